Source: an optimization exercise on an open RTL-to-GDS flow (aim: small area, a short achievable clock period and few clock cycles per item). Production flows keep margins and buffers that such runs may drop. RTL that was checked went through simulation tests only; none was proved equivalent to the original. Runs are listed by start time; runs that overlapped did not see each other's results, and the first one shown may already differ from the original design. Some runs may be left out. An edit can pass the tests and still lose a function that they never use. Only the layout flow was run in runs 2 to 5, 9, 12, 29 and 31 to 33; the RTL was not checked for function there. Power figures rest on the tool's default switching activity, not on a simulated workload.

===== config.mk =====
export PLATFORM = sky130hd
export DESIGN_NAME = multiplier
export DESIGN_NICKNAME = multiplier
export VERILOG_FILES = /design/flow/design.v
export SDC_FILE = /design/flow/constraint.sdc
export NUM_CORES = 4
export LEC_CHECK = 0
export CAP_MARGIN = 20
export CORE_MARGIN = 2
export CORE_UTILIZATION = 40
export SLEW_MARGIN = 20

===== constraint.sdc =====
create_clock -name core_clock -period 8.0 [get_ports {clk}]
set_input_delay 1.6000 -clock core_clock [delete_from_list [all_inputs] [get_ports {clk}]]
set_output_delay 1.6000 -clock core_clock [all_outputs]
set_load 0.01 [all_outputs]

===== design.v =====
module multiplier(
    input clk,
    input logic valid_in,
    input logic[31:0] a,
    input logic[31:0] b,
    output logic valid_out,
    output logic[63:0] r
);
    logic[31:0] mp, mp_next;
    logic[63:0] mc, mc_next;
    logic[63:0] acc, acc_next;
    logic[5:0] i, i_next;
    logic[3:0] mp_nibble;
    assign mp_nibble = mp[3:0];
    assign mp_next = ((valid_in ==1) ? a : ((i <= 7) ? mp>>4 : mp));
    assign mc_next = ((valid_in ==1) ? {32'b0, b} : ((i <= 7) ? mc<<4 : mc));
    assign acc_next = ((valid_in ==1) ? 0 : ((i <= 7) ? acc + mp_nibble * mc : acc));
    assign i_next = ((valid_in ==1) ? 0 : ((i <= 7) ? ((mp == 0) ? 8 : i + 1) : i));
    always_ff @(posedge clk) begin
        mp <= mp_next;
        mc <= mc_next;
        acc <= acc_next;
        i <= i_next;
        if (i_next==8) begin
            r <= acc_next;
            valid_out <= 1;
        end
        else begin
            r <= r;
            valid_out <= 0;
        end
    end
endmodule

===== run.sh =====
#!/bin/bash
# synth_recipe.tcl (not shown) runs the flow's synth.tcl, then flattens the netlist and writes it again
# the make line also repeats each setting of config.mk as NAME=value (left out here)
make -C /OpenROAD-flow-scripts/flow DESIGN_CONFIG=/design/flow/config.mk WORK_HOME=/design/flow/orfs CLKGATE_MAP_FILE= SYNTH_SCRIPT=/design/flow/synth_recipe.tcl finish

==> results.sh, run 1 <==
export IMPL_outcome="finished clean"
export IMPL_cts_sinks=231
export IMPL_dpl_cell_area_um2=20300
export IMPL_num_antenna_cells=0
export IMPL_syn_cell_area_um2=18500
export IMPL_critPathSlowestCell="edfxtp_1"
export IMPL_die_h_um=219
export IMPL_setup_viol=0
export IMPL_clockBufferDepth=3
export IMPL_final_common_cell="inv_1"
export IMPL_dp_hpwl_um=35100
export IMPL_cts_tree="yes"
export IMPL_initial_core_util=0.407
export IMPL_hold_viol=0
export IMPL_cts_hold_buf=0
export IMPL_p_per_area_nw_per_um2=296
export IMPL_synth_area_leaders="edfxtp_1 21%, fa_1 20%, dfxtp_1 11%, and2_1 8.2%, inv_1 6.3%"
export IMPL_yosys_area_top_type="edfxtp_1"
export IMPL_areaGrowthSynthToFinish_pct=14.7
export IMPL_synth_top_area_frac=0.208
export IMPL_cts_buffers=28
export IMPL_ys_ff_latch=231
export IMPL_first_pass_iters=5
export IMPL_final_max_slew_viol_count=0
export IMPL_clk_pin_slew_ns=0.06
export IMPL_timing_rr_end="r[63]"
export IMPL_dr_total_vias=13800
export IMPL_arrival_ns=6.49
export IMPL_grt_pass1_vias=14600
export IMPL_grt_met2_usage=0.351
export IMPL_layoutNonFillerInstCount=2664
export IMPL_grt_overflow=0
export IMPL_drt_initial_drc_count=785
export IMPL_min_path_cells=2
export IMPL_fillers=4399
export IMPL_drt_wl_total_um=46900
export IMPL_antenna_found_initial=0
export IMPL_synth_cell_types=74
export IMPL_swShare=0.439
export IMPL_synth_seq_area_share=0.319
export IMPL_finish_utilization=0.466
export IMPL_synth_edf_count=128
export IMPL_avgSynthCellArea_um2=9.38
export IMPL_syn_inst=1971
export IMPL_synth_ff_type="edfxtp_1"
export IMPL_use_met3=0.0291
export IMPL_power_mw=6.28
export IMPL_rows=78
export IMPL_r2r_cells=17
export IMPL_clock_power_share=0.204
export IMPL_fin_nets=2358
export IMPL_cp_num_buf_inv=3
export IMPL_routabilityCongestion=0.850
export IMPL_rsz0062_at_grt="false"
export IMPL_grt_max_degree=62
export IMPL_seq_power_share=0.251
export IMPL_final_cell_mix="307 x inv_1, 242 x and2_1, 209 x nand2_1"
export IMPL_worst_slack_ns=1.83
export IMPL_root_buffer="clkbuf_16"
export IMPL_synthArstFlopShare=0
export IMPL_crit_path_end_kind="register"
export IMPL_cp_top_family="adder cells"
export IMPL_fmax_mhz=162
export IMPL_max_stage_delay_ns=0.95
export IMPL_path_max_fanout=35
export IMPL_io_buffer_count=130
export IMPL_multi_input_area_um2=11100
export IMPL_leakage_nw=9.22
export IMPL_r2r_start="mp[1]"
export IMPL_cp_startpoint="mp[1]"
export IMPL_crit_cells=17
export IMPL_required_ns=8.32
export IMPL_die_w_um=219
export IMPL_crit_chain="buf_4 > and2_1 > fa_1 > fa_1 > inv_1 > fa_1 > inv_1 > ha_1 > a21oi_2 > o21ai_0 > a221oi_1 > nor2_1 > a211oi_1 > o21ai_1 > or2_1 > a211oi_2 > mux2_1"
export IMPL_dp_slack_ns=1.96
export IMPL_pwr_share_comb=0.544
export IMPL_avgRoutedWirePerCell_um=17.6
export IMPL_die_area_um2=48000
export IMPL_max_slew_margin=0.293
export IMPL_tightest_slew_ns=1.06
export IMPL_syn_nets=2287
export IMPL_p_sw_mw=2.76
export IMPL_yosysWarnings=1
export IMPL_r2r_setup_slack_ns=1.83
export IMPL_drcViolationCount=0
export IMPL_coreArea_um2=45500
export IMPL_viasPerCell=5.16
export IMPL_grt_total_usage=0.204
export IMPL_busiest_layer="met2"
export IMPL_max_cap_violations=0
export IMPL_startpoint_type="register"
export IMPL_dp_cells=2612
export IMPL_hp_class="register to register"
export IMPL_ant_nets=0
export IMPL_path_class="register to register"
export IMPL_htreeDepth=1
export IMPL_final_cell_area_um2=21200
export IMPL_met1_usage=0.265
export IMPL_post_cts_buffers=0
export IMPL_p_int_mw=3.52
export IMPL_drive_gt1_frac=0.0678
export IMPL_setup_tns_ns=0
export IMPL_crit_top_cell="fa_1"
export IMPL_worstSkewPairLatency_ns=0.58
export IMPL_cts_resized=0
export IMPL_hold_ws_ns=0.463
export IMPL_ir_drop_v=0.000205
export IMPL_pin_count=131
export IMPL_regArea_um2=5910
export IMPL_grt_pass1_wl_um=78000
export IMPL_fin_crit_ns=6.17
export IMPL_skew_ns=0.0147
export IMPL_endpoint="r[63]"
export IMPL_period_share=0.772
-- worst register-to-register path: cells and delay by family (launching register included) --
kind	cells	cell delay [ns]
AOI/OAI and AO/OA	6	1.63
adders and majority gates	4	1.76
buffers and inverters	3	0.58
DFF	1	0.95
muxes	1	0.36
and+or+nand+nor	3	0.63
-- routing by layer --
| layer | vias up | routed length, µm | share of wire |
|---|---|---|---|
| met4 | 0 | 1580 | 0.034 |
| met1 | 6745 | 20400 | 0.44 |
| li1 | 6585 | - | - |
| met2 | 341 | 22700 | 0.48 |
| met5 | - | 0 | 0 |
| met3 | 82 | 2220 | 0.047 |
-- power groups by stage --
stage               Combinational [mW]  Clock [mW]  Sequential, mW
global placement                  3.36           0            1.60
global route                      3.87        1.36            1.60
floorplan                         2.58           0            1.55
CTS                               3.43        1.32            1.58
finish                            3.42        1.28            1.58
detailed placement                3.40           0            1.60
-- logic make-up after synthesis --
kind of cell	Yosys count	synth area share
and+or+nand+nor	637	0.178
adders and majority gates	250	0.243
muxes	59	0.0358
DFF	231	0.319
buffers and inverters	411	0.0841
xor gates and xnor gates	45	0.0213
AOI/OAI and AO/OA	338	0.118
-- state kept, by name, summed over array words and instances, names as in the netlist --
register / flops
mp: 32
r: 64
acc: 64
mc: 64
valid_out: 1
i: 6
-- cell usage after synthesis, types with 5 or more instances --
cell / instances
ha_1: 68
nand3_1: 16
o21ai_0: 40
xor2_1: 20
nand3b_1: 5
buf_2: 9
dfxtp_1: 103
xnor2_1: 25
a21oi_1: 144
mux2_2: 56
o22ai_1: 16
o21ai_1: 9
and3_1: 5
a31oi_1: 7
nor2_1: 65
o21bai_1: 11
edfxtp_1: 128
inv_1: 308
nor3_1: 19
a21o_1: 34
and2_1: 242
a211oi_1: 8
nor4_1: 13
nor2b_1: 9
fa_1: 182
o21a_1: 11
or3_1: 5
nand4_1: 34
clkbuf_1: 90
o211ai_1: 7
nand2_1: 209
-- area by class of cell --
type | count | area share
well taps | 600 | 0.0354
repair buffers | 143 | 0.0662
clock buffers | 40 | 0.0385
inverters | 309 | 0.0547
clock inverters | 12 | 0.00531
multi-input cells | 1329 | 0.521
flip-flops and latches | 231 | 0.278
-- worst min-delay path by stage --
stage / from / endpoint / slack (ns)
2_1_floorplan: mc[63] / mc[63] / 0.44
3_3_place_gp: mc[63] / mc[63] / 0.45
3_5_place_dp: mc[63] / mc[63] / 0.46
4_1_cts: mc[63] / mc[63] / 0.47
5_1_grt: mc[63] / mc[63] / 0.48
6_report: mc[63] / mc[63] / 0.46
Testbench counts, summed over its fixed seeds: cycles 119,980, items 16,000.
==> run 2: changes to the inputs <==
==> design.v (replaced) <==
module multiplier(
    input clk,
    input logic valid_in,
    input logic[31:0] a,
    input logic[31:0] b,
    output logic valid_out,
    output logic[63:0] r
);
    localparam int K  = 4;
    localparam int NC = 32 / K;
    localparam int CW = $clog2(NC + 1);
    logic [31:0] A, B;
    logic [63:0] acc;
    logic [CW-1:0] cnt;
    logic [NC-1:0] za, zb, pa, pb;
    logic [CW-1:0] na, nb;
    logic swap;
    always_comb begin
        for (int i = 0; i < NC; i++) begin
            za[i] = |a[i*K +: K];
            zb[i] = |b[i*K +: K];
        end
        pa[NC-1] = za[NC-1];
        pb[NC-1] = zb[NC-1];
        for (int i = NC - 2; i >= 0; i--) begin
            pa[i] = pa[i+1] | za[i];
            pb[i] = pb[i+1] | zb[i];
        end
        na = '0;
        nb = '0;
        for (int i = 0; i < NC; i++) begin
            na = na + CW'(pa[i]);
            nb = nb + CW'(pb[i]);
        end
        swap = |(pa & ~pb);
    end
    logic [K-1:0] chunk;
    assign chunk = A[(cnt - 1'b1) * K +: K];
    always_ff @(posedge clk) begin
        if (valid_in) begin
            A   <= swap ? b : a;
            B   <= swap ? a : b;
            cnt <= swap ? nb : na;
            acc <= '0;
        end else if (cnt != 0) begin
            acc <= (acc << K) + chunk * B;
            cnt <= cnt - 1'b1;
        end
    end
    assign valid_out = (cnt == 0);
    assign r = acc;
endmodule
==> run 2 against run 1 <==
Still clean. Worst hold slack gained 0.012 ns. Global-route usage decreased by 1.0 points. Final cell count shrank 36%. Via count decreased by 36%. Fmax is 13% lower. Clock skew shrank 0.0011 ns. First-iteration DRC count is 37% lower. Non-clock buffer count decreased by 2. Count of clock-buffer cells in the layout decreased by 23. Cell area down 35%. Routed wire length decreased by 39%. Area after synthesis fell by 38%. Highest routed layer unchanged.
==> results.sh, run 2 <==
export IMPL_outcome="finished clean"
export IMPL_post_cts_buffers=0
export IMPL_worstSkewPairLatency_ns=0.43
export IMPL_cts_buffers=17
export IMPL_met1_usage=0.286
export IMPL_period_share=0.885
export IMPL_die_w_um=174
export IMPL_crit_chain="inv_1 > ha_1 > mux4_2 > a22oi_1 > nor2_1 > buf_4 > and2_1 > fa_1 > fa_1 > inv_1 > fa_1 > inv_1 > ha_1 > nand4_1 > nor2_1 > nand3_1 > a211oi_1 > o21ai_1 > a2111oi_1 > xnor2_1 > o21ai_0"
export IMPL_final_common_cell="inv_1"
export IMPL_drt_wl_total_um=28600
export IMPL_grt_max_degree=63
export IMPL_cts_hold_buf=0
export IMPL_syn_cell_area_um2=11500
export IMPL_htreeDepth=4
export IMPL_synth_area_leaders="edfxtp_1 18%, fa_1 17%, dfxtp_1 11%, and2_1 6.8%, ha_1 5.9%"
export IMPL_max_cap_violations=0
export IMPL_synthArstFlopShare=0
export IMPL_drive_gt1_frac=0.0933
export IMPL_clockBufferDepth=2
export IMPL_synth_edf_count=68
export IMPL_fin_crit_ns=7.08
export IMPL_rows=62
export IMPL_skew_ns=0.0136
export IMPL_arrival_ns=7.34
export IMPL_cts_tree="yes"
export IMPL_initial_core_util=0.404
export IMPL_first_pass_iters=5
export IMPL_top_register="acc"
export IMPL_finish_utilization=0.482
export IMPL_drt_initial_drc_count=498
export IMPL_use_met3=0.0241
export IMPL_avgRoutedWirePerCell_um=16.7
export IMPL_routabilityCongestion=0.859
export IMPL_grt_met2_usage=0.298
export IMPL_setup_tns_ns=0
export IMPL_syn_nets=1428
export IMPL_synth_ff_type="edfxtp_1"
export IMPL_dp_hpwl_um=22400
export IMPL_drcViolationCount=0
export IMPL_grt_overflow=0
export IMPL_grt_pass1_wl_um=46700
export IMPL_path_class="register to register"
export IMPL_io_buffer_count=130
export IMPL_dr_total_vias=8821
export IMPL_areaGrowthSynthToFinish_pct=19.3
export IMPL_grt_total_usage=0.194
export IMPL_fmax_mhz=141
export IMPL_final_cell_mix="138 x inv_1, 129 x clkdlybuf4s50_1, 125 x and2_1"
export IMPL_max_stage_delay_ns=0.60
export IMPL_ant_nets=0
export IMPL_cts_sinks=132
export IMPL_final_max_slew_viol_count=0
export IMPL_tightest_slew_ns=1.03
export IMPL_hold_viol=0
export IMPL_fillers=2756
export IMPL_fin_nets=1533
export IMPL_pin_count=131
export IMPL_synth_top_area_frac=0.177
export IMPL_yosysWarnings=1
export IMPL_busiest_layer="met2"
export IMPL_largest_reg_flops=64
export IMPL_required_ns=8.27
export IMPL_crit_path_end_kind="register"
export IMPL_largestRegisters="acc: 64 flops, A: 32 flops, B: 32 flops"
export IMPL_clk_pin_slew_ns=0.07
export IMPL_grt_pass1_vias=8693
export IMPL_avgSynthCellArea_um2=9.53
export IMPL_num_antenna_cells=0
export IMPL_hp_class="register to register"
export IMPL_viasPerCell=5.15
export IMPL_synth_seq_area_share=0.288
export IMPL_synth_most_common_cell="inv_1"
export IMPL_yosys_top_cells_count="138 x inv_1, 125 x and2_1, 97 x fa_1"
export IMPL_synth_cell_types=73
export IMPL_path_max_fanout=32
export IMPL_syn_inst=1211
export IMPL_die_h_um=174
export IMPL_coreArea_um2=28500
export IMPL_yosys_area_top_type="edfxtp_1"
export IMPL_die_area_um2=30200
export IMPL_ys_ff_latch=132
export IMPL_antenna_found_initial=0
export IMPL_rsz0062_at_grt="false"
export IMPL_max_slew_margin=0.313
export IMPL_critPathSlowestCell="ha_1"
export IMPL_setup_viol=0
export IMPL_root_buffer="clkbuf_16"
export IMPL_cts_resized=0
export IMPL_startpoint_type="register"
run 2: changes by cell type after synthesis, moves of 60 or more:
cell	delta
inv_1	-170
and2_1	-117
nand2_1	-114
fa_1	-85
a21oi_1	-84
edfxtp_1	-60
run 2: final cells by class:
type	instances	area [µm²]	area share
Clock buffer	17	425	0.0309
Clock inverter	15	179	0.0130
Multi-Input combinational cell	884	7450	0.541
Tap cell	384	480	0.0349
Inverter	140	526	0.0382
Sequential cell	132	3320	0.241
Timing Repair Buffer	141	1380	0.100
run 2: path summary, 6_finish.rpt:
| check | from | end | slack, ns | depth (start not counted) |
|---|---|---|---|---|
| worst min-delay path | acc[13] | acc[13] | 0.48 | 2 |
| worst min register to register | acc[13] | acc[13] | 0.48 | 2 |
| worst max-delay path | cnt[0] | acc[54] | 0.92 | 21 |
| worst max register to register | cnt[0] | acc[54] | 0.92 | 21 |
run 2: per-stage QoR:
step | hold WS, ns | instances | instance area [µm²] | setup slack [ns]
3_3_place_gp | 0.458 | 1681 | 13200 | 1.08
5_1_grt | 0.509 | 1713 | 13800 | 0.392
3_5_place_dp | 0.469 | 1681 | 13200 | 0.935
2_1_floorplan | 0.488 | 1211 | 11500 | 1.36
6_report | 0.476 | 1713 | 13800 | 0.923
4_1_cts | 0.478 | 1713 | 13800 | 0.912
run 2: worst max-delay path, delay by kind of cell, from the launching register on:
| kind | cells | cell delay [ns] |
|---|---|---|
| adder cells (fa/ha/maj) | 5 | 2.56 |
| AO/OA/AOI/OAI | 5 | 1.67 |
| AND/OR/NAND/NOR | 5 | 0.91 |
| flip-flops | 1 | 0.59 |
| multiplexers | 1 | 0.56 |
| buffers and inverters | 4 | 0.44 |
| XOR/XNOR | 1 | 0.17 |
run 2: layer usage:
metal  vias up  wire length (µm)
met3        33              1130
li1       4356                 -
met2       213             12700
met1      4219             14300
met5         -                 0
met4         0               587
run 2: cells by family after synthesis:
| kind of cell | count (synthesis) | synth area share |
|---|---|---|
| XOR/XNOR | 44 | 0.0334 |
| multiplexers | 72 | 0.0773 |
| buffers and inverters | 195 | 0.0674 |
| adder cells (fa/ha/maj) | 151 | 0.227 |
| flip-flops | 132 | 0.288 |
| AND/OR/NAND/NOR | 393 | 0.180 |
| AO/OA/AOI/OAI | 224 | 0.127 |
Power of run 2 is not shown: the default activity estimate is doubtful for this run.
==> run 3: changes to the inputs <==
==> design.v (replaced) <==
module multiplier(
    input clk,
    input logic valid_in,
    input logic[31:0] a,
    input logic[31:0] b,
    output logic valid_out,
    output logic[63:0] r
);
    logic [31:0] A, B;
    logic v;
    always_ff @(posedge clk) begin
        if (valid_in) begin
            A <= a;
            B <= b;
            v <= 1'b1;
        end
    end
    assign valid_out = v;
    assign r = {32'b0, A} * {32'b0, B};
endmodule
==> run 3 against run 2 <==
Worst setup slack got worse by 2.4 ns. Fmax decreased by 26%. Utilization increased by 2.4 points. Routed wire length increased to 3.6 times the previous value. Now fails the layout checks on setup timing. Die area increased to 3.0 times the previous value. Critical endpoint is now r[50]. Non-clock buffer count increased by 514. Global-route usage increased by 4.0 points.
==> results.sh, run 3 <==
export IMPL_synth_seq_area_share=0.0545
export IMPL_path_max_fanout=6
export IMPL_syn_inst=3760
export IMPL_fin_nets=5423
export IMPL_ys_ff_latch=64
export IMPL_grt_total_usage=0.234
export IMPL_num_antenna_cells=0
export IMPL_worst_slack_ns=-1.52
export IMPL_dp_slack_ns=-1.60
export IMPL_setup_viol=51
export IMPL_io_buffer_count=129
export IMPL_hp_class="input port to register"
export IMPL_route_met3_wl_um=3070
export IMPL_grt_pass1_wl_um=162000
export IMPL_avgRoutedWirePerCell_um=19.2
export IMPL_synth_ff_type="edfxtp_1"
export IMPL_drive_gt1_frac=0.219
export IMPL_startpoint_type="register"
export IMPL_drt_initial_drc_count=1322
export IMPL_tightest_slew_ns=1.04
export IMPL_first_pass_iters=5
export IMPL_outcome="finished with violations"
export IMPL_regArea_um2=1920
export IMPL_yosysWarnings=1
export IMPL_arrival_ns=7.92
export IMPL_ant_nets=0
export IMPL_cts_buffers=9
export IMPL_dr_total_vias=26500
export IMPL_hold_viol=0
export IMPL_synth_compound_gate_area_share=0.0384
export IMPL_syn_nets=4985
export IMPL_cts_hold_buf=0
export IMPL_wl_met1_um=38700
export IMPL_multi_input_area_um2=31000
export IMPL_viasPerCell=4.95
export IMPL_fmax_mhz=105
export IMPL_hold_start="valid_in"
export IMPL_coreArea_um2=87000
export IMPL_antenna_found_initial=1
export IMPL_final_cell_mix="834 x inv_1, 820 x fa_1, 571 x and2_1"
export IMPL_yosys_area_share_simple=0.174
export IMPL_max_cap_violations=0
export IMPL_pin_count=131
export IMPL_min_path_cells=1
export IMPL_root_buffer="clkbuf_16"
export IMPL_muxShareOfSynthArea=0.000284
export IMPL_initial_core_util=0.405
export IMPL_synth_edf_count=64
export IMPL_synth_cell_types=58
export IMPL_grt_overflow=0
export IMPL_largestRegisters="A: 32 flops, B: 32 flops"
export IMPL_final_common_cell="inv_1"
export IMPL_syn_cell_area_um2=35300
export IMPL_avgSynthCellArea_um2=9.38
export IMPL_rsz0062_at_grt="true"
export IMPL_synth_top_family_by_area="adder cells"
export IMPL_synth_most_common_cell="fa_1"
export IMPL_period_share=1.19
export IMPL_fillers=8023
export IMPL_yosys_area_top_type="fa_1"
export IMPL_hold_path_end="B[0]"
export IMPL_so_violations="setup timing"
export IMPL_clk_pin_slew_ns=0.09
export IMPL_hold_ws_ns=1.56
export IMPL_cts_tree="yes"
export IMPL_die_h_um=301
export IMPL_cts_sinks=64
export IMPL_synth_fa_ha_area_frac=0.602
export IMPL_drt_wl_total_um=103000
export IMPL_grt_pass1_vias=29300
export IMPL_wl_met2_um=56500
export IMPL_final_max_slew_viol_count=0
export IMPL_max_slew_margin=0.304
export IMPL_crit_path_end_kind="primary output"
export IMPL_required_ns=6.40
export IMPL_synthArstFlopShare=0
export IMPL_areaGrowthSynthToFinish_pct=24.8
export IMPL_path_class="register to primary output"
export IMPL_fin_crit_ns=9.52
export IMPL_synth_xor_area_frac=0.0146
export IMPL_finish_utilization=0.506
export IMPL_htreeDepth=3
export IMPL_synth_area_leaders="fa_1 51%, and2_1 11%, ha_1 9.3%, inv_1 9.2%, edfxtp_1 5.4%"
export IMPL_dp_hpwl_um=87000
export IMPL_grt_max_degree=57
export IMPL_drcViolationCount=0
export IMPL_top_layer="met4"
export IMPL_die_area_um2=90600
export IMPL_rows=108
export IMPL_die_w_um=301
export IMPL_synth_top_area_frac=0.508
export IMPL_routabilityCongestion=0.897
export IMPL_setup_tns_ns=-50.36
export IMPL_yosys_top_cells_count="896 x fa_1, 863 x inv_1, 603 x and2_1"
export IMPL_clockBufferDepth=2
run 3: how the worst max path moves through the flow:
stage	startpoint	endpoint	slack [ns]	cells after the start
floorplan	B[20]	r[62]	-0.58	24
finish	A[8]	r[50]	-1.52	24
global route	A[20]	r[50]	-1.74	25
CTS	B[22]	r[62]	-1.51	26
global placement	B[19]	r[54]	-1.51	25
detailed placement	B[21]	r[62]	-1.60	27
run 3: worst max-delay path, cell delays in order, from the launching register on:
cell and delay [ns]:
edfxtp_1 0.36, buf_6 0.15, buf_4 0.16, buf_4 0.15
nand2_1 0.08, fa_1 0.53, fa_1 0.51, fa_1 0.54
fa_2 0.48, fa_1 0.55, fa_2 0.64, fa_1 0.44
fa_1 0.51, inv_2 0.05, ha_4 0.26, nand4_1 0.21
or4_4 0.50, or3_4 0.38, a31oi_4 0.15, buf_6 0.14
a31o_4 0.18, buf_6 0.11, a21oi_2 0.05, xnor2_1 0.21
buf_2 0.17
run 3: kinds of logic (layout without fill, tap and decap cells):
family / count (synthesis) / after routing
compound gates: 205 / 205
xor+xnor: 59 / 59
fa+ha+maj: 1159 / 1159
buf+inv: 1091 / 1534
flops: 64 / 64
mux: 1 / 1
other cells: 1 / 1
simple gates: 1180 / 1180
run 3: through the flow:
step           instances  cell area (µm²)
2_1_floorplan       3760            35600
3_3_place_gp        5257            41200
3_5_place_dp        5257            41200
4_1_cts             5312            42900
5_1_grt             5358            44000
6_report            5358            44000
run 3: final cells by class:
class / instances / share of cell area
well taps: 1155 / 0.0328
inverters: 863 / 0.0736
repair buffers: 655 / 0.137
clock buffers: 9 / 0.00511
clock inverters: 7 / 0.00284
multi-input cells: 2605 / 0.705
flip-flops and latches: 64 / 0.0436
run 3: timing repair:
action | CTS | global route
buffers inserted | 40 | 51
pin swaps | 156 | 191
endpoints found under the setup margin | 55 | 55
gates resized for setup | 472 | 200
cloned | 1 | 4
run 3: metal layers:
layer	track usage	vias to the layer above
li1	-	11800
met1	0.277	14000
met2	0.440	567
met3	0.0177	193
met4	0.0924	0
met5	0	-
Power of run 3 is not shown: default switching activity piles up to over one toggle a cycle in this logic, so the estimate is an artifact.
==> run 4: changes to the inputs <==
==> design.v (replaced) <==
module multiplier(
    input clk,
    input logic valid_in,
    input logic[31:0] a,
    input logic[31:0] b,
    output logic valid_out,
    output logic[63:0] r
);
    localparam int K  = 4;
    localparam int NC = 32 / K;
    localparam int CW = $clog2(NC + 1);
    logic [31:0] A, B;
    logic [63:0] acc;
    logic [CW-1:0] cnt;
    logic [K-1:0] C;
    logic [NC-1:0] za, zb, pa, pb;
    logic [CW-1:0] na, nb;
    logic [K-1:0] ta, tb;
    logic swap;
    always_comb begin
        for (int i = 0; i < NC; i++) begin
            za[i] = |a[i*K +: K];
            zb[i] = |b[i*K +: K];
        end
        pa[NC-1] = za[NC-1];
        pb[NC-1] = zb[NC-1];
        for (int i = NC - 2; i >= 0; i--) begin
            pa[i] = pa[i+1] | za[i];
            pb[i] = pb[i+1] | zb[i];
        end
        na = '0;
        nb = '0;
        ta = '0;
        tb = '0;
        for (int i = 0; i < NC; i++) begin
            na = na + CW'(pa[i]);
            nb = nb + CW'(pb[i]);
            if (i == NC - 1) begin
                ta = ta | a[i*K +: K];
                tb = tb | b[i*K +: K];
            end else begin
                ta = ta | (a[i*K +: K] & {K{~pa[i+1]}});
                tb = tb | (b[i*K +: K] & {K{~pb[i+1]}});
            end
        end
        swap = |(pa & ~pb);
    end
    logic [K-1:0] nxt;
    always_comb begin
        nxt = '0;
        for (int i = 0; i < NC - 1; i++)
            if (cnt == CW'(i + 2)) nxt = A[i*K +: K];
    end
    always_ff @(posedge clk) begin
        if (valid_in) begin
            A   <= swap ? b : a;
            B   <= swap ? a : b;
            cnt <= swap ? nb : na;
            C   <= swap ? tb : ta;
            acc <= '0;
        end else if (cnt != 0) begin
            acc <= (acc << K) + C * B;
            cnt <= cnt - 1'b1;
            C   <= nxt;
        end
    end
    assign valid_out = (cnt == 0);
    assign r = acc;
endmodule
==> run 4 against run 3 <==
Sequential share of layout area is 19 points higher. Critical path type is now input port to register. Utilization decreased by 2.3 points. Flip-flop and latch count up 68. Critical endpoint is now cnt[1]. Now clean on timing, DRC and antenna.
==> results.sh, run 4 <==
export IMPL_outcome="finished clean"
export IMPL_yosys_top_cells_count="172 x inv_1, 129 x and2_1, 109 x nand2_1"
export IMPL_top_register="acc"
export IMPL_avgSynthCellArea_um2=8.96
export IMPL_synth_top_area_frac=0.170
export IMPL_final_cell_mix="172 x inv_1, 129 x and2_1, 129 x clkdlybuf4s50_1"
export IMPL_initial_core_util=0.406
export IMPL_cts_resized=0
export IMPL_clockBufferDepth=2
export IMPL_die_h_um=177
export IMPL_die_w_um=177
export IMPL_crit_path_end_kind="register"
export IMPL_tightest_slew_ns=1.04
export IMPL_rsz0062_at_grt="false"
export IMPL_grt_max_degree=82
export IMPL_yosysWarnings=1
export IMPL_avgRoutedWirePerCell_um=17.7
export IMPL_drt_wl_total_um=32500
export IMPL_fillers=2835
export IMPL_largestRegisters="acc: 64 flops, B: 32 flops, A: 28 flops"
export IMPL_clk_pin_slew_ns=0.06
export IMPL_grt_pass1_vias=9892
export IMPL_areaGrowthSynthToFinish_pct=19.0
export IMPL_die_area_um2=31400
export IMPL_fin_nets=1654
export IMPL_worstSkewPairLatency_ns=0.44
export IMPL_rows=63
export IMPL_grt_pass1_wl_um=53300
export IMPL_grt_overflow=0
export IMPL_syn_inst=1338
export IMPL_fin_crit_ns=6.38
export IMPL_syn_nets=1557
export IMPL_dp_hpwl_um=25000
export IMPL_startpoint_type="input port"
export IMPL_period_share=0.797
export IMPL_synth_ff_type="edfxtp_1"
export IMPL_routabilityCongestion=0.946
export IMPL_num_antenna_cells=0
export IMPL_htreeDepth=4
export IMPL_cts_buffers=17
export IMPL_ant_nets=0
export IMPL_setup_tns_ns=0
export IMPL_synth_cell_types=62
export IMPL_coreArea_um2=29600
export IMPL_synth_seq_area_share=0.277
export IMPL_final_max_slew_viol_count=0
export IMPL_cts_sinks=132
export IMPL_fmax_mhz=157
export IMPL_cts_hold_buf=0
export IMPL_drive_gt1_frac=0.0691
export IMPL_drt_initial_drc_count=695
export IMPL_final_common_cell="inv_1"
export IMPL_syn_cell_area_um2=12000
export IMPL_post_cts_buffers=0
export IMPL_grt_total_usage=0.216
export IMPL_largest_reg_flops=64
export IMPL_arrival_ns=6.66
export IMPL_critPathSlowestCell="or4_1"
export IMPL_path_class="input port to register"
export IMPL_path_max_fanout=9
export IMPL_root_buffer="clkbuf_16"
export IMPL_max_slew_margin=0.306
export IMPL_yosys_area_top_type="edfxtp_1"
export IMPL_hold_viol=0
export IMPL_ys_ff_latch=132
export IMPL_first_pass_iters=4
export IMPL_drcViolationCount=0
export IMPL_viasPerCell=5.38
export IMPL_synth_most_common_cell="inv_1"
export IMPL_max_cap_violations=0
export IMPL_synthArstFlopShare=0
export IMPL_synth_edf_count=68
export IMPL_antenna_found_initial=0
export IMPL_required_ns=8.28
export IMPL_pin_count=131
export IMPL_cts_tree="yes"
export IMPL_setup_viol=0
export IMPL_max_stage_delay_ns=0.70
export IMPL_io_buffer_count=130
export IMPL_skew_ns=0.00755
export IMPL_crit_chain="clkdlybuf4s50_1 > or4_1 > or4_4 > inv_2 > nand2_1 > or3_1 > nor3_1 > ha_1 > inv_1 > fa_1 > fa_1 > inv_1 > ha_1 > inv_1 > fa_1 > mux2_2 > mux2i_1"
export IMPL_synth_area_leaders="edfxtp_1 17%, fa_1 16%, dfxtp_1 11%, and2_1 6.7%, ha_1 5.8%"
export IMPL_dr_total_vias=9885
export IMPL_hp_class="register to register"
run 4: cell count changes in the layout (fill, tap and decap cells not counted), moves of 57 or more:
cell / delta
fa_1: -723
inv_1: -662
and2_1: -442
buf_4: -380
nand2_1: -356
ha_1: -167
buf_6: -86
fa_2: -76
a21oi_1: +64
dfxtp_1: +64
mux2_2: +57
run 4: area by class of cell:
| type | instances | area [µm²] | share of cell area |
|---|---|---|---|
| tap | 390 | 488 | 0.0342 |
| clock inverter | 13 | 229 | 0.0160 |
| inverter | 175 | 657 | 0.0460 |
| multi-input combinational | 972 | 7770 | 0.545 |
| sequential | 132 | 3320 | 0.233 |
| timing repair buffer | 137 | 1360 | 0.0956 |
| clock buffer | 19 | 433 | 0.0303 |
run 4: worst max-delay path, delay by kind of cell:
family	cells	cell delay (ns)
AND/OR/NAND/NOR	5	2.13
buffers and inverters	5	0.75
multiplexers	2	0.40
adder cells (fa/ha/maj)	5	1.79
run 4: path summary, 6_finish.rpt:
path              slack (ns)       to  startpoint  cells past startpoint
hold reg to reg         0.47   acc[8]      acc[8]                      2
hold / removal          0.47   acc[8]      acc[8]                      2
setup / recovery        1.62   cnt[1]       b[29]                     17
setup reg to reg        2.06  acc[40]        C[2]                     15
run 4: logic make-up after synthesis:
family | count (synthesis) | synth area share
flip-flops | 132 | 0.277
AND/OR/NAND/NOR | 415 | 0.185
adder cells (fa/ha/maj) | 153 | 0.220
XOR/XNOR | 37 | 0.0270
AO/OA/AOI/OAI | 301 | 0.155
buffers and inverters | 234 | 0.0745
multiplexers | 66 | 0.0611
run 4: per-stage QoR:
stage               hold WS [ns]  instances  utilization  worst slack (ns)  instance area [µm²]
finish                     0.468       1838        0.483              1.62                14300
global route               0.499       1838        0.483              1.37                14300
CTS                        0.472       1838        0.483              1.68                14300
detailed placement         0.463       1806        0.460              1.23                13600
global placement           0.458       1806        0.460              1.36                13600
floorplan                  0.488       1338            -              2.00                12000
run 4: routing by layer:
metal / up-vias / wire, µm / global-route usage
met2: 293 / 14400 / 0.334
met4: 0 / 687 / 0.0682
met1: 4724 / 15900 / 0.309
li1: 4819 / - / -
met5: - / 0 / 0
met3: 49 / 1530 / 0.0335
Power of run 4 is not shown: the default activity estimate is doubtful for this run.
==> run 5: changes to the inputs <==
--- a/config.mk
+++ b/config.mk
@@ -5,7 +5,9 @@
 export SDC_FILE = /design/flow/constraint.sdc
 export NUM_CORES = 4
 export LEC_CHECK = 0
+export ABC_CLOCK_PERIOD_IN_PS = 3500
 export CAP_MARGIN = 20
 export CORE_MARGIN = 2
-export CORE_UTILIZATION = 40
+export CORE_UTILIZATION = 60
+export SETUP_SLACK_MARGIN = 4.5
 export SLEW_MARGIN = 20
==> run 5 against run 4 <==
Register-to-register slack improved by 0.87 ns. Cell area is 19% higher. Fmax is 13% higher. Area after synthesis is the same. Routed wire length grew 40%. Critical path depth increased by 2. Count of clock-buffer cells in the layout shrank 2. Global-route usage increased by 16 points. Utilization is 39 points higher. Largest cell class unchanged. Highest routed layer unchanged.
==> results.sh, run 5 <==
export IMPL_crit_path_end_kind="register"
export IMPL_synth_area_leaders="edfxtp_1 17%, fa_1 16%, dfxtp_1 11%, and2_1 6.7%, ha_1 5.8%"
export IMPL_crit_top_cell="inv_1"
export IMPL_outcome="finished clean"
export IMPL_cp_num_buf_inv=6
export IMPL_grt_pass1_vias=11800
export IMPL_grt_pass1_wl_um=63300
export IMPL_grt_total_usage=0.377
export IMPL_dp_slack_ns=1.42
export IMPL_synthArstFlopShare=0
export IMPL_grt_max_degree=84
export IMPL_avgRoutedWirePerCell_um=24.4
export IMPL_arrival_ns=5.91
export IMPL_top_register="acc"
export IMPL_layoutNonFillerInstCount=1861
export IMPL_fin_nets=1802
export IMPL_num_antenna_cells=0
export IMPL_htreeDepth=4
export IMPL_tightest_slew_ns=1.20
export IMPL_dr_total_vias=12400
export IMPL_regArea_um2=3320
export IMPL_syn_cell_area_um2=12000
export IMPL_root_buffer="clkbuf_16"
export IMPL_die_area_um2=21100
export IMPL_max_cap_violations=0
export IMPL_drcViolationCount=0
export IMPL_synth_top_area_frac=0.170
export IMPL_fin_crit_ns=5.63
export IMPL_worst_slack_ns=2.37
export IMPL_startpoint_type="input port"
export IMPL_fillers=937
export IMPL_hold_viol=0
export IMPL_die_h_um=145
export IMPL_dpl_cell_area_um2=13900
export IMPL_dp_cells=1683
export IMPL_ys_ff_latch=132
export IMPL_skew_ns=0.0143
export IMPL_syn_inst=1338
export IMPL_cts_buffers=17
export IMPL_synth_edf_count=68
export IMPL_final_max_slew_viol_count=0
export IMPL_rsz0062_at_grt="true"
export IMPL_crit_chain="dlygate4sd2_1 > or4_4 > inv_4 > and4_4 > and2_4 > inv_1 > nor2_2 > nand2_2 > nor2_2 > ha_1 > inv_1 > fa_1 > fa_1 > inv_1 > ha_1 > inv_1 > fa_1 > mux2_4 > mux2i_1"
export IMPL_synth_seq_area_share=0.277
export IMPL_drive_gt1_frac=0.291
export IMPL_clk_pin_slew_ns=0.07
export IMPL_grt_overflow=0
export IMPL_io_buffer_count=130
export IMPL_drt_wl_total_um=45500
export IMPL_first_pass_iters=14
export IMPL_fmax_mhz=178
export IMPL_worstSkewPairLatency_ns=0.44
export IMPL_synth_most_common_cell="inv_1"
export IMPL_path_class="input port to register"
export IMPL_avgSynthCellArea_um2=8.96
export IMPL_yosys_top_cells_count="172 x inv_1, 129 x and2_1, 109 x nand2_1"
export IMPL_multi_input_area_um2=9190
export IMPL_max_stage_delay_ns=0.59
export IMPL_cp_top_family="adder cells"
export IMPL_cts_sinks=132
export IMPL_r2r_setup_slack_ns=2.93
export IMPL_coreArea_um2=19500
export IMPL_hp_class="register to register"
export IMPL_initial_core_util=0.614
export IMPL_final_common_cell="inv_1"
export IMPL_critPathSlowestCell="or4_4"
export IMPL_largestRegisters="acc: 64 flops, B: 32 flops, A: 28 flops"
export IMPL_routabilityCongestion=0.959
export IMPL_die_w_um=145
export IMPL_period_share=0.703
export IMPL_final_cell_area_um2=17000
export IMPL_clockBufferDepth=2
export IMPL_syn_nets=1557
export IMPL_areaGrowthSynthToFinish_pct=42.0
export IMPL_setup_tns_ns=0
export IMPL_required_ns=8.28
export IMPL_yosys_area_top_type="edfxtp_1"
export IMPL_ant_nets=0
export IMPL_final_cell_mix="157 x inv_1, 114 x and2_1, 103 x nand2_1"
export IMPL_antenna_found_initial=0
export IMPL_pin_count=131
export IMPL_drt_initial_drc_count=1360
export IMPL_max_slew_margin=0.198
export IMPL_synth_cell_types=62
export IMPL_rows=51
export IMPL_viasPerCell=6.69
export IMPL_setup_viol=0
export IMPL_yosysWarnings=1
export IMPL_dp_hpwl_um=25100
export IMPL_largest_reg_flops=64
export IMPL_path_max_fanout=3
export IMPL_cts_tree="yes"
export IMPL_synth_ff_type="edfxtp_1"
==> run 5: cell type report <==
cell class | instances | share of cell area
sequential | 132 | 0.195
tap | 265 | 0.0195
clock buffer | 17 | 0.0250
inverter | 175 | 0.0396
multi-input combinational | 974 | 0.540
timing repair buffer | 283 | 0.170
clock inverter | 15 | 0.0107
==> run 5: path summary, 6_finish.rpt <==
check          from      end  depth (start not counted)
min          acc[8]   acc[8]                          2
min reg2reg  acc[8]   acc[8]                          2
max           a[31]   cnt[1]                         19
max reg2reg    C[3]  acc[59]                         20
==> run 5: cell families (layout without fill, tap and decap cells) <==
kind of cell | after synthesis | after routing | synth area share
and+or+nand+nor | 415 | 416 | 0.185
AOI/OAI and AO/OA | 301 | 302 | 0.155
buffers and inverters | 234 | 490 | 0.0745
adders and majority gates | 153 | 153 | 0.220
DFF | 132 | 132 | 0.277
muxes | 66 | 66 | 0.0611
xor gates and xnor gates | 37 | 37 | 0.0270
==> run 5: layer usage <==
| metal | part of all wire | up-vias | track usage |
|---|---|---|---|
| met2 | 0.47 | 1065 | 0.611 |
| met1 | 0.36 | 5994 | 0.488 |
| met4 | 0.063 | 0 | 0.161 |
| met5 | 0 | - | 0 |
| li1 | - | 5126 | - |
| met3 | 0.11 | 258 | 0.0871 |
==> run 5: worst register-to-register path, cell delays in order, from the launching register on <==
cell	delay, ns
edfxtp_1	0.52
buf_6	0.19
buf_6	0.13
and2_4	0.13
fa_1	0.45
fa_1	0.50
inv_1	0.05
fa_1	0.53
inv_2	0.06
ha_4	0.23
a21o_1	0.16
a221o_1	0.36
buf_4	0.15
buf_6	0.11
a21oi_4	0.13
o31a_1	0.32
a21o_4	0.25
buf_6	0.15
nand3_4	0.17
a211oi_4	0.31
nor3_2	0.05
==> run 5: timing repair <==
item / 4_1_cts / 5_1_grt
setup endpoints to repair: 137 / 135
cloned: 9 / 6
hold buffers: 0 / 0
pin swaps: 106 / 71
buffers inserted: 96 / 35
resized for setup: 225 / 109
hold endpoints to repair: 0 / 0
==> run 5: metrics by stage <==
stage,util,hold WS (ns)
4_1_cts,0.829,0.476
6_report,0.872,0.472
5_1_grt,0.872,0.516
3_3_place_gp,0.712,0.456
3_5_place_dp,0.712,0.466
2_1_floorplan,-,0.488
Power of run 5 is not shown: the default activity estimate is doubtful for this run.
--- run 6: outline of the changes from run 5 ---
design.v: 69 -> 5791 lines; modules unchanged: 0
  multiplier: edited, 69 -> 5791 lines, shown in part
==> module multiplier, changes in run 6, first 75 of 5843 lines <==
@@ -6,64 +6,5786 @@
     output logic valid_out,
     output logic[63:0] r
 );
-    localparam int K  = 4;
-    localparam int NC = 32 / K;
-    localparam int CW = $clog2(NC + 1);
-    logic [31:0] A, B;
-    logic [63:0] acc;
-    logic [CW-1:0] cnt;
-    logic [K-1:0] C;
-    logic [NC-1:0] za, zb, pa, pb;
-    logic [CW-1:0] na, nb;
-    logic [K-1:0] ta, tb;
-    logic swap;
-    always_comb begin
-        for (int i = 0; i < NC; i++) begin
-            za[i] = |a[i*K +: K];
-            zb[i] = |b[i*K +: K];
-        end
-        pa[NC-1] = za[NC-1];
-        pb[NC-1] = zb[NC-1];
-        for (int i = NC - 2; i >= 0; i--) begin
-            pa[i] = pa[i+1] | za[i];
-            pb[i] = pb[i+1] | zb[i];
-        end
-        na = '0;
-        nb = '0;
-        ta = '0;
-        tb = '0;
-        for (int i = 0; i < NC; i++) begin
-            na = na + CW'(pa[i]);
-            nb = nb + CW'(pb[i]);
-            if (i == NC - 1) begin
-                ta = ta | a[i*K +: K];
-                tb = tb | b[i*K +: K];
-            end else begin
-                ta = ta | (a[i*K +: K] & {K{~pa[i+1]}});
-                tb = tb | (b[i*K +: K] & {K{~pb[i+1]}});
-            end
-        end
-        swap = |(pa & ~pb);
-    end
-    logic [K-1:0] nxt;
-    always_comb begin
-        nxt = '0;
-        for (int i = 0; i < NC - 1; i++)
-            if (cnt == CW'(i + 2)) nxt = A[i*K +: K];
-    end
+    wire p1;
+    wire p2;
+    wire p3;
+    wire p4;
+    wire p5;
+    wire p6;
+    wire p7;
+    wire p8;
+    wire p9;
+    wire p10;
+    wire p11;
+    wire p12;
+    wire p13;
+    wire p14;
+    wire p15;
+    wire p16;
+    wire p17;
+    wire p18;
+    wire p19;
+    wire p20;
+    wire p21;
+    wire p22;
+    wire p23;
+    wire p24;
+    wire p25;
+    wire p26;
==> config.mk (replaced) <==
export PLATFORM = sky130hd
export DESIGN_NAME = multiplier
export DESIGN_NICKNAME = multiplier
export VERILOG_FILES = /design/flow/design.v
export SDC_FILE = /design/flow/constraint.sdc
export NUM_CORES = 4
export LEC_CHECK = 0
export CAP_MARGIN = 20
export CORE_MARGIN = 2
export CORE_UTILIZATION = 40
export SLEW_MARGIN = 20
==> run 6 against run 5 <==
Worst hold slack improved by 1.2 ns. First-iteration DRC count rose by 60%. Flip-flop and latch count fell by 7.
==> results.sh, run 6 <==
export IMPL_grt_overflow=0
export IMPL_rows=109
export IMPL_pin_count=131
export IMPL_hold_path_end="xr[2]"
export IMPL_synth_area_leaders="fa_1 51%, edfxtp_1 11%, inv_1 10%, and2_1 10%, nand2_1 5.3%"
export IMPL_outcome="finished clean"
export IMPL_synth_edf_count=125
export IMPL_max_cap_violations=0
export IMPL_path_max_fanout=15
export IMPL_ys_ff_latch=125
export IMPL_path_class="input port to register"
export IMPL_viasPerCell=5.10
export IMPL_drcViolationCount=0
export IMPL_crit_chain="clkdlybuf4s50_1 > buf_4 > nand2_1 > fa_1 > fa_1 > fa_1 > fa_1 > inv_1 > fa_1 > inv_1 > fa_1 > inv_1 > fa_1"
export IMPL_htreeDepth=4
export IMPL_tightest_slew_ns=1.14
export IMPL_avgSynthCellArea_um2=9.35
export IMPL_yosysWarnings=1
export IMPL_grt_total_usage=0.266
export IMPL_period_share=0.841
export IMPL_cts_tree="yes"
export IMPL_hold_viol=0
export IMPL_areaGrowthSynthToFinish_pct=10.4
export IMPL_largest_reg_flops=63
export IMPL_hold_start="valid_in"
export IMPL_syn_cell_area_um2=35500
export IMPL_post_cts_buffers=0
export IMPL_final_cell_mix="994 x inv_1, 900 x fa_1, 594 x and2_1"
export IMPL_ant_nets=0
export IMPL_max_stage_delay_ns=1.07
export IMPL_crit_path_end_kind="register"
export IMPL_io_buffer_count=129
export IMPL_clk_pin_slew_ns=0.06
export IMPL_cts_hold_buf=0
export IMPL_max_slew_margin=0.238
export IMPL_hp_class="input port to register"
export IMPL_dpl_cell_area_um2=38600
export IMPL_drive_gt1_frac=0.0463
export IMPL_syn_nets=4858
export IMPL_regArea_um2=3750
export IMPL_final_common_cell="inv_1"
export IMPL_syn_inst=3799
export IMPL_dp_hpwl_um=91500
export IMPL_fin_crit_ns=6.73
export IMPL_yosys_top_cells_count="994 x inv_1, 900 x fa_1, 594 x and2_1"
export IMPL_die_w_um=302
export IMPL_synth_seq_area_share=0.106
export IMPL_cts_resized=0
export IMPL_clockBufferDepth=2
export IMPL_die_area_um2=91200
export IMPL_largestRegisters="xr: 63 flops, yr: 62 flops"
export IMPL_synth_top_area_frac=0.507
export IMPL_drt_initial_drc_count=2170
export IMPL_min_path_cells=1
export IMPL_fmax_mhz=149
export IMPL_fin_nets=4934
export IMPL_synthArstFlopShare=0
export IMPL_required_ns=8.18
export IMPL_startpoint_type="input port"
export IMPL_multi_input_area_um2=27300
export IMPL_arrival_ns=6.91
export IMPL_drt_wl_total_um=117000
export IMPL_grt_max_degree=73
export IMPL_critPathSlowestCell="clkdlybuf4s50_1"
export IMPL_crit_top_cell="fa_1"
export IMPL_cts_sinks=125
export IMPL_setup_tns_ns=0
export IMPL_cts_buffers=17
export IMPL_synth_cell_types=60
export IMPL_root_buffer="clkbuf_16"
export IMPL_antenna_found_initial=4
export IMPL_grt_pass1_wl_um=178000
export IMPL_synth_most_common_cell="inv_1"
export IMPL_fillers=8520
export IMPL_initial_core_util=0.403
export IMPL_final_cell_area_um2=39300
export IMPL_synth_ff_type="edfxtp_1"
export IMPL_die_h_um=302
export IMPL_routabilityCongestion=0.991
export IMPL_dr_total_vias=25800
export IMPL_first_pass_iters=5
export IMPL_yosys_area_top_type="fa_1"
export IMPL_top_register="xr"
export IMPL_grt_pass1_vias=28000
export IMPL_rsz0062_at_grt="false"
export IMPL_avgRoutedWirePerCell_um=23.1
export IMPL_final_max_slew_viol_count=0
export IMPL_coreArea_um2=88200
export IMPL_setup_viol=0
## run 6: cell count changes in the layout (fill, tap and decap cells not counted), moves of 50 or more
cell	change
and2_1	+480
dfxtp_1	-64
edfxtp_1	+57
fa_1	+812
ha_1	+67
inv_1	+837
mux2_2	-50
nand2_1	+397
## run 6: kinds of logic (layout without fill, tap and decap cells)
kind of cell,count (synthesis),after routing,share of synthesized area
AO/OA/AOI/OAI,224,224,0.0412
adder cells (fa/ha/maj),993,993,0.540
flip-flops,125,125,0.106
AND/OR/NAND/NOR,1200,1200,0.172
XOR/XNOR,55,55,0.0136
multiplexers,1,1,0.000282
buffers and inverters,1200,1289,0.127
other,1,5,0.000106
## run 6: routing by layer
layer	GRT usage	vias to the layer above	wire, µm
li1	-	11000	-
met1	0.383	13400	50400
met2	0.401	1250	50600
met3	0.0659	205	12200
met4	0.0724	0	3540
met5	0	-	0
## run 6: per-stage QoR
step / hold WS [ns] / worst slack [ns] / std cells / util
after floorplan: 1.71 / 1.87 / 3799 / -
after global placement: 2.18 / 0.932 / 5021 / 0.437
after detailed placement: 2.18 / 0.885 / 5021 / 0.437
after CTS: 1.71 / 1.36 / 5053 / 0.445
after global routing: 1.74 / 1.16 / 5054 / 0.445
final: 1.71 / 1.27 / 5057 / 0.445
## run 6: layout make-up
type,count,share of cell area
Sequential cell,125,0.0956
Multi-Input combinational cell,2474,0.695
Antenna cell,4,0.000255
Tap cell,1165,0.0371
Clock buffer,18,0.0109
Timing Repair Buffer,262,0.0599
Clock inverter,14,0.00644
Inverter,995,0.0952
## run 6: how the worst max path moves through the flow
stage | end | startpoint
floorplan | yr[33] | b[25]
global placement | yr[27] | a[10]
detailed placement | yr[29] | a[12]
CTS | yr[29] | a[12]
global route | yr[34] | a[7]
finish | yr[29] | a[12]
## run 6: critical path: cells and delay by family
kind                       cells  cell delay [ns]
buffers and inverters          5             1.63
and+or+nand+nor                1             0.11
adders and majority gates      7             3.54
Testbench counts for the RTL of run 6, summed over its fixed seeds: cycles 16,000, items 16,000.
Power of run 6 is not shown: the default activity estimate is doubtful for this run.
==> run 7: changes to the inputs <==
==> flow/run.sh (new file) <==
#!/bin/bash
# The standard layout, with Yosys's generic abc pass in synth's fine stage
# skipped (SYNTH_ARGS=-noabc) so that extract_fa maps the RTL's carry-save
# full adders to adder cells without inverters between them. Everything else,
# including the final abc mapping, is the standard flow.
set -euo pipefail
cd "$(dirname "$0")/.."
bash standard.sh SYNTH_ARGS=-noabc finish > standard_make.log 2>&1
==> standard.sh (new file) <==
#!/bin/bash
# synth_recipe.tcl (not shown) runs the flow's synth.tcl, then flattens the netlist and writes it again
# the make line also repeats each setting of config.mk as NAME=value (left out here)
make -C /OpenROAD-flow-scripts/flow DESIGN_CONFIG=/design/flow/config.mk WORK_HOME=/design/flow/orfs CLKGATE_MAP_FILE= SYNTH_SCRIPT=/design/flow/synth_recipe.tcl "${@:-finish}"
removed: run.sh
==> run 7 against run 6 <==
Global-route usage grew 1.7 points. Flip-flop and latch count is the same. Synthesized cell count shrank 26%. Critical path depth is the same. Utilization shrank 0.69 points. Via count shrank 11%. Critical endpoint is now r[61]. Highest routed layer is now met5.
==> results.sh, run 7 <==
export IMPL_yosys_area_top_type="fa_1"
export IMPL_hp_class="input port to register"
export IMPL_cts_hold_buf=0
export IMPL_rows=105
export IMPL_outcome="finished clean"
export IMPL_drt_wl_total_um=117000
export IMPL_grt_pass1_wl_um=175000
export IMPL_required_ns=6.40
export IMPL_synth_top_area_frac=0.545
export IMPL_top_register="xr"
export IMPL_dr_total_vias=23000
export IMPL_seq_power_share=0.132
export IMPL_die_w_um=292
export IMPL_period_share=0.857
export IMPL_startpoint_type="register"
export IMPL_antenna_found_initial=19
export IMPL_max_stage_delay_ns=0.95
export IMPL_crit_chain="ha_1 > fa_1 > a211oi_1 > o32ai_2 > a31o_2 > a31oi_2 > o21ai_1 > buf_4 > a311oi_1 > nor4bb_1 > a31oi_1 > xnor2_1 > clkdlybuf4s50_1"
export IMPL_cp_num_buf_inv=2
export IMPL_synth_most_common_cell="and2_1"
export IMPL_pin_count=131
export IMPL_drt_initial_drc_count=2421
export IMPL_critPathSlowestCell="a311oi_1"
export IMPL_synthArstFlopShare=0
export IMPL_synth_ff_type="edfxtp_1"
export IMPL_avgRoutedWirePerCell_um=30.0
export IMPL_ir_drop_v=0.000310
export IMPL_clk_pin_slew_ns=0.07
export IMPL_final_common_cell="and2_1"
export IMPL_die_h_um=292
export IMPL_max_cap_violations=0
export IMPL_hold_ws_ns=1.72
export IMPL_syn_inst=2816
export IMPL_rsz0062_at_grt="false"
export IMPL_areaGrowthSynthToFinish_pct=8.55
export IMPL_synth_edf_count=125
export IMPL_coreArea_um2=82000
export IMPL_synth_cell_types=63
export IMPL_path_max_fanout=4
export IMPL_hold_viol=0
export IMPL_drive_gt1_frac=0.0502
export IMPL_grt_overflow=0
export IMPL_crit_path_end_kind="primary output"
export IMPL_synth_seq_area_share=0.113
export IMPL_finish_utilization=0.438
export IMPL_grt_max_degree=70
export IMPL_pwr_share_comb=0.807
export IMPL_path_class="register to primary output"
export IMPL_avgSynthCellArea_um2=11.7
export IMPL_tightest_slew_ns=1.17
export IMPL_arrival_ns=5.26
export IMPL_leakage_nw=15.1
export IMPL_htreeDepth=4
export IMPL_swShare=0.475
export IMPL_grt_pass1_vias=26300
export IMPL_fin_crit_ns=6.86
export IMPL_die_area_um2=85000
export IMPL_initial_core_util=0.403
export IMPL_synth_area_leaders="fa_1 54%, and2_1 20%, edfxtp_1 11%, ha_1 3.5%, clkbuf_1 2.4%"
export IMPL_routabilityCongestion=0.960
export IMPL_fin_nets=3876
export IMPL_cts_resized=0
export IMPL_largestRegisters="xr: 63 flops, yr: 62 flops"
export IMPL_setup_tns_ns=0
export IMPL_cts_sinks=125
export IMPL_final_cell_mix="1034 x and2_1, 900 x fa_1, 125 x edfxtp_1"
export IMPL_cp_top_family="compound AO/OA/AOI/OAI gates"
export IMPL_drcViolationCount=0
export IMPL_yosysWarnings=1
export IMPL_ant_nets=0
export IMPL_max_slew_margin=0.216
export IMPL_root_buffer="clkbuf_16"
export IMPL_io_buffer_count=129
export IMPL_viasPerCell=5.89
export IMPL_p_sw_mw=6.93
export IMPL_cts_buffers=17
export IMPL_clockBufferDepth=2
export IMPL_fmax_mhz=146
export IMPL_largest_reg_flops=63
export IMPL_p_per_area_nw_per_um2=406
export IMPL_cts_tree="yes"
export IMPL_clock_power_share=0.061
export IMPL_grt_total_usage=0.283
export IMPL_ys_ff_latch=125
export IMPL_dp_hpwl_um=84600
export IMPL_syn_cell_area_um2=33100
export IMPL_post_cts_buffers=0
export IMPL_first_pass_iters=5
export IMPL_p_int_mw=7.66
export IMPL_setup_viol=0
export IMPL_yosys_top_cells_count="1034 x and2_1, 900 x fa_1, 213 x clkbuf_1"
export IMPL_final_max_slew_viol_count=0
export IMPL_syn_nets=3875
==> run 7: cell types whose count changed after synthesis, moves of 8 or more <==
cell / change
o21ai_0: +14
and3_1: +8
clkbuf_1: +17
nand2_1: -462
nor2_1: -13
o21ai_1: -12
nand3_1: +8
and2_1: +440
inv_1: -980
==> run 7: stage by stage <==
stage	total power, mW	area (µm²)	setup WS (ns)	instances
2_1_floorplan	9.03	33100	2.19	2816
3_3_place_gp	13.3	35300	1.01	3868
3_5_place_dp	13.6	35200	0.983	3868
4_1_cts	14.5	35900	1.11	3899
5_1_grt	15.8	35900	0.866	3902
6_report	14.6	35900	1.14	3908
==> run 7: per-layer routing <==
metal,GRT usage,vias to the layer above,wire length (µm)
met5,0,-,97
met3,0.0623,349,11100
li1,-,8900,-
met4,0.125,16,5410
met2,0.450,1453,54500
met1,0.373,12300,46200
==> run 7: final timing paths <==
path,startpoint,endpoint,cells after the start,slack (ns)
setup / recovery,xr[1],r[61],13,1.14
hold / removal,valid_in,xr[22],1,1.72
==> run 7: cell type report <==
| type | instances | area [µm²] |
|---|---|---|
| Sequential cell | 125 | 3750 |
| Inverter | 14 | 52.6 |
| Tap cell | 1070 | 1340 |
| Clock inverter | 9 | 191 |
| Antenna cell | 9 | 22.5 |
| Clock buffer | 22 | 444 |
| Fill cell | 7593 | 46100 |
| Timing Repair Buffer | 197 | 1640 |
| Multi-Input combinational cell | 2462 | 28500 |
==> run 7: power groups by stage <==
stage | Sequential (mW) | Clock [mW] | Combinational (mW)
final | 1.93 | 0.886 | 11.8
after global routing | 1.95 | 0.923 | 12.9
after CTS | 1.92 | 0.902 | 11.7
after global placement | 1.92 | 0 | 11.3
after floorplan | 1.81 | 0 | 7.23
after detailed placement | 1.93 | 0 | 11.7
==> run 7: cells by family (layout without fill, tap and decap cells) <==
| group | count (synthesis) | count (layout) | synth area share |
|---|---|---|---|
| mux | 1 | 1 | 0.000303 |
| simple gates | 1189 | 1189 | 0.220 |
| flops | 125 | 125 | 0.113 |
| other cells | 1 | 10 | 0.000113 |
| buf+inv | 229 | 242 | 0.0262 |
| fa+ha+maj | 993 | 993 | 0.580 |
| xor+xnor | 54 | 54 | 0.0143 |
| compound gates | 224 | 224 | 0.0460 |
==> run 8: changes to the inputs <==
--- a/config.mk
+++ b/config.mk
@@ -5,7 +5,8 @@
 export SDC_FILE = /design/flow/constraint.sdc
 export NUM_CORES = 4
 export LEC_CHECK = 0
+export ABC_CLOCK_PERIOD_IN_PS = 3000
 export CAP_MARGIN = 20
 export CORE_MARGIN = 2
-export CORE_UTILIZATION = 40
+export CORE_UTILIZATION = 60
 export SLEW_MARGIN = 20
==> run 8 against run 7 <==
Still clean on timing, DRC and antenna. Area after synthesis stayed put. Cell area is 1.6% lower. Synthesized cell count stayed put. Non-clock buffer count is 5 lower. Critical endpoint is now r[49].
==> results.sh, run 8 <==
export IMPL_path_max_fanout=4
export IMPL_max_stage_delay_ns=0.79
export IMPL_drive_gt1_frac=0.0521
export IMPL_dp_slack_ns=1.17
export IMPL_hold_ws_ns=1.78
export IMPL_die_h_um=239
export IMPL_avgSynthCellArea_um2=11.7
export IMPL_synth_ff_type="edfxtp_1"
export IMPL_outcome="finished clean"
export IMPL_worst_slack_ns=1.39
export IMPL_fmax_mhz=151
export IMPL_required_ns=6.40
export IMPL_cts_resized=0
export IMPL_grt_overflow=0
export IMPL_setup_tns_ns=0
export IMPL_period_share=0.826
export IMPL_first_pass_iters=6
export IMPL_synth_most_common_cell="and2_1"
export IMPL_cts_sinks=125
export IMPL_pin_count=131
export IMPL_final_cell_mix="1034 x and2_1, 900 x fa_1, 125 x edfxtp_1"
export IMPL_die_area_um2=57000
export IMPL_hold_viol=0
export IMPL_crit_chain="ha_1 > fa_1 > a211oi_1 > o32ai_2 > a31o_2 > a31oi_2 > o21ai_1 > a311oi_1 > nor2_1 > a31oi_1 > xnor2_1 > clkdlybuf4s50_1"
export IMPL_routabilityCongestion=0.977
export IMPL_htreeDepth=4
export IMPL_grt_pass1_wl_um=165000
export IMPL_rsz0062_at_grt="false"
export IMPL_cts_hold_buf=0
export IMPL_yosys_top_cells_count="1034 x and2_1, 900 x fa_1, 213 x clkbuf_1"
export IMPL_fin_crit_ns=6.61
export IMPL_ys_ff_latch=125
export IMPL_synth_edf_count=125
export IMPL_startpoint_type="register"
export IMPL_areaGrowthSynthToFinish_pct=6.85
export IMPL_antenna_found_initial=6
export IMPL_post_cts_buffers=0
export IMPL_max_cap_violations=0
export IMPL_cts_buffers=17
export IMPL_crit_path_end_kind="primary output"
export IMPL_tightest_slew_ns=1.15
export IMPL_ant_nets=0
export IMPL_arrival_ns=5.01
export IMPL_final_common_cell="and2_1"
export IMPL_cp_num_buf_inv=1
export IMPL_rows=86
export IMPL_root_buffer="clkbuf_16"
export IMPL_grt_max_degree=68
export IMPL_path_class="register to primary output"
export IMPL_synth_seq_area_share=0.113
export IMPL_max_slew_margin=0.234
export IMPL_initial_core_util=0.604
export IMPL_dp_hpwl_um=79400
export IMPL_synth_top_area_frac=0.545
export IMPL_coreArea_um2=54800
export IMPL_drt_initial_drc_count=2136
export IMPL_clk_pin_slew_ns=0.06
export IMPL_synth_area_leaders="fa_1 54%, and2_1 20%, edfxtp_1 11%, ha_1 3.5%, clkbuf_1 2.4%"
export IMPL_hp_class="input port to register"
export IMPL_fin_nets=3871
export IMPL_grt_total_usage=0.406
export IMPL_yosys_area_top_type="fa_1"
export IMPL_syn_nets=3875
export IMPL_top_register="xr"
export IMPL_cts_tree="yes"
export IMPL_fillers=4237
export IMPL_synth_cell_types=63
export IMPL_io_buffer_count=129
export IMPL_largestRegisters="xr: 63 flops, yr: 62 flops"
export IMPL_die_w_um=239
export IMPL_largest_reg_flops=63
export IMPL_cp_top_family="compound AO/OA/AOI/OAI gates"
export IMPL_drcViolationCount=0
export IMPL_dr_total_vias=22900
export IMPL_drt_wl_total_um=110000
export IMPL_finish_utilization=0.645
export IMPL_final_max_slew_viol_count=0
export IMPL_syn_inst=2816
export IMPL_critPathSlowestCell="a311oi_1"
export IMPL_yosysWarnings=1
export IMPL_grt_pass1_vias=25500
export IMPL_viasPerCell=6.50
export IMPL_avgRoutedWirePerCell_um=31.1
export IMPL_setup_viol=0
export IMPL_clockBufferDepth=2
export IMPL_synthArstFlopShare=0
export IMPL_syn_cell_area_um2=33100
run 8: cell count changes in the layout (fill, tap and decap cells not counted), sizes merged:
| cell | previous run | this run |
|---|---|---|
| clkdlybuf4s50 | 97 | 94 |
| clkbuf | 22 | 17 |
| bufinv | 6 | 3 |
| clkinvlp | 0 | 5 |
| buf | 100 | 98 |
| diode | 9 | 1 |
| inv | 14 | 16 |
run 8: area by class of cell:
cell class | count | area (µm²) | area share
tap | 704 | 881 | 0.0249
inverter | 14 | 52.6 | 0.00149
clock inverter | 13 | 168 | 0.00474
timing repair buffer | 192 | 1600 | 0.0454
antenna | 1 | 2.50 | 0.0000708
clock buffer | 17 | 425 | 0.0120
sequential | 125 | 3750 | 0.106
multi-input combinational | 2462 | 28500 | 0.805
run 8: metrics by stage:
step                instance area, µm²  std cells
CTS                              35300       3527
global route                     35300       3527
finish                           35300       3528
detailed placement               34700       3497
floorplan                        33100       2816
global placement                 34700       3497
run 8: worst paths after layout:
| path | from | end | slack, ns | cells after the start |
|---|---|---|---|---|
| max | xr[1] | r[49] | 1.39 | 12 |
| min | valid_in | yr[48] | 1.78 | 1 |
run 8: metal layers:
layer  global-route usage  routed length, µm  up-vias
li1                     -                  -     8878
met1                0.561              43000    12200
met2                0.612              49400     1542
met3                0.127              13600      267
met4                0.147               3880        6
met5                    0                 46        -
run 8: cells by family (layout without fill, tap and decap cells):
logic type | Yosys count | after routing | share of synthesized area
AOI/OAI and AO/OA | 224 | 224 | 0.0460
other | 1 | 2 | 0.000113
DFF | 125 | 125 | 0.113
adders and majority gates | 993 | 993 | 0.580
and+or+nand+nor | 1189 | 1189 | 0.220
muxes | 1 | 1 | 0.000303
xor gates and xnor gates | 54 | 54 | 0.0143
buffers and inverters | 229 | 236 | 0.0262
Power of run 8 is not shown: the default activity estimate is doubtful for this run.
--- run 9: outline of the changes from run 8 ---
design.v: 5791 -> 4275 lines; modules unchanged: 0
  multiplier: edited, 5791 -> 4275 lines, shown in part
==> module multiplier, changes in run 9, first 109 of 6834 lines <==
@@ -6,9 +6,9 @@
     output logic valid_out,
     output logic[63:0] r
 );
-    wire p1;
-    wire p2;
-    wire p3;
+    wire one1;
+    wire two2;
+    wire neg3;
     wire p4;
     wire p5;
     wire p6;
@@ -42,10 +42,10 @@
     wire p34;
     wire p35;
     wire p36;
-    wire p37;
-    wire p38;
-    wire p39;
-    wire p40;
+    wire ns37;
+    wire one38;
+    wire two39;
+    wire neg40;
     wire p41;
     wire p42;
     wire p43;
@@ -79,10 +79,10 @@
     wire p71;
     wire p72;
     wire p73;
-    wire p74;
-    wire p75;
-    wire p76;
-    wire p77;
+    wire ns74;
+    wire one75;
+    wire two76;
+    wire neg77;
     wire p78;
     wire p79;
     wire p80;
@@ -116,10 +116,10 @@
     wire p108;
     wire p109;
     wire p110;
-    wire p111;
-    wire p112;
-    wire p113;
-    wire p114;
+    wire ns111;
+    wire one112;
+    wire two113;
+    wire neg114;
     wire p115;
     wire p116;
     wire p117;
@@ -153,10 +153,10 @@
     wire p145;
     wire p146;
     wire p147;
-    wire p148;
-    wire p149;
-    wire p150;
-    wire p151;
+    wire ns148;
+    wire one149;
+    wire two150;
+    wire neg151;
     wire p152;
     wire p153;
     wire p154;
@@ -190,10 +190,10 @@
     wire p182;
     wire p183;
     wire p184;
-    wire p185;
-    wire p186;
-    wire p187;
-    wire p188;
+    wire ns185;
+    wire one186;
+    wire two187;
+    wire neg188;
     wire p189;
     wire p190;
     wire p191;
@@ -227,10 +227,10 @@
     wire p219;
     wire p220;
     wire p221;
-    wire p222;
-    wire p223;
-    wire p224;
-    wire p225;
+    wire ns222;
+    wire one223;
+    wire two224;
+    wire neg225;
     wire p226;
     wire p227;
     wire p228;
@@ -264,10 +264,10 @@
     wire p256;
     wire p257;
     wire p258;
-    wire p259;
-    wire p260;
--- a/config.mk
+++ b/config.mk
@@ -9,4 +9,5 @@
 export CAP_MARGIN = 20
 export CORE_MARGIN = 2
 export CORE_UTILIZATION = 60
+export SETUP_SLACK_MARGIN = 2.5
 export SLEW_MARGIN = 20
==> run 9 against run 8 <==
Highest routed layer unchanged. Critical endpoint is now yr[30]. Largest cell class unchanged. Via count rose by 62%. Still clean on timing, DRC and antenna. Die area grew 6.0%. Routed wire length up 40%. First-iteration DRC count grew to 2.9 times the previous value.
==> results.sh, run 9 <==
export IMPL_outcome="finished clean"
export IMPL_cts_sinks=127
export IMPL_avgRoutedWirePerCell_um=29.9
export IMPL_hold_path_end="xr[0]"
export IMPL_rsz0062_at_grt="true"
export IMPL_pin_count=131
export IMPL_ys_ff_latch=127
export IMPL_synth_edf_count=127
export IMPL_die_area_um2=60400
export IMPL_setup_tns_ns=0
export IMPL_hold_viol=0
export IMPL_die_h_um=246
export IMPL_final_max_slew_viol_count=0
export IMPL_io_buffer_count=129
export IMPL_rows=88
export IMPL_synth_seq_area_share=0.109
export IMPL_fin_nets=5071
export IMPL_die_w_um=246
export IMPL_regArea_um2=3810
export IMPL_final_common_cell="nor2_1"
export IMPL_synth_xor_area_frac=0.0312
export IMPL_first_pass_iters=10
export IMPL_largest_reg_flops=64
export IMPL_muxShareOfSynthArea=0.000285
export IMPL_yosys_area_top_type="fa_1"
export IMPL_synth_top_family_by_area="adder cells"
export IMPL_top_register="xr"
export IMPL_dr_total_vias=37100
export IMPL_dpl_cell_area_um2=36900
export IMPL_syn_cell_area_um2=35100
export IMPL_cts_buffers=17
export IMPL_path_max_fanout=25
export IMPL_multi_input_area_um2=30000
export IMPL_synth_fa_ha_area_frac=0.345
export IMPL_root_buffer="clkbuf_16"
export IMPL_leakage_nw=15.7
export IMPL_synth_top_area_frac=0.267
export IMPL_fin_crit_ns=5.58
export IMPL_yosysWarnings=1
export IMPL_drt_wl_total_um=154000
export IMPL_max_cap_violations=0
export IMPL_fmax_mhz=179
export IMPL_routabilityCongestion=1.04
export IMPL_antenna_found_initial=10
export IMPL_arrival_ns=5.78
export IMPL_htreeDepth=4
export IMPL_grt_max_degree=72
export IMPL_cts_tree="yes"
export IMPL_largestRegisters="xr: 64 flops, yr: 63 flops"
export IMPL_hold_start="a[1]"
export IMPL_crit_path_end_kind="register"
export IMPL_period_share=0.697
export IMPL_avgSynthCellArea_um2=7.80
export IMPL_path_class="input port to register"
export IMPL_grt_pass1_vias=33100
export IMPL_dp_hpwl_um=108000
export IMPL_max_slew_margin=0.329
export IMPL_synth_ff_type="edfxtp_1"
export IMPL_viasPerCell=7.22
export IMPL_synth_area_leaders="fa_1 27%, edfxtp_1 11%, a221oi_1 9.7%, nor2_1 7.3%, ha_1 6.5%"
export IMPL_required_ns=8.20
export IMPL_clk_pin_slew_ns=0.06
export IMPL_p_per_area_nw_per_um2=388
export IMPL_synthArstFlopShare=0
export IMPL_tightest_slew_ns=1.01
export IMPL_fillers=4800
export IMPL_final_cell_mix="669 x nor2_1, 576 x nand2_1, 435 x fa_1"
export IMPL_grt_total_usage=0.499
export IMPL_grt_pass1_wl_um=223000
export IMPL_clockBufferDepth=2
export IMPL_yosys_top_cells_count="686 x nor2_1, 590 x nand2_1, 482 x clkbuf_1"
export IMPL_final_cell_area_um2=40100
export IMPL_drcViolationCount=0
export IMPL_yosys_area_share_simple=0.158
export IMPL_syn_nets=5218
export IMPL_syn_inst=4501
export IMPL_grt_overflow=0
export IMPL_ir_drop_v=0.000551
export IMPL_startpoint_type="input port"
export IMPL_drt_initial_drc_count=6250
export IMPL_initial_core_util=0.607
export IMPL_synth_most_common_cell="nor2_1"
export IMPL_coreArea_um2=57800
export IMPL_setup_viol=0
export IMPL_ant_nets=0
export IMPL_areaGrowthSynthToFinish_pct=14.2
export IMPL_min_path_cells=1
export IMPL_synth_compound_gate_area_share=0.272
export IMPL_hp_class="input port to register"
export IMPL_synth_cell_types=73
export IMPL_drive_gt1_frac=0.150
## run 9: worst max-delay path, cell delays in order
cell and delay, ns:
buf_16 0.19, buf_6 0.18, inv_1 0.14, nand2_2 0.30
o21ai_0 0.15, a21oi_2 0.53, ha_1 0.36, fa_1 0.52
fa_2 0.46, fa_2 0.36, fa_2 0.54, fa_1 0.40
## run 9: where the power goes
| part | switching (mW) | internal, mW | total [mW] |
|---|---|---|---|
| registers | 0.260 | 1.72 | 1.98 |
| clock network | 0.344 | 0.435 | 0.779 |
| logic | 7.17 | 5.62 | 12.8 |
| total | 7.78 | 7.77 | 15.6 |
## run 9: kinds of logic after synthesis
group,after synthesis
mux,1
flops,127
simple gates,1401
other cells,1
buf+inv,794
xor+xnor,125
compound gates,1358
fa+ha+maj,694
## run 9: worst max path at each step
stage                from     end  slack [ns]  depth (start not counted)
detailed placement  a[12]  yr[34]        0.87                         12
global route        xr[3]   r[33]        2.37                         12
finish              a[17]  yr[30]        2.42                         12
global placement    a[20]  yr[32]        0.91                         12
floorplan           a[28]  yr[36]        2.40                         13
CTS                 a[21]  yr[31]        2.49                         12
## run 9: routing by layer
metal | share of wire | vias to the layer above | GRT usage
met1 | 0.36 | 17500 | 0.671
met4 | 0.059 | 10 | 0.206
li1 | - | 15500 | -
met2 | 0.39 | 3395 | 0.681
met5 | 0.00076 | - | 0.0155
met3 | 0.18 | 675 | 0.238
## run 9: layout make-up
type,count,share of cell area
Tap cell,765,0.0239
Multi-Input combinational cell,3593,0.748
Inverter,212,0.0205
Timing Repair Buffer,403,0.0975
Clock buffer,17,0.0106
Sequential cell,127,0.0952
Clock inverter,15,0.00375
Antenna cell,7,0.000437
## run 9: what timing repair did
| action | 4_1_cts | 5_1_grt |
|---|---|---|
| setup buffers | 36 | 35 |
| pin swaps | 38 | 40 |
| setup endpoints to repair | 110 | 94 |
| hold buffers | 0 | 0 |
| resized for setup | 358 | 184 |
| cloned | 16 | 4 |
## run 9: through the flow
stage | hold WS, ns | total power, mW | instances | worst slack (ns) | util
2_1_floorplan | 1.70 | 9.19 | 4501 | 2.40 | -
3_3_place_gp | 2.03 | 13.5 | 5009 | 0.906 | 0.638
3_5_place_dp | 2.03 | 13.8 | 5009 | 0.874 | 0.638
4_1_cts | 1.55 | 14.9 | 5093 | 2.49 | 0.674
5_1_grt | 1.55 | 16.6 | 5133 | 2.37 | 0.693
6_report | 1.57 | 15.6 | 5139 | 2.42 | 0.693
==> run 10: changes to the inputs <==
==> design.v: back to that of run 6 <==
--- a/config.mk
+++ b/config.mk
@@ -9,5 +9,5 @@
 export CAP_MARGIN = 20
 export CORE_MARGIN = 2
 export CORE_UTILIZATION = 60
-export SETUP_SLACK_MARGIN = 2.5
+export SETUP_SLACK_MARGIN = 3.5
 export SLEW_MARGIN = 20
==> run 10 against run 9 <==
Flip-flop and latch count decreased by 2. Highest routed layer unchanged. Critical path depth decreased by 1. Non-clock buffer count decreased by 20. Count of clock-buffer cells in the layout increased by 1. Cell area increased by 2.1%. Synthesized cell count decreased by 37%. Final cell count decreased by 27%. Die area decreased by 5.7%. Still clean. Worst setup slack improved by 0.13 ns. Sequential share of layout area decreased by 0.34 points.
==> results.sh, run 10 <==
export IMPL_fmax_mhz=184
export IMPL_fin_crit_ns=5.45
export IMPL_yosys_area_top_type="fa_1"
export IMPL_final_max_slew_viol_count=0
export IMPL_synth_ff_type="edfxtp_1"
export IMPL_syn_inst=2816
export IMPL_syn_nets=3875
export IMPL_synth_edf_count=125
export IMPL_avgSynthCellArea_um2=11.7
export IMPL_root_buffer="clkbuf_16"
export IMPL_synth_seq_area_share=0.113
export IMPL_fillers=3513
export IMPL_crit_path_end_kind="register"
export IMPL_largest_reg_flops=63
export IMPL_dp_slack_ns=1.04
export IMPL_coreArea_um2=54800
export IMPL_tightest_slew_ns=1.09
export IMPL_setup_tns_ns=0
export IMPL_viasPerCell=6.57
export IMPL_rsz0062_at_grt="true"
export IMPL_die_area_um2=57000
export IMPL_avgRoutedWirePerCell_um=33.0
export IMPL_startpoint_type="input port"
export IMPL_drt_initial_drc_count=2396
export IMPL_largestRegisters="xr: 63 flops, yr: 62 flops"
export IMPL_cts_buffers=17
export IMPL_synth_top_area_frac=0.545
export IMPL_period_share=0.681
export IMPL_worst_slack_ns=2.55
export IMPL_fin_nets=4062
export IMPL_top_register="xr"
export IMPL_crit_top_cell="fa_2"
export IMPL_required_ns=8.20
export IMPL_max_stage_delay_ns=0.58
export IMPL_crit_chain="buf_12 > buf_12 > buf_16 > and2_1 > fa_2 > fa_2 > fa_1 > fa_2 > fa_2 > fa_2 > fa_2"
export IMPL_hold_path_end="xr[0]"
export IMPL_drcViolationCount=0
export IMPL_synth_most_common_cell="and2_1"
export IMPL_final_common_cell="and2_1"
export IMPL_outcome="finished clean"
export IMPL_hold_ws_ns=1.60
export IMPL_yosysWarnings=1
export IMPL_final_cell_mix="881 x and2_1, 512 x fa_1, 388 x fa_2"
export IMPL_ant_nets=0
export IMPL_setup_viol=0
export IMPL_pin_count=131
export IMPL_synth_area_leaders="fa_1 54%, and2_1 20%, edfxtp_1 11%, ha_1 3.5%, clkbuf_1 2.4%"
export IMPL_path_class="input port to register"
export IMPL_synthArstFlopShare=0
export IMPL_max_slew_margin=0.270
export IMPL_htreeDepth=4
export IMPL_grt_pass1_vias=27300
export IMPL_path_max_fanout=6
export IMPL_dr_total_vias=24500
export IMPL_synth_cell_types=63
export IMPL_drive_gt1_frac=0.360
export IMPL_antenna_found_initial=23
export IMPL_yosys_top_cells_count="1034 x and2_1, 900 x fa_1, 213 x clkbuf_1"
export IMPL_die_w_um=239
export IMPL_cts_sinks=125
export IMPL_hp_class="input port to register"
export IMPL_syn_cell_area_um2=33100
export IMPL_initial_core_util=0.604
export IMPL_ys_ff_latch=125
export IMPL_rows=86
export IMPL_hold_start="b[0]"
export IMPL_max_cap_violations=0
export IMPL_io_buffer_count=129
export IMPL_clk_pin_slew_ns=0.08
export IMPL_first_pass_iters=7
export IMPL_drt_wl_total_um=123000
export IMPL_clockBufferDepth=2
export IMPL_areaGrowthSynthToFinish_pct=23.7
export IMPL_dp_hpwl_um=77100
export IMPL_cts_hold_buf=0
export IMPL_grt_total_usage=0.449
export IMPL_die_h_um=239
export IMPL_hold_viol=0
export IMPL_grt_overflow=0
export IMPL_min_path_cells=2
export IMPL_grt_pass1_wl_um=180000
export IMPL_grt_max_degree=79
export IMPL_finish_utilization=0.747
export IMPL_routabilityCongestion=0.944
export IMPL_arrival_ns=5.65
export IMPL_critPathSlowestCell="fa_2"
export IMPL_cts_tree="yes"
run 10: cell type report:
type / instances / area, µm² / area share
antenna: 13 / 32.5 / 0.000795
timing repair buffer: 383 / 4710 / 0.115
clock buffer: 18 / 429 / 0.0105
tap: 704 / 881 / 0.0215
multi-input combinational: 2462 / 30900 / 0.755
sequential: 125 / 3750 / 0.0917
inverter: 14 / 52.6 / 0.00128
clock inverter: 14 / 160 / 0.00391
run 10: cell families (layout without fill, tap and decap cells):
family,Yosys count,in the layout,share of synthesized area
adder cells (fa/ha/maj),993,993,0.580
buffers and inverters,229,429,0.0262
AO/OA/AOI/OAI,224,224,0.0460
other,1,14,0.000113
XOR/XNOR,54,54,0.0143
AND/OR/NAND/NOR,1189,1189,0.220
multiplexers,1,1,0.000303
flip-flops,125,125,0.113
run 10: how the worst max path moves through the flow:
stage,endpoint,depth (start not counted),slack (ns),start
after floorplan,yr[36],10,2.42,a[5]
after global placement,yr[37],10,1.03,b[29]
after detailed placement,yr[34],10,1.04,b[24]
after CTS,yr[35],11,2.60,b[25]
after global routing,yr[33],11,2.56,b[25]
final,yr[27],11,2.55,a[10]
run 10: repair_timing:
action | in CTS | in global routing
gates resized for setup | 1013 | 168
cloned | 30 | 0
endpoints found under the setup margin | 161 | 139
pin swaps | 339 | 189
endpoints found under the hold margin | 0 | 0
setup buffers | 107 | 43
run 10: routing by layer:
layer / global-route usage / part of all wire / vias up
met5: 0 / 0.00084 / -
met4: 0.240 / 0.061 / 16
met3: 0.179 / 0.14 / 477
met2: 0.661 / 0.44 / 1853
met1: 0.576 / 0.36 / 12900
li1: - / - / 9303
run 10: critical path: cells and delay by family:
family | cells | cell delay [ns]
buffers and inverters | 3 | 0.39
adders and majority gates | 7 | 3.47
and+or+nand+nor | 1 | 0.17
run 10: through the flow:
stage / instance area (µm²) / cells
2_1_floorplan: 34400 / 2816
3_3_place_gp: 35700 / 3508
3_5_place_dp: 35700 / 3508
4_1_cts: 39900 / 3677
5_1_grt: 40900 / 3723
6_report: 40900 / 3733
Testbench counts for the RTL of run 10, summed over its fixed seeds: cycles 16,000, items 16,000.
Power of run 10 is not shown: the default activity estimate is doubtful for this run.
==> run 11: changes to the inputs <==
--- a/config.mk
+++ b/config.mk
@@ -9,5 +9,5 @@
 export CAP_MARGIN = 20
 export CORE_MARGIN = 2
 export CORE_UTILIZATION = 60
-export SETUP_SLACK_MARGIN = 3.5
+export SETUP_SLACK_MARGIN = 2.5
 export SLEW_MARGIN = 20
==> run 11 against run 10 <==
Count of clock-buffer cells in the layout unchanged. Via count decreased by 5.3%. Non-clock buffer count shrank 154. Worst hold slack better by 0.10 ns. Synthesized cell count unchanged. Fmax is 2.6% lower. Final cell count fell by 4.3%. Die area unchanged.
==> results.sh, run 11 <==
export IMPL_outcome="finished clean"
export IMPL_routabilityCongestion=0.941
export IMPL_largestRegisters="xr: 63 flops, yr: 62 flops"
export IMPL_root_buffer="clkbuf_16"
export IMPL_pin_count=131
export IMPL_cts_sinks=125
export IMPL_hold_viol=0
export IMPL_synth_seq_area_share=0.113
export IMPL_coreArea_um2=54800
export IMPL_largest_reg_flops=63
export IMPL_syn_inst=2816
export IMPL_path_max_fanout=5
export IMPL_seq_power_share=0.128
export IMPL_rsz0062_at_grt="true"
export IMPL_regArea_um2=3750
export IMPL_min_path_cells=2
export IMPL_yosys_top_cells_count="1034 x and2_1, 900 x fa_1, 213 x clkbuf_1"
export IMPL_required_ns=8.23
export IMPL_syn_cell_area_um2=33100
export IMPL_grt_total_usage=0.418
export IMPL_setup_tns_ns=0
export IMPL_synth_xor_area_frac=0.0143
export IMPL_io_buffer_count=129
export IMPL_avgRoutedWirePerCell_um=31.8
export IMPL_synth_area_leaders="fa_1 54%, and2_1 20%, edfxtp_1 11%, ha_1 3.5%, clkbuf_1 2.4%"
export IMPL_die_h_um=239
export IMPL_grt_overflow=0
export IMPL_final_cell_mix="1020 x and2_1, 820 x fa_1, 125 x edfxtp_1"
export IMPL_cts_buffers=17
export IMPL_tightest_slew_ns=1.09
export IMPL_top_register="xr"
export IMPL_yosys_area_share_simple=0.220
export IMPL_swShare=0.479
export IMPL_areaGrowthSynthToFinish_pct=11.3
export IMPL_power_mw=15.7
export IMPL_final_max_slew_viol_count=0
export IMPL_pwr_share_comb=0.820
export IMPL_ant_nets=0
export IMPL_yosys_area_top_type="fa_1"
export IMPL_die_w_um=239
export IMPL_synth_edf_count=125
export IMPL_antenna_found_initial=9
export IMPL_clock_power_share=0.052
export IMPL_dp_slack_ns=0.955
export IMPL_max_slew_margin=0.275
export IMPL_first_pass_iters=5
export IMPL_leakage_nw=15.6
export IMPL_hp_class="input port to register"
export IMPL_avgSynthCellArea_um2=11.7
export IMPL_fillers=4076
export IMPL_synth_ff_type="edfxtp_1"
export IMPL_ys_ff_latch=125
export IMPL_die_area_um2=57000
export IMPL_fin_crit_ns=5.59
export IMPL_p_int_mw=8.20
export IMPL_synthArstFlopShare=0
export IMPL_startpoint_type="input port"
export IMPL_final_common_cell="and2_1"
export IMPL_synth_most_common_cell="and2_1"
export IMPL_grt_pass1_vias=26000
export IMPL_ir_drop_v=0.000331
export IMPL_dr_total_vias=23200
export IMPL_multi_input_area_um2=28900
export IMPL_grt_pass1_wl_um=168000
export IMPL_crit_path_end_kind="register"
export IMPL_clockBufferDepth=2
export IMPL_synth_fa_ha_area_frac=0.580
export IMPL_drive_gt1_frac=0.119
export IMPL_htreeDepth=4
export IMPL_initial_core_util=0.604
export IMPL_p_per_area_nw_per_um2=428
export IMPL_muxShareOfSynthArea=0.000303
export IMPL_period_share=0.699
export IMPL_synth_compound_gate_area_share=0.0460
export IMPL_synth_cell_types=63
export IMPL_fmax_mhz=179
export IMPL_synth_top_family_by_area="adder cells"
export IMPL_cts_tree="yes"
export IMPL_clk_pin_slew_ns=0.07
export IMPL_synth_top_area_frac=0.545
export IMPL_rows=86
export IMPL_grt_max_degree=75
export IMPL_arrival_ns=5.82
export IMPL_max_cap_violations=0
export IMPL_fin_nets=3908
export IMPL_dp_hpwl_um=75000
export IMPL_path_class="input port to register"
export IMPL_drcViolationCount=0
export IMPL_yosysWarnings=1
export IMPL_p_sw_mw=7.55
export IMPL_setup_viol=0
export IMPL_worst_slack_ns=2.41
export IMPL_syn_nets=3875
export IMPL_drt_initial_drc_count=2400
export IMPL_viasPerCell=6.50
export IMPL_drt_wl_total_um=114000
==> run 11: logic make-up after synthesis <==
family,after synthesis
buffers and inverters,229
muxes,1
AOI/OAI and AO/OA,224
DFF,125
other,1
adders and majority gates,993
and+or+nand+nor,1189
xor gates and xnor gates,54
==> run 11: worst paths after layout <==
check                 start  endpoint  slack, ns
worst max-delay path   a[7]    yr[36]       2.41
worst min-delay path   a[1]     yr[1]       1.70
==> run 11: timing repair <==
item,in CTS,in global routing
cloned,10,3
endpoints found under the setup margin,104,57
hold buffers,0,0
pin swaps,35,58
buffers inserted,29,21
gates resized for setup,213,120
==> run 11: stage by stage <==
stage | std cells | hold WS [ns] | cell area (µm²) | utilization
after floorplan | 2816 | 1.71 | 33300 | -
after global placement | 3471 | 2.19 | 34600 | 0.632
after detailed placement | 3471 | 2.20 | 34600 | 0.632
after CTS | 3542 | 1.66 | 36200 | 0.661
after global routing | 3567 | 1.68 | 36800 | 0.672
final | 3573 | 1.70 | 36800 | 0.672
==> run 11: final cells by class <==
type                    count  share of cell area
clock inverters            14             0.00435
diodes                      7            0.000476
flip-flops and latches    125               0.102
clock buffers              18              0.0117
repair buffers            229              0.0702
inverters                  14             0.00143
well taps                 704              0.0239
multi-input cells        2462               0.786
==> run 11: critical path, stage by stage <==
cell and delay, ns:
buf_6 0.11, buf_12 0.14, buf_12 0.12, and2_4 0.15, fa_1 0.51, fa_2 0.39
fa_2 0.41, fa_2 0.55, fa_2 0.46, fa_2 0.41, fa_2 0.55, fa_2 0.42
==> run 11: metal layers <==
layer	track usage	wire, µm
met1	0.569	43400
met2	0.624	51600
met3	0.134	14300
met4	0.178	4370
met5	0	24
==> run 11: power by group through the flow <==
stage / registers [mW] / clock network, mW / logic (mW)
after floorplan: 1.81 / 0 / 7.28
after global placement: 1.98 / 0 / 11.7
after detailed placement: 1.98 / 0 / 12.1
after CTS: 1.98 / 0.834 / 12.5
after global routing: 2.02 / 0.856 / 14.0
final: 2.01 / 0.819 / 12.9
--- run 12: outline of the changes from run 11 ---
design.v: 5791 -> 5331 lines; modules unchanged: 0
  multiplier: edited, 5791 -> 5331 lines, shown in part
==> module multiplier, changes in run 12, first 116 of 7256 lines <==
@@ -6,42 +6,42 @@
     output logic valid_out,
     output logic[63:0] r
 );
-    wire p1;
-    wire p2;
-    wire p3;
-    wire p4;
-    wire p5;
-    wire p6;
-    wire p7;
-    wire p8;
-    wire p9;
-    wire p10;
-    wire p11;
-    wire p12;
-    wire p13;
-    wire p14;
-    wire p15;
-    wire p16;
-    wire p17;
-    wire p18;
-    wire p19;
-    wire p20;
-    wire p21;
-    wire p22;
-    wire p23;
-    wire p24;
-    wire p25;
-    wire p26;
-    wire p27;
-    wire p28;
-    wire p29;
-    wire p30;
-    wire p31;
-    wire p32;
-    wire p33;
-    wire p34;
-    wire p35;
-    wire p36;
+    wire one1;
+    wire two2;
+    wire neg3;
+    wire bx4;
+    wire bx5;
+    wire bx6;
+    wire bx7;
+    wire bx8;
+    wire bx9;
+    wire bx10;
+    wire bx11;
+    wire bx12;
+    wire bx13;
+    wire bx14;
+    wire bx15;
+    wire bx16;
+    wire bx17;
+    wire bx18;
+    wire bx19;
+    wire bx20;
+    wire bx21;
+    wire bx22;
+    wire bx23;
+    wire bx24;
+    wire bx25;
+    wire bx26;
+    wire bx27;
+    wire bx28;
+    wire bx29;
+    wire bx30;
+    wire bx31;
+    wire bx32;
+    wire bx33;
+    wire bx34;
+    wire bx35;
+    wire bx36;
     wire p37;
     wire p38;
     wire p39;
@@ -75,43 +75,43 @@
     wire p67;
     wire p68;
     wire p69;
-    wire p70;
-    wire p71;
-    wire p72;
-    wire p73;
-    wire p74;
-    wire p75;
-    wire p76;
-    wire p77;
-    wire p78;
-    wire p79;
-    wire p80;
-    wire p81;
-    wire p82;
-    wire p83;
-    wire p84;
-    wire p85;
-    wire p86;
-    wire p87;
-    wire p88;
-    wire p89;
-    wire p90;
-    wire p91;
-    wire p92;
-    wire p93;
-    wire p94;
-    wire p95;
-    wire p96;
-    wire p97;
-    wire p98;
-    wire p99;
-    wire p100;
-    wire p101;
-    wire p102;
--- a/config.mk
+++ b/config.mk
@@ -8,6 +8,6 @@
 export ABC_CLOCK_PERIOD_IN_PS = 3000
 export CAP_MARGIN = 20
 export CORE_MARGIN = 2
-export CORE_UTILIZATION = 60
+export CORE_UTILIZATION = 50
 export SETUP_SLACK_MARGIN = 2.5
 export SLEW_MARGIN = 20
==> run 12 against run 11 <==
Sequential share of layout area increased by 0.63 points. Worst setup slack improved by 0.067 ns. Utilization decreased by 5.0 points. Largest power group unchanged. Critical path depth increased by 2. Synthesized cell count increased by 5.0%. Still clean.
==> results.sh, run 12 <==
export IMPL_arrival_ns=5.76
export IMPL_yosysWarnings=1
export IMPL_final_cell_mix="430 x xnor2_1, 403 x fa_1, 383 x o22ai_1"
export IMPL_final_max_slew_viol_count=0
export IMPL_die_w_um=244
export IMPL_root_buffer="clkbuf_16"
export IMPL_path_class="input port to register"
export IMPL_yosys_top_cells_count="522 x xnor2_1, 469 x fa_1, 436 x o22ai_1"
export IMPL_io_buffer_count=129
export IMPL_ys_ff_latch=127
export IMPL_grt_pass1_vias=25600
export IMPL_dr_total_vias=25400
export IMPL_hold_viol=0
export IMPL_dp_cells=3700
export IMPL_crit_chain="clkdlybuf4s15_1 > ha_1 > nand2b_4 > buf_4 > inv_6 > buf_4 > xnor2_2 > o22ai_1 > ha_1 > fa_1 > fa_1 > fa_1 > fa_1 > fa_1"
export IMPL_grt_pass1_wl_um=167000
export IMPL_max_stage_delay_ns=0.60
export IMPL_leakage_nw=13.8
export IMPL_fin_crit_ns=5.52
export IMPL_avgSynthCellArea_um2=9.72
export IMPL_clk_pin_slew_ns=0.07
export IMPL_max_slew_margin=0.301
export IMPL_fin_nets=3832
export IMPL_hp_class="input port to register"
export IMPL_initial_core_util=0.508
export IMPL_synth_most_common_cell="xnor2_1"
export IMPL_rsz0062_at_grt="true"
export IMPL_ant_nets=0
export IMPL_clockBufferDepth=2
export IMPL_synth_ff_type="edfxtp_1"
export IMPL_required_ns=8.24
export IMPL_synth_seq_area_share=0.133
export IMPL_largest_reg_flops=64
export IMPL_tightest_slew_ns=1.05
export IMPL_routabilityCongestion=1.01
export IMPL_htreeDepth=4
export IMPL_cts_buffers=17
export IMPL_dp_hpwl_um=84800
export IMPL_grt_max_degree=72
export IMPL_antenna_found_initial=5
export IMPL_coreArea_um2=56600
export IMPL_grt_total_usage=0.382
export IMPL_layoutNonFillerInstCount=3871
export IMPL_fmax_mhz=181
export IMPL_crit_path_end_kind="register"
export IMPL_synth_top_area_frac=0.327
export IMPL_synth_area_leaders="fa_1 33%, xnor2_1 16%, edfxtp_1 13%, o22ai_1 9.5%, ha_1 8.5%"
export IMPL_critPathSlowestCell="fa_1"
export IMPL_syn_inst=2958
export IMPL_final_common_cell="xnor2_1"
export IMPL_rows=87
export IMPL_drt_wl_total_um=115000
export IMPL_grt_overflow=0
export IMPL_syn_nets=3689
export IMPL_areaGrowthSynthToFinish_pct=22.5
export IMPL_cp_top_family="adder cells"
export IMPL_outcome="finished clean"
export IMPL_setup_tns_ns=0
export IMPL_path_max_fanout=4
export IMPL_drive_gt1_frac=0.212
export IMPL_largestRegisters="xr: 64 flops, yr: 63 flops"
export IMPL_die_h_um=244
export IMPL_pin_count=131
export IMPL_period_share=0.690
export IMPL_cts_sinks=127
export IMPL_synth_edf_count=127
export IMPL_startpoint_type="input port"
export IMPL_max_cap_violations=0
export IMPL_syn_cell_area_um2=28700
export IMPL_avgRoutedWirePerCell_um=29.6
export IMPL_ir_drop_v=0.000462
export IMPL_cts_tree="yes"
export IMPL_top_register="xr"
export IMPL_yosys_area_top_type="fa_1"
export IMPL_drcViolationCount=0
export IMPL_synth_cell_types=62
export IMPL_cp_num_buf_inv=4
export IMPL_synthArstFlopShare=0
export IMPL_p_per_area_nw_per_um2=465
export IMPL_drt_initial_drc_count=2983
export IMPL_die_area_um2=59400
export IMPL_first_pass_iters=8
export IMPL_crit_top_cell="fa_1"
export IMPL_viasPerCell=6.56
export IMPL_setup_viol=0
## run 12: through the flow
stage | area, µm² | hold WS [ns] | util | setup slack (ns) | power (mW)
final | 35200 | 1.47 | 0.622 | 2.48 | 16.4
after floorplan | 29100 | 1.70 | - | 2.43 | 9.85
after global placement | 30900 | 1.98 | 0.546 | 0.811 | 14.1
after CTS | 34000 | 1.46 | 0.601 | 2.36 | 15.9
after global routing | 35200 | 1.48 | 0.622 | 2.40 | 17.7
after detailed placement | 30900 | 1.99 | 0.546 | 0.756 | 14.5
## run 12: final cells by class
cell class                      count  area [µm²]
Timing Repair Buffer              351        3330
Inverter                          215        1030
Clock inverter                     14         155
Sequential cell                   127        3810
Clock buffer                       18         429
Antenna cell                        1        2.50
Tap cell                          756         946
Multi-Input combinational cell   2370       25300
Timing Repair inverter             19         185
Fill cell                        4721       21400
## run 12: final timing paths
kind,start,endpoint,slack (ns),cells after the start
setup / recovery,a[14],yr[45],2.48,14
hold / removal,a[1],xr[0],1.47,1
## run 12: timing repair
item / in CTS / in global routing
endpoints found under the hold margin: 0 / 0
pin swaps: 56 / 54
hold buffers: 0 / 0
buffers inserted: 89 / 26
setup endpoints to repair: 127 / 85
gates cloned: 20 / 3
resized for setup: 388 / 227
## run 12: kinds of logic (layout without fill, tap and decap cells)
logic type | after synthesis | count (layout) | share of synthesized area
XOR/XNOR | 548 | 548 | 0.167
other | 1 | 2 | 0.000130
AND/OR/NAND/NOR | 377 | 377 | 0.0584
adder cells (fa/ha/maj) | 665 | 665 | 0.412
buffers and inverters | 461 | 617 | 0.0606
flip-flops | 127 | 127 | 0.133
AO/OA/AOI/OAI | 779 | 779 | 0.169
## run 12: report_power, final
part | internal, mW | switching, mW | total (mW)
clock network | 0.461 | 0.355 | 0.816
registers | 1.85 | 0.280 | 2.13
logic | 6.21 | 7.20 | 13.4
total | 8.52 | 7.84 | 16.4
## run 12: per-layer routing
layer	routed length, µm	track usage	vias to the layer above	part of all wire
li1	-	-	10600	-
met1	44100	0.509	12600	0.38
met2	47900	0.543	1834	0.42
met3	15900	0.144	380	0.14
met4	6610	0.196	10	0.058
met5	133	0	-	0.0012
==> run 13: changes to the inputs <==
==> design.v: back to that of run 6 <==
--- a/config.mk
+++ b/config.mk
@@ -8,6 +8,6 @@
 export ABC_CLOCK_PERIOD_IN_PS = 3000
 export CAP_MARGIN = 20
 export CORE_MARGIN = 2
-export CORE_UTILIZATION = 50
+export CORE_UTILIZATION = 70
 export SETUP_SLACK_MARGIN = 2.5
 export SLEW_MARGIN = 20
==> run 13 against run 12 <==
Largest cell class unchanged. Via count fell by 5.0%. Die area fell by 18%. Final cell count fell by 10%.
==> results.sh, run 13 <==
export IMPL_max_stage_delay_ns=0.56
export IMPL_synth_top_area_frac=0.545
export IMPL_ys_ff_latch=125
export IMPL_cts_buffers=17
export IMPL_path_max_fanout=32
export IMPL_final_cell_area_um2=36500
export IMPL_fin_crit_ns=5.52
export IMPL_avgRoutedWirePerCell_um=31.9
export IMPL_areaGrowthSynthToFinish_pct=10.3
export IMPL_first_pass_iters=8
export IMPL_yosys_top_cells_count="1034 x and2_1, 900 x fa_1, 213 x clkbuf_1"
export IMPL_max_cap_violations=0
export IMPL_antenna_found_initial=10
export IMPL_grt_pass1_vias=26900
export IMPL_coreArea_um2=46600
export IMPL_yosys_area_top_type="fa_1"
export IMPL_syn_nets=3875
export IMPL_crit_path_end_kind="register"
export IMPL_route_met3_wl_um=17400
export IMPL_final_common_cell="and2_1"
export IMPL_hold_viol=0
export IMPL_pin_count=131
export IMPL_dp_hpwl_um=73100
export IMPL_drcViolationCount=0
export IMPL_largestRegisters="xr: 63 flops, yr: 62 flops"
export IMPL_cts_hold_buf=0
export IMPL_fin_nets=3888
export IMPL_final_cell_mix="1023 x and2_1, 804 x fa_1, 125 x edfxtp_1"
export IMPL_cts_tree="yes"
export IMPL_viasPerCell=6.96
export IMPL_ant_nets=0
export IMPL_clockBufferDepth=2
export IMPL_synth_ff_type="edfxtp_1"
export IMPL_top_layer="met5"
export IMPL_avgSynthCellArea_um2=11.7
export IMPL_startpoint_type="input port"
export IMPL_syn_cell_area_um2=33100
export IMPL_die_h_um=221
export IMPL_htreeDepth=4
export IMPL_hp_class="input port to register"
export IMPL_wl_met1_um=37800
export IMPL_outcome="finished clean"
export IMPL_dpl_cell_area_um2=34600
export IMPL_critPathSlowestCell="fa_1"
export IMPL_root_buffer="clkbuf_16"
export IMPL_drt_wl_total_um=111000
export IMPL_path_class="input port to register"
export IMPL_period_share=0.691
export IMPL_max_slew_margin=0.376
export IMPL_routabilityCongestion=1.00
export IMPL_setup_viol=0
export IMPL_rows=79
export IMPL_yosysWarnings=1
export IMPL_die_area_um2=49000
export IMPL_synth_cell_types=63
export IMPL_synthArstFlopShare=0
export IMPL_synth_area_leaders="fa_1 54%, and2_1 20%, edfxtp_1 11%, ha_1 3.5%, clkbuf_1 2.4%"
export IMPL_clk_pin_slew_ns=0.06
export IMPL_cts_sinks=125
export IMPL_fmax_mhz=181
export IMPL_top_register="xr"
export IMPL_grt_max_degree=72
export IMPL_tightest_slew_ns=0.936
export IMPL_wl_met2_um=48900
export IMPL_syn_inst=2816
export IMPL_grt_pass1_wl_um=165000
export IMPL_synth_edf_count=125
export IMPL_io_buffer_count=129
export IMPL_cp_num_buf_inv=1
export IMPL_initial_core_util=0.710
export IMPL_fillers=2864
export IMPL_drt_initial_drc_count=3078
export IMPL_largest_reg_flops=63
export IMPL_synth_most_common_cell="and2_1"
export IMPL_required_ns=8.18
export IMPL_drive_gt1_frac=0.115
export IMPL_crit_chain="buf_4 > and2_1 > fa_1 > fa_1 > fa_1 > fa_1 > fa_2 > fa_1 > fa_2"
export IMPL_rsz0062_at_grt="true"
export IMPL_synth_seq_area_share=0.113
export IMPL_crit_top_cell="fa_1"
export IMPL_die_w_um=221
export IMPL_final_max_slew_viol_count=0
export IMPL_arrival_ns=5.71
export IMPL_grt_total_usage=0.464
export IMPL_dr_total_vias=24100
export IMPL_setup_tns_ns=0
export IMPL_cp_top_family="adder cells"
export IMPL_grt_overflow=0
-- run 13: cell types whose count changed in the layout (fill, tap and decap cells not counted), sizes merged, moves of 19 or more --
cell,delta
a21oi,-27
and2,+1020
buf,-113
fa,+431
ha,-103
inv,-199
nand2,-141
nand3,-19
nor2,-45
o21ai,-70
o22ai,-436
xnor2,-490
-- run 13: cell type report --
| cell class | instances | area, µm² | area share |
|---|---|---|---|
| inverters | 14 | 52.6 | 0.00144 |
| multi-input cells | 2462 | 28900 | 0.793 |
| diodes | 18 | 45.0 | 0.00123 |
| flip-flops and latches | 125 | 3750 | 0.103 |
| clock buffers | 17 | 425 | 0.0117 |
| clock inverters | 15 | 161 | 0.00442 |
| well taps | 607 | 759 | 0.0208 |
| repair buffers | 209 | 2340 | 0.0642 |
-- run 13: kinds of logic after synthesis --
group | count (synthesis) | share of synthesized area
compound gates | 224 | 0.0460
xor+xnor | 54 | 0.0143
fa+ha+maj | 993 | 0.580
buf+inv | 229 | 0.0262
flops | 125 | 0.113
mux | 1 | 0.000303
other cells | 1 | 0.000113
simple gates | 1189 | 0.220
-- run 13: through the flow --
stage	hold slack [ns]	cells	utilization	worst slack, ns
after floorplan	1.71	2816	-	2.42
after global placement	2.10	3380	0.742	1.12
after detailed placement	2.11	3380	0.742	1.12
after CTS	1.63	3439	0.773	2.49
after global routing	1.65	3450	0.783	2.33
final	1.64	3467	0.784	2.48
-- run 13: path summary, 6_finish.rpt --
kind              start  slack, ns  depth (start not counted)      to
hold / removal     b[0]       1.64                          2   xr[0]
setup / recovery   b[7]       2.48                          9  yr[38]
-- run 13: per-layer routing --
metal  track usage  up-vias
met2         0.686     2271
met5      0.000978        -
met4         0.241        2
met1         0.585    12400
met3         0.205      524
li1              -     8946
-- run 13: repair_timing --
action / CTS / global route
pin swaps: 27 / 70
resized for setup: 233 / 126
cloned: 14 / 2
endpoints found under the setup margin: 113 / 61
buffers inserted: 13 / 8
Testbench counts for the RTL of run 13, summed over its fixed seeds: cycles 16,000, items 16,000.
Power of run 13 is not shown: the default activity estimate is doubtful for this run.
--- run 14: outline of the changes from run 13 ---
design.v: 5791 -> 4431 lines; modules unchanged: 0
  multiplier: edited, 5791 -> 4431 lines, shown in part
==> module multiplier, changes in run 14, first 116 of 7256 lines <==
@@ -6,42 +6,42 @@
     output logic valid_out,
     output logic[63:0] r
 );
-    wire p1;
-    wire p2;
-    wire p3;
-    wire p4;
-    wire p5;
-    wire p6;
-    wire p7;
-    wire p8;
-    wire p9;
-    wire p10;
-    wire p11;
-    wire p12;
-    wire p13;
-    wire p14;
-    wire p15;
-    wire p16;
-    wire p17;
-    wire p18;
-    wire p19;
-    wire p20;
-    wire p21;
-    wire p22;
-    wire p23;
-    wire p24;
-    wire p25;
-    wire p26;
-    wire p27;
-    wire p28;
-    wire p29;
-    wire p30;
-    wire p31;
-    wire p32;
-    wire p33;
-    wire p34;
-    wire p35;
-    wire p36;
+    wire one1;
+    wire two2;
+    wire neg3;
+    wire bx4;
+    wire bx5;
+    wire bx6;
+    wire bx7;
+    wire bx8;
+    wire bx9;
+    wire bx10;
+    wire bx11;
+    wire bx12;
+    wire bx13;
+    wire bx14;
+    wire bx15;
+    wire bx16;
+    wire bx17;
+    wire bx18;
+    wire bx19;
+    wire bx20;
+    wire bx21;
+    wire bx22;
+    wire bx23;
+    wire bx24;
+    wire bx25;
+    wire bx26;
+    wire bx27;
+    wire bx28;
+    wire bx29;
+    wire bx30;
+    wire bx31;
+    wire bx32;
+    wire bx33;
+    wire bx34;
+    wire bx35;
+    wire bx36;
     wire p37;
     wire p38;
     wire p39;
@@ -75,43 +75,43 @@
     wire p67;
     wire p68;
     wire p69;
-    wire p70;
-    wire p71;
-    wire p72;
-    wire p73;
-    wire p74;
-    wire p75;
-    wire p76;
-    wire p77;
-    wire p78;
-    wire p79;
-    wire p80;
-    wire p81;
-    wire p82;
-    wire p83;
-    wire p84;
-    wire p85;
-    wire p86;
-    wire p87;
-    wire p88;
-    wire p89;
-    wire p90;
-    wire p91;
-    wire p92;
-    wire p93;
-    wire p94;
-    wire p95;
-    wire p96;
-    wire p97;
-    wire p98;
-    wire p99;
-    wire p100;
-    wire p101;
-    wire p102;
--- a/config.mk
+++ b/config.mk
@@ -8,6 +8,6 @@
 export ABC_CLOCK_PERIOD_IN_PS = 3000
 export CAP_MARGIN = 20
 export CORE_MARGIN = 2
-export CORE_UTILIZATION = 70
-export SETUP_SLACK_MARGIN = 2.5
+export CORE_UTILIZATION = 55
+export SETUP_SLACK_MARGIN = 3.0
 export SLEW_MARGIN = 20
==> run 14 against run 13 <==
Still clean. Critical path depth increased by 6. First-iteration DRC count increased by 32%. Via count increased by 12%. Fmax increased by 1.2%. Non-clock buffer count increased by 314. Global-route usage decreased by 1.7 points. Highest routed layer unchanged.
==> results.sh, run 14 <==
export IMPL_dr_total_vias=26900
export IMPL_p_sw_mw=8.15
export IMPL_worst_slack_ns=2.54
export IMPL_drt_initial_drc_count=4053
export IMPL_critPathSlowestCell="fa_2"
export IMPL_ys_ff_latch=127
export IMPL_routabilityCongestion=1.04
export IMPL_avgRoutedWirePerCell_um=32.3
export IMPL_max_slew_margin=0.355
export IMPL_regArea_um2=3810
export IMPL_largest_reg_flops=64
export IMPL_startpoint_type="input port"
export IMPL_first_pass_iters=9
export IMPL_final_max_slew_viol_count=0
export IMPL_rsz0062_at_grt="true"
export IMPL_tightest_slew_ns=0.968
export IMPL_die_area_um2=51900
export IMPL_die_w_um=228
export IMPL_synthArstFlopShare=0
export IMPL_grt_total_usage=0.448
export IMPL_syn_nets=3472
export IMPL_final_cell_mix="350 x o22ai_1, 334 x xnor2_1, 291 x fa_1"
export IMPL_fin_crit_ns=5.46
export IMPL_rows=82
export IMPL_grt_pass1_vias=26400
export IMPL_leakage_nw=14.5
export IMPL_crit_top_cell="fa_2"
export IMPL_hold_viol=0
export IMPL_outcome="finished clean"
export IMPL_synth_seq_area_share=0.138
export IMPL_swShare=0.488
export IMPL_grt_max_degree=92
export IMPL_yosys_area_top_type="fa_1"
export IMPL_syn_cell_area_um2=27600
export IMPL_fin_nets=3790
export IMPL_cts_tree="yes"
export IMPL_final_cell_area_um2=38200
export IMPL_fillers=3123
export IMPL_finish_utilization=0.766
export IMPL_cts_buffers=17
export IMPL_path_class="input port to register"
export IMPL_ir_drop_v=0.000605
export IMPL_drcViolationCount=0
export IMPL_dp_hpwl_um=81900
export IMPL_ant_nets=0
export IMPL_io_buffer_count=129
export IMPL_avgSynthCellArea_um2=9.82
export IMPL_clock_power_share=0.047
export IMPL_p_per_area_nw_per_um2=438
export IMPL_yosysWarnings=1
export IMPL_path_max_fanout=7
export IMPL_crit_chain="buf_8 > ha_4 > nor2b_4 > buf_6 > buf_12 > buf_12 > xor2_4 > a22oi_2 > fa_1 > inv_2 > fa_1 > fa_2 > fa_2 > fa_2 > fa_2"
export IMPL_arrival_ns=5.69
export IMPL_antenna_found_initial=3
export IMPL_areaGrowthSynthToFinish_pct=38.4
export IMPL_dpl_cell_area_um2=30400
export IMPL_crit_path_end_kind="register"
export IMPL_clk_pin_slew_ns=0.07
export IMPL_root_buffer="clkbuf_16"
export IMPL_period_share=0.682
export IMPL_top_register="xr"
export IMPL_layoutNonFillerInstCount=3812
export IMPL_pin_count=131
export IMPL_clockBufferDepth=2
export IMPL_htreeDepth=4
export IMPL_synth_edf_count=127
export IMPL_hp_class="input port to register"
export IMPL_drt_wl_total_um=123000
export IMPL_synth_most_common_cell="xnor2_1"
export IMPL_max_stage_delay_ns=0.57
export IMPL_drive_gt1_frac=0.387
export IMPL_required_ns=8.23
export IMPL_setup_viol=0
export IMPL_viasPerCell=7.06
export IMPL_synth_ff_type="edfxtp_1"
export IMPL_synth_top_area_frac=0.340
export IMPL_cts_sinks=127
export IMPL_die_h_um=228
export IMPL_initial_core_util=0.553
export IMPL_p_int_mw=8.56
export IMPL_synth_cell_types=66
export IMPL_fmax_mhz=183
export IMPL_max_cap_violations=0
export IMPL_final_common_cell="o22ai_1"
export IMPL_multi_input_area_um2=26800
export IMPL_grt_pass1_wl_um=171000
export IMPL_setup_tns_ns=0
export IMPL_grt_overflow=0
export IMPL_yosys_top_cells_count="501 x xnor2_1, 468 x fa_1, 460 x o22ai_1"
export IMPL_dp_slack_ns=1.24
export IMPL_dp_cells=3442
export IMPL_syn_inst=2807
export IMPL_pwr_share_comb=0.830
export IMPL_largestRegisters="xr: 64 flops, yr: 63 flops"
export IMPL_synth_area_leaders="fa_1 34%, xnor2_1 16%, edfxtp_1 14%, o22ai_1 10%, ha_1 5.9%"
export IMPL_coreArea_um2=49900
export IMPL_seq_power_share=0.123
==> run 14: worst paths after layout <==
path	startpoint	end	slack [ns]	depth (start not counted)
worst max-delay path	a[28]	yr[38]	2.54	15
worst min-delay path	a[1]	xr[0]	1.44	1
==> run 14: metrics by stage <==
stage                     total power [mW]  hold slack [ns]
final                                 16.7             1.44
after global placement                13.7             2.09
after global routing                  17.8             1.43
after CTS                             15.6             1.42
after floorplan                       9.50             1.70
after detailed placement              14.0             2.09
==> run 14: what timing repair did <==
item,in CTS,in global routing
hold buffers,0,0
pin swaps,163,205
setup endpoints to repair,146,103
cloned,30,2
buffers inserted,212,92
gates resized for setup,814,407
==> run 14: logic make-up (layout without fill, tap and decap cells) <==
kind of cell    count (synthesis)  after routing  share of synthesized area
compound gates                782            783                      0.177
xor+xnor                      544            544                      0.173
fa+ha+maj                     599            599                      0.399
buf+inv                       355            685                     0.0490
flops                         127            127                      0.138
other cells                     1              3                   0.000136
simple gates                  399            399                     0.0638
==> run 14: power groups by stage <==
stage          logic (mW)  registers, mW  clock network [mW]
2_1_floorplan        7.68           1.83                   0
3_3_place_gp         11.7           1.99                   0
3_5_place_dp         12.0           1.99                   0
4_1_cts              12.8           1.99               0.790
5_1_grt              15.0           2.06               0.814
6_report             13.9           2.06               0.782
==> run 14: area by class of cell <==
class                   count  share of cell area
diodes                      2            0.000131
clock buffers              17              0.0111
clock inverters            15             0.00321
inverters                 105              0.0169
multi-input cells        2326               0.701
flip-flops and latches    127              0.0999
well taps                 672              0.0220
repair buffers            523               0.136
repair inverters           25             0.00901
==> run 14: critical path: cells and delay by family <==
family                     cells  cell delay (ns)
adders and majority gates      7             3.08
buffers and inverters          5             0.55
and+or+nand+nor                1             0.15
xor gates and xnor gates       1             0.16
AOI/OAI and AO/OA              1             0.11
==> run 14: metal layers <==
metal	up-vias	track usage	share of wire
li1	10600	-	-
met1	13200	0.567	0.35
met2	2464	0.641	0.42
met3	667	0.193	0.15
met4	4	0.255	0.074
met5	-	0.0129	0.0011
Testbench counts for the RTL of run 14, summed over its fixed seeds: cycles 16,000, items 16,000.
==> run 15: changes to the inputs <==
--- a/config.mk
+++ b/config.mk
@@ -8,6 +8,6 @@
 export ABC_CLOCK_PERIOD_IN_PS = 3000
 export CAP_MARGIN = 20
 export CORE_MARGIN = 2
-export CORE_UTILIZATION = 55
-export SETUP_SLACK_MARGIN = 3.0
+export CORE_UTILIZATION = 50
+export SETUP_SLACK_MARGIN = 2.5
 export SLEW_MARGIN = 20
==> run 15 against run 14 <==
Sequential share of layout area grew 1.5 points. Fmax shrank 2.9%. Via count shrank 8.8%. Global-route usage shrank 5.7 points. Worst hold slack lost 0.027 ns. Non-clock buffer count shrank 167. Final cell count shrank 3.8%. Worst setup slack lost 0.16 ns. Synthesized cell count is the same. Critical endpoint is now yr[32]. Highest routed layer unchanged.
==> results.sh, run 15 <==
export IMPL_outcome="finished clean"
export IMPL_regArea_um2=3810
export IMPL_largest_reg_flops=64
export IMPL_syn_cell_area_um2=27600
export IMPL_die_h_um=239
export IMPL_crit_path_end_kind="register"
export IMPL_grt_pass1_wl_um=161000
export IMPL_final_common_cell="xnor2_1"
export IMPL_path_class="input port to register"
export IMPL_finish_utilization=0.606
export IMPL_final_cell_area_um2=33200
export IMPL_io_buffer_count=129
export IMPL_power_mw=15.4
export IMPL_dpl_cell_area_um2=29800
export IMPL_syn_inst=2807
export IMPL_rows=86
export IMPL_first_pass_iters=7
export IMPL_routabilityCongestion=1.01
export IMPL_synthArstFlopShare=0
export IMPL_grt_max_degree=70
export IMPL_clk_pin_slew_ns=0.08
export IMPL_synth_most_common_cell="xnor2_1"
export IMPL_viasPerCell=6.70
export IMPL_final_max_slew_viol_count=0
export IMPL_seq_power_share=0.134
export IMPL_cp_top_family="adder cells"
export IMPL_p_per_area_nw_per_um2=464
export IMPL_fmax_mhz=178
export IMPL_synth_cell_types=66
export IMPL_drcViolationCount=0
export IMPL_max_slew_margin=0.343
export IMPL_crit_cells=12
export IMPL_leakage_nw=12.5
export IMPL_pwr_share_comb=0.816
export IMPL_final_cell_mix="449 x xnor2_1, 426 x o22ai_1, 422 x fa_1"
export IMPL_setup_tns_ns=0
export IMPL_antenna_found_initial=6
export IMPL_fin_crit_ns=5.62
export IMPL_yosysWarnings=1
export IMPL_endpoint="yr[32]"
export IMPL_crit_top_cell="fa_1"
export IMPL_max_cap_violations=0
export IMPL_pin_count=131
export IMPL_areaGrowthSynthToFinish_pct=20.3
export IMPL_hold_viol=0
export IMPL_dr_total_vias=24600
export IMPL_rsz0062_at_grt="true"
export IMPL_grt_pass1_vias=24600
export IMPL_dp_hpwl_um=83300
export IMPL_cts_sinks=127
export IMPL_synth_edf_count=127
export IMPL_critPathSlowestCell="fa_1"
export IMPL_crit_chain="clkbuf_4 > ha_4 > nor2b_4 > clkbuf_16 > xnor2_1 > o22ai_1 > fa_1 > fa_1 > fa_1 > fa_2 > fa_1 > fa_2"
export IMPL_p_sw_mw=7.49
export IMPL_htreeDepth=4
export IMPL_avgRoutedWirePerCell_um=30.4
export IMPL_hp_class="input port to register"
export IMPL_hold_ws_ns=1.41
export IMPL_setup_viol=0
export IMPL_top_register="xr"
export IMPL_fin_nets=3613
export IMPL_clock_power_share=0.050
export IMPL_path_max_fanout=7
export IMPL_cp_startpoint="a[29]"
export IMPL_worst_slack_ns=2.38
export IMPL_layoutNonFillerInstCount=3666
export IMPL_grt_total_usage=0.391
export IMPL_syn_nets=3472
export IMPL_arrival_ns=5.84
export IMPL_yosys_area_top_type="fa_1"
export IMPL_synth_top_area_frac=0.340
export IMPL_cp_num_buf_inv=2
export IMPL_ir_drop_v=0.000430
export IMPL_synth_seq_area_share=0.138
export IMPL_largestRegisters="xr: 64 flops, yr: 63 flops"
export IMPL_cts_hold_buf=0
export IMPL_synth_ff_type="edfxtp_1"
export IMPL_p_int_mw=7.91
export IMPL_drive_gt1_frac=0.200
export IMPL_dp_slack_ns=1.13
export IMPL_ys_ff_latch=127
export IMPL_tightest_slew_ns=0.986
export IMPL_yosys_top_cells_count="501 x xnor2_1, 468 x fa_1, 460 x o22ai_1"
export IMPL_drt_initial_drc_count=2931
export IMPL_initial_core_util=0.503
export IMPL_drt_wl_total_um=112000
export IMPL_max_stage_delay_ns=0.55
export IMPL_die_area_um2=57000
export IMPL_grt_overflow=0
export IMPL_root_buffer="clkbuf_16"
export IMPL_avgSynthCellArea_um2=9.82
export IMPL_fillers=4661
export IMPL_multi_input_area_um2=24000
export IMPL_ant_nets=0
export IMPL_required_ns=8.22
export IMPL_startpoint_type="input port"
export IMPL_swShare=0.486
export IMPL_period_share=0.702
export IMPL_coreArea_um2=54800
export IMPL_cts_tree="yes"
export IMPL_die_w_um=239
export IMPL_dp_cells=3499
export IMPL_synth_area_leaders="fa_1 34%, xnor2_1 16%, edfxtp_1 14%, o22ai_1 10%, ha_1 5.9%"
export IMPL_clockBufferDepth=2
export IMPL_cts_buffers=17
run 15: layout make-up:
class / instances / share of cell area
diodes: 1 / 0.0000754
repair buffers: 356 / 0.0966
well taps: 704 / 0.0265
repair inverters: 14 / 0.00434
clock buffers: 19 / 0.0130
inverters: 105 / 0.0195
multi-input cells: 2327 / 0.722
flip-flops and latches: 127 / 0.115
clock inverters: 13 / 0.00317
run 15: cells by family after synthesis:
group,after synthesis,synth area share
other cells,1,0.000136
simple gates,399,0.0638
flops,127,0.138
fa+ha+maj,599,0.399
compound gates,782,0.177
xor+xnor,544,0.173
buf+inv,355,0.0490
run 15: worst min-delay path by stage:
stage,endpoint,start,cells past startpoint
detailed placement,xr[40],valid_in,1
global route,xr[0],a[1],1
CTS,xr[0],a[1],1
global placement,xr[40],valid_in,1
floorplan,xr[0],a[1],0
finish,xr[0],a[1],1
run 15: power by group through the flow:
stage	clock, mW	sequential (mW)	combinational, mW
global route	0.803	2.07	13.7
CTS	0.781	2.03	12.1
floorplan	0	1.83	7.45
detailed placement	0	2.04	11.7
global placement	0	2.04	11.4
finish	0.770	2.07	12.6
run 15: routing by layer:
metal / global-route usage / routed length (µm) / vias up
li1: - / - / 10200
met1: 0.529 / 44000 / 12300
met2: 0.568 / 47600 / 1693
met3: 0.125 / 13900 / 372
met4: 0.187 / 5990 / 12
met5: 0 / 96 / -
run 15: repair_timing:
action                     in CTS  in global routing
hold endpoints to repair        0                  0
pin swaps                      31                 65
resized for setup             271                220
cloned                         13                  5
setup buffers                  80                 36
setup endpoints to repair     116                 77
==> run 16: changes to the inputs <==
--- a/config.mk
+++ b/config.mk
@@ -8,6 +8,6 @@
 export ABC_CLOCK_PERIOD_IN_PS = 3000
 export CAP_MARGIN = 20
 export CORE_MARGIN = 2
-export CORE_UTILIZATION = 50
-export SETUP_SLACK_MARGIN = 2.5
+export CORE_UTILIZATION = 60
+export SETUP_SLACK_MARGIN = 2.0
 export SLEW_MARGIN = 20
==> run 16 against run 15 <==
Utilization is 7.3 points higher. Via count down 2.3%. First-iteration DRC count increased by 27%. Fmax down 6.6%. Synthesized cell count unchanged. Worst hold slack improved by 0.16 ns. Sequential power about the same. Critical path depth is 3 lower. Combinational power decreased by 6%. Die area decreased by 16%. Total power down 5.3%. Flip-flop and latch count stayed put.
==> results.sh, run 16 <==
export IMPL_outcome="finished clean"
export IMPL_max_cap_violations=0
export IMPL_cts_sinks=127
export IMPL_antenna_found_initial=2
export IMPL_grt_overflow=0
export IMPL_largestRegisters="xr: 64 flops, yr: 63 flops"
export IMPL_cp_top_family="adder cells"
export IMPL_dr_total_vias=24000
export IMPL_final_cell_mix="495 x xnor2_1, 468 x fa_1, 459 x o22ai_1"
export IMPL_cts_tree="yes"
export IMPL_synth_edf_count=127
export IMPL_crit_chain="clkdlybuf4s50_1 > xnor2_1 > o22ai_1 > fa_1 > fa_1 > fa_1 > fa_1 > fa_1 > fa_1"
export IMPL_yosys_area_top_type="fa_1"
export IMPL_synth_seq_area_share=0.138
export IMPL_rows=78
export IMPL_drt_wl_total_um=102000
export IMPL_drive_gt1_frac=0.0903
export IMPL_hp_class="input port to register"
export IMPL_critPathSlowestCell="clkdlybuf4s50_1"
export IMPL_dp_hpwl_um=79200
export IMPL_arrival_ns=6.23
export IMPL_areaGrowthSynthToFinish_pct=11.7
export IMPL_top_register="xr"
export IMPL_pin_count=131
export IMPL_drcViolationCount=0
export IMPL_grt_pass1_wl_um=151000
export IMPL_dp_slack_ns=1.17
export IMPL_syn_inst=2807
export IMPL_fillers=3587
export IMPL_coreArea_um2=45400
export IMPL_max_slew_margin=0.176
export IMPL_cp_num_buf_inv=1
export IMPL_die_w_um=218
export IMPL_die_h_um=218
export IMPL_viasPerCell=6.94
export IMPL_drt_initial_drc_count=3719
export IMPL_routabilityCongestion=1.02
export IMPL_multi_input_area_um2=22700
export IMPL_avgRoutedWirePerCell_um=29.5
export IMPL_clk_pin_slew_ns=0.08
export IMPL_final_common_cell="xnor2_1"
export IMPL_setup_tns_ns=0
export IMPL_ant_nets=0
export IMPL_syn_nets=3472
export IMPL_crit_path_end_kind="register"
export IMPL_synth_most_common_cell="xnor2_1"
export IMPL_path_class="input port to register"
export IMPL_min_path_cells=1
export IMPL_root_buffer="clkbuf_16"
export IMPL_ys_ff_latch=127
export IMPL_regArea_um2=3810
export IMPL_largest_reg_flops=64
export IMPL_p_per_area_nw_per_um2=474
export IMPL_first_pass_iters=8
export IMPL_period_share=0.752
export IMPL_grt_total_usage=0.433
export IMPL_grt_max_degree=83
export IMPL_yosys_top_cells_count="501 x xnor2_1, 468 x fa_1, 460 x o22ai_1"
export IMPL_avgSynthCellArea_um2=9.82
export IMPL_grt_pass1_vias=24000
export IMPL_synth_cell_types=66
export IMPL_yosysWarnings=1
export IMPL_synth_area_leaders="fa_1 34%, xnor2_1 16%, edfxtp_1 14%, o22ai_1 10%, ha_1 5.9%"
export IMPL_startpoint_type="input port"
export IMPL_required_ns=8.21
export IMPL_htreeDepth=4
export IMPL_tightest_slew_ns=1.23
export IMPL_synth_top_area_frac=0.340
export IMPL_synth_ff_type="edfxtp_1"
export IMPL_hold_viol=0
export IMPL_synthArstFlopShare=0
export IMPL_clockBufferDepth=2
export IMPL_syn_cell_area_um2=27600
export IMPL_setup_viol=0
export IMPL_cts_hold_buf=0
export IMPL_worst_slack_ns=1.98
export IMPL_path_max_fanout=11
export IMPL_die_area_um2=47700
export IMPL_rsz0062_at_grt="true"
export IMPL_final_max_slew_viol_count=0
export IMPL_initial_core_util=0.608
export IMPL_hold_path_end="xr[0]"
export IMPL_crit_top_cell="fa_1"
export IMPL_leakage_nw=11.6
export IMPL_max_stage_delay_ns=1.05
export IMPL_fin_nets=3508
export IMPL_fin_crit_ns=6.02
export IMPL_hold_start="a[1]"
export IMPL_io_buffer_count=129
export IMPL_ir_drop_v=0.000595
export IMPL_cts_buffers=17
export IMPL_fmax_mhz=166
[run 16: cell counts after synthesis]
No cell type changed its count.
[run 16: worst max path at each step]
| stage | from | slack [ns] | cells past startpoint | endpoint |
|---|---|---|---|---|
| CTS | a[5] | 2.01 | 12 | yr[31] |
| floorplan | a[27] | 2.03 | 12 | yr[34] |
| finish | b[13] | 1.98 | 9 | yr[35] |
| detailed placement | a[19] | 1.17 | 12 | yr[29] |
| global route | xr[38] | 1.96 | 10 | r[49] |
| global placement | a[19] | 1.19 | 12 | yr[30] |
[run 16: layout make-up]
| cell class | count | area share |
|---|---|---|
| sequential | 127 | 0.124 |
| inverter | 105 | 0.0196 |
| timing repair inverter | 6 | 0.00146 |
| tap | 600 | 0.0244 |
| clock inverter | 15 | 0.00447 |
| timing repair buffer | 261 | 0.0763 |
| clock buffer | 17 | 0.0138 |
| multi-input combinational | 2325 | 0.736 |
| antenna | 2 | 0.000163 |
[run 16: repair_timing]
item	in CTS	in global routing
setup buffers	9	18
setup endpoints to repair	60	56
pin swaps	1	2
endpoints found under the hold margin	0	0
gates resized for setup	37	60
cloned	2	4
[run 16: power breakdown]
part	total (mW)	internal (mW)	switching (mW)
Clock	0.793	0.430	0.364
Sequential	2.04	1.76	0.278
Combinational	11.8	5.34	6.42
[run 16: cell families after synthesis]
logic type               share of synthesized area
AO/OA/AOI/OAI                                0.177
XOR/XNOR                                     0.173
adder cells (fa/ha/maj)                      0.399
buffers and inverters                       0.0490
flip-flops                                   0.138
other                                     0.000136
AND/OR/NAND/NOR                             0.0638
[run 16: stage by stage]
stage	util	hold slack, ns	cell area (µm²)	instances	power [mW]
floorplan	-	1.70	27600	2807	9.20
global placement	0.650	2.06	29500	3391	13.1
detailed placement	0.650	2.06	29500	3391	13.5
CTS	0.669	1.55	30300	3434	14.4
global route	0.678	1.59	30800	3456	15.9
finish	0.678	1.57	30800	3458	14.6
[run 16: layer usage]
layer  GRT usage  wire (µm)
met3       0.148      15100
met1       0.589      38400
met5           0        192
met2       0.622      42600
met4       0.205       5700
==> run 17: changes to the inputs <==
--- a/config.mk
+++ b/config.mk
@@ -5,7 +5,6 @@
 export SDC_FILE = /design/flow/constraint.sdc
 export NUM_CORES = 4
 export LEC_CHECK = 0
-export ABC_CLOCK_PERIOD_IN_PS = 3000
 export CAP_MARGIN = 20
 export CORE_MARGIN = 2
 export CORE_UTILIZATION = 60
==> run 17 against run 16 <==
First-iteration DRC count unchanged. Sequential share of layout area unchanged. Routed wire length unchanged. Worst hold slack unchanged.
==> results.sh, run 17 <==
export IMPL_fmax_mhz=166
export IMPL_drcViolationCount=0
export IMPL_swShare=0.484
export IMPL_crit_path_end_kind="register"
export IMPL_p_per_area_nw_per_um2=474
export IMPL_synthArstFlopShare=0
export IMPL_rsz0062_at_grt="true"
export IMPL_path_max_fanout=11
export IMPL_root_buffer="clkbuf_16"
export IMPL_first_pass_iters=8
export IMPL_dr_total_vias=24000
export IMPL_rows=78
export IMPL_hp_class="input port to register"
export IMPL_p_int_mw=7.53
export IMPL_syn_nets=3472
export IMPL_syn_cell_area_um2=27600
export IMPL_pin_count=131
export IMPL_regArea_um2=3810
export IMPL_clock_power_share=0.054
export IMPL_yosysWarnings=1
export IMPL_cts_sinks=127
export IMPL_setup_tns_ns=0
export IMPL_coreArea_um2=45400
export IMPL_htreeDepth=4
export IMPL_grt_pass1_wl_um=151000
export IMPL_ir_drop_v=0.000595
export IMPL_max_stage_delay_ns=1.05
export IMPL_max_slew_margin=0.176
export IMPL_die_area_um2=47700
export IMPL_final_cell_mix="495 x xnor2_1, 468 x fa_1, 459 x o22ai_1"
export IMPL_dp_cells=3391
export IMPL_cts_tree="yes"
export IMPL_critPathSlowestCell="clkdlybuf4s50_1"
export IMPL_leakage_nw=11.6
export IMPL_ant_nets=0
export IMPL_dp_hpwl_um=79200
export IMPL_hold_viol=0
export IMPL_syn_inst=2807
export IMPL_crit_top_cell="fa_1"
export IMPL_yosys_top_cells_count="501 x xnor2_1, 468 x fa_1, 460 x o22ai_1"
export IMPL_max_cap_violations=0
export IMPL_finish_utilization=0.678
export IMPL_cts_hold_buf=0
export IMPL_avgRoutedWirePerCell_um=29.5
export IMPL_required_ns=8.21
export IMPL_layoutNonFillerInstCount=3458
export IMPL_startpoint_type="input port"
export IMPL_hold_ws_ns=1.57
export IMPL_drt_wl_total_um=102000
export IMPL_tightest_slew_ns=1.23
export IMPL_synth_seq_area_share=0.138
export IMPL_outcome="finished clean"
export IMPL_synth_edf_count=127
export IMPL_final_common_cell="xnor2_1"
export IMPL_min_path_cells=1
export IMPL_io_buffer_count=129
export IMPL_die_w_um=218
export IMPL_clk_pin_slew_ns=0.08
export IMPL_drive_gt1_frac=0.0903
export IMPL_avgSynthCellArea_um2=9.82
export IMPL_synth_most_common_cell="xnor2_1"
export IMPL_fillers=3587
export IMPL_fin_nets=3508
export IMPL_final_cell_area_um2=30800
export IMPL_period_share=0.752
export IMPL_final_max_slew_viol_count=0
export IMPL_ys_ff_latch=127
export IMPL_seq_power_share=0.140
export IMPL_antenna_found_initial=2
export IMPL_synth_area_leaders="fa_1 34%, xnor2_1 16%, edfxtp_1 14%, o22ai_1 10%, ha_1 5.9%"
export IMPL_viasPerCell=6.94
export IMPL_synth_ff_type="edfxtp_1"
export IMPL_grt_pass1_vias=24000
export IMPL_grt_overflow=0
export IMPL_p_sw_mw=7.06
export IMPL_setup_viol=0
export IMPL_grt_total_usage=0.433
export IMPL_cts_buffers=17
export IMPL_yosys_area_top_type="fa_1"
export IMPL_multi_input_area_um2=22700
export IMPL_initial_core_util=0.608
export IMPL_routabilityCongestion=1.02
export IMPL_largestRegisters="xr: 64 flops, yr: 63 flops"
export IMPL_arrival_ns=6.23
export IMPL_synth_cell_types=66
export IMPL_fin_crit_ns=6.02
export IMPL_largest_reg_flops=64
export IMPL_areaGrowthSynthToFinish_pct=11.7
export IMPL_synth_top_area_frac=0.340
export IMPL_pwr_share_comb=0.806
export IMPL_grt_max_degree=83
export IMPL_drt_initial_drc_count=3719
export IMPL_clockBufferDepth=2
export IMPL_path_class="input port to register"
export IMPL_top_register="xr"
export IMPL_dpl_cell_area_um2=29500
export IMPL_crit_chain="clkdlybuf4s50_1 > xnor2_1 > o22ai_1 > fa_1 > fa_1 > fa_1 > fa_1 > fa_1 > fa_1"
export IMPL_die_h_um=218
-- run 17: cell counts in the layout (fill, tap and decap cells not counted) --
No cell type changed its count.
-- run 17: routing by layer --
metal / GRT usage / vias up / routed length, µm
met4: 0.205 / 4 / 5700
met1: 0.589 / 11700 / 38400
met5: 0 / - / 192
met3: 0.148 / 370 / 15100
li1: - / 9981 / -
met2: 0.622 / 1933 / 42600
-- run 17: cell type report --
cell class	count	share of cell area
multi-input combinational	2325	0.736
sequential	127	0.124
timing repair buffer	261	0.0763
tap	600	0.0244
inverter	105	0.0196
clock buffer	17	0.0138
clock inverter	15	0.00447
timing repair inverter	6	0.00146
antenna	2	0.000163
-- run 17: cells by family (layout without fill, tap and decap cells) --
| family | count (synthesis) | in the layout | share of synthesized area |
|---|---|---|---|
| compound gates | 782 | 782 | 0.177 |
| xor+xnor | 544 | 544 | 0.173 |
| fa+ha+maj | 599 | 599 | 0.399 |
| buf+inv | 355 | 404 | 0.0490 |
| flops | 127 | 127 | 0.138 |
| other cells | 1 | 3 | 0.000136 |
| simple gates | 399 | 399 | 0.0638 |
-- run 17: critical path: cells and delay by family --
kind | cells | cell delay (ns)
XOR/XNOR | 1 | 0.59
buffers and inverters | 1 | 1.05
adder cells (fa/ha/maj) | 6 | 2.82
AO/OA/AOI/OAI | 1 | 0.16
-- run 17: worst paths after layout --
check   from  endpoint  slack (ns)
max    b[13]    yr[35]        1.98
min     a[1]     xr[0]        1.57
-- run 17: power groups by stage --
stage | combinational, mW | sequential, mW | clock (mW)
after global routing | 13.0 | 2.05 | 0.824
after global placement | 11.0 | 2.02 | 0
final | 11.8 | 2.04 | 0.793
after CTS | 11.6 | 2.00 | 0.802
after floorplan | 7.37 | 1.83 | 0
after detailed placement | 11.4 | 2.01 | 0
-- run 17: what timing repair did --
item,4_1_cts,5_1_grt
pin swaps,1,2
cloned,2,4
setup endpoints to repair,60,56
buffers inserted,9,18
gates resized for setup,37,60
-- run 17: per-stage QoR --
| step | setup slack (ns) | power [mW] |
|---|---|---|
| final | 1.98 | 14.6 |
| after CTS | 2.01 | 14.4 |
| after global placement | 1.19 | 13.1 |
| after global routing | 1.96 | 15.9 |
| after detailed placement | 1.17 | 13.5 |
| after floorplan | 2.03 | 9.20 |
==> run 18: changes to the inputs <==
--- a/config.mk
+++ b/config.mk
@@ -5,8 +5,10 @@
 export SDC_FILE = /design/flow/constraint.sdc
 export NUM_CORES = 4
 export LEC_CHECK = 0
+export ABC_CLOCK_PERIOD_IN_PS = 3000
 export CAP_MARGIN = 20
 export CORE_MARGIN = 2
 export CORE_UTILIZATION = 60
-export SETUP_SLACK_MARGIN = 2.0
+export SETUP_SLACK_MARGIN = 2.5
 export SLEW_MARGIN = 20
+export TNS_END_PERCENT = 0
==> run 18 against run 17 <==
Still clean on timing, DRC and antenna. Clock power grew 8.8%. Fmax increased by 2.0%. Final cell count up 0.81%. Area after synthesis is the same. Flip-flop and latch count did not move. Total power increased by 3.2%. Non-clock buffer count rose by 22.
==> results.sh, run 18 <==
export IMPL_syn_nets=3472
export IMPL_fmax_mhz=169
export IMPL_root_buffer="clkbuf_16"
export IMPL_syn_cell_area_um2=27600
export IMPL_io_buffer_count=129
export IMPL_setup_viol=0
export IMPL_drt_initial_drc_count=3585
export IMPL_yosys_top_cells_count="501 x xnor2_1, 468 x fa_1, 460 x o22ai_1"
export IMPL_antenna_found_initial=4
export IMPL_die_h_um=218
export IMPL_viasPerCell=7.03
export IMPL_areaGrowthSynthToFinish_pct=16.3
export IMPL_pin_count=131
export IMPL_fin_crit_ns=5.90
export IMPL_final_cell_mix="456 x xnor2_1, 437 x o22ai_1, 433 x fa_1"
export IMPL_dr_total_vias=24500
export IMPL_die_area_um2=47700
export IMPL_synth_most_common_cell="xnor2_1"
export IMPL_avgSynthCellArea_um2=9.82
export IMPL_routabilityCongestion=1.02
export IMPL_grt_total_usage=0.437
export IMPL_avgRoutedWirePerCell_um=30.1
export IMPL_layoutNonFillerInstCount=3486
export IMPL_grt_overflow=0
export IMPL_final_max_slew_viol_count=0
export IMPL_setup_tns_ns=0
export IMPL_largestRegisters="xr: 64 flops, yr: 63 flops"
export IMPL_grt_pass1_wl_um=151000
export IMPL_synthArstFlopShare=0
export IMPL_cts_tree="yes"
export IMPL_path_max_fanout=11
export IMPL_p_sw_mw=7.27
export IMPL_final_common_cell="xnor2_1"
export IMPL_required_ns=8.21
export IMPL_leakage_nw=12.1
export IMPL_clockBufferDepth=2
export IMPL_drive_gt1_frac=0.150
export IMPL_dpl_cell_area_um2=29500
export IMPL_max_slew_margin=0.103
export IMPL_dp_hpwl_um=79100
export IMPL_dp_cells=3387
export IMPL_rows=78
export IMPL_fin_nets=3535
export IMPL_ir_drop_v=0.000581
export IMPL_hold_start="a[1]"
export IMPL_drt_wl_total_um=105000
export IMPL_first_pass_iters=7
export IMPL_tightest_slew_ns=1.34
export IMPL_initial_core_util=0.608
export IMPL_arrival_ns=6.11
export IMPL_outcome="finished clean"
export IMPL_syn_inst=2807
export IMPL_clk_pin_slew_ns=0.08
export IMPL_ys_ff_latch=127
export IMPL_cts_sinks=127
export IMPL_drcViolationCount=0
export IMPL_max_cap_violations=0
export IMPL_period_share=0.738
export IMPL_hold_ws_ns=1.59
export IMPL_startpoint_type="input port"
export IMPL_p_per_area_nw_per_um2=469
export IMPL_cts_buffers=17
export IMPL_synth_edf_count=127
export IMPL_seq_power_share=0.135
export IMPL_grt_max_degree=82
export IMPL_coreArea_um2=45400
export IMPL_p_int_mw=7.79
export IMPL_crit_path_end_kind="register"
export IMPL_yosys_area_top_type="fa_1"
export IMPL_cp_startpoint="b[26]"
export IMPL_synth_cell_types=66
export IMPL_top_register="xr"
export IMPL_hp_class="input port to register"
export IMPL_yosysWarnings=1
export IMPL_grt_pass1_vias=24200
export IMPL_synth_seq_area_share=0.138
export IMPL_clock_power_share=0.057
export IMPL_hold_viol=0
export IMPL_pwr_share_comb=0.808
export IMPL_rsz0062_at_grt="true"
export IMPL_synth_top_area_frac=0.340
export IMPL_synth_ff_type="edfxtp_1"
export IMPL_synth_area_leaders="fa_1 34%, xnor2_1 16%, edfxtp_1 14%, o22ai_1 10%, ha_1 5.9%"
export IMPL_largest_reg_flops=64
export IMPL_die_w_um=218
export IMPL_ant_nets=0
export IMPL_final_cell_area_um2=32100
export IMPL_path_class="input port to register"
export IMPL_cts_hold_buf=0
export IMPL_htreeDepth=4
export IMPL_swShare=0.483
[run 18: cell types whose count changed in the layout (fill, tap and decap cells not counted), sizes merged]
cell / change
inv: +8
clkbuf: +8
clkinv: -5
clkdlybuf4s15: +4
clkinvlp: -1
diode: +1
bufinv: +2
dlygate4sd2: +23
buf: +23
clkdlybuf4s50: -31
dlymetal6s2s: -4
[run 18: final timing paths]
kind,endpoint,slack (ns),depth (start not counted)
setup / recovery,yr[30],2.10,9
hold / removal,xr[0],1.59,1
[run 18: cell type report]
| class | count | area (µm²) |
|---|---|---|
| Inverter | 105 | 668 |
| Tap cell | 600 | 751 |
| Timing Repair inverter | 11 | 103 |
| Antenna cell | 3 | 7.51 |
| Fill cell | 3373 | 13300 |
| Sequential cell | 127 | 3810 |
| Timing Repair Buffer | 283 | 2620 |
| Clock inverter | 14 | 171 |
| Clock buffer | 18 | 429 |
| Multi-Input combinational cell | 2325 | 23500 |
[run 18: repair_timing]
action                                  CTS  global route
setup buffers                            34            17
endpoints found under the setup margin  117            93
endpoints found under the hold margin     0             0
gates cloned                              9             3
gates resized for setup                 194           124
pin swaps                                19            32
[run 18: power groups by stage]
stage / Combinational, mW / Clock [mW] / Sequential (mW)
3_5_place_dp: 11.5 / 0 / 2.01
2_1_floorplan: 7.42 / 0 / 1.83
3_3_place_gp: 11.1 / 0 / 2.01
6_report: 12.2 / 0.863 / 2.03
4_1_cts: 11.8 / 0.864 / 2.00
5_1_grt: 13.3 / 0.893 / 2.04
[run 18: through the flow]
| stage | setup WS (ns) | util | total power, mW |
|---|---|---|---|
| after CTS | 2.32 | 0.688 | 14.6 |
| after global routing | 2.17 | 0.707 | 16.2 |
| final | 2.10 | 0.707 | 15.1 |
| after floorplan | 2.46 | - | 9.25 |
| after global placement | 1.14 | 0.650 | 13.2 |
| after detailed placement | 1.03 | 0.650 | 13.5 |
[run 18: worst max-delay path, stage by stage]
cell,delay [ns]
dlygate4sd2_1,1.10
xnor2_1,0.24
o22ai_1,0.32
fa_2,0.50
fa_1,0.55
fa_2,0.49
fa_2,0.36
fa_1,0.54
fa_1,0.41
[run 18: cell families after synthesis]
| family | after synthesis | synth area share |
|---|---|---|
| flops | 127 | 0.138 |
| fa+ha+maj | 599 | 0.399 |
| simple gates | 399 | 0.0638 |
| xor+xnor | 544 | 0.173 |
| buf+inv | 355 | 0.0490 |
| other cells | 1 | 0.000136 |
| compound gates | 782 | 0.177 |
[run 18: per-layer routing]
metal / wire length (µm) / track usage
met5: 25 / 0
met4: 6860 / 0.236
met3: 15400 / 0.159
met2: 43300 / 0.620
met1: 39400 / 0.582
==> run 19: changes to the inputs <==
==> config.mk (replaced) <==
export PLATFORM = sky130hd
export DESIGN_NAME = multiplier
export DESIGN_NICKNAME = multiplier
export VERILOG_FILES = /design/flow/design.v
export SDC_FILE = /design/flow/constraint.sdc
export NUM_CORES = 4
export LEC_CHECK = 0
export ABC_AREA = 1
export CAP_MARGIN = 20
export CORE_MARGIN = 2
export CORE_UTILIZATION = 60
export SETUP_SLACK_MARGIN = 2.0
export SLEW_MARGIN = 20
==> run 19 against run 18 <==
First-iteration DRC count rose by 1.0%. Cell area rose by 3.1%. Synthesized cell count rose by 23%. Critical endpoint is now yr[33]. Final cell count rose by 22%. Worst setup slack got worse by 0.095 ns. Flip-flop and latch count did not move. Routed wire length rose by 8.5%. Non-clock buffer count rose by 8. Via count rose by 12%. Count of clock-buffer cells in the layout fell by 1. Die area rose by 7.5%. Fmax fell by 1.6%.
==> results.sh, run 19 <==
export IMPL_grt_pass1_wl_um=166000
export IMPL_yosysWarnings=1
export IMPL_finish_utilization=0.677
export IMPL_final_common_cell="nand2_1"
export IMPL_initial_core_util=0.608
export IMPL_hp_class="input port to register"
export IMPL_synth_most_common_cell="nand2_1"
export IMPL_grt_max_degree=67
export IMPL_top_register="xr"
export IMPL_syn_inst=3440
export IMPL_dpl_cell_area_um2=31600
export IMPL_avgRoutedWirePerCell_um=26.9
export IMPL_fin_nets=4227
export IMPL_synth_top_area_frac=0.316
export IMPL_rsz0062_at_grt="true"
export IMPL_fin_crit_ns=6.00
export IMPL_period_share=0.750
export IMPL_io_buffer_count=129
export IMPL_die_area_um2=51300
export IMPL_largestRegisters="xr: 64 flops, yr: 63 flops"
export IMPL_setup_viol=0
export IMPL_first_pass_iters=9
export IMPL_synth_area_leaders="fa_1 32%, edfxtp_1 13%, o22ai_1 11%, xor2_1 9.2%, nand2_1 8.5%"
export IMPL_final_cell_mix="664 x nand2_1, 521 x o22ai_1, 467 x fa_1"
export IMPL_crit_path_end_kind="register"
export IMPL_arrival_ns=6.19
export IMPL_syn_cell_area_um2=29700
export IMPL_tightest_slew_ns=0.997
export IMPL_cts_tree="yes"
export IMPL_viasPerCell=6.45
export IMPL_rows=81
export IMPL_synth_ff_type="edfxtp_1"
export IMPL_cts_sinks=127
export IMPL_cp_startpoint="b[16]"
export IMPL_dp_hpwl_um=90100
export IMPL_synthArstFlopShare=0
export IMPL_pin_count=131
export IMPL_synth_cell_types=31
export IMPL_cts_buffers=17
export IMPL_fmax_mhz=167
export IMPL_areaGrowthSynthToFinish_pct=11.4
export IMPL_routabilityCongestion=1.04
export IMPL_yosys_area_top_type="fa_1"
export IMPL_required_ns=8.20
export IMPL_yosys_top_cells_count="671 x nand2_1, 525 x o22ai_1, 468 x fa_1"
export IMPL_outcome="finished clean"
export IMPL_die_w_um=226
export IMPL_dr_total_vias=27400
export IMPL_setup_tns_ns=0
export IMPL_die_h_um=226
export IMPL_max_slew_margin=0.333
export IMPL_grt_overflow=0
export IMPL_largest_reg_flops=64
export IMPL_htreeDepth=4
export IMPL_ant_nets=0
export IMPL_startpoint_type="input port"
export IMPL_path_class="input port to register"
export IMPL_root_buffer="clkbuf_16"
export IMPL_grt_pass1_vias=26600
export IMPL_endpoint="yr[33]"
export IMPL_ys_ff_latch=127
export IMPL_drt_initial_drc_count=3622
export IMPL_syn_nets=4105
export IMPL_drive_gt1_frac=0.0887
export IMPL_antenna_found_initial=5
export IMPL_coreArea_um2=48800
export IMPL_synth_seq_area_share=0.128
export IMPL_final_cell_area_um2=33100
export IMPL_synth_edf_count=127
export IMPL_drcViolationCount=0
export IMPL_clk_pin_slew_ns=0.06
export IMPL_drt_wl_total_um=114000
export IMPL_path_max_fanout=15
export IMPL_clockBufferDepth=2
export IMPL_avgSynthCellArea_um2=8.63
export IMPL_hold_viol=0
export IMPL_final_max_slew_viol_count=0
export IMPL_grt_total_usage=0.448
export IMPL_cts_hold_buf=0
export IMPL_max_cap_violations=0
==> run 19: cell types whose count changed after synthesis, sizes merged, moves of 60 or more <==
cell and delta:
o21ai -60, xnor2 -289, xor2 +270, inv +356
nand2 +498, clkbuf -71, o22ai +65
==> run 19: routing by layer <==
layer,track usage,wire [µm],vias to the layer above
met2,0.668,48000,2203
met4,0.268,9070,2
li1,-,-,11600
met1,0.565,40300,13000
met5,0,13,-
met3,0.157,16500,559
==> run 19: worst max-delay path, stage by stage <==
cell             delay, ns
clkdlybuf4s50_1       0.67
inv_2                 0.56
xor2_1                0.30
o22ai_1               0.18
fa_1                  0.50
fa_1                  0.55
fa_1                  0.46
fa_1                  0.41
fa_1                  0.55
fa_1                  0.41
==> run 19: cells by family after synthesis <==
kind of cell,synth area share
xor gates and xnor gates,0.155
and+or+nand+nor,0.126
buffers and inverters,0.0930
other,0.000126
AOI/OAI and AO/OA,0.127
adders and majority gates,0.371
DFF,0.128
==> run 19: worst min-delay path by stage <==
stage	depth (start not counted)	from	to
after floorplan	0	a[1]	xr[0]
after global placement	1	a[1]	xr[0]
after detailed placement	1	a[1]	xr[0]
after CTS	1	a[1]	xr[0]
after global routing	1	a[1]	xr[0]
final	1	a[1]	xr[0]
==> run 19: timing repair <==
action / CTS / global route
gates resized for setup: 8 / 53
setup endpoints to repair: 38 / 47
pin swaps: 10 / 11
cloned: 5 / 2
setup buffers: 13 / 60
==> run 19: layout make-up <==
type | instances | area (µm²)
Timing Repair inverter | 1 | 7.51
Antenna cell | 2 | 5.00
Multi-Input combinational cell | 2658 | 23300
Timing Repair Buffer | 291 | 2660
Fill cell | 4054 | 15800
Clock buffer | 17 | 425
Inverter | 466 | 1810
Clock inverter | 14 | 179
Sequential cell | 127 | 3810
Tap cell | 664 | 831
==> run 19: per-stage QoR <==
stage          setup slack [ns]  hold slack, ns  instances
2_1_floorplan              2.30            1.70       3440
3_3_place_gp               1.31            2.07       4127
3_5_place_dp               1.21            2.08       4127
4_1_cts                    1.99            1.58       4176
5_1_grt                    1.96            1.58       4238
6_report                   2.00            1.59       4240
Power of run 19 is not shown: the default activity estimate is doubtful for this run.
==> run 20: changes to the inputs <==
==> flow/run.sh (replaced) <==
#!/bin/bash
# The standard layout, with two changes to how it is made:
# - Yosys's generic abc pass in synth's fine stage is skipped (SYNTH_ARGS=-noabc)
#   so that extract_fa maps the RTL's carry-save full adders to adder cells
#   without inverters between them; the final abc mapping is unchanged.
# - every input and output port is still buffered, but with sky130_fd_sc_hd__buf_2
#   instead of the slow delay buffer buffer_ports picks by default.
set -euo pipefail
cd "$(dirname "$0")/.."
bash standard.sh SYNTH_ARGS=-noabc "BUFFER_PORTS_ARGS=-buffer_cell sky130_fd_sc_hd__buf_2" finish > standard_make.log 2>&1
--- a/config.mk
+++ b/config.mk
@@ -5,7 +5,7 @@
 export SDC_FILE = /design/flow/constraint.sdc
 export NUM_CORES = 4
 export LEC_CHECK = 0
-export ABC_AREA = 1
+export ABC_CLOCK_PERIOD_IN_PS = 3000
 export CAP_MARGIN = 20
 export CORE_MARGIN = 2
 export CORE_UTILIZATION = 60
==> run 20 against run 19 <==
Still clean on timing, DRC and antenna. Routed wire length is 11% lower. First-iteration DRC count decreased by 4.4%. Critical path depth is 2 higher. Cell area decreased by 12%. Fmax barely moved. Utilization shrank 3.3 points. Worst hold slack lost 0.16 ns.
==> results.sh, run 20 <==
export IMPL_outcome="finished clean"
export IMPL_setup_viol=0
export IMPL_arrival_ns=6.20
export IMPL_setup_tns_ns=0
export IMPL_root_buffer="clkbuf_16"
export IMPL_crit_chain="buf_2 > ha_1 > nand2b_1 > inv_6 > xnor2_1 > o22ai_1 > fa_1 > fa_1 > fa_1 > fa_1 > fa_1 > fa_1"
export IMPL_first_pass_iters=6
export IMPL_power_mw=14.0
export IMPL_ant_nets=0
export IMPL_cts_tree="yes"
export IMPL_die_area_um2=47700
export IMPL_yosys_top_cells_count="501 x xnor2_1, 468 x fa_1, 460 x o22ai_1"
export IMPL_synthArstFlopShare=0
export IMPL_syn_inst=2807
export IMPL_tightest_slew_ns=1.21
export IMPL_ys_ff_latch=127
export IMPL_synth_ff_type="edfxtp_1"
export IMPL_met1_usage=0.584
export IMPL_die_h_um=218
export IMPL_busiest_layer="met2"
export IMPL_synth_edf_count=127
export IMPL_grt_pass1_vias=23700
export IMPL_p_per_area_nw_per_um2=477
export IMPL_leakage_nw=11.1
export IMPL_grt_max_degree=72
export IMPL_drive_gt1_frac=0.101
export IMPL_cts_hold_buf=0
export IMPL_grt_met2_usage=0.620
export IMPL_syn_cell_area_um2=27600
export IMPL_fmax_mhz=167
export IMPL_antenna_found_initial=5
export IMPL_crit_top_cell="fa_1"
export IMPL_die_w_um=218
export IMPL_synth_area_leaders="fa_1 34%, xnor2_1 16%, edfxtp_1 14%, o22ai_1 10%, ha_1 5.9%"
export IMPL_drt_initial_drc_count=3462
export IMPL_critPathSlowestCell="fa_1"
export IMPL_drt_wl_total_um=102000
export IMPL_largest_reg_flops=64
export IMPL_path_max_fanout=26
export IMPL_use_met3=0.161
export IMPL_final_common_cell="xnor2_1"
export IMPL_required_ns=8.20
export IMPL_max_stage_delay_ns=0.55
export IMPL_startpoint_type="input port"
export IMPL_cts_sinks=127
export IMPL_coreArea_um2=45400
export IMPL_cts_buffers=17
export IMPL_grt_total_usage=0.433
export IMPL_max_slew_margin=0.191
export IMPL_endpoint="yr[39]"
export IMPL_grt_pass1_wl_um=150000
export IMPL_ir_drop_v=0.000582
export IMPL_path_class="input port to register"
export IMPL_routabilityCongestion=1.04
export IMPL_htreeDepth=4
export IMPL_grt_overflow=0
export IMPL_rsz0062_at_grt="true"
export IMPL_rows=78
export IMPL_hold_viol=0
export IMPL_synth_most_common_cell="xnor2_1"
export IMPL_yosysWarnings=1
export IMPL_largestRegisters="xr: 64 flops, yr: 63 flops"
export IMPL_hp_class="input port to register"
export IMPL_initial_core_util=0.608
export IMPL_period_share=0.750
export IMPL_clockBufferDepth=2
export IMPL_pin_count=131
export IMPL_fin_nets=3442
export IMPL_top_register="xr"
export IMPL_cp_startpoint="a[15]"
export IMPL_avgSynthCellArea_um2=9.82
export IMPL_io_buffer_count=129
export IMPL_syn_nets=3472
export IMPL_max_cap_violations=0
export IMPL_drcViolationCount=0
export IMPL_dp_hpwl_um=78800
export IMPL_num_antenna_cells=0
export IMPL_synth_seq_area_share=0.138
export IMPL_avgRoutedWirePerCell_um=30.0
export IMPL_areaGrowthSynthToFinish_pct=6.05
export IMPL_synth_cell_types=66
export IMPL_synth_top_area_frac=0.340
export IMPL_dr_total_vias=23800
export IMPL_final_max_slew_viol_count=0
export IMPL_final_cell_mix="501 x xnor2_1, 468 x fa_1, 460 x o22ai_1"
export IMPL_yosys_area_top_type="fa_1"
export IMPL_fin_crit_ns=6.00
export IMPL_viasPerCell=7.02
export IMPL_crit_path_end_kind="register"
export IMPL_clk_pin_slew_ns=0.07
-- run 20: cell count changes in the layout (fill, tap and decap cells not counted), sizes merged, moves of 17 or more --
| cell | change |
|---|---|
| nand2 | -498 |
| inv | -351 |
| xnor2 | +289 |
| xor2 | -270 |
| clkdlybuf4s50 | -126 |
| o22ai | -65 |
| o21ai | +60 |
| a21oi | +59 |
| nor2 | -53 |
| buf | +38 |
| a21o | +27 |
| nand2b | +17 |
-- run 20: through the flow --
stage | cell area (µm²) | hold WS [ns] | std cells | util | setup slack, ns
finish | 29200 | 1.43 | 3389 | 0.644 | 2.00
global route | 29200 | 1.46 | 3389 | 0.644 | 1.99
CTS | 29200 | 1.42 | 3388 | 0.644 | 1.95
detailed placement | 28600 | 1.92 | 3357 | 0.631 | 1.39
global placement | 28600 | 1.92 | 3357 | 0.631 | 1.44
floorplan | 27600 | 1.70 | 2807 | - | 2.03
-- run 20: per-layer routing --
metal	wire length, µm	up-vias
li1	-	9835
met1	38700	11700
met2	42400	1876
met3	15000	353
met4	5340	10
met5	68	-
-- run 20: what timing repair did --
action | 4_1_cts | 5_1_grt
endpoints found under the setup margin | 14 | 31
setup buffers | 0 | 0
gates cloned | 0 | 0
resized for setup | 2 | 7
hold endpoints to repair | 0 | 0
-- run 20: final cells by class --
type | instances | area (µm²)
Multi-Input combinational cell | 2325 | 22500
Sequential cell | 127 | 3810
Timing Repair Buffer | 201 | 1200
Fill cell | 3787 | 16100
Clock inverter | 12 | 136
Clock buffer | 19 | 433
Tap cell | 600 | 751
Inverter | 105 | 404
-- run 20: critical path, delay by kind of cell --
family	cells	cell delay, ns
compound gates	1	0.14
buf+inv	2	0.52
xor+xnor	1	0.33
fa+ha+maj	7	3.10
simple gates	1	0.48
-- run 20: worst min-delay path by stage --
stage          cells after the start  start  slack, ns     to
6_report                           1   a[1]       1.43  xr[0]
5_1_grt                            1   a[1]       1.46  xr[0]
4_1_cts                            1   a[1]       1.42  xr[0]
3_5_place_dp                       1   a[1]       1.92  xr[0]
3_3_place_gp                       1   a[1]       1.92  xr[0]
2_1_floorplan                      0   a[1]       1.70  xr[0]
-- run 20: logic make-up (layout without fill, tap and decap cells) --
family / after synthesis / after routing / synth area share
AOI/OAI and AO/OA: 782 / 782 / 0.177
buffers and inverters: 355 / 337 / 0.0490
and+or+nand+nor: 399 / 399 / 0.0638
other: 1 / 1 / 0.000136
DFF: 127 / 127 / 0.138
adders and majority gates: 599 / 599 / 0.399
xor gates and xnor gates: 544 / 544 / 0.173
-- run 20: report_power, final --
part / switching [mW] / internal (mW) / leakage (nW)
logic: 6.45 / 4.69 / 9.57
clock network: 0.345 / 0.458 / 0.272
registers: 0.246 / 1.76 / 1.24
total: 7.05 / 6.91 / 11.1
==> run 21: changes to the inputs <==
==> flow/run.sh (replaced) <==
#!/bin/bash
# The standard layout, with two changes to how it is made:
# - Yosys's generic abc pass in synth's fine stage is skipped (SYNTH_ARGS=-noabc)
#   so that extract_fa maps the RTL's carry-save full adders to adder cells
#   without inverters between them; the final abc mapping is unchanged.
# - every input and output port is still buffered, but with sky130_fd_sc_hd__buf_4
#   instead of the slow delay buffer buffer_ports picks by default.
set -euo pipefail
cd "$(dirname "$0")/.."
bash standard.sh SYNTH_ARGS=-noabc "BUFFER_PORTS_ARGS=-buffer_cell sky130_fd_sc_hd__buf_4" finish > standard_make.log 2>&1
==> run 21 against run 20 <==
Utilization rose by 0.91 points. Sequential power barely moved. Combinational power rose by 4%. Non-clock buffer count rose by 1. Via count fell by 0.53%. Flip-flop and latch count did not move.
==> results.sh, run 21 <==
export IMPL_coreArea_um2=45400
export IMPL_drcViolationCount=0
export IMPL_critPathSlowestCell="fa_1"
export IMPL_dp_hpwl_um=76600
export IMPL_setup_tns_ns=0
export IMPL_max_cap_violations=0
export IMPL_synth_area_leaders="fa_1 34%, xnor2_1 16%, edfxtp_1 14%, o22ai_1 10%, ha_1 5.9%"
export IMPL_setup_viol=0
export IMPL_hold_viol=0
export IMPL_grt_pass1_vias=23600
export IMPL_rsz0062_at_grt="false"
export IMPL_routabilityCongestion=0.999
export IMPL_p_sw_mw=7.06
export IMPL_die_w_um=218
export IMPL_fmax_mhz=170
export IMPL_final_max_slew_viol_count=0
export IMPL_die_h_um=218
export IMPL_clock_power_share=0.061
export IMPL_synth_top_area_frac=0.340
export IMPL_clk_pin_slew_ns=0.06
export IMPL_synth_seq_area_share=0.138
export IMPL_pwr_share_comb=0.799
export IMPL_root_buffer="clkbuf_16"
export IMPL_max_slew_margin=0.184
export IMPL_syn_inst=2807
export IMPL_avgSynthCellArea_um2=9.82
export IMPL_hp_class="input port to register"
export IMPL_required_ns=8.20
export IMPL_p_per_area_nw_per_um2=485
export IMPL_grt_total_usage=0.426
export IMPL_tightest_slew_ns=1.22
export IMPL_rows=78
export IMPL_avgRoutedWirePerCell_um=29.4
export IMPL_wl_met1_um=38500
export IMPL_grt_overflow=0
export IMPL_path_max_fanout=18
export IMPL_outcome="finished clean"
export IMPL_max_stage_delay_ns=0.71
export IMPL_path_class="input port to register"
export IMPL_largest_reg_flops=64
export IMPL_dr_total_vias=23700
export IMPL_clockBufferDepth=2
export IMPL_leakage_nw=11.2
export IMPL_synthArstFlopShare=0
export IMPL_final_cell_mix="501 x xnor2_1, 468 x fa_1, 460 x o22ai_1"
export IMPL_cp_startpoint="a[21]"
export IMPL_swShare=0.491
export IMPL_arrival_ns=6.08
export IMPL_antenna_found_initial=2
export IMPL_largestRegisters="xr: 64 flops, yr: 63 flops"
export IMPL_drt_wl_total_um=99800
export IMPL_cp_num_buf_inv=3
export IMPL_cp_top_family="adder cells"
export IMPL_crit_top_cell="fa_1"
export IMPL_grt_pass1_wl_um=148000
export IMPL_route_met3_wl_um=14000
export IMPL_yosys_top_cells_count="501 x xnor2_1, 468 x fa_1, 460 x o22ai_1"
export IMPL_syn_nets=3472
export IMPL_period_share=0.735
export IMPL_endpoint="yr[40]"
export IMPL_crit_cells=12
export IMPL_power_mw=14.4
export IMPL_ir_drop_v=0.000486
export IMPL_ys_ff_latch=127
export IMPL_synth_edf_count=127
export IMPL_first_pass_iters=6
export IMPL_p_int_mw=7.33
export IMPL_die_area_um2=47700
export IMPL_ant_nets=0
export IMPL_synth_most_common_cell="xnor2_1"
export IMPL_dp_slack_ns=1.50
export IMPL_synth_ff_type="edfxtp_1"
export IMPL_startpoint_type="input port"
export IMPL_wl_met2_um=42300
export IMPL_syn_cell_area_um2=27600
export IMPL_synth_cell_types=66
export IMPL_fin_crit_ns=5.88
export IMPL_top_register="xr"
export IMPL_pin_count=131
export IMPL_yosysWarnings=1
export IMPL_cts_tree="yes"
export IMPL_crit_chain="buf_4 > ha_1 > nand2b_1 > inv_2 > buf_4 > xnor2_1 > o22ai_1 > fa_1 > fa_1 > fa_1 > fa_1 > fa_1"
export IMPL_worst_slack_ns=2.12
export IMPL_initial_core_util=0.608
export IMPL_seq_power_share=0.140
export IMPL_top_layer="met5"
export IMPL_fin_nets=3443
export IMPL_final_common_cell="xnor2_1"
export IMPL_areaGrowthSynthToFinish_pct=7.55
export IMPL_cts_sinks=127
export IMPL_cts_buffers=17
export IMPL_viasPerCell=6.98
export IMPL_htreeDepth=4
export IMPL_cts_hold_buf=0
export IMPL_grt_max_degree=88
export IMPL_crit_path_end_kind="register"
export IMPL_drive_gt1_frac=0.102
export IMPL_yosys_area_top_type="fa_1"
export IMPL_io_buffer_count=129
export IMPL_drt_initial_drc_count=3321
## run 21: cell types whose count changed in the layout (fill, tap and decap cells not counted), moves of 2 or more
cell	change
buf_4	+126
bufinv_16	+2
inv_4	+3
buf_12	+2
buf_2	-128
clkbuf_1	-2
inv_2	-2
## run 21: power by group through the flow
stage	Combinational (mW)	Sequential, mW	Clock [mW]
after floorplan	7.37	1.83	0
after global placement	10.9	1.99	0
after detailed placement	11.2	1.99	0
after CTS	11.3	1.98	0.886
after global routing	12.6	2.02	0.912
final	11.5	2.01	0.883
## run 21: cells by family (layout without fill, tap and decap cells)
group           Yosys count  in the layout  synth area share
other cells               1              2          0.000136
compound gates          782            782             0.177
fa+ha+maj               599            599             0.399
simple gates            399            399            0.0638
buf+inv                 355            339            0.0490
flops                   127            127             0.138
xor+xnor                544            544             0.173
## run 21: worst min path at each step
stage,start,end,slack (ns),depth (start not counted)
3_5_place_dp,a[31],xr[63],2.12,2
5_1_grt,a[1],xr[0],1.67,1
2_1_floorplan,a[1],xr[0],1.70,0
3_3_place_gp,a[31],xr[63],2.13,2
6_report,a[1],xr[0],1.64,1
4_1_cts,a[31],xr[63],1.63,2
## run 21: stage by stage
stage	area, µm²	hold slack [ns]	cells	utilization
after floorplan	27600	1.70	2807	-
after global placement	28900	2.13	3353	0.637
after global routing	29700	1.67	3391	0.653
final	29700	1.64	3392	0.654
after detailed placement	28900	2.12	3353	0.637
after CTS	29600	1.63	3385	0.651
## run 21: routing by layer
| layer | vias up | track usage |
|---|---|---|
| li1 | 9852 | - |
| met1 | 11700 | 0.578 |
| met2 | 1785 | 0.617 |
| met3 | 330 | 0.143 |
| met4 | 4 | 0.196 |
| met5 | - | 0 |
## run 21: final cells by class
class                      count  area, µm²
multi-input combinational   2325      22500
fill                        3726      15700
sequential                   127       3810
timing repair buffer         202       1560
tap                          600        751
clock buffer                  17        425
inverter                     105        407
clock inverter                15        208
antenna                        1       2.50
## run 21: what timing repair did
action	4_1_cts	5_1_grt
resized for setup	2	13
setup buffers	0	6
hold endpoints to repair	0	0
setup endpoints to repair	4	29
==> run 22: changes to the inputs <==
--- a/config.mk
+++ b/config.mk
@@ -9,5 +9,5 @@
 export CAP_MARGIN = 20
 export CORE_MARGIN = 2
 export CORE_UTILIZATION = 60
-export SETUP_SLACK_MARGIN = 2.0
+export SETUP_SLACK_MARGIN = 3.0
 export SLEW_MARGIN = 20
==> run 22 against run 21 <==
Non-clock buffer count is 194 higher. Via count is 12% higher. Flip-flop and latch count stayed put. Worst hold slack worse by 0.11 ns. First-iteration DRC count is 16% higher.
==> results.sh, run 22 <==
export IMPL_dr_total_vias=26400
export IMPL_grt_total_usage=0.465
export IMPL_grt_pass1_vias=25500
export IMPL_final_cell_mix="369 x o22ai_1, 347 x xnor2_1, 306 x fa_1"
export IMPL_root_buffer="clkbuf_16"
export IMPL_initial_core_util=0.608
export IMPL_arrival_ns=5.54
export IMPL_yosys_area_top_type="fa_1"
export IMPL_ant_nets=0
export IMPL_setup_viol=0
export IMPL_final_max_slew_viol_count=0
export IMPL_fmax_mhz=189
export IMPL_cts_buffers=17
export IMPL_fin_nets=3661
export IMPL_pwr_share_comb=0.819
export IMPL_avgSynthCellArea_um2=9.82
export IMPL_hold_start="a[1]"
export IMPL_die_area_um2=47700
export IMPL_synth_cell_types=66
export IMPL_rows=78
export IMPL_viasPerCell=7.31
export IMPL_drive_gt1_frac=0.351
export IMPL_syn_nets=3472
export IMPL_drcViolationCount=0
export IMPL_synth_top_area_frac=0.340
export IMPL_syn_inst=2807
export IMPL_p_int_mw=8.35
export IMPL_path_class="input port to register"
export IMPL_required_ns=8.25
export IMPL_tightest_slew_ns=1.16
export IMPL_ir_drop_v=0.000699
export IMPL_max_slew_margin=0.224
export IMPL_final_common_cell="o22ai_1"
export IMPL_crit_path_end_kind="register"
export IMPL_cts_tree="yes"
export IMPL_synth_most_common_cell="xnor2_1"
export IMPL_antenna_found_initial=4
export IMPL_top_register="xr"
export IMPL_dp_hpwl_um=75500
export IMPL_hp_class="input port to register"
export IMPL_outcome="finished clean"
export IMPL_fin_crit_ns=5.29
export IMPL_clk_pin_slew_ns=0.07
export IMPL_grt_pass1_wl_um=161000
export IMPL_hold_viol=0
export IMPL_power_mw=16.2
export IMPL_period_share=0.661
export IMPL_first_pass_iters=14
export IMPL_synth_seq_area_share=0.138
export IMPL_rsz0062_at_grt="true"
export IMPL_drt_wl_total_um=116000
export IMPL_leakage_nw=13.6
export IMPL_die_h_um=218
export IMPL_p_sw_mw=7.84
export IMPL_hold_ws_ns=1.53
export IMPL_synth_edf_count=127
export IMPL_largestRegisters="xr: 64 flops, yr: 63 flops"
export IMPL_synthArstFlopShare=0
export IMPL_yosysWarnings=1
export IMPL_synth_ff_type="edfxtp_1"
export IMPL_synth_area_leaders="fa_1 34%, xnor2_1 16%, edfxtp_1 14%, o22ai_1 10%, ha_1 5.9%"
export IMPL_syn_cell_area_um2=27600
export IMPL_coreArea_um2=45400
export IMPL_ys_ff_latch=127
export IMPL_routabilityCongestion=1.05
export IMPL_seq_power_share=0.128
export IMPL_die_w_um=218
export IMPL_p_per_area_nw_per_um2=448
export IMPL_yosys_top_cells_count="501 x xnor2_1, 468 x fa_1, 460 x o22ai_1"
export IMPL_swShare=0.484
export IMPL_startpoint_type="input port"
export IMPL_io_buffer_count=129
export IMPL_max_cap_violations=0
export IMPL_largest_reg_flops=64
export IMPL_areaGrowthSynthToFinish_pct=31.0
export IMPL_drt_initial_drc_count=3863
export IMPL_cp_startpoint="a[7]"
export IMPL_setup_tns_ns=0
export IMPL_grt_overflow=0
export IMPL_path_max_fanout=13
export IMPL_avgRoutedWirePerCell_um=32.2
export IMPL_htreeDepth=4
export IMPL_cts_sinks=127
export IMPL_clock_power_share=0.053
export IMPL_pin_count=131
export IMPL_clockBufferDepth=2
export IMPL_grt_max_degree=75
## run 22: cell counts after synthesis
Identical to the previous run, type by type.
## run 22: routing by layer
layer / track usage / up-vias / routed length [µm]
li1: - / 10300 / -
met1: 0.599 / 12900 / 40200
met2: 0.664 / 2462 / 48700
met3: 0.194 / 715 / 18400
met4: 0.256 / 12 / 8720
met5: 0.00729 / - / 299
## run 22: cell type report
| cell class | count | area (µm²) |
|---|---|---|
| Timing Repair Buffer | 396 | 3790 |
| Tap cell | 600 | 751 |
| Sequential cell | 127 | 3810 |
| Clock buffer | 17 | 425 |
| Multi-Input combinational cell | 2325 | 26200 |
| Inverter | 105 | 657 |
| Antenna cell | 1 | 2.50 |
| Fill cell | 2723 | 9260 |
| Timing Repair inverter | 24 | 323 |
| Clock inverter | 15 | 181 |
## run 22: repair_timing
item | CTS | global route
hold endpoints to repair | 0 | 0
pin swaps | 86 | 118
setup endpoints to repair | 127 | 94
cloned | 24 | 5
resized for setup | 317 | 380
hold buffers | 0 | 0
setup buffers | 137 | 84
## run 22: critical path, cell delays in order
cell and delay [ns]:
buf_4 0.14, ha_4 0.13, nand2b_4 0.18, inv_16 0.07, buf_4 0.16, xnor2_2 0.22, o22ai_1 0.22, fa_1 0.47
fa_2 0.57, fa_2 0.44, fa_2 0.36, fa_2 0.54, fa_2 0.42
## run 22: path summary, 6_finish.rpt
check     end  slack (ns)  depth (start not counted)
max    yr[40]        2.71                         13
min     xr[0]        1.53                          1
## run 22: cells by family after synthesis
| kind of cell | Yosys count | share of synthesized area |
|---|---|---|
| flops | 127 | 0.138 |
| simple gates | 399 | 0.0638 |
| compound gates | 782 | 0.177 |
| fa+ha+maj | 599 | 0.399 |
| buf+inv | 355 | 0.0490 |
| other cells | 1 | 0.000136 |
| xor+xnor | 544 | 0.173 |
## run 22: power groups by stage
stage                     registers, mW  logic (mW)  clock network (mW)
after floorplan                    1.83        7.68                   0
after global placement             1.99        11.0                   0
after detailed placement           2.00        11.5                   0
after CTS                          1.99        12.1               0.861
after global routing               2.06        14.3               0.887
final                              2.07        13.3               0.862
## run 22: stage by stage
step,std cells,util,setup slack (ns),area (µm²)
3_3_place_gp,3327,0.654,1.61,29700
5_1_grt,3609,0.796,2.67,36100
6_report,3610,0.796,2.71,36100
3_5_place_dp,3327,0.654,1.59,29700
2_1_floorplan,2807,-,2.50,29200
4_1_cts,3520,0.733,2.77,33300
==> run 23: changes to the inputs <==
--- a/config.mk
+++ b/config.mk
@@ -9,5 +9,5 @@
 export CAP_MARGIN = 20
 export CORE_MARGIN = 2
 export CORE_UTILIZATION = 60
-export SETUP_SLACK_MARGIN = 3.0
+export SETUP_SLACK_MARGIN = 2.75
 export SLEW_MARGIN = 20
==> run 23 against run 22 <==
Global-route usage fell by 2.0 points. Largest power group unchanged. First-iteration DRC count is 1.6% lower. Routed wire length is 7.5% lower. Synthesized cell count unchanged. Worst hold slack got worse by 0.013 ns. Largest cell class unchanged. Via count decreased by 5.5%. Count of clock-buffer cells in the layout is the same. Combinational power is 7% lower. Critical path type unchanged. Sequential power decreased by 3%. Critical path depth is 1 lower.
==> results.sh, run 23 <==
export IMPL_coreArea_um2=45400
export IMPL_dr_total_vias=25000
export IMPL_seq_power_share=0.131
export IMPL_leakage_nw=12.3
export IMPL_cts_hold_buf=0
export IMPL_max_slew_margin=0.313
export IMPL_hold_start="a[1]"
export IMPL_synth_seq_area_share=0.138
export IMPL_viasPerCell=7.14
export IMPL_max_cap_violations=0
export IMPL_areaGrowthSynthToFinish_pct=18.0
export IMPL_cts_tree="yes"
export IMPL_p_per_area_nw_per_um2=469
export IMPL_crit_top_cell="fa_2"
export IMPL_root_buffer="clkbuf_16"
export IMPL_fmax_mhz=187
export IMPL_p_int_mw=7.71
export IMPL_yosysWarnings=1
export IMPL_startpoint_type="input port"
export IMPL_clock_power_share=0.053
export IMPL_die_area_um2=47700
export IMPL_synth_most_common_cell="xnor2_1"
export IMPL_drive_gt1_frac=0.218
export IMPL_antenna_found_initial=1
export IMPL_largestRegisters="xr: 64 flops, yr: 63 flops"
export IMPL_regArea_um2=3810
export IMPL_pin_count=131
export IMPL_ant_nets=0
export IMPL_syn_cell_area_um2=27600
export IMPL_dp_hpwl_um=76800
export IMPL_routabilityCongestion=1.02
export IMPL_required_ns=8.22
export IMPL_cp_startpoint="a[7]"
export IMPL_drt_initial_drc_count=3803
export IMPL_grt_total_usage=0.445
export IMPL_ir_drop_v=0.000595
export IMPL_syn_nets=3472
export IMPL_top_register="xr"
export IMPL_grt_overflow=0
export IMPL_initial_core_util=0.608
export IMPL_hold_ws_ns=1.52
export IMPL_power_mw=15.2
export IMPL_crit_chain="buf_4 > ha_2 > clkinvlp_4 > o21ai_0 > nand2_1 > o21ai_0 > ha_1 > fa_2 > fa_2 > fa_2 > fa_2 > fa_1"
export IMPL_rsz0062_at_grt="true"
export IMPL_synth_ff_type="edfxtp_1"
export IMPL_hp_class="input port to register"
export IMPL_yosys_area_top_type="fa_1"
export IMPL_endpoint="yr[41]"
export IMPL_multi_input_area_um2=24000
export IMPL_clockBufferDepth=2
export IMPL_synth_top_area_frac=0.340
export IMPL_rows=78
export IMPL_dp_slack_ns=1.52
export IMPL_drcViolationCount=0
export IMPL_fin_nets=3546
export IMPL_setup_tns_ns=0
export IMPL_finish_utilization=0.717
export IMPL_period_share=0.668
export IMPL_synthArstFlopShare=0
export IMPL_crit_path_end_kind="register"
export IMPL_cp_top_family="adder cells"
export IMPL_clk_pin_slew_ns=0.08
export IMPL_crit_cells=12
export IMPL_synth_cell_types=66
export IMPL_synth_area_leaders="fa_1 34%, xnor2_1 16%, edfxtp_1 14%, o22ai_1 10%, ha_1 5.9%"
export IMPL_die_w_um=218
export IMPL_worst_slack_ns=2.66
export IMPL_path_class="input port to register"
export IMPL_final_cell_mix="435 x xnor2_1, 423 x o22ai_1, 402 x fa_1"
export IMPL_critPathSlowestCell="fa_2"
export IMPL_max_stage_delay_ns=0.55
export IMPL_swShare=0.494
export IMPL_cp_num_buf_inv=2
export IMPL_yosys_top_cells_count="501 x xnor2_1, 468 x fa_1, 460 x o22ai_1"
export IMPL_cts_buffers=17
export IMPL_p_sw_mw=7.53
export IMPL_io_buffer_count=129
export IMPL_final_common_cell="xnor2_1"
export IMPL_hold_viol=0
export IMPL_tightest_slew_ns=1.03
export IMPL_drt_wl_total_um=108000
export IMPL_fin_crit_ns=5.34
export IMPL_syn_inst=2807
export IMPL_avgRoutedWirePerCell_um=30.8
export IMPL_final_max_slew_viol_count=0
export IMPL_pwr_share_comb=0.816
export IMPL_arrival_ns=5.57
export IMPL_outcome="finished clean"
export IMPL_num_antenna_cells=0
export IMPL_synth_edf_count=127
export IMPL_first_pass_iters=7
export IMPL_htreeDepth=4
export IMPL_cts_sinks=127
export IMPL_path_max_fanout=12
export IMPL_fillers=3357
export IMPL_grt_pass1_wl_um=154000
export IMPL_grt_max_degree=74
export IMPL_largest_reg_flops=64
export IMPL_setup_viol=0
export IMPL_avgSynthCellArea_um2=9.82
export IMPL_grt_pass1_vias=24300
export IMPL_ys_ff_latch=127
export IMPL_die_h_um=218
run 23: cell type report:
type / count / area share
multi-input cells: 2326 / 0.738
well taps: 600 / 0.0231
repair inverters: 16 / 0.00431
flip-flops and latches: 127 / 0.117
repair buffers: 288 / 0.0796
inverters: 105 / 0.0196
clock buffers: 17 / 0.0131
clock inverters: 15 / 0.00481
run 23: layer usage:
layer / vias to the layer above / GRT usage / part of all wire
li1: 10100 / - / -
met1: 12000 / 0.605 / 0.37
met2: 2267 / 0.631 / 0.41
met3: 537 / 0.160 / 0.15
met4: 2 / 0.219 / 0.067
met5: - / 0 / 0.00012
run 23: timing repair:
action / 4_1_cts / 5_1_grt
endpoints found under the setup margin: 102 / 70
setup buffers: 57 / 46
pin swaps: 5 / 45
gates cloned: 14 / 7
resized for setup: 119 / 144
run 23: stage by stage:
| stage | area [µm²] | instances |
|---|---|---|
| 6_report | 32500 | 3494 |
| 5_1_grt | 32500 | 3494 |
| 4_1_cts | 31200 | 3441 |
| 3_5_place_dp | 29400 | 3338 |
| 3_3_place_gp | 29400 | 3338 |
| 2_1_floorplan | 28700 | 2807 |
run 23: logic make-up (layout without fill, tap and decap cells):
group                    Yosys count  count (layout)  share of synthesized area
AO/OA/AOI/OAI                    782             783                      0.177
XOR/XNOR                         544             544                      0.173
adder cells (fa/ha/maj)          599             599                      0.399
buffers and inverters            355             441                     0.0490
flip-flops                       127             127                      0.138
other                              1               1                   0.000136
AND/OR/NAND/NOR                  399             399                     0.0638
run 23: worst min-delay path by stage:
| stage | to | cells after the start |
|---|---|---|
| after floorplan | xr[0] | 0 |
| after global placement | r[0] | 2 |
| after detailed placement | r[0] | 2 |
| after CTS | xr[0] | 1 |
| after global routing | xr[63] | 2 |
| final | xr[0] | 1 |
run 23: power by group through the flow:
| stage | Sequential, mW | Combinational (mW) | Clock [mW] |
|---|---|---|---|
| 2_1_floorplan | 1.83 | 7.60 | 0 |
| 3_3_place_gp | 1.98 | 11.3 | 0 |
| 3_5_place_dp | 1.98 | 11.7 | 0 |
| 4_1_cts | 1.97 | 11.9 | 0.820 |
| 5_1_grt | 2.01 | 13.4 | 0.837 |
| 6_report | 2.00 | 12.4 | 0.804 |
==> run 24: changes to the inputs <==
--- a/config.mk
+++ b/config.mk
@@ -9,5 +9,5 @@
 export CAP_MARGIN = 20
 export CORE_MARGIN = 2
 export CORE_UTILIZATION = 60
-export SETUP_SLACK_MARGIN = 2.75
+export SETUP_SLACK_MARGIN = 2.25
 export SLEW_MARGIN = 20
==> run 24 against run 23 <==
Still clean. Critical path depth is 2 lower. Global-route usage is 1.6 points lower. Worst setup slack worse by 0.35 ns. Fmax is 6.2% lower. Via count is 5.0% lower. Final cell count is 3.2% lower. Critical endpoint is now yr[45].
==> results.sh, run 24 <==
export IMPL_largestRegisters="xr: 64 flops, yr: 63 flops"
export IMPL_drive_gt1_frac=0.102
export IMPL_synth_edf_count=127
export IMPL_grt_overflow=0
export IMPL_drcViolationCount=0
export IMPL_hold_viol=0
export IMPL_areaGrowthSynthToFinish_pct=7.95
export IMPL_ant_nets=0
export IMPL_dr_total_vias=23700
export IMPL_yosysWarnings=1
export IMPL_rsz0062_at_grt="false"
export IMPL_cts_hold_buf=0
export IMPL_crit_path_end_kind="register"
export IMPL_grt_met2_usage=0.618
export IMPL_cp_startpoint="a[19]"
export IMPL_cts_buffers=17
export IMPL_avgRoutedWirePerCell_um=29.8
export IMPL_setup_viol=0
export IMPL_syn_nets=3472
export IMPL_required_ns=8.17
export IMPL_clockBufferDepth=2
export IMPL_finish_utilization=0.656
export IMPL_largest_reg_flops=64
export IMPL_fin_nets=3434
export IMPL_initial_core_util=0.608
export IMPL_period_share=0.712
export IMPL_viasPerCell=7.01
export IMPL_max_cap_violations=0
export IMPL_pin_count=131
export IMPL_path_class="input port to register"
export IMPL_busiest_layer="met2"
export IMPL_arrival_ns=5.87
export IMPL_num_antenna_cells=0
export IMPL_yosys_area_top_type="fa_1"
export IMPL_synth_ff_type="edfxtp_1"
export IMPL_die_h_um=218
export IMPL_synthArstFlopShare=0
export IMPL_routabilityCongestion=0.978
export IMPL_avgSynthCellArea_um2=9.82
export IMPL_clk_pin_slew_ns=0.06
export IMPL_fin_crit_ns=5.70
export IMPL_cts_tree="yes"
export IMPL_first_pass_iters=6
export IMPL_synth_area_leaders="fa_1 34%, xnor2_1 16%, edfxtp_1 14%, o22ai_1 10%, ha_1 5.9%"
export IMPL_setup_tns_ns=0
export IMPL_outcome="finished clean"
export IMPL_synth_top_area_frac=0.340
export IMPL_drt_initial_drc_count=3141
export IMPL_path_max_fanout=20
export IMPL_die_area_um2=47700
export IMPL_rows=78
export IMPL_final_max_slew_viol_count=0
export IMPL_root_buffer="clkbuf_16"
export IMPL_die_w_um=218
export IMPL_syn_inst=2807
export IMPL_synth_seq_area_share=0.138
export IMPL_use_met3=0.161
export IMPL_final_cell_mix="501 x xnor2_1, 468 x fa_1, 459 x o22ai_1"
export IMPL_grt_pass1_wl_um=149000
export IMPL_yosys_top_cells_count="501 x xnor2_1, 468 x fa_1, 460 x o22ai_1"
export IMPL_antenna_found_initial=0
export IMPL_grt_max_degree=70
export IMPL_final_common_cell="xnor2_1"
export IMPL_met1_usage=0.574
export IMPL_hold_start="a[1]"
export IMPL_tightest_slew_ns=1.03
export IMPL_coreArea_um2=45400
export IMPL_grt_total_usage=0.429
export IMPL_synth_most_common_cell="xnor2_1"
export IMPL_htreeDepth=4
export IMPL_max_slew_margin=0.310
export IMPL_fmax_mhz=176
export IMPL_io_buffer_count=129
export IMPL_dp_hpwl_um=77500
export IMPL_syn_cell_area_um2=27600
export IMPL_cts_sinks=127
export IMPL_ys_ff_latch=127
export IMPL_synth_cell_types=66
export IMPL_top_register="xr"
export IMPL_drt_wl_total_um=101000
export IMPL_startpoint_type="input port"
export IMPL_hp_class="input port to register"
export IMPL_grt_pass1_vias=23400
run 24: cell families (layout without fill, tap and decap cells):
family | after synthesis | in the layout | synth area share
other | 1 | 1 | 0.000136
flip-flops | 127 | 127 | 0.138
AND/OR/NAND/NOR | 399 | 399 | 0.0638
XOR/XNOR | 544 | 544 | 0.173
adder cells (fa/ha/maj) | 599 | 599 | 0.399
AO/OA/AOI/OAI | 782 | 782 | 0.177
buffers and inverters | 355 | 330 | 0.0490
run 24: metrics by stage:
step                      cells  worst slack [ns]  area, µm²  hold WS (ns)
after floorplan            2807              2.26      27600          1.70
after global placement     3345              1.43      28900          2.12
after detailed placement   3345              1.36      28900          2.13
after CTS                  3380              2.26      29600          1.53
after global routing       3382              2.25      29800          1.49
final                      3382              2.30      29800          1.48
run 24: path summary, 6_finish.rpt:
kind                  to  slack [ns]  cells after the start
setup / recovery  yr[45]        2.30                     10
hold / removal     xr[0]        1.48                      1
run 24: worst max-delay path: stages:
cell     delay, ns
buf_4         0.15
ha_1          0.30
inv_1         0.70
buf_4         0.39
o22ai_1       0.14
fa_1          0.47
fa_1          0.50
fa_1          0.51
fa_1          0.55
fa_1          0.54
run 24: final cells by class:
class                           count  area [µm²]
Clock buffer                       18         429
Multi-Input combinational cell   2325       22600
Timing Repair inverter              1        8.76
Clock inverter                     14         204
Tap cell                          600         751
Sequential cell                   127        3810
Fill cell                        3740       15600
Timing Repair Buffer              192        1500
Inverter                          105         485
run 24: repair_timing:
action,in CTS,in global routing
gates cloned,0,1
buffers inserted,3,1
resized for setup,13,46
setup endpoints to repair,42,53
pin swaps,0,0
run 24: routing by layer:
metal | routed length, µm | vias up
met5 | 26 | -
met4 | 5100 | 2
met3 | 14700 | 319
met2 | 42900 | 1837
met1 | 38100 | 11700
li1 | - | 9844
Power of run 24 is not shown: the default activity estimate is doubtful for this run.
==> run 25: changes to the inputs <==
--- a/config.mk
+++ b/config.mk
@@ -8,6 +8,6 @@
 export ABC_CLOCK_PERIOD_IN_PS = 3000
 export CAP_MARGIN = 20
 export CORE_MARGIN = 2
-export CORE_UTILIZATION = 60
-export SETUP_SLACK_MARGIN = 2.25
+export CORE_UTILIZATION = 70
+export SETUP_SLACK_MARGIN = 2.5
 export SLEW_MARGIN = 20
==> run 25 against run 24 <==
Global-route usage up 7.9 points. Non-clock buffer count increased by 48. Worst hold slack got worse by 0.021 ns. Die area down 14%. First-iteration DRC count is 48% higher. Via count increased by 7.1%. Largest cell class unchanged. Highest routed layer unchanged.
==> results.sh, run 25 <==
export IMPL_outcome="finished clean"
export IMPL_largestRegisters="xr: 64 flops, yr: 63 flops"
export IMPL_crit_top_cell="fa_1"
export IMPL_areaGrowthSynthToFinish_pct=11.9
export IMPL_rows=72
export IMPL_leakage_nw=11.7
export IMPL_crit_chain="buf_4 > ha_1 > nand2b_4 > clkinv_8 > xnor2_1 > o22ai_1 > fa_1 > fa_1 > fa_2 > fa_1 > fa_1 > fa_1"
export IMPL_required_ns=8.23
export IMPL_routabilityCongestion=1.07
export IMPL_fin_crit_ns=5.59
export IMPL_largest_reg_flops=64
export IMPL_p_sw_mw=7.35
export IMPL_path_class="input port to register"
export IMPL_antenna_found_initial=4
export IMPL_synth_ff_type="edfxtp_1"
export IMPL_die_area_um2=41000
export IMPL_p_per_area_nw_per_um2=480
export IMPL_rsz0062_at_grt="true"
export IMPL_crit_path_end_kind="register"
export IMPL_coreArea_um2=38700
export IMPL_drive_gt1_frac=0.147
export IMPL_die_w_um=202
export IMPL_syn_inst=2807
export IMPL_cts_buffers=17
export IMPL_ys_ff_latch=127
export IMPL_first_pass_iters=10
export IMPL_yosys_area_top_type="fa_1"
export IMPL_htreeDepth=4
export IMPL_dp_hpwl_um=75800
export IMPL_drt_wl_total_um=106000
export IMPL_seq_power_share=0.138
export IMPL_avgRoutedWirePerCell_um=31.5
export IMPL_avgSynthCellArea_um2=9.82
export IMPL_cp_top_family="adder cells"
export IMPL_grt_pass1_wl_um=154000
export IMPL_die_h_um=202
export IMPL_clk_pin_slew_ns=0.07
export IMPL_synthArstFlopShare=0
export IMPL_ant_nets=0
export IMPL_grt_overflow=0
export IMPL_synth_cell_types=66
export IMPL_cts_tree="yes"
export IMPL_pin_count=131
export IMPL_startpoint_type="input port"
export IMPL_setup_viol=0
export IMPL_synth_edf_count=127
export IMPL_yosys_area_share_simple=0.0638
export IMPL_hp_class="input port to register"
export IMPL_grt_max_degree=76
export IMPL_root_buffer="clkbuf_16"
export IMPL_syn_nets=3472
export IMPL_synth_area_leaders="fa_1 34%, xnor2_1 16%, edfxtp_1 14%, o22ai_1 10%, ha_1 5.9%"
export IMPL_synth_xor_area_frac=0.173
export IMPL_synth_most_common_cell="xnor2_1"
export IMPL_clockBufferDepth=2
export IMPL_grt_total_usage=0.508
export IMPL_synth_top_area_frac=0.340
export IMPL_path_max_fanout=16
export IMPL_synth_seq_area_share=0.138
export IMPL_max_slew_margin=0.234
export IMPL_initial_core_util=0.712
export IMPL_finish_utilization=0.796
export IMPL_grt_pass1_vias=25400
export IMPL_max_cap_violations=0
export IMPL_viasPerCell=7.55
export IMPL_top_register="xr"
export IMPL_max_stage_delay_ns=0.54
export IMPL_muxShareOfSynthArea=0
export IMPL_final_max_slew_viol_count=0
export IMPL_fmax_mhz=179
export IMPL_synth_top_family_by_area="adder cells"
export IMPL_setup_tns_ns=0
export IMPL_final_cell_mix="487 x xnor2_1, 451 x o22ai_1, 445 x fa_1"
export IMPL_synth_fa_ha_area_frac=0.399
export IMPL_tightest_slew_ns=1.15
export IMPL_drcViolationCount=0
export IMPL_swShare=0.496
export IMPL_syn_cell_area_um2=27600
export IMPL_yosysWarnings=1
export IMPL_ir_drop_v=0.000477
export IMPL_p_int_mw=7.46
export IMPL_pwr_share_comb=0.805
export IMPL_final_common_cell="xnor2_1"
export IMPL_drt_initial_drc_count=4662
export IMPL_synth_compound_gate_area_share=0.177
export IMPL_yosys_top_cells_count="501 x xnor2_1, 468 x fa_1, 460 x o22ai_1"
export IMPL_critPathSlowestCell="fa_1"
export IMPL_hold_viol=0
export IMPL_fin_nets=3491
export IMPL_cp_num_buf_inv=2
export IMPL_cts_sinks=127
export IMPL_period_share=0.698
export IMPL_arrival_ns=5.81
export IMPL_io_buffer_count=129
export IMPL_clock_power_share=0.057
export IMPL_dr_total_vias=25400
run 25: cell counts after synthesis:
No cell type changed its count.
run 25: routing by layer:
layer,routed length (µm),track usage,vias to the layer above
met1,36000,0.639,12200
met4,8350,0.296,6
met5,80,0.00357,-
met3,17900,0.222,715
met2,43500,0.732,2565
li1,-,-,9934
run 25: path summary, 6_finish.rpt:
path              startpoint  endpoint  slack, ns  depth (start not counted)
setup / recovery        a[5]    yr[37]       2.41                         12
hold / removal          a[1]     xr[0]       1.46                          1
run 25: kinds of logic (layout without fill, tap and decap cells):
logic type      Yosys count  after routing
compound gates          782            782
fa+ha+maj               599            599
xor+xnor                544            544
simple gates            399            400
buf+inv                 355            386
flops                   127            127
other cells               1              5
run 25: metrics by stage:
stage	cell area, µm²	hold WS [ns]	power, mW	instances	setup slack (ns)
2_1_floorplan	28000	1.70	9.27	2807	2.46
3_3_place_gp	28900	2.13	12.7	3261	1.66
3_5_place_dp	28900	2.15	13.3	3261	1.55
4_1_cts	30000	1.49	14.3	3319	2.48
5_1_grt	30800	1.45	15.8	3357	2.36
6_report	30900	1.46	14.8	3361	2.41
run 25: timing repair:
| action | 4_1_cts | 5_1_grt |
|---|---|---|
| buffers inserted | 20 | 32 |
| endpoints found under the setup margin | 79 | 52 |
| resized for setup | 64 | 89 |
| cloned | 6 | 6 |
| hold buffers | 0 | 0 |
| pin swaps | 0 | 5 |
run 25: power groups by stage:
stage	combinational [mW]	clock, mW	sequential, mW
2_1_floorplan	7.45	0	1.83
3_3_place_gp	10.7	0	1.99
3_5_place_dp	11.3	0	2.01
4_1_cts	11.4	0.837	2.00
5_1_grt	12.9	0.863	2.04
6_report	11.9	0.842	2.04
run 25: final cells by class:
cell class | instances | area [µm²]
fillers | 2383 | 7880
inverters | 105 | 642
clock inverters | 15 | 173
flip-flops and latches | 127 | 3810
multi-input cells | 2326 | 23000
clock buffers | 17 | 425
repair inverters | 9 | 68.8
repair buffers | 240 | 2030
diodes | 4 | 10.0
well taps | 518 | 648
==> run 26: changes to the inputs <==
--- a/config.mk
+++ b/config.mk
@@ -8,6 +8,6 @@
 export ABC_CLOCK_PERIOD_IN_PS = 3000
 export CAP_MARGIN = 20
 export CORE_MARGIN = 2
-export CORE_UTILIZATION = 70
+export CORE_UTILIZATION = 60
 export SETUP_SLACK_MARGIN = 2.5
 export SLEW_MARGIN = 20
==> run 26 against run 25 <==
Still clean on timing, DRC and antenna. Sequential share of layout area up 0.11 points. Clock power shrank 3.6%. Via count down 6.0%. Final cell count is 1.8% higher. First-iteration DRC count shrank 27%. Total power shrank 0.89%. Routed wire length shrank 4.0%. Flip-flop and latch count unchanged. Die area increased by 16%. Synthesized cell count stayed put. Sequential power is essentially flat. Highest routed layer unchanged.
==> results.sh, run 26 <==
export IMPL_io_buffer_count=129
export IMPL_syn_cell_area_um2=27600
export IMPL_routabilityCongestion=1.03
export IMPL_max_cap_violations=0
export IMPL_arrival_ns=5.69
export IMPL_regArea_um2=3810
export IMPL_final_max_slew_viol_count=0
export IMPL_htreeDepth=4
export IMPL_synth_ff_type="edfxtp_1"
export IMPL_yosys_area_top_type="fa_1"
export IMPL_yosysWarnings=1
export IMPL_grt_pass1_wl_um=148000
export IMPL_viasPerCell=6.97
export IMPL_path_max_fanout=10
export IMPL_period_share=0.689
export IMPL_coreArea_um2=45400
export IMPL_hold_viol=0
export IMPL_die_area_um2=47700
export IMPL_avgSynthCellArea_um2=9.82
export IMPL_cts_tree="yes"
export IMPL_ir_drop_v=0.000580
export IMPL_largestRegisters="xr: 64 flops, yr: 63 flops"
export IMPL_pin_count=131
export IMPL_path_class="input port to register"
export IMPL_grt_max_degree=69
export IMPL_setup_viol=0
export IMPL_met1_usage=0.570
export IMPL_die_h_um=218
export IMPL_rsz0062_at_grt="true"
export IMPL_areaGrowthSynthToFinish_pct=10.9
export IMPL_synth_edf_count=127
export IMPL_drt_wl_total_um=102000
export IMPL_busiest_layer="met2"
export IMPL_outcome="finished clean"
export IMPL_startpoint_type="input port"
export IMPL_ys_ff_latch=127
export IMPL_hold_ws_ns=1.47
export IMPL_synth_cell_types=66
export IMPL_drive_gt1_frac=0.135
export IMPL_multi_input_area_um2=22900
export IMPL_largest_reg_flops=64
export IMPL_synth_area_leaders="fa_1 34%, xnor2_1 16%, edfxtp_1 14%, o22ai_1 10%, ha_1 5.9%"
export IMPL_crit_path_end_kind="register"
export IMPL_clockBufferDepth=2
export IMPL_syn_inst=2807
export IMPL_hp_class="input port to register"
export IMPL_max_slew_margin=0.349
export IMPL_dp_hpwl_um=76700
export IMPL_top_register="xr"
export IMPL_synth_most_common_cell="xnor2_1"
export IMPL_yosys_top_cells_count="501 x xnor2_1, 468 x fa_1, 460 x o22ai_1"
export IMPL_hold_path_end="xr[0]"
export IMPL_drcViolationCount=0
export IMPL_synth_top_area_frac=0.340
export IMPL_fin_crit_ns=5.51
export IMPL_synthArstFlopShare=0
export IMPL_cts_sinks=127
export IMPL_tightest_slew_ns=0.976
export IMPL_grt_overflow=0
export IMPL_final_cell_mix="488 x xnor2_1, 457 x o22ai_1, 451 x fa_1"
export IMPL_use_met3=0.163
export IMPL_cts_buffers=17
export IMPL_final_common_cell="xnor2_1"
export IMPL_first_pass_iters=8
export IMPL_fmax_mhz=181
export IMPL_dr_total_vias=23900
export IMPL_fin_nets=3473
export IMPL_power_mw=14.7
export IMPL_ant_nets=0
export IMPL_leakage_nw=11.5
export IMPL_rows=78
export IMPL_fillers=3618
export IMPL_grt_pass1_vias=23400
export IMPL_grt_met2_usage=0.619
export IMPL_required_ns=8.17
export IMPL_antenna_found_initial=2
export IMPL_setup_tns_ns=0
export IMPL_hold_start="a[1]"
export IMPL_root_buffer="clkbuf_16"
export IMPL_min_path_cells=1
export IMPL_synth_seq_area_share=0.138
export IMPL_syn_nets=3472
export IMPL_die_w_um=218
export IMPL_initial_core_util=0.608
export IMPL_avgRoutedWirePerCell_um=29.7
export IMPL_clk_pin_slew_ns=0.08
export IMPL_drt_initial_drc_count=3413
export IMPL_p_per_area_nw_per_um2=480
export IMPL_grt_total_usage=0.425
==> run 26: cell count changes in the layout (fill, tap and decap cells not counted), sizes merged <==
| cell | before | now |
|---|---|---|
| buf | 238 | 223 |
| inv | 96 | 90 |
| bufinv | 8 | 7 |
| clkinvlp | 17 | 19 |
| nor2b | 9 | 8 |
| clkinv | 8 | 10 |
| diode | 4 | 3 |
==> run 26: per-layer routing <==
layer / part of all wire / vias up / wire, µm
li1: - / 9928 / -
met1: 0.38 / 11700 / 38400
met2: 0.42 / 1894 / 43100
met3: 0.15 / 325 / 15300
met4: 0.047 / 4 / 4810
met5: 0.00028 / - / 28
==> run 26: cells by family after synthesis <==
group | after synthesis | synth area share
other | 1 | 0.000136
flip-flops | 127 | 0.138
buffers and inverters | 355 | 0.0490
AO/OA/AOI/OAI | 782 | 0.177
adder cells (fa/ha/maj) | 599 | 0.399
AND/OR/NAND/NOR | 399 | 0.0638
XOR/XNOR | 544 | 0.173
==> run 26: metrics by stage <==
stage | area, µm² | setup WS [ns] | instances | util
3_3_place_gp | 29000 | 1.68 | 3346 | 0.639
3_5_place_dp | 29000 | 1.66 | 3346 | 0.639
4_1_cts | 29900 | 2.46 | 3384 | 0.658
5_1_grt | 30600 | 2.46 | 3420 | 0.673
2_1_floorplan | 28000 | 2.46 | 2807 | -
6_report | 30600 | 2.49 | 3423 | 0.674
==> run 26: worst max-delay path by stage <==
stage,slack (ns),start,end
3_3_place_gp,1.68,a[13],yr[29]
5_1_grt,2.46,a[23],yr[29]
2_1_floorplan,2.46,a[1],yr[31]
3_5_place_dp,1.66,a[13],yr[29]
6_report,2.49,a[9],xr[41]
4_1_cts,2.46,xr[11],r[60]
==> run 26: area by class of cell <==
cell class | count | share of cell area
inverters | 105 | 0.0205
well taps | 600 | 0.0246
clock buffers | 18 | 0.0140
repair inverters | 8 | 0.00188
diodes | 3 | 0.000246
flip-flops and latches | 127 | 0.125
multi-input cells | 2325 | 0.749
clock inverters | 13 | 0.00454
repair buffers | 224 | 0.0607
==> run 26: what timing repair did <==
item | in CTS | in global routing
pin swaps | 0 | 3
gates cloned | 0 | 8
hold buffers | 0 | 0
gates resized for setup | 44 | 76
endpoints found under the setup margin | 79 | 71
buffers inserted | 7 | 28
==> run 26: power by group <==
part,internal (mW),switching [mW],total [mW]
sequential,1.76,0.251,2.01
clock,0.456,0.355,0.812
combinational,5.17,6.68,11.8
total,7.39,7.28,14.7
==> run 26: worst max-delay path, cell delays in order <==
cell	delay, ns
buf_4	0.16
ha_1	0.44
clkinvlp_2	0.54
o22ai_1	0.30
ha_1	0.29
fa_1	0.53
fa_1	0.45
fa_2	0.36
fa_1	0.43
fa_1	0.58
==> run 27: changes to the inputs <==
--- a/design.v
+++ b/design.v
@@ -4417,15 +4417,21 @@
     assign c2204 = (ns1120 & p1152) | (ns1120 & c2080) | (p1152 & c2080);
     assign x = {s2203, c2200, s2199, c2196, c2194, s2193, c2190, c2188, c2186, c2184, s2183, c2180, c2178, c2176, c2174, c2172, c2170, c2168, s2167, c2164, c2162, c2160, c2158, c2156, c2154, c2152, c2150, c2148, c2146, c2144, c2142, c2140, c2138, c2136, c2134, c2132, c2130, c2128, c2126, c2124, c2122, c2120, c2118, c2116, c2114, c2112, c2110, c2108, c2106, c2104, c2102, c2100, c2098, c2096, c2094, c2092, c2090, c2088, c2086, c2084, c2082, p39, p38, neg3};
     assign y = {c2202, s2201, c2198, s2197, s2195, c2192, s2191, s2189, s2187, s2185, c2182, s2181, s2179, s2177, s2175, s2173, s2171, s2169, c2166, s2165, s2163, s2161, s2159, s2157, s2155, s2153, s2151, s2149, s2147, s2145, s2143, s2141, s2139, s2137, s2135, s2133, s2131, s2129, s2127, s2125, s2123, s2121, s2119, s2117, s2115, s2113, s2111, s2109, s2107, s2105, s2103, s2101, s2099, s2097, s2095, s2093, s2091, s2089, s2087, s2085, s2083, s2081, 1'b0, p37};
-    logic [63:0] xr, yr;
+    wire [12:0] lo;
+    assign lo = {1'b0, x[11:0]} + {1'b0, y[11:0]};
+    logic [12:0] lr;
+    logic [63:12] xr, yr;
     logic v;
     always_ff @(posedge clk) begin
         if (valid_in) begin
-            xr <= x;
-            yr <= y;
+            lr <= lo;
+            xr <= x[63:12];
+            yr <= y[63:12];
             v <= 1'b1;
         end
     end
     assign valid_out = v;
-    assign r = xr + yr;
+    wire [52:0] hi;
+    assign hi = {xr, lr[12]} + {yr, lr[12]};
+    assign r = {hi[52:1], lr[11:0]};
 endmodule
==> flow/run.sh (replaced) <==
#!/bin/bash
# The standard layout, with two changes to how it is made:
# - Yosys's generic abc pass in synth's fine stage is skipped (SYNTH_ARGS=-noabc)
#   so that extract_fa maps the RTL's carry-save full adders to adder cells
#   without inverters between them; the final abc mapping is unchanged.
# - every input and output port is still buffered, but with sky130_fd_sc_hd__buf_1
#   instead of the slow delay buffer buffer_ports picks by default.
set -euo pipefail
cd "$(dirname "$0")/.."
bash standard.sh SYNTH_ARGS=-noabc "BUFFER_PORTS_ARGS=-buffer_cell sky130_fd_sc_hd__buf_1" finish > standard_make.log 2>&1
==> run 27 against run 26 <==
Clock power shrank 3.6%. Global-route usage grew 0.36 points. Largest cell class unchanged. Flip-flop and latch count shrank 10. Worst setup slack lost 0.051 ns. Routed wire length grew 2.5%. Sequential share of layout area shrank 1.2 points.
==> results.sh, run 27 <==
export IMPL_outcome="finished clean"
export IMPL_final_max_slew_viol_count=0
export IMPL_grt_max_degree=78
export IMPL_synth_ff_type="edfxtp_1"
export IMPL_drive_gt1_frac=0.164
export IMPL_yosys_area_top_type="fa_1"
export IMPL_hp_class="input port to register"
export IMPL_grt_overflow=0
export IMPL_max_slew_margin=0.315
export IMPL_final_cell_mix="465 x xnor2_1, 437 x o22ai_1, 429 x fa_1"
export IMPL_initial_core_util=0.610
export IMPL_synth_cell_types=66
export IMPL_fmax_mhz=180
export IMPL_ant_nets=0
export IMPL_dp_cells=3263
export IMPL_io_buffer_count=129
export IMPL_yosys_top_cells_count="505 x xnor2_1, 469 x fa_1, 459 x o22ai_1"
export IMPL_grt_pass1_wl_um=147000
export IMPL_die_w_um=216
export IMPL_syn_inst=2695
export IMPL_syn_nets=3361
export IMPL_avgSynthCellArea_um2=10.0
export IMPL_largestRegisters="xr: 52 flops, yr: 52 flops, lr: 13 flops"
export IMPL_cts_sinks=117
export IMPL_grt_total_usage=0.429
export IMPL_coreArea_um2=44300
export IMPL_setup_viol=0
export IMPL_ys_ff_latch=117
export IMPL_crit_top_cell="fa_1"
export IMPL_clockBufferDepth=2
export IMPL_regArea_um2=3510
export IMPL_cts_hold_buf=0
export IMPL_crit_chain="clkbuf_8 > ha_1 > nand2b_4 > inv_8 > xnor2_1 > o22ai_1 > fa_1 > fa_1 > fa_2 > fa_2 > fa_1 > fa_1"
export IMPL_drcViolationCount=0
export IMPL_drt_wl_total_um=104000
export IMPL_die_area_um2=46800
export IMPL_leakage_nw=11.8
export IMPL_synthArstFlopShare=0
export IMPL_final_cell_area_um2=31200
export IMPL_root_buffer="clkbuf_16"
export IMPL_fin_nets=3464
export IMPL_first_pass_iters=6
export IMPL_p_per_area_nw_per_um2=460
export IMPL_pin_count=131
export IMPL_clk_pin_slew_ns=0.06
export IMPL_htreeDepth=4
export IMPL_arrival_ns=5.74
export IMPL_hold_viol=0
export IMPL_dpl_cell_area_um2=28300
export IMPL_syn_cell_area_um2=27000
export IMPL_max_stage_delay_ns=0.60
export IMPL_cts_buffers=17
export IMPL_max_cap_violations=0
export IMPL_fillers=3384
export IMPL_multi_input_area_um2=23100
export IMPL_die_h_um=216
export IMPL_antenna_found_initial=6
export IMPL_final_common_cell="xnor2_1"
export IMPL_path_class="input port to register"
export IMPL_rows=77
export IMPL_grt_pass1_vias=23300
export IMPL_startpoint_type="input port"
export IMPL_layoutNonFillerInstCount=3403
export IMPL_dp_hpwl_um=76300
export IMPL_fin_crit_ns=5.56
export IMPL_synth_seq_area_share=0.130
export IMPL_period_share=0.695
export IMPL_path_max_fanout=16
export IMPL_dr_total_vias=23800
export IMPL_synth_top_area_frac=0.347
export IMPL_avgRoutedWirePerCell_um=30.6
export IMPL_areaGrowthSynthToFinish_pct=15.4
export IMPL_tightest_slew_ns=1.03
export IMPL_synth_most_common_cell="xnor2_1"
export IMPL_cts_tree="yes"
export IMPL_critPathSlowestCell="fa_1"
export IMPL_setup_tns_ns=0
export IMPL_synth_edf_count=117
export IMPL_drt_initial_drc_count=3200
export IMPL_routabilityCongestion=1.02
export IMPL_rsz0062_at_grt="true"
export IMPL_hold_ws_ns=1.71
export IMPL_cp_top_family="adder cells"
export IMPL_crit_path_end_kind="register"
export IMPL_finish_utilization=0.704
export IMPL_yosysWarnings=1
export IMPL_cp_num_buf_inv=2
export IMPL_required_ns=8.18
export IMPL_viasPerCell=7.01
export IMPL_synth_area_leaders="fa_1 35%, xnor2_1 16%, edfxtp_1 13%, o22ai_1 11%, ha_1 6.1%"
export IMPL_ir_drop_v=0.000565
[run 27: cell count changes in the layout (fill, tap and decap cells not counted), moves of 30 or more]
| cell | change |
|---|---|
| buf_4 | -44 |
| o31ai_1 | +30 |
| nand2_1 | -40 |
| nand3_1 | -34 |
| o21ai_0 | -47 |
| buf_1 | +94 |
[run 27: logic make-up after synthesis]
| group | count (synthesis) | synth area share |
|---|---|---|
| AOI/OAI and AO/OA | 737 | 0.172 |
| and+or+nand+nor | 305 | 0.0522 |
| buffers and inverters | 361 | 0.0521 |
| xor gates and xnor gates | 574 | 0.186 |
| adders and majority gates | 600 | 0.408 |
| other | 1 | 0.000139 |
| DFF | 117 | 0.130 |
[run 27: layout make-up]
class	instances	area share
clock inverter	14	0.00441
tap	592	0.0237
multi-input combinational	2218	0.740
timing repair buffer	328	0.0818
antenna	1	0.0000802
clock buffer	17	0.0136
timing repair inverter	13	0.00357
sequential	117	0.113
inverter	103	0.0206
[run 27: power by group]
group | internal (mW) | total [mW] | switching (mW)
Combinational | 4.92 | 11.7 | 6.75
Sequential | 1.71 | 1.92 | 0.207
Clock | 0.452 | 0.783 | 0.331
Total | 7.08 | 14.4 | 7.28
[run 27: layer usage]
metal | wire (µm) | GRT usage | vias up
li1 | - | - | 9702
met1 | 38600 | 0.574 | 11700
met2 | 43900 | 0.633 | 2027
met3 | 15600 | 0.148 | 392
met4 | 5890 | 0.189 | 12
met5 | 121 | 0 | -
[run 27: path summary, 6_finish.rpt]
| kind | start | endpoint | slack, ns | cells after the start |
|---|---|---|---|---|
| setup / recovery | a[1] | yr[33] | 2.44 | 12 |
| hold / removal | a[31] | xr[63] | 1.71 | 3 |
[run 27: what timing repair did]
item / CTS / global route
setup buffers: 22 / 66
setup endpoints to repair: 83 / 61
resized for setup: 125 / 175
gates cloned: 4 / 16
pin swaps: 10 / 43
[run 27: stage by stage]
step                power, mW  setup WS, ns
finish                   14.4          2.44
global route             15.5          2.38
CTS                      13.8          2.49
detailed placement       12.8          1.45
global placement         12.5          1.47
floorplan                9.12          2.49
Testbench counts for the RTL of run 27, summed over its fixed seeds: cycles 16,000, items 16,000.
==> run 28: changes to the inputs <==
==> flow/run.sh (replaced) <==
#!/bin/bash
# The standard layout, with two changes to how it is made:
# - Yosys's generic abc pass in synth's fine stage is skipped (SYNTH_ARGS=-noabc)
#   so that extract_fa maps the RTL's carry-save full adders to adder cells
#   without inverters between them; the final abc mapping is unchanged.
# - every input and output port is still buffered, but with sky130_fd_sc_hd__buf_4
#   instead of the slow delay buffer buffer_ports picks by default.
set -euo pipefail
cd "$(dirname "$0")/.."
bash standard.sh SYNTH_ARGS=-noabc "BUFFER_PORTS_ARGS=-buffer_cell sky130_fd_sc_hd__buf_4" finish > standard_make.log 2>&1
--- a/config.mk
+++ b/config.mk
@@ -8,6 +8,6 @@
 export ABC_CLOCK_PERIOD_IN_PS = 3000
 export CAP_MARGIN = 20
 export CORE_MARGIN = 2
-export CORE_UTILIZATION = 60
+export CORE_UTILIZATION = 65
 export SETUP_SLACK_MARGIN = 2.5
 export SLEW_MARGIN = 20
==> run 28 against run 27 <==
Critical endpoint is now yr[32]. Largest power group unchanged. Critical path depth unchanged. Non-clock buffer count fell by 100. Count of clock-buffer cells in the layout grew 2. Clock power rose by 0.9%. Via count decreased by 0.62%. First-iteration DRC count increased by 0.47%. Worst hold slack better by 0.0091 ns. Area after synthesis is the same. Global-route usage increased by 1.6 points.
==> results.sh, run 28 <==
export IMPL_outcome="finished clean"
export IMPL_routabilityCongestion=1.05
export IMPL_synth_most_common_cell="xnor2_1"
export IMPL_fin_nets=3363
export IMPL_period_share=0.685
export IMPL_rsz0062_at_grt="true"
export IMPL_grt_pass1_wl_um=143000
export IMPL_initial_core_util=0.661
export IMPL_yosys_area_top_type="fa_1"
export IMPL_ys_ff_latch=117
export IMPL_wl_met1_um=35400
export IMPL_cts_sinks=117
export IMPL_p_per_area_nw_per_um2=474
export IMPL_drt_initial_drc_count=3215
export IMPL_tightest_slew_ns=1.12
export IMPL_grt_overflow=0
export IMPL_die_w_um=208
export IMPL_route_met3_wl_um=15400
export IMPL_path_class="input port to register"
export IMPL_drt_wl_total_um=99200
export IMPL_synth_ff_type="edfxtp_1"
export IMPL_avgSynthCellArea_um2=10.0
export IMPL_fillers=2939
export IMPL_final_common_cell="xnor2_1"
export IMPL_areaGrowthSynthToFinish_pct=11.4
export IMPL_hp_class="input port to register"
export IMPL_arrival_ns=5.67
export IMPL_fmax_mhz=182
export IMPL_yosys_top_cells_count="505 x xnor2_1, 469 x fa_1, 459 x o22ai_1"
export IMPL_synth_cell_types=66
export IMPL_synth_seq_area_share=0.130
export IMPL_grt_total_usage=0.445
export IMPL_syn_nets=3361
export IMPL_hold_path_end="lr[0]"
export IMPL_dr_total_vias=23700
export IMPL_root_buffer="clkbuf_16"
export IMPL_final_cell_mix="485 x xnor2_1, 448 x o22ai_1, 440 x fa_1"
export IMPL_grt_max_degree=81
export IMPL_clk_pin_slew_ns=0.06
export IMPL_viasPerCell=7.30
export IMPL_drcViolationCount=0
export IMPL_hold_start="a[1]"
export IMPL_clockBufferDepth=2
export IMPL_min_path_cells=2
export IMPL_ant_nets=0
export IMPL_synth_area_leaders="fa_1 35%, xnor2_1 16%, edfxtp_1 13%, o22ai_1 11%, ha_1 6.1%"
export IMPL_setup_tns_ns=0
export IMPL_top_layer="met5"
export IMPL_max_slew_margin=0.253
export IMPL_ir_drop_v=0.000467
export IMPL_die_area_um2=43300
export IMPL_die_h_um=208
export IMPL_cts_tree="yes"
export IMPL_hold_ws_ns=1.72
export IMPL_max_cap_violations=0
export IMPL_crit_path_end_kind="register"
export IMPL_syn_cell_area_um2=27000
export IMPL_final_max_slew_viol_count=0
export IMPL_dp_hpwl_um=69900
export IMPL_first_pass_iters=6
export IMPL_synth_edf_count=117
export IMPL_yosysWarnings=1
export IMPL_largestRegisters="xr: 52 flops, yr: 52 flops, lr: 13 flops"
export IMPL_setup_viol=0
export IMPL_path_max_fanout=13
export IMPL_hold_viol=0
export IMPL_htreeDepth=4
export IMPL_cts_hold_buf=0
export IMPL_synth_top_area_frac=0.347
export IMPL_coreArea_um2=40900
export IMPL_io_buffer_count=129
export IMPL_antenna_found_initial=4
export IMPL_drive_gt1_frac=0.148
export IMPL_cts_buffers=17
export IMPL_syn_inst=2695
export IMPL_startpoint_type="input port"
export IMPL_grt_pass1_vias=23400
export IMPL_pin_count=131
export IMPL_leakage_nw=11.5
export IMPL_required_ns=8.19
export IMPL_wl_met2_um=41000
export IMPL_fin_crit_ns=5.48
export IMPL_synthArstFlopShare=0
export IMPL_avgRoutedWirePerCell_um=30.5
export IMPL_rows=74
run 28: cell counts after synthesis:
Identical to the previous run, type by type.
run 28: critical path, stage by stage:
cell and delay [ns]:
buf_4 0.15, ha_1 0.20, nand2b_4 0.21, bufinv_16 0.28, xnor2_1 0.12, o22ai_1 0.25, fa_1 0.50, fa_1 0.53
fa_1 0.45, fa_2 0.37, fa_1 0.56, fa_1 0.44
run 28: worst max-delay path by stage:
| stage | slack, ns | cells past startpoint | to | from |
|---|---|---|---|---|
| final | 2.52 | 12 | yr[32] | a[7] |
| after global routing | 2.48 | 12 | yr[35] | a[31] |
| after CTS | 2.48 | 12 | yr[28] | a[9] |
| after detailed placement | 1.57 | 12 | yr[31] | a[1] |
| after global placement | 1.64 | 13 | yr[27] | a[1] |
| after floorplan | 2.49 | 13 | yr[38] | a[27] |
run 28: where the power goes:
| group | internal, mW | switching, mW | total (mW) |
|---|---|---|---|
| clock | 0.456 | 0.335 | 0.790 |
| combinational | 5.18 | 6.35 | 11.5 |
| sequential | 1.71 | 0.239 | 1.95 |
run 28: cells by family after synthesis:
kind of cell	Yosys count	share of synthesized area
flops	117	0.130
simple gates	305	0.0522
xor+xnor	574	0.186
compound gates	737	0.172
fa+ha+maj	600	0.408
buf+inv	361	0.0521
other cells	1	0.000139
run 28: metrics by stage:
| stage | instance area, µm² | power [mW] | instances | setup slack [ns] | util |
|---|---|---|---|---|---|
| after floorplan | 27500 | 9.12 | 2695 | 2.49 | - |
| after global placement | 28200 | 12.5 | 3148 | 1.64 | 0.690 |
| after detailed placement | 28200 | 12.9 | 3148 | 1.57 | 0.690 |
| after CTS | 29200 | 13.8 | 3195 | 2.48 | 0.715 |
| after global routing | 30100 | 15.3 | 3242 | 2.48 | 0.736 |
| final | 30100 | 14.3 | 3248 | 2.52 | 0.736 |
run 28: area by class of cell:
class / instances / area [µm²] / share of cell area
clock buffers: 19 / 433 / 0.0144
diodes: 6 / 15.0 / 0.000498
well taps: 532 / 666 / 0.0221
repair inverters: 11 / 87.6 / 0.00291
flip-flops and latches: 117 / 3510 / 0.117
inverters: 103 / 652 / 0.0216
repair buffers: 228 / 1890 / 0.0629
multi-input cells: 2219 / 22700 / 0.754
clock inverters: 13 / 134 / 0.00444
run 28: what timing repair did:
item	in CTS	in global routing
endpoints found under the setup margin	83	63
pin swaps	1	11
buffers inserted	8	39
gates cloned	7	8
resized for setup	59	92
run 28: per-layer routing:
metal / global-route usage / vias up
li1: - / 9500
met1: 0.580 / 11600
met2: 0.638 / 2112
met3: 0.169 / 508
met4: 0.255 / 4
met5: 0.00445 / -
==> run 29: changes to the inputs <==
--- a/design.v
+++ b/design.v
@@ -4417,21 +4417,21 @@
     assign c2204 = (ns1120 & p1152) | (ns1120 & c2080) | (p1152 & c2080);
     assign x = {s2203, c2200, s2199, c2196, c2194, s2193, c2190, c2188, c2186, c2184, s2183, c2180, c2178, c2176, c2174, c2172, c2170, c2168, s2167, c2164, c2162, c2160, c2158, c2156, c2154, c2152, c2150, c2148, c2146, c2144, c2142, c2140, c2138, c2136, c2134, c2132, c2130, c2128, c2126, c2124, c2122, c2120, c2118, c2116, c2114, c2112, c2110, c2108, c2106, c2104, c2102, c2100, c2098, c2096, c2094, c2092, c2090, c2088, c2086, c2084, c2082, p39, p38, neg3};
     assign y = {c2202, s2201, c2198, s2197, s2195, c2192, s2191, s2189, s2187, s2185, c2182, s2181, s2179, s2177, s2175, s2173, s2171, s2169, c2166, s2165, s2163, s2161, s2159, s2157, s2155, s2153, s2151, s2149, s2147, s2145, s2143, s2141, s2139, s2137, s2135, s2133, s2131, s2129, s2127, s2125, s2123, s2121, s2119, s2117, s2115, s2113, s2111, s2109, s2107, s2105, s2103, s2101, s2099, s2097, s2095, s2093, s2091, s2089, s2087, s2085, s2083, s2081, 1'b0, p37};
-    wire [12:0] lo;
-    assign lo = {1'b0, x[11:0]} + {1'b0, y[11:0]};
-    logic [12:0] lr;
-    logic [63:12] xr, yr;
+    wire [16:0] lo;
+    assign lo = {1'b0, x[15:0]} + {1'b0, y[15:0]};
+    logic [16:0] lr;
+    logic [63:16] xr, yr;
     logic v;
     always_ff @(posedge clk) begin
         if (valid_in) begin
             lr <= lo;
-            xr <= x[63:12];
-            yr <= y[63:12];
+            xr <= x[63:16];
+            yr <= y[63:16];
             v <= 1'b1;
         end
     end
     assign valid_out = v;
-    wire [52:0] hi;
-    assign hi = {xr, lr[12]} + {yr, lr[12]};
-    assign r = {hi[52:1], lr[11:0]};
+    wire [48:0] hi;
+    assign hi = {xr, lr[16]} + {yr, lr[16]};
+    assign r = {hi[48:1], lr[15:0]};
 endmodule
--- a/config.mk
+++ b/config.mk
@@ -8,6 +8,6 @@
 export ABC_CLOCK_PERIOD_IN_PS = 3000
 export CAP_MARGIN = 20
 export CORE_MARGIN = 2
-export CORE_UTILIZATION = 65
+export CORE_UTILIZATION = 60
 export SETUP_SLACK_MARGIN = 2.5
 export SLEW_MARGIN = 20
==> run 29 against run 28 <==
First-iteration DRC count down 26%. Utilization shrank 5.8 points. Via count decreased by 5.6%. Critical path type unchanged. Critical endpoint is now yr[24]. Largest cell class unchanged. Largest power group unchanged.
==> results.sh, run 29 <==
export IMPL_outcome="finished clean"
export IMPL_coreArea_um2=44200
export IMPL_syn_nets=3337
export IMPL_routabilityCongestion=0.954
export IMPL_clockBufferDepth=2
export IMPL_setup_viol=0
export IMPL_dp_hpwl_um=71000
export IMPL_fmax_mhz=181
export IMPL_yosys_top_cells_count="505 x xnor2_1, 469 x fa_1, 455 x o22ai_1"
export IMPL_grt_max_degree=65
export IMPL_grt_pass1_wl_um=140000
export IMPL_root_buffer="clkbuf_16"
export IMPL_rows=77
export IMPL_final_cell_mix="493 x xnor2_1, 447 x fa_1, 442 x o22ai_1"
export IMPL_rsz0062_at_grt="true"
export IMPL_max_stage_delay_ns=0.65
export IMPL_crit_top_cell="fa_1"
export IMPL_drt_wl_total_um=94400
export IMPL_yosysWarnings=1
export IMPL_syn_cell_area_um2=26900
export IMPL_synth_edf_count=113
export IMPL_die_w_um=216
export IMPL_synth_most_common_cell="xnor2_1"
export IMPL_final_cell_area_um2=30000
export IMPL_hp_class="input port to register"
export IMPL_avgSynthCellArea_um2=10.1
export IMPL_viasPerCell=6.82
export IMPL_ir_drop_v=0.000614
export IMPL_cts_sinks=113
export IMPL_crit_path_end_kind="register"
export IMPL_antenna_found_initial=3
export IMPL_io_buffer_count=129
export IMPL_yosys_area_top_type="fa_1"
export IMPL_synth_seq_area_share=0.126
export IMPL_final_max_slew_viol_count=0
export IMPL_clk_pin_slew_ns=0.06
export IMPL_largestRegisters="xr: 48 flops, yr: 48 flops, lr: 17 flops"
export IMPL_layoutNonFillerInstCount=3281
export IMPL_grt_total_usage=0.406
export IMPL_htreeDepth=4
export IMPL_synth_top_area_frac=0.349
export IMPL_final_common_cell="xnor2_1"
export IMPL_avgRoutedWirePerCell_um=28.8
export IMPL_grt_pass1_vias=23100
export IMPL_die_h_um=216
export IMPL_path_max_fanout=12
export IMPL_initial_core_util=0.608
export IMPL_fin_nets=3341
export IMPL_met1_usage=0.521
export IMPL_worst_slack_ns=2.49
export IMPL_synth_ff_type="edfxtp_1"
export IMPL_setup_tns_ns=0
export IMPL_cts_tree="yes"
export IMPL_arrival_ns=5.74
export IMPL_required_ns=8.23
export IMPL_dr_total_vias=22400
export IMPL_max_slew_margin=0.329
export IMPL_fin_crit_ns=5.51
export IMPL_startpoint_type="input port"
export IMPL_critPathSlowestCell="xnor2_1"
export IMPL_dp_cells=3198
export IMPL_cp_top_family="adder cells"
export IMPL_ys_ff_latch=113
export IMPL_grt_overflow=0
export IMPL_pin_count=131
export IMPL_cts_buffers=17
export IMPL_tightest_slew_ns=0.999
export IMPL_cts_hold_buf=0
export IMPL_grt_met2_usage=0.627
export IMPL_cp_num_buf_inv=3
export IMPL_busiest_layer="met2"
export IMPL_fillers=3463
export IMPL_max_cap_violations=0
export IMPL_p_per_area_nw_per_um2=471
export IMPL_syn_inst=2671
export IMPL_synthArstFlopShare=0
export IMPL_drt_initial_drc_count=2391
export IMPL_synth_cell_types=62
export IMPL_drive_gt1_frac=0.154
export IMPL_dpl_cell_area_um2=28200
export IMPL_drcViolationCount=0
export IMPL_dp_slack_ns=1.35
export IMPL_first_pass_iters=5
export IMPL_synth_area_leaders="fa_1 35%, xnor2_1 16%, edfxtp_1 13%, o22ai_1 11%, ha_1 6.1%"
export IMPL_path_class="input port to register"
export IMPL_ant_nets=0
export IMPL_areaGrowthSynthToFinish_pct=11.5
export IMPL_use_met3=0.122
export IMPL_die_area_um2=46500
export IMPL_crit_chain="buf_4 > ha_1 > nand2b_1 > clkinv_4 > buf_4 > xnor2_1 > o22ai_1 > fa_1 > fa_1 > fa_1 > fa_1"
export IMPL_leakage_nw=11.4
export IMPL_period_share=0.689
export IMPL_hold_viol=0
==> run 29: cell count changes after synthesis, moves of 4 or more <==
| cell | change |
|---|---|
| nand3_1 | -6 |
| and2_1 | -4 |
| buf_2 | +6 |
| buf_1 | -7 |
| edfxtp_1 | -4 |
| nand2_1 | -9 |
| nor4_1 | -4 |
| o22ai_1 | -4 |
| buf_4 | +4 |
| nand4_1 | +4 |
==> run 29: path summary, 6_finish.rpt <==
check | from | endpoint | slack, ns | cells past startpoint
setup / recovery | a[21] | yr[24] | 2.49 | 11
hold / removal | a[31] | xr[63] | 1.60 | 2
==> run 29: layer usage <==
layer	wire length, µm	share of wire
met4	5310	0.056
met3	10900	0.12
met2	42200	0.45
met5	54	0.00057
met1	36000	0.38
==> run 29: where the power goes <==
| group | total, mW | switching (mW) | internal (mW) |
|---|---|---|---|
| Sequential | 1.80 | 0.110 | 1.69 |
| Clock | 0.785 | 0.327 | 0.458 |
| Combinational | 11.5 | 6.33 | 5.20 |
| Total | 14.1 | 6.77 | 7.35 |
==> run 29: what timing repair did <==
action / in CTS / in global routing
endpoints found under the setup margin: 81 / 47
pin swaps: 2 / 4
setup buffers: 8 / 30
gates cloned: 5 / 7
resized for setup: 78 / 84
==> run 29: per-stage QoR <==
stage                     hold slack (ns)   util  power [mW]
final                                1.60  0.678        14.1
after global routing                 1.58  0.678        15.3
after global placement               2.01  0.638        12.5
after CTS                            1.57  0.662        13.9
after floorplan                      1.71      -        9.31
after detailed placement             2.01  0.638        13.0
==> run 29: cell type report <==
type / instances / area, µm² / area share
clock buffers: 17 / 425 / 0.0142
multi-input cells: 2196 / 22600 / 0.754
repair inverters: 11 / 82.6 / 0.00276
diodes: 1 / 2.50 / 0.0000835
clock inverters: 15 / 156 / 0.00522
repair buffers: 231 / 1900 / 0.0635
flip-flops and latches: 113 / 3390 / 0.113
inverters: 105 / 658 / 0.0220
well taps: 592 / 741 / 0.0247
==> run 29: cells by family (layout without fill, tap and decap cells) <==
| logic type | count (synthesis) | in the layout | synth area share |
|---|---|---|---|
| compound gates | 741 | 741 | 0.176 |
| xor+xnor | 574 | 574 | 0.187 |
| fa+ha+maj | 600 | 600 | 0.410 |
| buf+inv | 363 | 379 | 0.0536 |
| flops | 113 | 113 | 0.126 |
| other cells | 1 | 2 | 0.000140 |
| simple gates | 279 | 280 | 0.0467 |
==> run 30: changes to the inputs <==
--- a/design.v
+++ b/design.v
@@ -4417,21 +4417,21 @@
     assign c2204 = (ns1120 & p1152) | (ns1120 & c2080) | (p1152 & c2080);
     assign x = {s2203, c2200, s2199, c2196, c2194, s2193, c2190, c2188, c2186, c2184, s2183, c2180, c2178, c2176, c2174, c2172, c2170, c2168, s2167, c2164, c2162, c2160, c2158, c2156, c2154, c2152, c2150, c2148, c2146, c2144, c2142, c2140, c2138, c2136, c2134, c2132, c2130, c2128, c2126, c2124, c2122, c2120, c2118, c2116, c2114, c2112, c2110, c2108, c2106, c2104, c2102, c2100, c2098, c2096, c2094, c2092, c2090, c2088, c2086, c2084, c2082, p39, p38, neg3};
     assign y = {c2202, s2201, c2198, s2197, s2195, c2192, s2191, s2189, s2187, s2185, c2182, s2181, s2179, s2177, s2175, s2173, s2171, s2169, c2166, s2165, s2163, s2161, s2159, s2157, s2155, s2153, s2151, s2149, s2147, s2145, s2143, s2141, s2139, s2137, s2135, s2133, s2131, s2129, s2127, s2125, s2123, s2121, s2119, s2117, s2115, s2113, s2111, s2109, s2107, s2105, s2103, s2101, s2099, s2097, s2095, s2093, s2091, s2089, s2087, s2085, s2083, s2081, 1'b0, p37};
-    wire [16:0] lo;
-    assign lo = {1'b0, x[15:0]} + {1'b0, y[15:0]};
-    logic [16:0] lr;
-    logic [63:16] xr, yr;
+    wire [12:0] lo;
+    assign lo = {1'b0, x[11:0]} + {1'b0, y[11:0]};
+    logic [12:0] lr;
+    logic [63:12] xr, yr;
     logic v;
     always_ff @(posedge clk) begin
         if (valid_in) begin
             lr <= lo;
-            xr <= x[63:16];
-            yr <= y[63:16];
+            xr <= x[63:12];
+            yr <= y[63:12];
             v <= 1'b1;
         end
     end
     assign valid_out = v;
-    wire [48:0] hi;
-    assign hi = {xr, lr[16]} + {yr, lr[16]};
-    assign r = {hi[48:1], lr[15:0]};
+    wire [52:0] hi;
+    assign hi = {xr, lr[12]} + {yr, lr[12]};
+    assign r = {hi[52:1], lr[11:0]};
 endmodule
==> run 30 against run 29 <==
Still clean. Utilization increased by 0.22 points. Synthesized cell count is 0.90% higher. Clock power grew 11%. Critical path type unchanged. Critical endpoint is now xr[45]. Largest cell class unchanged. Largest power group unchanged.
==> results.sh, run 30 <==
export IMPL_outcome="finished clean"
export IMPL_rows=77
export IMPL_grt_max_degree=77
export IMPL_areaGrowthSynthToFinish_pct=11.4
export IMPL_htreeDepth=4
export IMPL_cts_buffers=17
export IMPL_final_max_slew_viol_count=0
export IMPL_drt_initial_drc_count=2908
export IMPL_synth_most_common_cell="xnor2_1"
export IMPL_path_class="input port to register"
export IMPL_startpoint_type="input port"
export IMPL_period_share=0.687
export IMPL_p_per_area_nw_per_um2=477
export IMPL_rsz0062_at_grt="true"
export IMPL_final_cell_mix="490 x xnor2_1, 448 x o22ai_1, 448 x fa_1"
export IMPL_max_cap_violations=0
export IMPL_synth_area_leaders="fa_1 35%, xnor2_1 16%, edfxtp_1 13%, o22ai_1 11%, ha_1 6.1%"
export IMPL_dp_slack_ns=1.51
export IMPL_cts_sinks=117
export IMPL_layoutNonFillerInstCount=3296
export IMPL_crit_path_end_kind="register"
export IMPL_synth_top_area_frac=0.347
export IMPL_ant_nets=0
export IMPL_first_pass_iters=7
export IMPL_synth_seq_area_share=0.130
export IMPL_drcViolationCount=0
export IMPL_yosys_top_cells_count="505 x xnor2_1, 469 x fa_1, 459 x o22ai_1"
export IMPL_antenna_found_initial=0
export IMPL_grt_pass1_wl_um=144000
export IMPL_routabilityCongestion=1.01
export IMPL_tightest_slew_ns=1.03
export IMPL_hold_viol=0
export IMPL_avgRoutedWirePerCell_um=29.7
export IMPL_pin_count=131
export IMPL_io_buffer_count=129
export IMPL_synth_edf_count=117
export IMPL_fin_crit_ns=5.50
export IMPL_die_area_um2=46800
export IMPL_clockBufferDepth=2
export IMPL_ir_drop_v=0.000561
export IMPL_root_buffer="clkbuf_16"
export IMPL_max_slew_margin=0.314
export IMPL_syn_cell_area_um2=27000
export IMPL_syn_nets=3361
export IMPL_synthArstFlopShare=0
export IMPL_drt_wl_total_um=97700
export IMPL_synth_cell_types=66
export IMPL_viasPerCell=7.00
export IMPL_yosys_area_top_type="fa_1"
export IMPL_grt_total_usage=0.417
export IMPL_clk_pin_slew_ns=0.07
export IMPL_cts_tree="yes"
export IMPL_grt_overflow=0
export IMPL_ys_ff_latch=117
export IMPL_dr_total_vias=23100
export IMPL_required_ns=8.22
export IMPL_hp_class="input port to register"
export IMPL_yosysWarnings=1
export IMPL_leakage_nw=11.4
export IMPL_path_max_fanout=15
export IMPL_largestRegisters="xr: 52 flops, yr: 52 flops, lr: 13 flops"
export IMPL_setup_viol=0
export IMPL_initial_core_util=0.610
export IMPL_drive_gt1_frac=0.145
export IMPL_die_h_um=216
export IMPL_die_w_um=216
export IMPL_dp_cells=3212
export IMPL_coreArea_um2=44300
export IMPL_avgSynthCellArea_um2=10.0
export IMPL_arrival_ns=5.71
export IMPL_setup_tns_ns=0
export IMPL_dp_hpwl_um=73900
export IMPL_synth_ff_type="edfxtp_1"
export IMPL_cts_hold_buf=0
export IMPL_fmax_mhz=182
export IMPL_final_common_cell="xnor2_1"
export IMPL_syn_inst=2695
export IMPL_fin_nets=3356
export IMPL_grt_pass1_vias=22800
export IMPL_worst_slack_ns=2.50
run 30: stage by stage:
stage,total power [mW],util,hold WS [ns],cell area (µm²)
after floorplan,9.12,-,1.71,27500
after global placement,12.6,0.639,2.01,28300
after detailed placement,13.0,0.639,2.01,28300
after CTS,14.0,0.662,1.59,29400
after global routing,15.5,0.680,1.62,30100
final,14.4,0.680,1.60,30100
run 30: final cells by class:
cell class	count	area [µm²]
multi-input combinational	2217	22700
clock inverter	15	210
timing repair buffer	227	1830
clock buffer	17	425
tap	592	741
sequential	117	3510
inverter	103	656
timing repair inverter	7	61.3
antenna	1	2.50
fill	3483	14200
run 30: report_power, final:
part / total [mW] / switching, mW / internal [mW]
logic: 11.6 / 6.40 / 5.17
clock network: 0.871 / 0.324 / 0.547
registers: 1.92 / 0.211 / 1.71
run 30: timing repair:
action / CTS / global route
pin swaps: 2 / 8
cloned: 0 / 7
setup buffers: 12 / 32
setup endpoints to repair: 84 / 56
resized for setup: 54 / 87
run 30: final timing paths:
check	from	end	slack, ns	depth (start not counted)
worst min-delay path	a[1]	lr[0]	1.60	2
worst max-delay path	a[23]	xr[45]	2.50	12
run 30: logic make-up after synthesis:
kind of cell               after synthesis  synth area share
and+or+nand+nor                        305            0.0522
other                                    1          0.000139
xor gates and xnor gates               574             0.186
DFF                                    117             0.130
buffers and inverters                  361            0.0521
AOI/OAI and AO/OA                      737             0.172
adders and majority gates              600             0.408
run 30: routing by layer:
| layer | vias up | wire, µm | global-route usage |
|---|---|---|---|
| met4 | 0 | 5260 | 0.193 |
| met1 | 11400 | 37500 | 0.572 |
| met2 | 1798 | 40700 | 0.598 |
| met5 | - | 0 | 0 |
| li1 | 9502 | - | - |
| met3 | 338 | 14300 | 0.142 |
run 30: worst max-delay path: stages:
cell and delay [ns]:
buf_4 0.15, ha_1 0.20, nand2b_2 0.28, bufinv_16 0.29, buf_6 0.24, xnor2_1 0.16
o22ai_1 0.30, fa_1 0.49, fa_1 0.41, fa_1 0.57, fa_1 0.57, fa_1 0.44
Testbench counts for the RTL of run 30, summed over its fixed seeds: cycles 16,000, items 16,000.
==> run 31: changes to the inputs <==
--- a/design.v
+++ b/design.v
@@ -4417,21 +4417,21 @@
     assign c2204 = (ns1120 & p1152) | (ns1120 & c2080) | (p1152 & c2080);
     assign x = {s2203, c2200, s2199, c2196, c2194, s2193, c2190, c2188, c2186, c2184, s2183, c2180, c2178, c2176, c2174, c2172, c2170, c2168, s2167, c2164, c2162, c2160, c2158, c2156, c2154, c2152, c2150, c2148, c2146, c2144, c2142, c2140, c2138, c2136, c2134, c2132, c2130, c2128, c2126, c2124, c2122, c2120, c2118, c2116, c2114, c2112, c2110, c2108, c2106, c2104, c2102, c2100, c2098, c2096, c2094, c2092, c2090, c2088, c2086, c2084, c2082, p39, p38, neg3};
     assign y = {c2202, s2201, c2198, s2197, s2195, c2192, s2191, s2189, s2187, s2185, c2182, s2181, s2179, s2177, s2175, s2173, s2171, s2169, c2166, s2165, s2163, s2161, s2159, s2157, s2155, s2153, s2151, s2149, s2147, s2145, s2143, s2141, s2139, s2137, s2135, s2133, s2131, s2129, s2127, s2125, s2123, s2121, s2119, s2117, s2115, s2113, s2111, s2109, s2107, s2105, s2103, s2101, s2099, s2097, s2095, s2093, s2091, s2089, s2087, s2085, s2083, s2081, 1'b0, p37};
-    wire [12:0] lo;
-    assign lo = {1'b0, x[11:0]} + {1'b0, y[11:0]};
-    logic [12:0] lr;
-    logic [63:12] xr, yr;
+    wire [16:0] lo;
+    assign lo = {1'b0, x[15:0]} + {1'b0, y[15:0]};
+    logic [16:0] lr;
+    logic [63:16] xr, yr;
     logic v;
     always_ff @(posedge clk) begin
         if (valid_in) begin
             lr <= lo;
-            xr <= x[63:12];
-            yr <= y[63:12];
+            xr <= x[63:16];
+            yr <= y[63:16];
             v <= 1'b1;
         end
     end
     assign valid_out = v;
-    wire [52:0] hi;
-    assign hi = {xr, lr[12]} + {yr, lr[12]};
-    assign r = {hi[52:1], lr[11:0]};
+    wire [48:0] hi;
+    assign hi = {xr, lr[16]} + {yr, lr[16]};
+    assign r = {hi[48:1], lr[15:0]};
 endmodule
--- a/config.mk
+++ b/config.mk
@@ -9,5 +9,5 @@
 export CAP_MARGIN = 20
 export CORE_MARGIN = 2
 export CORE_UTILIZATION = 60
-export SETUP_SLACK_MARGIN = 2.5
+export SETUP_SLACK_MARGIN = 2.65
 export SLEW_MARGIN = 20
==> run 31 against run 30 <==
Utilization grew 3.3 points. Area after synthesis decreased by 0.64%. Count of clock-buffer cells in the layout grew 1. Routed wire length increased by 1.1%. Final cell count increased by 1.1%. Fmax grew 1.6%. Via count grew 1.3%. Sequential share of layout area is 0.90 points lower. Die area is 0.63% lower. Combinational power grew 4%. Critical path type unchanged. Largest power group unchanged.
==> results.sh, run 31 <==
export IMPL_initial_core_util=0.608
export IMPL_path_max_fanout=6
export IMPL_ant_nets=0
export IMPL_leakage_nw=12.0
export IMPL_synth_most_common_cell="xnor2_1"
export IMPL_synthArstFlopShare=0
export IMPL_hp_class="input port to register"
export IMPL_clk_pin_slew_ns=0.06
export IMPL_final_cell_mix="453 x xnor2_1, 419 x o22ai_1, 411 x fa_1"
export IMPL_max_slew_margin=0.331
export IMPL_grt_max_degree=64
export IMPL_hold_ws_ns=1.48
export IMPL_synth_area_leaders="fa_1 35%, xnor2_1 16%, edfxtp_1 13%, o22ai_1 11%, ha_1 6.1%"
export IMPL_p_per_area_nw_per_um2=467
export IMPL_synth_ff_type="edfxtp_1"
export IMPL_layoutNonFillerInstCount=3333
export IMPL_ys_ff_latch=113
export IMPL_fin_nets=3394
export IMPL_drcViolationCount=0
export IMPL_root_buffer="clkbuf_16"
export IMPL_fin_crit_ns=5.41
export IMPL_drt_initial_drc_count=2889
export IMPL_io_buffer_count=129
export IMPL_yosys_area_share_simple=0.0467
export IMPL_regArea_um2=3390
export IMPL_yosys_top_cells_count="505 x xnor2_1, 469 x fa_1, 455 x o22ai_1"
export IMPL_outcome="finished clean"
export IMPL_startpoint_type="input port"
export IMPL_cts_sinks=113
export IMPL_setup_viol=0
export IMPL_synth_fa_ha_area_frac=0.410
export IMPL_dpl_cell_area_um2=28400
export IMPL_htreeDepth=4
export IMPL_grt_pass1_vias=23600
export IMPL_dp_hpwl_um=70000
export IMPL_setup_tns_ns=0
export IMPL_clock_power_share=0.054
export IMPL_antenna_found_initial=4
export IMPL_clockBufferDepth=2
export IMPL_die_area_um2=46500
export IMPL_period_share=0.676
export IMPL_max_cap_violations=0
export IMPL_pin_count=131
export IMPL_final_max_slew_viol_count=0
export IMPL_rows=77
export IMPL_routabilityCongestion=0.979
export IMPL_tightest_slew_ns=0.996
export IMPL_cts_tree="yes"
export IMPL_grt_overflow=0
export IMPL_synth_compound_gate_area_share=0.176
export IMPL_ir_drop_v=0.000525
export IMPL_final_cell_area_um2=31500
export IMPL_num_antenna_cells=0
export IMPL_grt_pass1_wl_um=143000
export IMPL_swShare=0.476
export IMPL_areaGrowthSynthToFinish_pct=17.3
export IMPL_seq_power_share=0.124
export IMPL_dr_total_vias=23400
export IMPL_die_w_um=216
export IMPL_synth_xor_area_frac=0.187
export IMPL_synth_top_family_by_area="adder cells"
export IMPL_syn_inst=2671
export IMPL_hold_viol=0
export IMPL_final_common_cell="xnor2_1"
export IMPL_multi_input_area_um2=23500
export IMPL_synth_cell_types=62
export IMPL_dp_cells=3185
export IMPL_viasPerCell=7.01
export IMPL_synth_seq_area_share=0.126
export IMPL_synth_edf_count=113
export IMPL_required_ns=8.23
export IMPL_drive_gt1_frac=0.219
export IMPL_rsz0062_at_grt="true"
export IMPL_grt_total_usage=0.414
export IMPL_largestRegisters="xr: 48 flops, yr: 48 flops, lr: 17 flops"
export IMPL_p_sw_mw=7.00
export IMPL_yosysWarnings=1
export IMPL_pwr_share_comb=0.822
export IMPL_drt_wl_total_um=98900
export IMPL_path_class="input port to register"
export IMPL_syn_nets=3337
export IMPL_avgSynthCellArea_um2=10.1
export IMPL_die_h_um=216
export IMPL_fillers=3229
export IMPL_fmax_mhz=185
export IMPL_yosys_area_top_type="fa_1"
export IMPL_syn_cell_area_um2=26900
export IMPL_crit_path_end_kind="register"
export IMPL_coreArea_um2=44200
export IMPL_arrival_ns=5.63
export IMPL_synth_top_area_frac=0.349
export IMPL_p_int_mw=7.72
export IMPL_cts_buffers=17
export IMPL_muxShareOfSynthArea=0
export IMPL_first_pass_iters=8
export IMPL_avgRoutedWirePerCell_um=29.7
[run 31: power groups by stage]
| stage | registers [mW] | clock network [mW] | logic, mW |
|---|---|---|---|
| final | 1.83 | 0.796 | 12.1 |
| after global placement | 1.81 | 0 | 10.8 |
| after detailed placement | 1.82 | 0 | 11.2 |
| after CTS | 1.81 | 0.816 | 11.5 |
| after global routing | 1.85 | 0.833 | 13.3 |
| after floorplan | 1.76 | 0 | 7.64 |
[run 31: critical path, stage by stage]
cell	delay [ns]
buf_4	0.15
ha_1	0.16
nand2b_4	0.29
inv_6	0.11
xnor2_1	0.28
o22ai_1	0.18
fa_1	0.48
fa_1	0.56
fa_1	0.47
fa_2	0.40
fa_1	0.53
fa_1	0.42
[run 31: kinds of logic after synthesis]
group           Yosys count
compound gates          741
fa+ha+maj               600
xor+xnor                574
other cells               1
simple gates            279
flops                   113
buf+inv                 363
[run 31: per-stage QoR]
stage / util / total power [mW] / setup slack [ns]
floorplan: - / 9.40 / 2.49
global placement: 0.642 / 12.6 / 1.38
detailed placement: 0.642 / 13.0 / 1.30
CTS: 0.670 / 14.1 / 2.58
global route: 0.713 / 16.0 / 2.53
finish: 0.713 / 14.7 / 2.59
[run 31: what timing repair did]
item / in CTS / in global routing
gates resized for setup: 84 / 183
setup buffers: 22 / 72
hold buffers: 0 / 0
endpoints found under the setup margin: 80 / 51
pin swaps: 4 / 44
gates cloned: 8 / 14
[run 31: per-layer routing]
layer,GRT usage,part of all wire,up-vias,wire length (µm)
met5,0,0.00026,-,26
met4,0.203,0.063,4,6260
met3,0.132,0.13,455,13300
met2,0.629,0.44,1819,43000
met1,0.537,0.37,11600,36300
li1,-,-,9495,-
[run 31: layout make-up]
class | instances | share of cell area
sequential | 113 | 0.108
clock buffer | 18 | 0.0136
multi-input combinational | 2199 | 0.747
inverter | 105 | 0.0220
tap | 592 | 0.0235
timing repair buffer | 279 | 0.0776
timing repair inverter | 13 | 0.00401
clock inverter | 14 | 0.00500
[run 31: worst paths after layout]
check  startpoint      to  cells after the start
max          a[3]  yr[32]                     12
min         a[31]  xr[63]                      2
==> run 32: changes to the inputs <==
--- a/config.mk
+++ b/config.mk
@@ -9,5 +9,6 @@
 export CAP_MARGIN = 20
 export CORE_MARGIN = 2
 export CORE_UTILIZATION = 60
-export SETUP_SLACK_MARGIN = 2.65
+export GPL_ROUTABILITY_DRIVEN = 0
+export SETUP_SLACK_MARGIN = 2.5
 export SLEW_MARGIN = 20
==> run 32 against run 31 <==
Still clean. Critical path depth did not move. Flip-flop and latch count did not move. Total power fell by 4.0%. Sequential power barely moved. Global-route usage fell by 0.57 points. Combinational power fell by 5%. Critical endpoint is now yr[34]. Largest power group unchanged. Highest routed layer unchanged.
==> results.sh, run 32 <==
export IMPL_pin_count=131
export IMPL_final_cell_mix="496 x xnor2_1, 449 x fa_1, 444 x o22ai_1"
export IMPL_cts_sinks=113
export IMPL_cp_top_family="adder cells"
export IMPL_synth_top_family_by_area="adder cells"
export IMPL_ir_drop_v=0.000507
export IMPL_final_common_cell="xnor2_1"
export IMPL_crit_chain="buf_4 > ha_1 > nand2b_4 > bufinv_16 > xnor2_1 > o22ai_2 > fa_1 > fa_1 > fa_1 > fa_1 > fa_1 > fa_1"
export IMPL_avgRoutedWirePerCell_um=28.7
export IMPL_wl_met1_um=35300
export IMPL_swShare=0.474
export IMPL_leakage_nw=11.4
export IMPL_cp_startpoint="a[3]"
export IMPL_yosysWarnings=1
export IMPL_ant_nets=0
export IMPL_synth_fa_ha_area_frac=0.410
export IMPL_dp_slack_ns=1.40
export IMPL_cts_tree="yes"
export IMPL_tightest_slew_ns=0.825
export IMPL_critPathSlowestCell="fa_1"
export IMPL_dr_total_vias=22500
export IMPL_top_layer="met5"
export IMPL_largestRegisters="xr: 48 flops, yr: 48 flops, lr: 17 flops"
export IMPL_outcome="finished clean"
export IMPL_dp_hpwl_um=70400
export IMPL_avgSynthCellArea_um2=10.1
export IMPL_die_w_um=216
export IMPL_rsz0062_at_grt="true"
export IMPL_crit_path_end_kind="register"
export IMPL_final_max_slew_viol_count=0
export IMPL_pwr_share_comb=0.814
export IMPL_synth_ff_type="edfxtp_1"
export IMPL_num_antenna_cells=0
export IMPL_arrival_ns=5.75
export IMPL_grt_total_usage=0.408
export IMPL_setup_viol=0
export IMPL_antenna_found_initial=3
export IMPL_synth_seq_area_share=0.126
export IMPL_die_area_um2=46500
export IMPL_fmax_mhz=181
export IMPL_setup_tns_ns=0
export IMPL_ys_ff_latch=113
export IMPL_clk_pin_slew_ns=0.06
export IMPL_path_class="input port to register"
export IMPL_muxShareOfSynthArea=0
export IMPL_max_cap_violations=0
export IMPL_root_buffer="clkbuf_16"
export IMPL_syn_cell_area_um2=26900
export IMPL_p_sw_mw=6.69
export IMPL_drcViolationCount=0
export IMPL_seq_power_share=0.127
export IMPL_startpoint_type="input port"
export IMPL_worst_slack_ns=2.49
export IMPL_die_h_um=216
export IMPL_synth_area_leaders="fa_1 35%, xnor2_1 16%, edfxtp_1 13%, o22ai_1 11%, ha_1 6.1%"
export IMPL_syn_nets=3337
export IMPL_syn_inst=2671
export IMPL_rows=77
export IMPL_yosys_top_cells_count="505 x xnor2_1, 469 x fa_1, 455 x o22ai_1"
export IMPL_crit_top_cell="fa_1"
export IMPL_synth_top_area_frac=0.349
export IMPL_cts_buffers=17
export IMPL_path_max_fanout=15
export IMPL_yosys_area_top_type="fa_1"
export IMPL_areaGrowthSynthToFinish_pct=11.6
export IMPL_drt_wl_total_um=93900
export IMPL_min_path_cells=2
export IMPL_io_buffer_count=129
export IMPL_initial_core_util=0.608
export IMPL_fin_crit_ns=5.51
export IMPL_viasPerCell=6.86
export IMPL_wl_met2_um=41800
export IMPL_cp_num_buf_inv=2
export IMPL_clock_power_share=0.058
export IMPL_p_per_area_nw_per_um2=471
export IMPL_drive_gt1_frac=0.150
export IMPL_fin_nets=3335
export IMPL_period_share=0.689
export IMPL_max_stage_delay_ns=0.60
export IMPL_p_int_mw=7.44
export IMPL_grt_pass1_vias=23200
export IMPL_fillers=3488
export IMPL_hold_start="a[1]"
export IMPL_grt_overflow=0
export IMPL_coreArea_um2=44200
export IMPL_max_slew_margin=0.445
export IMPL_synth_xor_area_frac=0.187
export IMPL_power_mw=14.1
export IMPL_drt_initial_drc_count=2367
export IMPL_grt_max_degree=64
export IMPL_synth_most_common_cell="xnor2_1"
export IMPL_synth_edf_count=113
export IMPL_grt_pass1_wl_um=140000
export IMPL_clockBufferDepth=2
export IMPL_htreeDepth=4
export IMPL_required_ns=8.24
export IMPL_route_met3_wl_um=11300
export IMPL_first_pass_iters=6
export IMPL_synth_cell_types=62
export IMPL_synth_compound_gate_area_share=0.176
export IMPL_hold_viol=0
export IMPL_synthArstFlopShare=0
export IMPL_yosys_area_share_simple=0.0467
export IMPL_hp_class="input port to register"
export IMPL_hold_path_end="lr[0]"
==> run 32: cell counts after synthesis <==
No cell type changed its count.
==> run 32: layer usage <==
layer  track usage  vias up
met5             0        -
met4         0.216        4
met3         0.120      342
met2         0.625     1509
met1         0.526    11200
li1              -     9399
==> run 32: kinds of logic after synthesis <==
| family | after synthesis |
|---|---|
| AOI/OAI and AO/OA | 741 |
| xor gates and xnor gates | 574 |
| adders and majority gates | 600 |
| buffers and inverters | 363 |
| DFF | 113 |
| other | 1 |
| and+or+nand+nor | 279 |
==> run 32: metrics by stage <==
step           cells  hold WS, ns   util  area [µm²]
6_report        3273         1.56  0.678       30000
5_1_grt         3273         1.55  0.678       30000
4_1_cts         3242         1.59  0.664       29400
3_5_place_dp    3193         2.01  0.638       28200
3_3_place_gp    3193         2.01  0.638       28200
2_1_floorplan   2671         1.71      -       27400
==> run 32: how the worst max path moves through the flow <==
stage,end,cells after the start
6_report,yr[34],12
3_5_place_dp,lr[14],17
2_1_floorplan,yr[34],12
5_1_grt,lr[14],18
3_3_place_gp,lr[14],17
4_1_cts,r[60],12
==> run 32: final cells by class <==
type | count | area (µm²) | area share
Inverter | 105 | 629 | 0.0210
Multi-Input combinational cell | 2197 | 22600 | 0.755
Sequential cell | 113 | 3390 | 0.113
Tap cell | 592 | 741 | 0.0247
Timing Repair inverter | 9 | 76.3 | 0.00254
Clock inverter | 14 | 189 | 0.00630
Timing Repair Buffer | 226 | 1890 | 0.0631
Clock buffer | 17 | 425 | 0.0142
==> run 32: power by group through the flow <==
stage | logic [mW] | clock network, mW | registers [mW]
after global placement | 10.7 | 0 | 1.80
after CTS | 11.2 | 0.840 | 1.80
after floorplan | 7.54 | 0 | 1.76
after detailed placement | 11.0 | 0 | 1.81
final | 11.5 | 0.823 | 1.80
after global routing | 12.7 | 0.857 | 1.82
==> run 32: repair_timing <==
| item | in CTS | in global routing |
|---|---|---|
| resized for setup | 78 | 71 |
| hold buffers | 0 | 0 |
| cloned | 8 | 4 |
| pin swaps | 2 | 14 |
| setup buffers | 10 | 27 |
| endpoints found under the setup margin | 82 | 55 |
==> run 33: changes to the inputs <==
--- a/config.mk
+++ b/config.mk
@@ -6,9 +6,8 @@
 export NUM_CORES = 4
 export LEC_CHECK = 0
 export ABC_CLOCK_PERIOD_IN_PS = 3000
-export CAP_MARGIN = 20
+export CAP_MARGIN = 0
 export CORE_MARGIN = 2
 export CORE_UTILIZATION = 60
-export GPL_ROUTABILITY_DRIVEN = 0
 export SETUP_SLACK_MARGIN = 2.5
-export SLEW_MARGIN = 20
+export SLEW_MARGIN = 0
==> run 33 against run 32 <==
Still clean on timing, DRC and antenna. Flip-flop and latch count stayed put. Final cell count is 0.24% higher. Cell area is 0.10% lower. Sequential share of layout area hardly changed. Total power hardly changed. Area after synthesis stayed put. Routed wire length is 0.58% higher. Die area stayed put. Via count is 0.36% lower. Critical endpoint is now yr[24].
==> results.sh, run 33 <==
export IMPL_outcome="finished clean"
export IMPL_arrival_ns=5.74
export IMPL_drt_wl_total_um=94400
export IMPL_grt_max_degree=65
export IMPL_grt_overflow=0
export IMPL_rows=77
export IMPL_synth_edf_count=113
export IMPL_leakage_nw=11.4
export IMPL_die_w_um=216
export IMPL_yosys_area_top_type="fa_1"
export IMPL_ir_drop_v=0.000614
export IMPL_seq_power_share=0.128
export IMPL_final_common_cell="xnor2_1"
export IMPL_cts_sinks=113
export IMPL_path_max_fanout=12
export IMPL_p_sw_mw=6.77
export IMPL_avgRoutedWirePerCell_um=28.8
export IMPL_pin_count=131
export IMPL_routabilityCongestion=0.954
export IMPL_synthArstFlopShare=0
export IMPL_final_cell_mix="493 x xnor2_1, 447 x fa_1, 442 x o22ai_1"
export IMPL_synth_most_common_cell="xnor2_1"
export IMPL_max_cap_violations=0
export IMPL_avgSynthCellArea_um2=10.1
export IMPL_synth_cell_types=62
export IMPL_root_buffer="clkbuf_16"
export IMPL_setup_viol=0
export IMPL_startpoint_type="input port"
export IMPL_drt_initial_drc_count=2391
export IMPL_cp_num_buf_inv=3
export IMPL_swShare=0.480
export IMPL_yosysWarnings=1
export IMPL_cp_top_family="adder cells"
export IMPL_ys_ff_latch=113
export IMPL_hold_viol=0
export IMPL_crit_top_cell="fa_1"
export IMPL_power_mw=14.1
export IMPL_initial_core_util=0.608
export IMPL_synth_ff_type="edfxtp_1"
export IMPL_pwr_share_comb=0.817
export IMPL_crit_chain="buf_4 > ha_1 > nand2b_1 > clkinv_4 > buf_4 > xnor2_1 > o22ai_1 > fa_1 > fa_1 > fa_1 > fa_1"
export IMPL_fin_crit_ns=5.51
export IMPL_syn_nets=3337
export IMPL_grt_total_usage=0.406
export IMPL_viasPerCell=6.82
export IMPL_cts_hold_buf=0
export IMPL_tightest_slew_ns=0.999
export IMPL_fmax_mhz=181
export IMPL_critPathSlowestCell="xnor2_1"
export IMPL_path_class="input port to register"
export IMPL_p_per_area_nw_per_um2=471
export IMPL_syn_cell_area_um2=26900
export IMPL_grt_pass1_wl_um=140000
export IMPL_die_h_um=216
export IMPL_coreArea_um2=44200
export IMPL_dr_total_vias=22400
export IMPL_drive_gt1_frac=0.154
export IMPL_final_cell_area_um2=30000
export IMPL_io_buffer_count=129
export IMPL_clockBufferDepth=2
export IMPL_setup_tns_ns=0
export IMPL_rsz0062_at_grt="true"
export IMPL_syn_inst=2671
export IMPL_dp_cells=3198
export IMPL_cts_buffers=17
export IMPL_p_int_mw=7.35
export IMPL_synth_seq_area_share=0.126
export IMPL_required_ns=8.23
export IMPL_yosys_top_cells_count="505 x xnor2_1, 469 x fa_1, 455 x o22ai_1"
export IMPL_crit_path_end_kind="register"
export IMPL_antenna_found_initial=3
export IMPL_first_pass_iters=5
export IMPL_areaGrowthSynthToFinish_pct=11.5
export IMPL_period_share=0.689
export IMPL_dp_hpwl_um=71000
export IMPL_cts_tree="yes"
export IMPL_grt_pass1_vias=23100
export IMPL_fin_nets=3341
export IMPL_dpl_cell_area_um2=28200
export IMPL_synth_area_leaders="fa_1 35%, xnor2_1 16%, edfxtp_1 13%, o22ai_1 11%, ha_1 6.1%"
export IMPL_final_max_slew_viol_count=0
export IMPL_max_stage_delay_ns=0.65
export IMPL_max_slew_margin=0.329
export IMPL_die_area_um2=46500
export IMPL_largestRegisters="xr: 48 flops, yr: 48 flops, lr: 17 flops"
export IMPL_hp_class="input port to register"
export IMPL_ant_nets=0
export IMPL_clk_pin_slew_ns=0.06
export IMPL_htreeDepth=4
export IMPL_synth_top_area_frac=0.349
export IMPL_layoutNonFillerInstCount=3281
export IMPL_clock_power_share=0.056
export IMPL_drcViolationCount=0
## run 33: cells by family (layout without fill, tap and decap cells)
group                    count (synthesis)  after routing  synth area share
adder cells (fa/ha/maj)                600            600             0.410
AO/OA/AOI/OAI                          741            741             0.176
XOR/XNOR                               574            574             0.187
AND/OR/NAND/NOR                        279            280            0.0467
buffers and inverters                  363            379            0.0536
other                                    1              2          0.000140
flip-flops                             113            113             0.126
## run 33: path summary, 6_finish.rpt
path / to / from / cells after the start
setup / recovery: yr[24] / a[21] / 11
hold / removal: xr[63] / a[31] / 2
## run 33: routing by layer
layer | GRT usage | part of all wire | routed length (µm)
met5 | 0 | 0.00057 | 54
met4 | 0.205 | 0.056 | 5310
met3 | 0.122 | 0.12 | 10900
met2 | 0.627 | 0.45 | 42200
met1 | 0.521 | 0.38 | 36000
## run 33: repair_timing
| action | CTS | global route |
|---|---|---|
| pin swaps | 2 | 4 |
| endpoints found under the setup margin | 81 | 47 |
| gates resized for setup | 78 | 84 |
| gates cloned | 5 | 7 |
| setup buffers | 8 | 30 |
## run 33: cell type report
class	instances	area, µm²
sequential	113	3390
inverter	105	658
clock inverter	15	156
fill	3463	14300
antenna	1	2.50
tap	592	741
timing repair inverter	11	82.6
clock buffer	17	425
multi-input combinational	2196	22600
timing repair buffer	231	1900
## run 33: power groups by stage
stage / registers (mW) / logic (mW) / clock network, mW
finish: 1.80 / 11.5 / 0.785
global route: 1.83 / 12.7 / 0.817
CTS: 1.80 / 11.3 / 0.798
detailed placement: 1.81 / 11.2 / 0
global placement: 1.80 / 10.7 / 0
floorplan: 1.76 / 7.54 / 0
## run 33: stage by stage
step	hold slack [ns]	utilization	setup slack, ns
3_3_place_gp	2.01	0.638	1.47
6_report	1.60	0.678	2.49
4_1_cts	1.57	0.662	2.47
3_5_place_dp	2.01	0.638	1.35
2_1_floorplan	1.71	-	2.48
5_1_grt	1.58	0.678	2.41

static timing again, ports no longer ideal:
How much do the figures lean on ideal ports? The routed layouts below were timed once more, with nothing changed but the port constraints. Step 1 assumes that a clkbuf_16 drives the clock port and a buf_2 every other input. Step 2 moves the port delays by t, midway between the first and last clock arrival at a register: inputs arrive t later, outputs are due t later. That takes back most of the time a late clock gives input paths. a / b / c = no drivers / after step 1 / after step 2; a / b = the first two.
| run | shift t [ns] | setup slack, ns | worst setup path after step 2 | slew at the worst register clock pin (ns) | worst data-port slew with drivers (ns) |
|---|---|---|---|---|---|
| run 1 | 0.625 | 1.827 / 1.827 / 1.827 | register to register | 0.07 / 0.07 | 0.06 |
| run 2 | 0.474 | 0.923 / 0.923 / 0.923 | register to register | 0.07 / 0.07 | 0.03 |
| run 3 | 0.461 | -1.520 / -1.581 / -1.120 | register to output | 0.09 / 0.09 | 0.09 |
| run 4 | 0.487 | 1.622 / 1.655 / 1.168 | input to register | 0.06 / 0.06 | 0.05 |
| run 5 | 0.487 | 2.375 / 2.408 / 1.921 | input to register | 0.07 / 0.07 | 0.05 |
| run 6 | 0.505 | 1.274 / 1.242 / 0.737 | input to register | 0.07 / 0.07 | 0.12 |
| run 7 | 0.538 | 1.145 / 1.076 / 0.864 | input to register | 0.07 / 0.07 | 0.08 |
| run 8 | 0.540 | 1.394 / 1.334 / 1.030 | input to register | 0.07 / 0.07 | 0.05 |
| run 9 | 0.526 | 2.424 / 2.398 / 1.872 | input to register | 0.07 / 0.07 | 0.17 |
| run 10 | 0.504 | 2.554 / 2.557 / 2.053 | input to register | 0.09 / 0.09 | 0.13 |
| run 11 | 0.532 | 2.410 / 2.432 / 1.900 | input to register | 0.08 / 0.08 | 0.07 |
| run 12 | 0.541 | 2.477 / 2.433 / 1.969 | input to register | 0.07 / 0.07 | 0.07 |
| run 13 | 0.512 | 2.476 / 2.499 / 1.997 | input to register | 0.07 / 0.07 | 0.11 |
| run 14 | 0.561 | 2.542 / 2.556 / 1.995 | input to register | 0.07 / 0.07 | 0.12 |
| run 15 | 0.552 | 2.380 / 2.418 / 1.866 | input to register | 0.08 / 0.08 | 0.08 |
| run 16 | 0.530 | 1.982 / 2.013 / 1.483 | input to register | 0.08 / 0.08 | 0.07 |
| run 17 | 0.530 | 1.982 / 2.013 / 1.483 | input to register | 0.08 / 0.08 | 0.07 |
| run 18 | 0.530 | 2.098 / 2.144 / 1.615 | input to register | 0.09 / 0.09 | 0.07 |
| run 19 | 0.516 | 2.003 / 2.036 / 1.520 | input to register | 0.06 / 0.06 | 0.04 |
| run 20 | 0.533 | 1.998 / 2.039 / 1.506 | input to register | 0.07 / 0.07 | 0.07 |
| run 21 | 0.520 | 2.123 / 2.072 / 1.640 | input to register | 0.08 / 0.08 | 0.08 |
| run 22 | 0.559 | 2.709 / 2.678 / 2.118 | input to register | 0.07 / 0.07 | 0.25 |
| run 23 | 0.556 | 2.655 / 2.617 / 2.061 | input to register | 0.08 / 0.08 | 0.23 |
| run 24 | 0.530 | 2.305 / 2.339 / 1.809 | input to register | 0.07 / 0.07 | 0.07 |
| run 25 | 0.530 | 2.412 / 2.429 / 1.900 | input to register | 0.08 / 0.08 | 0.18 |
| run 26 | 0.535 | 2.489 / 2.530 / 1.995 | input to register | 0.08 / 0.08 | 0.07 |
| run 27 | 0.516 | 2.438 / 2.458 / 1.941 | input to register | 0.07 / 0.07 | 0.06 |
| run 28 | 0.518 | 2.518 / 2.365 / 1.846 | input to register | 0.08 / 0.08 | 0.24 |
| run 29 | 0.550 | 2.489 / 2.460 / 1.925 | input to register | 0.06 / 0.06 | 0.09 |
| run 30 | 0.538 | 2.505 / 2.513 / 1.975 | input to register | 0.07 / 0.07 | 0.08 |
| run 31 | 0.560 | 2.592 / 2.512 / 1.952 | input to register | 0.07 / 0.07 | 0.21 |
| run 32 | 0.554 | 2.489 / 2.447 / 1.893 | input to register | 0.06 / 0.06 | 0.17 |
| run 33 | 0.550 | 2.489 / 2.460 / 1.925 | input to register | 0.06 / 0.06 | 0.09 |
The setup slack of run 28, which loses most, moves by -0.153 ns with the drivers and by -0.672 ns with both steps.
